From an optimization exercise on the open Yosys and OpenROAD flow, aimed at small area; shortcuts taken in it are not production practice. The RTL was checked by simulation tests, not by an equivalence proof against the original design. Order is by start time. A run may have started before the one above it ended, and the first run may already hold edits. The series may have gaps, and a smaller design here may also do less where the tests do not look. The clock cells of runs 8 to 13 come from the design's own scripts or RTL, not from TritonCTS. No driver is modelled on the clock port, so clock power and skew are understated where the tree is cut down; a real chip needs a root buffer or a tree.

File: flow/run.sh
#!/bin/bash
# synth_recipe.tcl (not shown) runs the flow's synth.tcl, then flattens the netlist and writes it again
# the make line also repeats each setting of config.mk as NAME=value (left out here)
make -C /OpenROAD-flow-scripts/flow DESIGN_CONFIG=/design/flow/config.mk WORK_HOME=/design/flow/orfs CLKGATE_MAP_FILE= SYNTH_SCRIPT=/design/flow/synth_recipe.tcl finish
File: flow/config.mk
export PLATFORM = sky130hd
export DESIGN_NAME = system
export DESIGN_NICKNAME = system
export VERILOG_FILES = /design/flow/design.v
export SDC_FILE = /design/flow/constraint.sdc
export NUM_CORES = 4
export LEC_CHECK = 0
export CAP_MARGIN = 20
export CORE_MARGIN = 2
export CORE_UTILIZATION = 40
export SLEW_MARGIN = 20
File: flow/constraint.sdc
create_clock -name core_clock -period 12.0 [get_ports {CLOCK_50}]
set_input_delay 2.4000 -clock core_clock [delete_from_list [all_inputs] [get_ports {CLOCK_50}]]
set_output_delay 2.4000 -clock core_clock [all_outputs]
set_load 0.01 [all_outputs]
File: flow/design.v
module Debouncer
#(
	parameter WIDTH = 19
)
(
	input wire iClock,
	input wire iReset_n,
	input wire iBouncy,
	output reg oPulse,
	output reg oState
);
reg [1:0] FF;
always @(posedge iClock)
	if (!iReset_n)
		FF <= 2'b0;
	else
		FF <= { FF[0], iBouncy };
reg [WIDTH-1:0] Counter;
wire [WIDTH-1:0] NextCounter;
wire CarryOut;
assign { CarryOut, NextCounter } = Counter + 1'b1;
always @(posedge iClock)
	if (!iReset_n)
		Counter <= {WIDTH{1'b0}};
	else if (^FF)
		Counter <= {WIDTH{1'b0}};
	else if (!CarryOut)
		Counter <= NextCounter;
reg State;
always @(posedge iClock)
	if (!iReset_n)
		State <= 1'b0;
	else if (CarryOut)
		State <= FF[1];
assign oState = State;
assign oPulse = State != FF[1] && CarryOut && !State;
endmodule
module controller #(
	parameter SCAN = 1000000,
	parameter DEB_WIDTH = 19
) (
	input   		clk,
	input   		reset_n,
	output [3:0] rowN,
	input 	  [3:0] columnN,
	output reg [3:0] key,
	output ready
	);
	reg [3:0] row;
	wire [3:0] column;
	assign rowN=~row;
	assign column=~columnN;
	wire [3:0] cold;
	wire [7:0] value;
	integer counter;
		assign value={row,cold};
	always @(posedge clk)
		if (!reset_n)
		begin
			counter<=0;
			row<=4'b0001;
		end
		else if (counter>=SCAN && ~ready)
		begin	
			counter<=0;
			if(row==4'b1000)
				row<=4'b0001;
			else
				row<=row<<1;
		end
		else
			counter<=counter+1;
	assign ready = (value[3:0]==4'b0000 ? 1'b0 : 1'b1);
	always @(posedge clk)
		if (!reset_n)
			key<=4'b0000;
		else
			case (value)
				8'b00010001: key<=4'b0001;
				8'b00010010: key<=4'b0010;
				8'b00010100: key<=4'b0011;		
				8'b00011000: key<=4'b1010;
				8'b00100001: key<=4'b0100;
				8'b00100010: key<=4'b0101;
				8'b00100100: key<=4'b0110;		
				8'b00101000: key<=4'b1011;
				8'b01000001: key<=4'b0111;
				8'b01000010: key<=4'b1000;
				8'b01000100: key<=4'b1001;		
				8'b01001000: key<=4'b1100;
				8'b10000001: key<=4'b1111;
				8'b10000010: key<=4'b0000;
				8'b10000100: key<=4'b1110;		
				8'b10001000: key<=4'b1101;
				default: key<=key;
			endcase
Debouncer #(.WIDTH(DEB_WIDTH)) d0 (.iClock(clk),.iReset_n(reset_n),.iBouncy(column[0]), .oPulse(), .oState(cold[0]));
Debouncer #(.WIDTH(DEB_WIDTH)) d1 (.iClock(clk),.iReset_n(reset_n),.iBouncy(column[1]), .oPulse(), .oState(cold[1]));
Debouncer #(.WIDTH(DEB_WIDTH)) d2 (.iClock(clk),.iReset_n(reset_n),.iBouncy(column[2]), .oPulse(), .oState(cold[2]));
Debouncer #(.WIDTH(DEB_WIDTH)) d3 (.iClock(clk),.iReset_n(reset_n),.iBouncy(column[3]), .oPulse(), .oState(cold[3]));
endmodule
module state(
	input logic clk,
	input logic [1:0] state,
	input logic [3:0] value,
	output logic passThrough,
	output logic [1:0] selector
	);
always @(posedge clk)
	casex({state,value})
		6'b 000xxx: {passThrough,selector} <= 3'b 100;
		6'b 00100x: {passThrough,selector} <= 3'b 100;
		6'b 001010: {passThrough,selector} <= 3'b 101;
		6'b 001011: {passThrough,selector} <= 3'b 101;
		6'b 001100: {passThrough,selector} <= 3'b 101;
		6'b 001101: {passThrough,selector} <= 3'b 000;
		6'b 001110: {passThrough,selector} <= 3'b 000;
		6'b 001111: {passThrough,selector} <= 3'b 100;
		6'b 010xxx: {passThrough,selector} <= 3'b 110;
		6'b 01100x: {passThrough,selector} <= 3'b 110;
		6'b 011010: {passThrough,selector} <= 3'b 101;
		6'b 011011: {passThrough,selector} <= 3'b 101;
		6'b 011100: {passThrough,selector} <= 3'b 101;
		6'b 011101: {passThrough,selector} <= 3'b 001;
		6'b 011110: {passThrough,selector} <= 3'b 001;
		6'b 011111: {passThrough,selector} <= 3'b 100;
		6'b 100xxx: {passThrough,selector} <= 3'b 110;
		6'b 10100x: {passThrough,selector} <= 3'b 110;
		6'b 101010: {passThrough,selector} <= 3'b 010;
		6'b 101011: {passThrough,selector} <= 3'b 010;
		6'b 101100: {passThrough,selector} <= 3'b 010;
		6'b 101101: {passThrough,selector} <= 3'b 011;
		6'b 101110: {passThrough,selector} <= 3'b 010;
		6'b 101111: {passThrough,selector} <= 3'b 100;
		6'b 110xxx: {passThrough,selector} <= 3'b 100;
		6'b 1110xx: {passThrough,selector} <= 3'b 100;
		6'b 11110x: {passThrough,selector} <= 3'b 011;
		6'b 111110: {passThrough,selector} <= 3'b 011;
		6'b 111111: {passThrough,selector} <= 3'b 100;
	endcase
endmodule
module filter(
	input logic clk,
	input logic reset,
	input logic released,
	input logic passThrough,
	input logic [1:0] selector,
	input logic [3:0] key,
	output logic [5:0] filtered
	);
logic released_q;
always_ff @(posedge clk)
	released_q <= released;
always_ff @(posedge clk)
	if (!reset)
		filtered <= 6'b 001111;
	else if (released & ~released_q & (passThrough | (selector == 2'b 11 && key == 4'b 1101)))
		filtered <= {selector,key};
endmodule
module memory(
    input logic clk,
    input logic enable,
    input logic reset,
    input logic [1:0] address,
    input logic [3:0] write,
    output logic [2:0][3:0] read
    );
always_ff @(posedge clk)
    if(!reset)
        read <= '1;
    else if(read[2] != 4'b 1111 & address == 2'b 00)
        read <= '1;
    else if (address != 2'b 11 && enable)
        read[address] <= write;
endmodule
module binToBCDConverter(
    input [7:0] bin,
    output reg [7:0] bcd
    );
reg [3:0] i;
always @(bin)
    begin
        bcd = 0;
        for (i = 0; i < 8; i = i+1)
            begin
                 bcd = {bcd[6:0],bin[7-i]};
                 if(i < 7 && bcd[3:0] > 4) 
                      bcd[3:0] = bcd[3:0] + 3;
                 if(i < 7 && bcd[7:4] > 4)
                      bcd[7:4] = bcd[7:4] + 3;
            end
        if (bcd[7:4] == 0)
            bcd = {4'b 1111,bcd[3:0]};
    end
endmodule
module operator(
    input logic enable,
    input logic [3:0] val0,
    input logic [3:0] operation,
    input logic [3:0] val1,
    output logic negative,
    output logic [7:0] result
    );
logic [7:0] toConvert;
wire [7:0] converted;
always_comb
    begin
        toConvert = 8'b 0;
        result = 8'b 11111111;
        negative = 1;
        if (enable)
            begin
                if (operation == 4'b 1010)
                    begin
                        toConvert = val0 * val1;
                        result = converted;
                        negative = 1;
                    end
                else if (operation == 4'b 1011)
                    begin
                        toConvert = val0 - val1;
                        if (toConvert[7])
                            begin
                                toConvert = ~({val0 - val1} - 1);  
                                result = {4'b 1111, converted[3:0]};
                                negative = 0;
                            end
                        else
                            begin
                                result = converted;
                                negative = 1;
                            end                    
                    end
                else
                    begin
                        toConvert = val0 + val1;
                        result = converted;
                    end
            end
    end
binToBCDConverter converter (.bin(toConvert),.bcd(converted));
endmodule
module calcDecoder7 (in, out);
    input [3:0] in;
    output reg[6:0] out;
    always_comb
        case (in)
            4'b0000 : out = ~7'b0111111;
            4'b0001 : out = ~7'b0000110;
            4'b0010 : out = ~7'b1011011;
            4'b0011 : out = ~7'b1001111;
            4'b0100 : out = ~7'b1100110;
            4'b0101 : out = ~7'b1101101;
            4'b0110 : out = ~7'b1111101;
            4'b0111 : out = ~7'b0000111;
            4'b1000 : out = ~7'b1111111;
            4'b1001 : out = ~7'b1101111;
            4'b1010 : out = ~7'b1110110;
            4'b1011 : out = ~7'b1000000;
            4'b1100 : out = ~7'b1110111;
            4'b1101 : out = ~7'b0000000;
            4'b1110 : out = ~7'b0000000;
            4'b1111 : out = ~7'b0000000;
            default : out = ~7'b0000000;
        endcase
endmodule
module lights(
    input logic [2:0][3:0] values,
    output logic [7:0] LEDR,
    output logic [1:0] LEDG
    );
always_comb
    begin
        if (&values[1])
            LEDG = 0;
        else
            LEDG = {~&values[1][3:2],~&values[1][1:0]};
        if (~&values[0] && &values[1])
            LEDR = {values[0],4'b 0000};
        else if (&values[0] && ~&values[2])
            LEDR = {4'b 0000,values[0]};
        else if (~&values[0] && ~&values[2])
            LEDR = {values[0],values[2]};
        else
            LEDR = 8'b 00000000;
    end
endmodule
module alu(
	input logic	clk,
	input logic	reset,
	input logic released,
	input logic	[3:0] key,
	output logic [6:0] HEX0,
	output logic [6:0] HEX1,
	output logic [6:0] HEX2,
	output logic [6:0] HEX4,
	output logic [6:0] HEX5,
	output logic [6:0] HEX6,
	output logic [7:0] LEDG,
	output logic [7:0] LEDR
	);
wire negative;
wire passThrough;
wire [1:0] selector;
wire [5:0] filtered;
wire [2:0][3:0] values;
wire [7:0] result;
assign LEDG[6:2] = 5'b 00000;
assign LEDG[7] = released & (~|filtered[5:4] | &filtered[5:4]);
state	s0(
	.clk(clk),
	.state(filtered[5:4]),
	.value(key),
	.selector(selector),
	.passThrough(passThrough)
	);
filter f0(
	.clk(clk),
	.reset(reset),
	.released(released),
	.passThrough(passThrough),
	.selector(selector),
	.key(key),
	.filtered(filtered)
	);
memory m0(
	.clk(clk),
	.enable(passThrough),
	.reset(reset),
	.address(filtered[5:4]),
	.write(filtered[3:0]),
	.read(values)
	);
operator	op0(
	.enable(&filtered[5:4]),
	.val0(values[0]),
	.val1(values[2]),
	.operation(values[1]),
	.result(result),
	.negative(negative)
	);
calcDecoder7 cd0(
	.in(result[3:0]),
	.out(HEX0)
	);
calcDecoder7 cd1(
	.in(result[7:4]),
	.out(HEX1)
	);
calcDecoder7 cd2(
	.in({1'b 1,negative,2'b 11}),
	.out(HEX2)
	);
calcDecoder7 cd3(
	.in(values[2]),
	.out(HEX4)
	);
calcDecoder7 cd4(
	.in(values[1]),
	.out(HEX5)
	);
calcDecoder7 cd5(
	.in(values[0]),
	.out(HEX6)
	);
lights L0(
	.values(values),
	.LEDR(LEDR),
	.LEDG(LEDG[1:0])
	);
endmodule
module system(
	input logic CLOCK_50,
	input logic RESET_N,
	input logic KEY0,
	input logic [3:0] COLUMN_N,
	output logic [3:0] ROW_N,
	output logic [7:0] LEDG,
	output logic [7:0] LEDR,
	output logic [6:0] HEX0,
	output logic [6:0] HEX1,
	output logic [6:0] HEX2,
	output logic [6:0] HEX4,
	output logic [6:0] HEX5,
	output logic [6:0] HEX6
	);
wire ready;
wire [3:0] key;
controller #(
	.SCAN(300),
	.DEB_WIDTH(7)
	) c0 (
	.clk(CLOCK_50),
	.reset_n(RESET_N),
	.rowN(ROW_N),
	.columnN(COLUMN_N),
	.key(key),
	.ready(ready)
	);
alu a0(
	.clk(CLOCK_50),
	.reset(RESET_N & (~&key | ~KEY0)),
	.released(~ready),
	.key(key),
	.HEX0(HEX0),
	.HEX1(HEX1),
	.HEX2(HEX2),
	.HEX4(HEX4),
	.HEX5(HEX5),
	.HEX6(HEX6),
	.LEDR(LEDR),
	.LEDG(LEDG)
	);
endmodule
==> flow_summary.html, run 1 <==
<table>
<tr><th>Metric</th><th>Value</th></tr>
<tr><th colspan="2">Detailed routing</th></tr>
<tr><td>Residual DRC</td><td>0</td></tr>
<tr><td>Detailed router's first-iteration violation count</td><td>~380</td></tr>
<tr><td>Total via count in the routed design</td><td>just under 8,000</td></tr>
<tr><td>First-pass DRT Iterations</td><td>5</td></tr>
<tr><td>Routed WL</td><td>20,700 um</td></tr>
<tr><td>Wire length per cell after detailed routing</td><td>between 10 and 15 um</td></tr>
<tr><td>DR vias/cell</td><td>about 5.4</td></tr>
<tr><td>Post-route antenna net violation count</td><td>0</td></tr>
<tr><th colspan="2">Yosys</th></tr>
<tr><td>Area of the mapped netlist</td><td>8740 um2</td></tr>
<tr><td>Number of synthesized flops with an enable pin</td><td>0</td></tr>
<tr><td>Synth cell count leaders</td><td>nand2_1, dfxtp_1, nor2_1, ha_1, inv_1</td></tr>
<tr><td>Post-synthesis cell type with the largest combined area</td><td>dfxtp_1</td></tr>
<tr><td>Most used standard cell by instance count after synthesis</td><td>nand2_1</td></tr>
<tr><td>Mapped Avg Cell Area</td><td>7.92 um2</td></tr>
<tr><td>Synth Instances</td><td>1,103</td></tr>
<tr><td>Most used DFF post-synth</td><td>dfxtp_1</td></tr>
<tr><td>Area share of the largest cell type after synthesis</td><td>0.282</td></tr>
<tr><td>Synthesis-stage register bit count</td><td>about 120</td></tr>
<tr><td>Synth area leaders</td><td>dfxtp_1, ha_1, nand2_1</td></tr>
<tr><td>Unique masters post-synth</td><td>about 90</td></tr>
<tr><td>Proportion of synthesized flip-flops having asynchronous set or reset</td><td>0</td></tr>
<tr><td>Syn. warnings</td><td>11</td></tr>
<tr><td>Sequential share of the synthesized area</td><td>0.282</td></tr>
<tr><th colspan="2">Timing</th></tr>
<tr><td>Worst-Margin Slew</td><td>a little over 1 ns</td></tr>
<tr><td>Max Transition Viols Final</td><td>0</td></tr>
<tr><td>Maximum achievable frequency</td><td>approximately 86 MHz</td></tr>
<tr><td>Ratio of final minimum period to clock period</td><td>0.967</td></tr>
<tr><td>Post-route minimum period</td><td>~12 ns</td></tr>
<tr><td>Worst setup skew after layout</td><td>0.00729 ns</td></tr>
<tr><td>Final Setup Violations</td><td>0</td></tr>
<tr><td>Number of hold violations in the final report</td><td>0</td></tr>
<tr><td>Worst setup margin</td><td>0.399 ns</td></tr>
<tr><td>Worst slew margin relative to its limit</td><td>0.326</td></tr>
<tr><th colspan="2">Global route</th></tr>
<tr><td>Number of antenna violations at the first check in global routing</td><td>0</td></tr>
<tr><td>Congestion Overflow GR</td><td>0</td></tr>
<tr><td>Layer with the highest usage</td><td>met2</td></tr>
<tr><td>Vias in the first global route</td><td>slightly above 7,000</td></tr>
<tr><td>Wire length of the first global-routing pass</td><td>roughly 34,000 um</td></tr>
<tr><td>Met1 usage in global routing</td><td>0.237</td></tr>
<tr><td>Overall track demand over capacity in global routing</td><td>0.181</td></tr>
<tr><td>Met3 global-route usage</td><td>0.0335</td></tr>
<tr><td>Met2 Resource Use GR</td><td>0.298</td></tr>
<tr><td>Largest net degree at the start of global routing</td><td>33</td></tr>
<tr><th colspan="2">Placed design</th></tr>
<tr><td>Port bufs</td><td>57</td></tr>
<tr><td>Area of placed instances</td><td>about 9600 um2</td></tr>
<tr><td>Placement Setup Slack</td><td>-0.0127 ns</td></tr>
<tr><td>Final HPWL from detailed placement</td><td>between 15,000 and 20,000 um</td></tr>
<tr><td>Routability congestion estimate</td><td>0.845</td></tr>
<tr><th colspan="2">Worst setup path</th></tr>
<tr><td>Highest fanout seen on the critical path</td><td>5</td></tr>
<tr><td>CP Data Arrival Time</td><td>just over 9 ns</td></tr>
<tr><td>Most Frequent Cell on Critical Path</td><td>inv_1</td></tr>
<tr><td>Depth of the worst register-to-register path</td><td>11</td></tr>
<tr><td>Slowest cell on crit path</td><td>or4b_4</td></tr>
<tr><td>Crit path from</td><td>a0.m0.read[0]</td></tr>
<tr><td>Type of element capturing the critical path</td><td>primary output</td></tr>
<tr><td>Delay of the slowest cell on the worst path</td><td>about 0.54 ns</td></tr>
<tr><td>Critical R2R Launch</td><td>a0.f0.filtered[4]</td></tr>
<tr><td>Endpoint of the worst-slack reg-to-reg timing path</td><td>HEX5[1]</td></tr>
<tr><td>Critical setup path kind</td><td>reg2out</td></tr>
<tr><td>CP Capture Point</td><td>HEX1[6]</td></tr>
<tr><td>Critical Path RT</td><td>9.60 ns</td></tr>
<tr><td>FF-to-FF setup slack</td><td>just under 9 ns</td></tr>
<tr><td>Type of origin of the critical path</td><td>flop</td></tr>
<tr><th colspan="2">Run</th></tr>
<tr><td>Max-cap check violation count</td><td>0</td></tr>
<tr><th colspan="2">Clock tree</th></tr>
<tr><td>CTS tree</td><td>yes</td></tr>
<tr><td>Clock insertion delay at the later pin of the skew report</td><td>around 0.42 ns</td></tr>
<tr><td>CTS H-tree lvls</td><td>4</td></tr>
<tr><td>Number of clock buffers inserted by TritonCTS</td><td>17</td></tr>
<tr><td>Buffer type at the clock tree root</td><td>clkbuf_16</td></tr>
<tr><td>Sink Count</td><td>123</td></tr>
<tr><td>Clock Tree Buf Depth</td><td>2</td></tr>
<tr><td>Clock slew seen by the registers of the worst setup and hold paths</td><td>roughly 0.060 ns</td></tr>
<tr><th colspan="2">Cells and area</th></tr>
<tr><td>Final net count</td><td>about 1,300</td></tr>
<tr><td>Number of filler instances in the final layout</td><td>2,133</td></tr>
<tr><td>Final non-filler cell area</td><td>10,300 um2</td></tr>
<tr><td>Antenna diodes</td><td>0</td></tr>
<tr><td>Share of final-layout standard cells stronger than drive strength 1</td><td>0.106</td></tr>
<tr><td>Area delta synth-&gt;final</td><td>18.1%</td></tr>
<tr><th colspan="2">Floorplan</th></tr>
<tr><td>Std-Cell Rows</td><td>54</td></tr>
<tr><td>Initial Utilization</td><td>0.404</td></tr>
<tr><td>Chip Height</td><td>152 um</td></tr>
<tr><td>Die area</td><td>23,000 um2</td></tr>
<tr><td>Area of the core</td><td>around 22,000 um2</td></tr>
<tr><td>Chip width</td><td>152 um</td></tr>
<tr><td>I/O Pins</td><td>roughly 70</td></tr>
<tr><th colspan="2">Min path</th></tr>
<tr><td>HP Class</td><td>reg2reg</td></tr>
<tr><td>Worst hold path cell count</td><td>1</td></tr>
<tr><th colspan="2">Status</th></tr>
<tr><td>Result of the run</td><td>no timing/DRC/antenna violations</td></tr>
</table>
-- state kept, by name, summed over array words and instances, names as in the netlist, 4 cells and up --
name            flops
c0.d3.Counter       7
c0.row              4
c0.d2.Counter       7
a0.m0.read         12
c0.key              4
c0.d0.Counter       7
c0.counter         32
HEX4                7
HEX5                7
c0.d1.Counter       7
HEX6                7
a0.f0.filtered      6
-- cell families (layout without fill, tap and decap cells) --
| kind of cell | Yosys count | count (layout) | share of synthesized area |
|---|---|---|---|
| other | 2 | 11 | 0.000860 |
| multiplexers | 27 | 27 | 0.0321 |
| XOR/XNOR | 56 | 56 | 0.0570 |
| AO/OA/AOI/OAI | 258 | 258 | 0.209 |
| adder cells (fa/ha/maj) | 73 | 73 | 0.110 |
| buffers and inverters | 115 | 188 | 0.0586 |
| AND/OR/NAND/NOR | 449 | 449 | 0.251 |
| flip-flops | 123 | 123 | 0.282 |
-- layer usage --
metal / vias up / part of all wire
met2: 135 / 0.47
li1: 4053 / -
met4: 0 / 0.015
met5: - / 0
met1: 3696 / 0.47
met3: 25 / 0.041
-- layout by cell type (no fill, tap or decap), types with 11 or more instances in the layout --
cell type / instances
nand2_1: 129
dfxtp_1: 122
nor2_1: 105
a21oi_1: 65
inv_1: 64
ha_1: 63
clkdlybuf4s50_1: 47
o21ai_0: 44
nand3_1: 41
nor3_1: 32
buf_4: 32
xor2_1: 31
xnor2_1: 24
and2_1: 24
mux2i_1: 21
and3_1: 21
nor2b_1: 18
clkbuf_16: 17
nand4_1: 15
or3_1: 11
a31oi_1: 11
conb_1: 11
-- layout make-up --
type	instances	area (um2)	share of cell area
multi-input cells	874	5910	0.572
flip-flops and latches	123	2470	0.239
repair buffers	89	800	0.0775
clock buffers	20	457	0.0443
well taps	280	350	0.0340
inverters	67	251	0.0244
clock inverters	12	87.6	0.00849
-- worst max-delay path: cells and delay by family, from the launching register on --
kind | cells | cell delay [ns]
multiplexers | 1 | 0.16
XOR/XNOR | 1 | 0.18
AO/OA/AOI/OAI | 10 | 1.73
AND/OR/NAND/NOR | 16 | 2.54
adder cells (fa/ha/maj) | 9 | 2.77
flip-flops | 1 | 0.36
buffers and inverters | 9 | 1.02
-- how the worst min path moves through the flow --
stage	startpoint	endpoint	slack (ns)
after CTS	c0.d1.Counter[0]	c0.d1.Counter[0]	0.46
after floorplan	c0.d1.Counter[0]	c0.d1.Counter[0]	0.43
after detailed placement	c0.d3.Counter[0]	c0.d3.Counter[0]	0.45
after global placement	c0.d2.Counter[0]	c0.d2.Counter[0]	0.45
after global routing	c0.d3.Counter[0]	c0.d3.Counter[0]	0.48
final	c0.d1.Counter[0]	c0.d1.Counter[0]	0.46
-- repair_timing --
item                       4_1_cts  5_1_grt
hold buffers                     0        0
pin swaps                        3        9
gates cloned                     0        0
resized for setup               17       30
setup endpoints to repair       10       14
hold endpoints to repair         0        0
buffers inserted                 4        6
-- through the flow --
step,hold slack (ns),setup TNS [ns],std cells,utilization
floorplan,0.430,0,1112,-
global placement,0.448,0,1423,0.444
detailed placement,0.450,-0.0127,1423,0.444
CTS,0.463,0,1459,0.473
global route,0.478,-0.400,1465,0.477
finish,0.459,0,1465,0.477
Power of run 1 is not shown: the default activity estimate is doubtful for this run.
==> inputs of run 2 (changes only) <==
==> flow/design.v (replaced) <==
module Debouncer (
	input  wire iClock,
	input  wire iReset_n,
	input  wire iBouncy,
	output wire oState
);
reg [1:0] FF;
reg [6:0] Counter;
reg State;
wire low_ones = &Counter[5:0];
wire CarryOut = Counter[6] & low_ones;
wire fb = ~(Counter[6] ^ Counter[5]) | low_ones;
always @(posedge iClock) begin
	if (!iReset_n)
		FF <= 2'b00;
	else
		FF <= {FF[0], iBouncy};
	if (!iReset_n || (FF[1] ^ FF[0]))
		Counter <= 7'b1111110;
	else
		Counter <= {Counter[5:0], fb};
	if (!iReset_n)
		State <= 1'b0;
	else if (CarryOut)
		State <= FF[1];
end
assign oState = State;
endmodule
module controller (
	input        clk,
	input        reset_n,
	output [3:0] rowN,
	input  [3:0] columnN,
	output reg [3:0] key,
	output       ready
);
reg  [1:0] row;
reg  [8:0] counter;
wire [3:0] cold;
wire low_ones = &counter[7:0];
wire term = counter[8] & low_ones;
wire fb = ~(counter[8] ^ counter[4]) | low_ones;
assign ready = |cold;
assign rowN[0] = ~(row == 2'd0);
assign rowN[1] = ~(row == 2'd1);
assign rowN[2] = ~(row == 2'd2);
assign rowN[3] = ~(row == 2'd3);
always @(posedge clk)
	if (!reset_n) begin
		counter <= 9'b101111100;
		row <= 2'd0;
	end else if (term && !ready) begin
		counter <= 9'b101111100;
		row <= row + 2'd1;
	end else
		counter <= {counter[7:0], fb};
wire single = (cold == 4'b0001) | (cold == 4'b0010) | (cold == 4'b0100) | (cold == 4'b1000);
wire [1:0] col = {cold[2] | cold[3], cold[1] | cold[3]};
reg  [3:0] code;
always @* begin
	case ({row, col})
		4'b00_00: code = 4'h1;
		4'b00_01: code = 4'h2;
		4'b00_10: code = 4'h3;
		4'b00_11: code = 4'hA;
		4'b01_00: code = 4'h4;
		4'b01_01: code = 4'h5;
		4'b01_10: code = 4'h6;
		4'b01_11: code = 4'hB;
		4'b10_00: code = 4'h7;
		4'b10_01: code = 4'h8;
		4'b10_10: code = 4'h9;
		4'b10_11: code = 4'hC;
		4'b11_00: code = 4'hF;
		4'b11_01: code = 4'h0;
		4'b11_10: code = 4'hE;
		default:  code = 4'hD;
	endcase
end
always @(posedge clk)
	if (!reset_n)
		key <= 4'b0000;
	else if (single)
		key <= code;
Debouncer d0 (.iClock(clk), .iReset_n(reset_n), .iBouncy(~columnN[0]), .oState(cold[0]));
Debouncer d1 (.iClock(clk), .iReset_n(reset_n), .iBouncy(~columnN[1]), .oState(cold[1]));
Debouncer d2 (.iClock(clk), .iReset_n(reset_n), .iBouncy(~columnN[2]), .oState(cold[2]));
Debouncer d3 (.iClock(clk), .iReset_n(reset_n), .iBouncy(~columnN[3]), .oState(cold[3]));
endmodule
module state(
	input logic clk,
	input logic [1:0] state,
	input logic [3:0] value,
	output logic passThrough,
	output logic [1:0] selector
	);
always @(posedge clk)
	casex({state,value})
		6'b 000xxx: {passThrough,selector} <= 3'b 100;
		6'b 00100x: {passThrough,selector} <= 3'b 100;
		6'b 001010: {passThrough,selector} <= 3'b 101;
		6'b 001011: {passThrough,selector} <= 3'b 101;
		6'b 001100: {passThrough,selector} <= 3'b 101;
		6'b 001101: {passThrough,selector} <= 3'b 000;
		6'b 001110: {passThrough,selector} <= 3'b 000;
		6'b 001111: {passThrough,selector} <= 3'b 100;
		6'b 010xxx: {passThrough,selector} <= 3'b 110;
		6'b 01100x: {passThrough,selector} <= 3'b 110;
		6'b 011010: {passThrough,selector} <= 3'b 101;
		6'b 011011: {passThrough,selector} <= 3'b 101;
		6'b 011100: {passThrough,selector} <= 3'b 101;
		6'b 011101: {passThrough,selector} <= 3'b 001;
		6'b 011110: {passThrough,selector} <= 3'b 001;
		6'b 011111: {passThrough,selector} <= 3'b 100;
		6'b 100xxx: {passThrough,selector} <= 3'b 110;
		6'b 10100x: {passThrough,selector} <= 3'b 110;
		6'b 101010: {passThrough,selector} <= 3'b 010;
		6'b 101011: {passThrough,selector} <= 3'b 010;
		6'b 101100: {passThrough,selector} <= 3'b 010;
		6'b 101101: {passThrough,selector} <= 3'b 011;
		6'b 101110: {passThrough,selector} <= 3'b 010;
		6'b 101111: {passThrough,selector} <= 3'b 100;
		6'b 110xxx: {passThrough,selector} <= 3'b 100;
		6'b 1110xx: {passThrough,selector} <= 3'b 100;
		6'b 11110x: {passThrough,selector} <= 3'b 011;
		6'b 111110: {passThrough,selector} <= 3'b 011;
		6'b 111111: {passThrough,selector} <= 3'b 100;
	endcase
endmodule
module filter(
	input logic clk,
	input logic reset,
	input logic released,
	input logic passThrough,
	input logic [1:0] selector,
	input logic [3:0] key,
	output logic [5:0] filtered
	);
logic released_q;
always_ff @(posedge clk)
	released_q <= released;
always_ff @(posedge clk)
	if (!reset)
		filtered <= 6'b 001111;
	else if (released & ~released_q & (passThrough | (selector == 2'b 11 && key == 4'b 1101)))
		filtered <= {selector,key};
endmodule
module memory(
    input logic clk,
    input logic enable,
    input logic reset,
    input logic [1:0] address,
    input logic [3:0] write,
    output logic [2:0][3:0] read
    );
always_ff @(posedge clk)
    if(!reset)
        read <= '1;
    else if(read[2] != 4'b 1111 & address == 2'b 00)
        read <= '1;
    else if (address != 2'b 11 && enable)
        read[address] <= write;
endmodule
module operator (
    input  logic       enable,
    input  logic [3:0] val0,
    input  logic [3:0] operation,
    input  logic [3:0] val1,
    output logic       negative,
    output logic [6:0] hex0,
    output logic [6:0] hex1
    );
wire en = enable;
wire [3:0] a = val0, b = val1, op = operation;
wire [6:0] h0, h1;
wire neg;
wire mul = op == 4'hA;
wire sub = op == 4'hB;
wire [7:0] p = a * b;
wire [4:0] s = a + b;
wire lt = a < b;
wire [3:0] d = lt ? b - a : a - b;
wire [7:0] V = mul ? p : sub ? {4'b0, d} : {3'b0, s};
reg [7:0] bcd;
integer i;
always @* begin
  bcd = 0;
  for (i = 0; i < 8; i = i + 1) begin
    bcd = {bcd[6:0], V[7-i]};
    if (i < 7 && bcd[3:0] > 4) bcd[3:0] = bcd[3:0] + 3;
    if (i < 7 && bcd[7:4] > 4) bcd[7:4] = bcd[7:4] + 3;
  end
end
wire hib = ~en | (bcd[7:4] == 0) | (sub & lt);
function [6:0] seg(input [3:0] x);
  case (x)
    4'd0: seg = 7'b1000000; 4'd1: seg = 7'b1111001; 4'd2: seg = 7'b0100100; 4'd3: seg = 7'b0110000;
    4'd4: seg = 7'b0011001; 4'd5: seg = 7'b0010010; 4'd6: seg = 7'b0000010; 4'd7: seg = 7'b1111000;
    4'd8: seg = 7'b0000000; 4'd9: seg = 7'b0010000; default: seg = 7'bxxxxxxx;
  endcase
endfunction
assign h0 = en ? seg(bcd[3:0]) : 7'h7f;
assign h1 = hib ? 7'h7f : seg(bcd[7:4]);
assign neg = ~(en & sub & lt);
assign hex0 = h0;
assign hex1 = h1;
assign negative = neg;
endmodule
module calcDecoder7 (in, out);
    input [3:0] in;
    output [6:0] out;
    wire [15:0] m = 16'b1 << in;
    assign out[0] = ~(m[0] | m[2] | m[3] | m[5] | m[6] | m[7] | m[8] | m[9] | m[12]);
    assign out[1] = ~(m[0] | m[1] | m[2] | m[3] | m[4] | m[7] | m[8] | m[9] | m[10] | m[12]);
    assign out[2] = ~(m[0] | m[1] | m[3] | m[4] | m[5] | m[6] | m[7] | m[8] | m[9] | m[10] | m[12]);
    assign out[3] = ~(m[0] | m[2] | m[3] | m[5] | m[6] | m[8] | m[9]);
    assign out[4] = ~(m[0] | m[2] | m[6] | m[8] | m[10] | m[12]);
    assign out[5] = ~(m[0] | m[4] | m[5] | m[6] | m[8] | m[9] | m[10] | m[12]);
    assign out[6] = ~(m[2] | m[3] | m[4] | m[5] | m[6] | m[8] | m[9] | m[10] | m[11] | m[12]);
endmodule
module lights(
    input logic [2:0][3:0] values,
    output logic [7:0] LEDR,
    output logic [1:0] LEDG
    );
always_comb
    begin
        if (&values[1])
            LEDG = 0;
        else
            LEDG = {~&values[1][3:2],~&values[1][1:0]};
        if (~&values[0] && &values[1])
            LEDR = {values[0],4'b 0000};
        else if (&values[0] && ~&values[2])
            LEDR = {4'b 0000,values[0]};
        else if (~&values[0] && ~&values[2])
            LEDR = {values[0],values[2]};
        else
            LEDR = 8'b 00000000;
    end
endmodule
module alu(
	input logic	clk,
	input logic	reset,
	input logic released,
	input logic	[3:0] key,
	output logic [6:0] HEX0,
	output logic [6:0] HEX1,
	output logic [6:0] HEX2,
	output logic [6:0] HEX4,
	output logic [6:0] HEX5,
	output logic [6:0] HEX6,
	output logic [7:0] LEDG,
	output logic [7:0] LEDR
	);
wire negative;
wire passThrough;
wire [1:0] selector;
wire [5:0] filtered;
wire [2:0][3:0] values;
assign LEDG[6:2] = 5'b 00000;
assign LEDG[7] = released & ~(filtered[5] ^ filtered[4]);
state	s0(
	.clk(clk),
	.state(filtered[5:4]),
	.value(key),
	.selector(selector),
	.passThrough(passThrough)
	);
filter f0(
	.clk(clk),
	.reset(reset),
	.released(released),
	.passThrough(passThrough),
	.selector(selector),
	.key(key),
	.filtered(filtered)
	);
memory m0(
	.clk(clk),
	.enable(passThrough),
	.reset(reset),
	.address(filtered[5:4]),
	.write(filtered[3:0]),
	.read(values)
	);
operator	op0(
	.enable(&filtered[5:4]),
	.val0(values[0]),
	.val1(values[2]),
	.operation(values[1]),
	.hex0(HEX0),
	.hex1(HEX1),
	.negative(negative)
	);
assign HEX2 = {negative, 6'b111111};
calcDecoder7 cd3(
	.in(values[2]),
	.out(HEX4)
	);
calcDecoder7 cd4(
	.in(values[1]),
	.out(HEX5)
	);
calcDecoder7 cd5(
	.in(values[0]),
	.out(HEX6)
	);
lights L0(
	.values(values),
	.LEDR(LEDR),
	.LEDG(LEDG[1:0])
	);
endmodule
module system(
	input logic CLOCK_50,
	input logic RESET_N,
	input logic KEY0,
	input logic [3:0] COLUMN_N,
	output logic [3:0] ROW_N,
	output logic [7:0] LEDG,
	output logic [7:0] LEDR,
	output logic [6:0] HEX0,
	output logic [6:0] HEX1,
	output logic [6:0] HEX2,
	output logic [6:0] HEX4,
	output logic [6:0] HEX5,
	output logic [6:0] HEX6
	);
wire ready;
wire [3:0] key;
controller c0 (
	.clk(CLOCK_50),
	.reset_n(RESET_N),
	.rowN(ROW_N),
	.columnN(COLUMN_N),
	.key(key),
	.ready(ready)
	);
alu a0(
	.clk(CLOCK_50),
	.reset(RESET_N & (~&key | ~KEY0)),
	.released(~ready),
	.key(key),
	.HEX0(HEX0),
	.HEX1(HEX1),
	.HEX2(HEX2),
	.HEX4(HEX4),
	.HEX5(HEX5),
	.HEX6(HEX6),
	.LEDR(LEDR),
	.LEDG(LEDG)
	);
endmodule
==> flow_summary.html, run 2 <==
<table>
<tr><th>Metric</th><th>Value</th></tr>
<tr><th colspan="2">Status</th></tr>
<tr><td>Result of the run</td><td>no timing/DRC/antenna violations</td></tr>
<tr><th colspan="2">Clock tree</th></tr>
<tr><td>CTS H-tree lvls</td><td>3</td></tr>
<tr><td>Clock insertion delay at the later pin of the skew report</td><td>between 0.3 and 0.4 ns</td></tr>
<tr><td>Clock slew seen by the registers of the worst setup and hold paths</td><td>roughly 0.050 ns</td></tr>
<tr><td>Post-cts gate resize count</td><td>0</td></tr>
<tr><td>Number of clock buffers inserted by TritonCTS</td><td>9</td></tr>
<tr><td>Sink Count</td><td>77</td></tr>
<tr><td>Count of hold-fix buffers inserted at cts</td><td>0</td></tr>
<tr><td>CTS tree</td><td>yes</td></tr>
<tr><td>Setup bufs post-CTS</td><td>0</td></tr>
<tr><td>Clock Tree Buf Depth</td><td>2</td></tr>
<tr><td>Buffer type at the clock tree root</td><td>clkbuf_16</td></tr>
<tr><th colspan="2">Yosys</th></tr>
<tr><td>Synth cell count leaders</td><td>dfxtp_1, nand2_1, ha_1, nor2_1, inv_1</td></tr>
<tr><td>Syn. warnings</td><td>7</td></tr>
<tr><td>Unique masters post-synth</td><td>81</td></tr>
<tr><td>Number of synthesized flops with an enable pin</td><td>0</td></tr>
<tr><td>Sequential share of the synthesized area</td><td>0.262</td></tr>
<tr><td>Proportion of synthesized flip-flops having asynchronous set or reset</td><td>0</td></tr>
<tr><td>Most used standard cell by instance count after synthesis</td><td>dfxtp_1</td></tr>
<tr><td>Synthesis-stage register bit count</td><td>77</td></tr>
<tr><td>Mapped Avg Cell Area</td><td>approximately 8.2 um2</td></tr>
<tr><td>Synth Instances</td><td>722</td></tr>
<tr><td>Area share of the largest cell type after synthesis</td><td>0.262</td></tr>
<tr><td>Area of the mapped netlist</td><td>5890 um2</td></tr>
<tr><td>Post-synthesis cell type with the largest combined area</td><td>dfxtp_1</td></tr>
<tr><td>Synth area leaders</td><td>dfxtp_1, ha_1, nand2_1</td></tr>
<tr><td>Most used DFF post-synth</td><td>dfxtp_1</td></tr>
<tr><th colspan="2">Cells and area</th></tr>
<tr><td>Reg with most FFs</td><td>a0.m0.read</td></tr>
<tr><td>Share of final-layout standard cells stronger than drive strength 1</td><td>0.0974</td></tr>
<tr><td>Number of filler instances in the final layout</td><td>1,372</td></tr>
<tr><td>Final net count</td><td>~800</td></tr>
<tr><td>Largest registers</td><td>a0.m0.read (12), c0.counter (9)</td></tr>
<tr><td>Most used cells in the layout excluding fill and tap cells</td><td>dfxtp_1, nand2_1, clkdlybuf4s50_1</td></tr>
<tr><td>Commonest non-fill, non-tap cell in the layout</td><td>dfxtp_1</td></tr>
<tr><td>Antenna diodes</td><td>0</td></tr>
<tr><td>Area delta synth-&gt;final</td><td>16.0%</td></tr>
<tr><td>Number of flip-flops in the largest register</td><td>12</td></tr>
<tr><th colspan="2">Timing</th></tr>
<tr><td>Number of hold violations in the final report</td><td>0</td></tr>
<tr><td>Ratio of final minimum period to clock period</td><td>0.922</td></tr>
<tr><td>Maximum achievable frequency</td><td>between 90 and 100 MHz</td></tr>
<tr><td>Setup_tns</td><td>0 ns</td></tr>
<tr><td>Worst-Margin Slew</td><td>0.740 ns</td></tr>
<tr><td>Final Setup Violations</td><td>0</td></tr>
<tr><td>RSZ-0062 raised after global routing</td><td>false</td></tr>
<tr><td>Max Transition Viols Final</td><td>0</td></tr>
<tr><td>Worst slew margin relative to its limit</td><td>0.502</td></tr>
<tr><td>Post-route minimum period</td><td>11.07 ns</td></tr>
<tr><td>Worst setup skew after layout</td><td>0.00443 ns</td></tr>
<tr><th colspan="2">Detailed routing</th></tr>
<tr><td>Total via count in the routed design</td><td>between 4,000 and 5,000</td></tr>
<tr><td>Wire length per cell after detailed routing</td><td>between 10 and 15 um</td></tr>
<tr><td>Post-route antenna net violation count</td><td>0</td></tr>
<tr><td>Detailed router's first-iteration violation count</td><td>approximately 260</td></tr>
<tr><td>Routed WL</td><td>between 10,000 and 15,000 um</td></tr>
<tr><td>Residual DRC</td><td>0</td></tr>
<tr><td>DR vias/cell</td><td>approximately 5.3</td></tr>
<tr><td>First-pass DRT Iterations</td><td>4</td></tr>
<tr><th colspan="2">Worst setup path</th></tr>
<tr><td>Type of origin of the critical path</td><td>flop</td></tr>
<tr><td>Most Frequent Cell on Critical Path</td><td>inv_1</td></tr>
<tr><td>Highest fanout seen on the critical path</td><td>17</td></tr>
<tr><td>Number of buffers and inverters on the critical path</td><td>10</td></tr>
<tr><td>Type of element capturing the critical path</td><td>primary output</td></tr>
<tr><td>Critical setup path kind</td><td>reg2out</td></tr>
<tr><td>Slowest cell on crit path</td><td>dfxtp_1</td></tr>
<tr><td>Delay of the slowest cell on the worst path</td><td>approximately 0.75 ns</td></tr>
<tr><td>CP Data Arrival Time</td><td>between 8 and 9 ns</td></tr>
<tr><td>Critical Path RT</td><td>9.60 ns</td></tr>
<tr><td>Largest delay share family, worst path</td><td>adder cells</td></tr>
<tr><th colspan="2">Global route</th></tr>
<tr><td>Congestion Overflow GR</td><td>0</td></tr>
<tr><td>Largest net degree at the start of global routing</td><td>26</td></tr>
<tr><td>Vias in the first global route</td><td>4,939</td></tr>
<tr><td>Overall track demand over capacity in global routing</td><td>0.173</td></tr>
<tr><td>Wire length of the first global-routing pass</td><td>about 23,000 um</td></tr>
<tr><td>Number of antenna violations at the first check in global routing</td><td>0</td></tr>
<tr><th colspan="2">Floorplan</th></tr>
<tr><td>I/O Pins</td><td>between 60 and 70</td></tr>
<tr><td>Chip width</td><td>about 130 um</td></tr>
<tr><td>Area of the core</td><td>14,500 um2</td></tr>
<tr><td>Initial Utilization</td><td>0.407</td></tr>
<tr><td>Std-Cell Rows</td><td>44</td></tr>
<tr><td>Die area</td><td>~16,000 um2</td></tr>
<tr><td>Chip Height</td><td>between 100 and 150 um</td></tr>
<tr><th colspan="2">Placed design</th></tr>
<tr><td>Final HPWL from detailed placement</td><td>10,200 um</td></tr>
<tr><td>Port bufs</td><td>between 50 and 60</td></tr>
<tr><td>Routability congestion estimate</td><td>slightly below 0.9</td></tr>
<tr><th colspan="2">Run</th></tr>
<tr><td>Max-cap check violation count</td><td>0</td></tr>
<tr><th colspan="2">Min path</th></tr>
<tr><td>HP Class</td><td>reg2reg</td></tr>
</table>
## run 2: final cells by class
cell class	instances	area, um2	share of cell area
Clock buffer	11	243	0.0356
Timing Repair Buffer	57	571	0.0836
Multi-Input combinational cell	562	3990	0.584
Inverter	49	184	0.0269
Sequential cell	77	1540	0.226
Clock inverter	4	72.6	0.0106
Tap cell	184	230	0.0337
## run 2: final timing paths
check,from,endpoint,slack (ns),cells after the start
min,c0.counter[0],c0.counter[1],0.43,2
min reg2reg,c0.counter[0],c0.counter[1],0.43,2
max,a0.m0.read[1],HEX0[5],0.93,36
max reg2reg,a0.f0.filtered[4],a0.m0.read[4],9.83,5
## run 2: kinds of logic after synthesis
kind of cell | Yosys count | synth area share
AND/OR/NAND/NOR | 259 | 0.232
XOR/XNOR | 28 | 0.0416
adder cells (fa/ha/maj) | 63 | 0.141
flip-flops | 77 | 0.262
AO/OA/AOI/OAI | 175 | 0.207
multiplexers | 26 | 0.0474
other | 2 | 0.00128
buffers and inverters | 92 | 0.0669
## run 2: metrics by stage
step	cell area, um2	instances	hold slack, ns	util	setup WS (ns)
after floorplan	5920	731	0.408	-	2.33
after global placement	6510	929	0.415	0.450	1.63
after detailed placement	6510	929	0.418	0.450	1.35
after CTS	6830	944	0.427	0.472	0.951
after global routing	6830	944	0.444	0.472	0.177
final	6830	944	0.428	0.472	0.934
## run 2: per-layer routing
layer	share of wire	vias up	GRT usage
met4	0.015	0	0.0542
met1	0.46	2325	0.216
met3	0.034	17	0.0312
met5	0	-	0
li1	-	2572	-
met2	0.50	79	0.301
## run 2: tightest hold or removal path, stage by stage, from the launching register on
cell	delay [ns]
dfxtp_1	0.31
inv_1	0.05
nor2_1	0.03
Power of run 2 is not shown: the default activity estimate is doubtful for this run.
==> inputs of run 3 (changes only) <==
--- a/flow/config.mk
+++ b/flow/config.mk
@@ -7,2 +7,3 @@
 export LEC_CHECK = 0
+export ABC_AREA = 1
 export CAP_MARGIN = 20
==> flow_summary.html, run 3 <==
<table>
<tr><th>Metric</th><th>Value</th></tr>
<tr><th colspan="2">Yosys</th></tr>
<tr><td>Synthesis-stage register bit count</td><td>between 70 and 80</td></tr>
<tr><td>Most used standard cell by instance count after synthesis</td><td>nand2_1</td></tr>
<tr><td>Simple-gate area share of the yosys netlist</td><td>0.370</td></tr>
<tr><td>Synth area leaders</td><td>dfxtp_1, nand2_1, ha_1</td></tr>
<tr><td>Mapped Avg Cell Area</td><td>between 6 and 7 um2</td></tr>
<tr><td>Largest family of logic cells by synthesized area</td><td>simple AND/OR/NAND/NOR gates</td></tr>
<tr><td>Syn. warnings</td><td>7</td></tr>
<tr><td>Synth Instances</td><td>about 870</td></tr>
<tr><td>Number of synthesized flops with an enable pin</td><td>0</td></tr>
<tr><td>Synth cell count leaders</td><td>nand2_1, inv_1, nor2_1, dfxtp_1, nand3_1</td></tr>
<tr><td>Proportion of synthesized flip-flops having asynchronous set or reset</td><td>0</td></tr>
<tr><td>Unique masters post-synth</td><td>47</td></tr>
<tr><td>Area share of the largest cell type after synthesis</td><td>0.261</td></tr>
<tr><td>Post-synthesis cell type with the largest combined area</td><td>dfxtp_1</td></tr>
<tr><td>Area of the mapped netlist</td><td>a little under 6000 um2</td></tr>
<tr><td>Compound-gate portion of the synthesized area</td><td>0.104</td></tr>
<tr><td>Sequential share of the synthesized area</td><td>0.261</td></tr>
<tr><td>Share of the synthesized netlist area taken by xor and xnor gates</td><td>0.0134</td></tr>
<tr><td>Mux cell area share after synthesis</td><td>0</td></tr>
<tr><td>Synth Area in Adders</td><td>0.134</td></tr>
<tr><td>Most used DFF post-synth</td><td>dfxtp_1</td></tr>
<tr><th colspan="2">Worst setup path</th></tr>
<tr><td>Critical R2R Launch</td><td>c0.d3.State</td></tr>
<tr><td>Highest fanout seen on the critical path</td><td>15</td></tr>
<tr><td>Largest delay share family, worst path</td><td>adder cells</td></tr>
<tr><td>Endpoint of the worst-slack reg-to-reg timing path</td><td>a0.f0.filtered[5]</td></tr>
<tr><td>Instance count on the critical path</td><td>43</td></tr>
<tr><td>CP Capture Point</td><td>HEX0[0]</td></tr>
<tr><td>Number of buffers and inverters on the critical path</td><td>10</td></tr>
<tr><td>Delay of the slowest cell on the worst path</td><td>around 0.68 ns</td></tr>
<tr><td>FF-to-FF setup slack</td><td>just under 10 ns</td></tr>
<tr><td>Slowest cell on crit path</td><td>dfxtp_1</td></tr>
<tr><td>CP Data Arrival Time</td><td>7.52 ns</td></tr>
<tr><td>Type of element capturing the critical path</td><td>primary output</td></tr>
<tr><td>Critical setup path kind</td><td>reg2out</td></tr>
<tr><td>Critical Path RT</td><td>about 9.6 ns</td></tr>
<tr><td>Crit path from</td><td>a0.m0.read[1]</td></tr>
<tr><td>Type of origin of the critical path</td><td>flop</td></tr>
<tr><td>Most Frequent Cell on Critical Path</td><td>nand2_1</td></tr>
<tr><td>Depth of the worst register-to-register path</td><td>8</td></tr>
<tr><th colspan="2">Clock tree</th></tr>
<tr><td>Buffer type at the clock tree root</td><td>clkbuf_16</td></tr>
<tr><td>CTS H-tree lvls</td><td>3</td></tr>
<tr><td>Clock insertion delay at the later pin of the skew report</td><td>0.34 ns</td></tr>
<tr><td>Number of clock buffers inserted by TritonCTS</td><td>9</td></tr>
<tr><td>Clock slew seen by the registers of the worst setup and hold paths</td><td>~0.06 ns</td></tr>
<tr><td>Post-cts gate resize count</td><td>0</td></tr>
<tr><td>CTS tree</td><td>yes</td></tr>
<tr><td>Setup bufs post-CTS</td><td>0</td></tr>
<tr><td>Count of hold-fix buffers inserted at cts</td><td>0</td></tr>
<tr><td>Sink Count</td><td>77</td></tr>
<tr><td>Clock Tree Buf Depth</td><td>2</td></tr>
<tr><th colspan="2">Timing</th></tr>
<tr><td>Hold_ws</td><td>between 0.4 and 0.5 ns</td></tr>
<tr><td>Ratio of final minimum period to clock period</td><td>0.826</td></tr>
<tr><td>Worst slew margin relative to its limit</td><td>0.411</td></tr>
<tr><td>Worst setup skew after layout</td><td>slightly below 0.007 ns</td></tr>
<tr><td>Maximum achievable frequency</td><td>101 MHz</td></tr>
<tr><td>Number of hold violations in the final report</td><td>0</td></tr>
<tr><td>Post-route minimum period</td><td>approximately 10 ns</td></tr>
<tr><td>Setup_tns</td><td>0 ns</td></tr>
<tr><td>Max Transition Viols Final</td><td>0</td></tr>
<tr><td>Worst setup margin</td><td>roughly 2.1 ns</td></tr>
<tr><td>Worst-Margin Slew</td><td>0.861 ns</td></tr>
<tr><td>Final Setup Violations</td><td>0</td></tr>
<tr><td>RSZ-0062 raised after global routing</td><td>false</td></tr>
<tr><th colspan="2">Cells and area</th></tr>
<tr><td>Share of final-layout standard cells stronger than drive strength 1</td><td>0.117</td></tr>
<tr><td>Commonest non-fill, non-tap cell in the layout</td><td>nand2_1</td></tr>
<tr><td>Largest registers</td><td>a0.m0.read (12), c0.counter (9)</td></tr>
<tr><td>Area of the multi-input gates</td><td>roughly 3700 um2</td></tr>
<tr><td>Final net count</td><td>around 990</td></tr>
<tr><td>Number of filler instances in the final layout</td><td>1,500</td></tr>
<tr><td>Area of all sequential standard cells</td><td>between 1500 and 2000 um2</td></tr>
<tr><td>Reg with most FFs</td><td>a0.m0.read</td></tr>
<tr><td>Most used cells in the layout excluding fill and tap cells</td><td>nand2_1, inv_1, nor2_1</td></tr>
<tr><td>Area delta synth-&gt;final</td><td>16.7%</td></tr>
<tr><td>Antenna diodes</td><td>0</td></tr>
<tr><td>Number of flip-flops in the largest register</td><td>12</td></tr>
<tr><th colspan="2">Detailed routing</th></tr>
<tr><td>Routed WL</td><td>12,800 um</td></tr>
<tr><td>First-pass DRT Iterations</td><td>4</td></tr>
<tr><td>DR vias/cell</td><td>4.81</td></tr>
<tr><td>Detailed router's first-iteration violation count</td><td>between 300 and 400</td></tr>
<tr><td>Total via count in the routed design</td><td>between 5,000 and 6,000</td></tr>
<tr><td>Post-route antenna net violation count</td><td>0</td></tr>
<tr><td>Wire length per cell after detailed routing</td><td>between 10 and 15 um</td></tr>
<tr><td>Residual DRC</td><td>0</td></tr>
<tr><th colspan="2">Floorplan</th></tr>
<tr><td>Initial Utilization</td><td>0.407</td></tr>
<tr><td>I/O Pins</td><td>~70</td></tr>
<tr><td>Area of the core</td><td>between 10,000 and 15,000 um2</td></tr>
<tr><td>Die area</td><td>around 16,000 um2</td></tr>
<tr><td>Chip Height</td><td>around 130 um</td></tr>
<tr><td>Std-Cell Rows</td><td>44</td></tr>
<tr><td>Chip width</td><td>approximately 130 um</td></tr>
<tr><th colspan="2">Placed design</th></tr>
<tr><td>Port bufs</td><td>57</td></tr>
<tr><td>Final HPWL from detailed placement</td><td>a little over 10,000 um</td></tr>
<tr><td>Placement Setup Slack</td><td>approximately 2.4 ns</td></tr>
<tr><td>Routability congestion estimate</td><td>0.853</td></tr>
<tr><th colspan="2">Global route</th></tr>
<tr><td>Congestion Overflow GR</td><td>0</td></tr>
<tr><td>Largest net degree at the start of global routing</td><td>18</td></tr>
<tr><td>Wire length of the first global-routing pass</td><td>between 20,000 and 25,000 um</td></tr>
<tr><td>Vias in the first global route</td><td>~4,800</td></tr>
<tr><td>Number of antenna violations at the first check in global routing</td><td>0</td></tr>
<tr><td>Overall track demand over capacity in global routing</td><td>0.164</td></tr>
<tr><th colspan="2">Status</th></tr>
<tr><td>Result of the run</td><td>no timing/DRC/antenna violations</td></tr>
<tr><th colspan="2">Min path</th></tr>
<tr><td>HP Class</td><td>reg2reg</td></tr>
<tr><th colspan="2">Run</th></tr>
<tr><td>Max-cap check violation count</td><td>0</td></tr>
</table>
## run 3: cell count changes after synthesis, moves of 13 or more
cell	before	now
a21oi_1	41	26
clkbuf_1	28	11
inv_1	46	132
mux2i_1	22	0
nand2_1	62	189
nand2_2	1	22
nand3_1	21	56
nand3_2	0	14
nor2_1	48	93
nor2b_1	18	0
xnor2_1	18	5
## run 3: worst min-delay path by stage
| stage | from | end | slack [ns] | cells after the start |
|---|---|---|---|---|
| finish | c0.counter[0] | c0.counter[1] | 0.43 | 2 |
| global route | c0.counter[7] | c0.counter[8] | 0.45 | 2 |
| CTS | c0.counter[0] | c0.counter[1] | 0.43 | 2 |
| detailed placement | c0.counter[7] | c0.counter[8] | 0.42 | 2 |
| global placement | c0.counter[7] | c0.counter[8] | 0.41 | 2 |
| floorplan | c0.counter[7] | c0.counter[8] | 0.40 | 2 |
## run 3: layout make-up
class	instances	share of cell area
inverters	145	0.0800
flip-flops and latches	77	0.224
well taps	184	0.0335
multi-input cells	636	0.539
clock inverters	7	0.00818
clock buffers	9	0.0327
repair buffers	57	0.0829
## run 3: worst min-delay path, cell delays in order (launching register included)
cell	delay, ns
dfxtp_1	0.31
inv_1	0.05
nor2_1	0.03
## run 3: per-layer routing
metal | routed length, um | global-route usage | vias to the layer above | share of wire
li1 | - | - | 2888 | -
met1 | 6310 | 0.223 | 2383 | 0.49
met2 | 5890 | 0.271 | 77 | 0.46
met3 | 419 | 0.0257 | 12 | 0.033
met4 | 170 | 0.0464 | 0 | 0.013
met5 | 0 | 0 | - | 0
## run 3: cells by family after synthesis
group	after synthesis
and+or+nand+nor	456
xor gates and xnor gates	9
AOI/OAI and AO/OA	101
adders and majority gates	59
DFF	77
other	2
buffers and inverters	168
## run 3: through the flow
step,util,area (um2),std cells
after CTS,0.475,6880,1115
final,0.475,6880,1115
after global routing,0.475,6880,1115
after floorplan,-,5930,881
after detailed placement,0.456,6600,1099
after global placement,0.456,6600,1099
Power of run 3 is not shown: the default activity estimate is doubtful for this run.
==> inputs of run 4 (changes only) <==
==> flow/flow/run.sh (new file) <==
#!/bin/bash
# Standard ORFS layout; only the synthesis mapping differs (see my_synth.tcl).
set -euo pipefail
HERE=$(pwd)
export FLOW_FLOW_ABC_SCRIPT=$HERE/flow/area.abc
bash standard.sh SYNTH_SCRIPT=$HERE/flow/my_synth.tcl finish > flow_make.log 2>&1
==> flow/flow/area.abc (new file) <==
strash
balance; rewrite; refactor; balance; rewrite; rewrite -z; balance; refactor -z; rewrite -z; balance
balance -l; resub -K 6 -l; rewrite -l; resub -K 6 -N 2 -l; refactor -l; resub -K 8 -l; balance -l; resub -K 8 -N 2 -l; rewrite -l; resub -K 10 -l; rewrite -z -l; resub -K 10 -N 2 -l; balance -l; resub -K 12 -l; refactor -z -l; resub -K 12 -N 2 -l; rewrite -z -l; balance -l
dch -f
amap
topo
stime -c
==> flow/flow/my_synth.tcl (new file) <==
# The standard flow's synthesis (synth_recipe.tcl), with two changes to the mapping only:
# no full/half-adder extraction, and an area-oriented ABC script.
# Registers are inferred and mapped exactly as in the standard synthesis.
proc synth {args} { yosys synth -nofsm -noshare {*}$args }
proc extract_fa {args} { puts "extract_fa skipped" }
proc abc {args} {
  set i [lsearch -exact $args -script]
  if { $i >= 0 } { lset args [expr { $i + 1 }] $::env(FLOW_FLOW_ABC_SCRIPT) }
  yosys abc {*}$args
}
source $::env(SCRIPTS_DIR)/synth.tcl
# left out here: clear keep_hierarchy, flatten, clean up, hide names made inside functions, write 1_2_yosys.v
==> flow/standard.sh (new file) <==
#!/bin/bash
# synth_recipe.tcl (not shown) runs the flow's synth.tcl, then flattens the netlist and writes it again
# the make line also repeats each setting of config.mk as NAME=value (left out here)
make -C /OpenROAD-flow-scripts/flow DESIGN_CONFIG=/design/flow/config.mk WORK_HOME=/design/flow/orfs CLKGATE_MAP_FILE= SYNTH_SCRIPT=/design/flow/synth_recipe.tcl "${@:-finish}"
--- a/flow/config.mk
+++ b/flow/config.mk
@@ -7,3 +7,2 @@
 export LEC_CHECK = 0
-export ABC_AREA = 1
 export CAP_MARGIN = 20
removed: flow/run.sh
==> flow_summary.html, run 4 <==
<table>
<tr><th>Metric</th><th>Value</th></tr>
<tr><th colspan="2">Placed design</th></tr>
<tr><td>Area of placed instances</td><td>4840 um2</td></tr>
<tr><td>Port bufs</td><td>57</td></tr>
<tr><td>Placed Cells incl. Taps</td><td>789</td></tr>
<tr><td>Routability congestion estimate</td><td>between 0.9 and 1</td></tr>
<tr><td>Final HPWL from detailed placement</td><td>approximately 7800 um</td></tr>
<tr><th colspan="2">Worst setup path</th></tr>
<tr><td>Critical Path RT</td><td>9.60 ns</td></tr>
<tr><td>Critical setup path kind</td><td>reg2out</td></tr>
<tr><td>Type of origin of the critical path</td><td>flop</td></tr>
<tr><td>Slowest cell on crit path</td><td>clkdlybuf4s50_1</td></tr>
<tr><td>Number of buffers and inverters on the critical path</td><td>6</td></tr>
<tr><td>Delay of the slowest cell on the worst path</td><td>about 0.53 ns</td></tr>
<tr><td>Highest fanout seen on the critical path</td><td>11</td></tr>
<tr><td>Type of element capturing the critical path</td><td>primary output</td></tr>
<tr><td>Largest delay share family, worst path</td><td>simple AND/OR/NAND/NOR gates</td></tr>
<tr><td>CP Data Arrival Time</td><td>a little over 8 ns</td></tr>
<tr><td>Most Frequent Cell on Critical Path</td><td>nor2_1</td></tr>
<tr><th colspan="2">Detailed routing</th></tr>
<tr><td>Routed WL</td><td>approximately 10,000 um</td></tr>
<tr><td>Detailed router's first-iteration violation count</td><td>around 240</td></tr>
<tr><td>Residual DRC</td><td>0</td></tr>
<tr><td>Wire length per cell after detailed routing</td><td>12.6 um</td></tr>
<tr><td>Post-route antenna net violation count</td><td>0</td></tr>
<tr><td>DR vias/cell</td><td>5.16</td></tr>
<tr><td>Total via count in the routed design</td><td>~4,200</td></tr>
<tr><td>First-pass DRT Iterations</td><td>4</td></tr>
<tr><th colspan="2">Clock tree</th></tr>
<tr><td>Clock Tree Buf Depth</td><td>2</td></tr>
<tr><td>Count of hold-fix buffers inserted at cts</td><td>0</td></tr>
<tr><td>Sink Count</td><td>77</td></tr>
<tr><td>CTS tree</td><td>yes</td></tr>
<tr><td>CTS H-tree lvls</td><td>3</td></tr>
<tr><td>Number of clock buffers inserted by TritonCTS</td><td>9</td></tr>
<tr><td>Clock insertion delay at the later pin of the skew report</td><td>about 0.36 ns</td></tr>
<tr><td>Setup bufs post-CTS</td><td>0</td></tr>
<tr><td>Clock slew seen by the registers of the worst setup and hold paths</td><td>roughly 0.090 ns</td></tr>
<tr><td>Post-cts gate resize count</td><td>0</td></tr>
<tr><td>Buffer type at the clock tree root</td><td>clkbuf_8</td></tr>
<tr><th colspan="2">Floorplan</th></tr>
<tr><td>Initial Utilization</td><td>0.408</td></tr>
<tr><td>Chip width</td><td>~110 um</td></tr>
<tr><td>Die area</td><td>11,200 um2</td></tr>
<tr><td>Chip Height</td><td>~110 um</td></tr>
<tr><td>Std-Cell Rows</td><td>37</td></tr>
<tr><td>Area of the core</td><td>about 10,000 um2</td></tr>
<tr><td>I/O Pins</td><td>69</td></tr>
<tr><th colspan="2">Yosys</th></tr>
<tr><td>Syn. warnings</td><td>7</td></tr>
<tr><td>Sequential share of the synthesized area</td><td>0.371</td></tr>
<tr><td>Area share of the largest cell type after synthesis</td><td>0.371</td></tr>
<tr><td>Unique masters post-synth</td><td>34</td></tr>
<tr><td>Most used standard cell by instance count after synthesis</td><td>nor2_1</td></tr>
<tr><td>Synth cell count leaders</td><td>nor2_1, dfxtp_1, clkinv_1, nand2_1, o21ai_0</td></tr>
<tr><td>Most used DFF post-synth</td><td>dfxtp_1</td></tr>
<tr><td>Number of synthesized flops with an enable pin</td><td>0</td></tr>
<tr><td>Synth area leaders</td><td>dfxtp_1, nor2_1, clkinv_1</td></tr>
<tr><td>Synthesis-stage register bit count</td><td>77</td></tr>
<tr><td>Synth Instances</td><td>approximately 600</td></tr>
<tr><td>Post-synthesis cell type with the largest combined area</td><td>dfxtp_1</td></tr>
<tr><td>Proportion of synthesized flip-flops having asynchronous set or reset</td><td>0</td></tr>
<tr><td>Area of the mapped netlist</td><td>a little over 4000 um2</td></tr>
<tr><td>Mapped Avg Cell Area</td><td>between 6 and 7 um2</td></tr>
<tr><th colspan="2">Timing</th></tr>
<tr><td>Number of hold violations in the final report</td><td>0</td></tr>
<tr><td>Hold_ws</td><td>0.423 ns</td></tr>
<tr><td>Worst-Margin Slew</td><td>roughly 0.74 ns</td></tr>
<tr><td>Ratio of final minimum period to clock period</td><td>0.874</td></tr>
<tr><td>Final Setup Violations</td><td>0</td></tr>
<tr><td>Max Transition Viols Final</td><td>0</td></tr>
<tr><td>Maximum achievable frequency</td><td>approximately 95 MHz</td></tr>
<tr><td>Post-route minimum period</td><td>approximately 10 ns</td></tr>
<tr><td>Worst setup skew after layout</td><td>around 0.016 ns</td></tr>
<tr><td>Worst slew margin relative to its limit</td><td>0.504</td></tr>
<tr><td>RSZ-0062 raised after global routing</td><td>false</td></tr>
<tr><td>Setup_tns</td><td>0 ns</td></tr>
<tr><th colspan="2">Run</th></tr>
<tr><td>Max-cap check violation count</td><td>0</td></tr>
<tr><th colspan="2">Global route</th></tr>
<tr><td>Overall track demand over capacity in global routing</td><td>0.186</td></tr>
<tr><td>Vias in the first global route</td><td>~3,700</td></tr>
<tr><td>Number of antenna violations at the first check in global routing</td><td>0</td></tr>
<tr><td>Wire length of the first global-routing pass</td><td>roughly 17,000 um</td></tr>
<tr><td>Congestion Overflow GR</td><td>0</td></tr>
<tr><td>Largest net degree at the start of global routing</td><td>23</td></tr>
<tr><th colspan="2">Cells and area</th></tr>
<tr><td>Final non-filler cell area</td><td>a little over 5000 um2</td></tr>
<tr><td>Antenna diodes</td><td>0</td></tr>
<tr><td>Number of flip-flops in the largest register</td><td>12</td></tr>
<tr><td>Final net count</td><td>671</td></tr>
<tr><td>Area delta synth-&gt;final</td><td>21.7%</td></tr>
<tr><td>Final cell count without fillers</td><td>between 800 and 900</td></tr>
<tr><td>Most used cells in the layout excluding fill and tap cells</td><td>nor2_1, dfxtp_1, clkinv_1</td></tr>
<tr><td>Reg with most FFs</td><td>a0.m0.read</td></tr>
<tr><td>Commonest non-fill, non-tap cell in the layout</td><td>nor2_1</td></tr>
<tr><td>Share of final-layout standard cells stronger than drive strength 1</td><td>0.0239</td></tr>
<tr><td>Largest registers</td><td>a0.m0.read (12), c0.counter (9)</td></tr>
<tr><th colspan="2">Status</th></tr>
<tr><td>Result of the run</td><td>no timing/DRC/antenna violations</td></tr>
<tr><th colspan="2">Min path</th></tr>
<tr><td>HP Class</td><td>reg2reg</td></tr>
</table>
[run 4: cell types whose count changed in the layout (fill, tap and decap cells not counted), sizes merged, moves of 8 or more]
cell    previous run  this run
or3                0        11
o21a               1        16
inv              145         3
clkinv             4        75
nor3              14        29
ha                52         0
o221ai             2        16
nor2              97       139
o22ai              2        10
nand2            219        51
nand4             15         6
nand3             71         7
[run 4: worst register-to-register path: cells and delay by family, from the launching register on]
kind,cells,cell delay [ns]
flip-flops,1,0.52
AO/OA/AOI/OAI,2,0.62
AND/OR/NAND/NOR,2,0.62
buffers and inverters,2,0.61
[run 4: layer usage]
metal	global-route usage	up-vias	part of all wire	wire (um)
met2	0.303	127	0.44	4430
li1	-	2188	-	-
met4	0.0498	0	0.014	141
met5	0	-	0	0
met3	0.0276	15	0.056	562
met1	0.257	1822	0.49	4990
[run 4: layout make-up]
class | instances | area [um2]
fillers | 1013 | 5130
clock buffers | 9 | 124
multi-input cells | 446 | 2280
well taps | 136 | 170
inverters | 73 | 274
repair buffers | 57 | 571
clock inverters | 7 | 91.3
flip-flops and latches | 77 | 1540
[run 4: path summary, 6_finish.rpt]
kind	slack (ns)	from	endpoint	cells after the start
worst max register to register	9.49	a0.m0.read[10]	a0.m0.read[6]	6
worst min register to register	0.42	c0.d2.FF[0]	c0.d2.FF[1]	2
worst min-delay path	0.42	c0.d2.FF[0]	c0.d2.FF[1]	2
worst max-delay path	1.52	a0.m0.read[10]	HEX0[0]	44
[run 4: metrics by stage]
step                      setup WS [ns]   util
after floorplan                    3.37      -
after global placement             2.22  0.475
after detailed placement           2.04  0.475
after CTS                          1.60  0.496
after global routing              0.312  0.496
final                              1.52  0.496
[run 4: kinds of logic after synthesis]
family / after synthesis / synth area share
other: 2 / 0.00181
buffers and inverters: 85 / 0.0877
and+or+nand+nor: 282 / 0.300
DFF: 77 / 0.371
AOI/OAI and AO/OA: 153 / 0.239
Power of run 4 is not shown: the default activity estimate is doubtful for this run.
==> inputs of run 5 (changes only) <==
==> flow/flow/run.sh (replaced) <==
#!/bin/bash
# Standard ORFS layout with: area-oriented synthesis mapping (my_synth.tcl),
# small port buffers, and a clock tree without dummy loads.
set -euo pipefail
HERE=$(pwd)
export FLOW_FLOW_ABC_SCRIPT=$HERE/flow/area.abc
bash standard.sh \
  SYNTH_SCRIPT=$HERE/flow/my_synth.tcl \
  "BUFFER_PORTS_ARGS=-buffer_cell sky130_fd_sc_hd__buf_1" \
  "CTS_ARGS=-sink_clustering_enable -repair_clock_nets -dont_use_dummy_load -buf_list {sky130_fd_sc_hd__clkbuf_2 sky130_fd_sc_hd__clkbuf_4 sky130_fd_sc_hd__clkbuf_8}" \
  finish > flow_make.log 2>&1
==> flow_summary.html, run 5 <==
<table>
<tr><th>Metric</th><th>Value</th></tr>
<tr><th colspan="2">Status</th></tr>
<tr><td>Result of the run</td><td>no timing/DRC/antenna violations</td></tr>
<tr><th colspan="2">Floorplan</th></tr>
<tr><td>Chip width</td><td>about 110 um</td></tr>
<tr><td>Std-Cell Rows</td><td>37</td></tr>
<tr><td>I/O Pins</td><td>69</td></tr>
<tr><td>Die area</td><td>11,200 um2</td></tr>
<tr><td>Chip Height</td><td>between 100 and 150 um</td></tr>
<tr><td>Initial Utilization</td><td>0.408</td></tr>
<tr><td>Area of the core</td><td>around 10,000 um2</td></tr>
<tr><th colspan="2">Placed design</th></tr>
<tr><td>Routability congestion estimate</td><td>around 0.92</td></tr>
<tr><td>Final HPWL from detailed placement</td><td>about 7700 um</td></tr>
<tr><td>Port bufs</td><td>57</td></tr>
<tr><td>Placed Cells incl. Taps</td><td>~790</td></tr>
<tr><th colspan="2">Global route</th></tr>
<tr><td>Congestion Overflow GR</td><td>0</td></tr>
<tr><td>Overall track demand over capacity in global routing</td><td>0.190</td></tr>
<tr><td>Vias in the first global route</td><td>roughly 3,900</td></tr>
<tr><td>Largest net degree at the start of global routing</td><td>23</td></tr>
<tr><td>Wire length of the first global-routing pass</td><td>about 18,000 um</td></tr>
<tr><td>Number of antenna violations at the first check in global routing</td><td>0</td></tr>
<tr><th colspan="2">Yosys</th></tr>
<tr><td>Most used standard cell by instance count after synthesis</td><td>nor2_1</td></tr>
<tr><td>Proportion of synthesized flip-flops having asynchronous set or reset</td><td>0</td></tr>
<tr><td>Simple-gate area share of the yosys netlist</td><td>0.300</td></tr>
<tr><td>Area of the mapped netlist</td><td>4150 um2</td></tr>
<tr><td>Unique masters post-synth</td><td>34</td></tr>
<tr><td>Number of synthesized flops with an enable pin</td><td>0</td></tr>
<tr><td>Synth area leaders</td><td>dfxtp_1, nor2_1, clkinv_1</td></tr>
<tr><td>Mux cell area share after synthesis</td><td>0</td></tr>
<tr><td>Post-synthesis cell type with the largest combined area</td><td>dfxtp_1</td></tr>
<tr><td>Mapped Avg Cell Area</td><td>6.93 um2</td></tr>
<tr><td>Most used DFF post-synth</td><td>dfxtp_1</td></tr>
<tr><td>Largest family of logic cells by synthesized area</td><td>simple AND/OR/NAND/NOR gates</td></tr>
<tr><td>Sequential share of the synthesized area</td><td>0.371</td></tr>
<tr><td>Synth Area in Adders</td><td>0</td></tr>
<tr><td>Synth cell count leaders</td><td>nor2_1, dfxtp_1, clkinv_1, nand2_1, o21ai_0</td></tr>
<tr><td>Share of the synthesized netlist area taken by xor and xnor gates</td><td>0</td></tr>
<tr><td>Syn. warnings</td><td>7</td></tr>
<tr><td>Synthesis-stage register bit count</td><td>slightly below 80</td></tr>
<tr><td>Synth Instances</td><td>599</td></tr>
<tr><td>Area share of the largest cell type after synthesis</td><td>0.371</td></tr>
<tr><td>Compound-gate portion of the synthesized area</td><td>0.239</td></tr>
<tr><th colspan="2">Clock tree</th></tr>
<tr><td>Sink Count</td><td>between 70 and 80</td></tr>
<tr><td>CTS tree</td><td>yes</td></tr>
<tr><td>Count of hold-fix buffers inserted at cts</td><td>0</td></tr>
<tr><td>Post-cts gate resize count</td><td>0</td></tr>
<tr><td>Clock Tree Buf Depth</td><td>2</td></tr>
<tr><td>Clock insertion delay at the later pin of the skew report</td><td>approximately 0.35 ns</td></tr>
<tr><td>CTS H-tree lvls</td><td>3</td></tr>
<tr><td>Setup bufs post-CTS</td><td>0</td></tr>
<tr><td>Clock slew seen by the registers of the worst setup and hold paths</td><td>0.08 ns</td></tr>
<tr><td>Buffer type at the clock tree root</td><td>clkbuf_8</td></tr>
<tr><td>Number of clock buffers inserted by TritonCTS</td><td>9</td></tr>
<tr><th colspan="2">Detailed routing</th></tr>
<tr><td>Detailed router's first-iteration violation count</td><td>around 220</td></tr>
<tr><td>Routed WL</td><td>about 9900 um</td></tr>
<tr><td>Residual DRC</td><td>0</td></tr>
<tr><td>First-pass DRT Iterations</td><td>5</td></tr>
<tr><td>Wire length per cell after detailed routing</td><td>about 12 um</td></tr>
<tr><td>DR vias/cell</td><td>between 5 and 6</td></tr>
<tr><td>Post-route antenna net violation count</td><td>0</td></tr>
<tr><td>Total via count in the routed design</td><td>about 4,100</td></tr>
<tr><th colspan="2">Timing</th></tr>
<tr><td>Post-route minimum period</td><td>slightly above 10 ns</td></tr>
<tr><td>Number of hold violations in the final report</td><td>0</td></tr>
<tr><td>Setup_tns</td><td>0 ns</td></tr>
<tr><td>Ratio of final minimum period to clock period</td><td>0.843</td></tr>
<tr><td>Maximum achievable frequency</td><td>between 90 and 100 MHz</td></tr>
<tr><td>Worst setup skew after layout</td><td>0.0247 ns</td></tr>
<tr><td>Max Transition Viols Final</td><td>0</td></tr>
<tr><td>Final Setup Violations</td><td>0</td></tr>
<tr><td>RSZ-0062 raised after global routing</td><td>false</td></tr>
<tr><td>Worst-Margin Slew</td><td>~0.73 ns</td></tr>
<tr><td>Worst slew margin relative to its limit</td><td>0.507</td></tr>
<tr><th colspan="2">Cells and area</th></tr>
<tr><td>Most used cells in the layout excluding fill and tap cells</td><td>nor2_1, dfxtp_1, clkinv_1</td></tr>
<tr><td>Area delta synth-&gt;final</td><td>10.9%</td></tr>
<tr><td>Area of the multi-input gates</td><td>between 2000 and 2500 um2</td></tr>
<tr><td>Share of final-layout standard cells stronger than drive strength 1</td><td>0.0136</td></tr>
<tr><td>Number of filler instances in the final layout</td><td>about 1,100</td></tr>
<tr><td>Final net count</td><td>~670</td></tr>
<tr><td>Antenna diodes</td><td>0</td></tr>
<tr><td>Commonest non-fill, non-tap cell in the layout</td><td>nor2_1</td></tr>
<tr><td>Finished Core Util</td><td>0.452</td></tr>
<tr><td>Final cell count without fillers</td><td>roughly 800</td></tr>
<tr><td>Area of all sequential standard cells</td><td>between 1500 and 2000 um2</td></tr>
<tr><td>Reg with most FFs</td><td>a0.m0.read</td></tr>
<tr><td>Largest registers</td><td>a0.m0.read (12), c0.counter (9)</td></tr>
<tr><td>Number of flip-flops in the largest register</td><td>12</td></tr>
<tr><th colspan="2">Run</th></tr>
<tr><td>Max-cap check violation count</td><td>0</td></tr>
<tr><th colspan="2">Worst setup path</th></tr>
<tr><td>Type of element capturing the critical path</td><td>primary output</td></tr>
<tr><td>Critical setup path kind</td><td>reg2out</td></tr>
<tr><td>Slowest cell on crit path</td><td>dfxtp_1</td></tr>
<tr><td>CP Data Arrival Time</td><td>roughly 7.7 ns</td></tr>
<tr><td>Highest fanout seen on the critical path</td><td>11</td></tr>
<tr><td>Type of origin of the critical path</td><td>flop</td></tr>
<tr><td>Critical Path RT</td><td>9.60 ns</td></tr>
<tr><td>Most Frequent Cell on Critical Path</td><td>nor2_1</td></tr>
<tr><td>Delay of the slowest cell on the worst path</td><td>just over 0.5 ns</td></tr>
<tr><th colspan="2">Min path</th></tr>
<tr><td>HP Class</td><td>reg2reg</td></tr>
</table>
-- run 5: cell types whose count changed in the layout (fill, tap and decap cells not counted), sizes merged --
| cell | previous run | this run |
|---|---|---|
| clkdlybuf4s50 | 57 | 0 |
| clkinvlp | 1 | 0 |
| inv | 3 | 0 |
| buf | 0 | 57 |
| clkinv | 75 | 73 |
| bufinv | 1 | 0 |
-- run 5: worst max-delay path: cells and delay by family (launching register included) --
kind	cells	cell delay, ns
buf+inv	6	1.03
compound gates	15	2.57
flops	1	0.51
simple gates	23	3.25
-- run 5: stage by stage --
stage / hold slack (ns) / cell area, um2 / setup slack (ns)
3_3_place_gp: 0.419 / 4480 / 2.69
2_1_floorplan: 0.408 / 4190 / 3.37
5_1_grt: 0.453 / 4610 / 0.470
3_5_place_dp: 0.419 / 4480 / 2.36
4_1_cts: 0.418 / 4610 / 1.93
6_report: 0.415 / 4610 / 1.88
-- run 5: path summary, 6_finish.rpt --
| kind | from | endpoint | slack [ns] | cells past startpoint |
|---|---|---|---|---|
| worst max-delay path | a0.m0.read[10] | HEX0[0] | 1.88 | 44 |
| worst min-delay path | c0.d2.FF[0] | c0.d2.FF[1] | 0.42 | 2 |
| worst max register to register | a0.m0.read[10] | a0.m0.read[4] | 9.47 | 6 |
| worst min register to register | c0.d2.FF[0] | c0.d2.FF[1] | 0.42 | 2 |
-- run 5: logic make-up after synthesis --
| logic type | after synthesis |
|---|---|
| AND/OR/NAND/NOR | 282 |
| AO/OA/AOI/OAI | 153 |
| buffers and inverters | 85 |
| flip-flops | 77 |
| other | 2 |
-- run 5: area by class of cell --
class	instances	area share
flip-flops and latches	77	0.335
clock buffers	9	0.0269
multi-input cells	446	0.496
inverters	73	0.0595
well taps	136	0.0369
repair buffers	57	0.0465
-- run 5: layer usage --
layer / vias up / routed length [um] / share of wire / global-route usage
met1: 1778 / 4950 / 0.50 / 0.264
met3: 16 / 486 / 0.049 / 0.0349
met4: 0 / 144 / 0.014 / 0.0545
met5: - / 0 / 0 / 0
li1: 2168 / - / - / -
met2: 100 / 4360 / 0.44 / 0.300
Power of run 5 is not shown: the default activity estimate is doubtful for this run.
==> inputs of run 6 (changes only) <==
--- a/flow/design.v
+++ b/flow/design.v
@@ -6,17 +6,22 @@
 );
-reg [1:0] FF;
+reg FF0, FF1n;
 reg [6:0] Counter;
 reg State;
-wire low_ones = &Counter[5:0];
-wire CarryOut = Counter[6] & low_ones;
-wire fb = ~(Counter[6] ^ Counter[5]) | low_ones;
+wire FF1 = ~FF1n;
+wire [6:0] s = Counter ^ 7'b0101010;
+wire low_ones = &s[5:0];
+wire CarryOut = s[6] & low_ones;
+wire fb = ~(s[6] ^ s[5]) | low_ones;
 always @(posedge iClock) begin
-	if (!iReset_n)
-		FF <= 2'b00;
-	else
-		FF <= {FF[0], iBouncy};
-	if (!iReset_n || (FF[1] ^ FF[0]))
-		Counter <= 7'b1111110;
+	if (!iReset_n) begin
+		FF0 <= 1'b0;
+		FF1n <= 1'b1;
+	end else begin
+		FF0 <= iBouncy;
+		FF1n <= ~FF0;
+	end
+	if (!iReset_n || (FF1 ^ FF0))
+		Counter <= 7'b1010100;
 	else
-		Counter <= {Counter[5:0], fb};
+		Counter <= {~Counter[5:0], fb};
 	if (!iReset_n)
@@ -24,3 +29,3 @@
 	else if (CarryOut)
-		State <= FF[1];
+		State <= FF1;
 end
@@ -39,5 +44,6 @@
 wire [3:0] cold;
-wire low_ones = &counter[7:0];
-wire term = counter[8] & low_ones;
-wire fb = ~(counter[8] ^ counter[4]) | low_ones;
+wire [8:0] cs = counter ^ 9'b010101010;
+wire low_ones = &cs[7:0];
+wire term = cs[8] & low_ones;
+wire fb = ~(cs[8] ^ cs[4]) | low_ones;
 assign ready = |cold;
@@ -49,9 +55,9 @@
 	if (!reset_n) begin
-		counter <= 9'b101111100;
+		counter <= 9'b111010110;
 		row <= 2'd0;
 	end else if (term && !ready) begin
-		counter <= 9'b101111100;
+		counter <= 9'b111010110;
 		row <= row + 2'd1;
 	end else
-		counter <= {counter[7:0], fb};
+		counter <= {~counter[7:0], fb};
 wire single = (cold == 4'b0001) | (cold == 4'b0010) | (cold == 4'b0100) | (cold == 4'b1000);
@@ -174,11 +180,18 @@
 wire [3:0] a = val0, b = val1, op = operation;
-wire [6:0] h0, h1;
-wire neg;
 wire mul = op == 4'hA;
 wire sub = op == 4'hB;
+function [6:0] seg(input [3:0] x);
+  case (x)
+    4'd0: seg = 7'b1000000; 4'd1: seg = 7'b1111001; 4'd2: seg = 7'b0100100; 4'd3: seg = 7'b0110000;
+    4'd4: seg = 7'b0011001; 4'd5: seg = 7'b0010010; 4'd6: seg = 7'b0000010; 4'd7: seg = 7'b1111000;
+    4'd8: seg = 7'b0000000; 4'd9: seg = 7'b0010000; default: seg = 7'b1111111;
+  endcase
+endfunction
+wire [3:0] bx = sub ? ~b : b;
+wire [4:0] t = a + bx + sub;       
+wire lt = sub & ~t[4];
+wire [3:0] dn = ~t[3:0] + 4'd1;    
+wire [4:0] as = lt ? {1'b0, dn} : sub ? {1'b0, t[3:0]} : t;
 wire [7:0] p = a * b;
-wire [4:0] s = a + b;
-wire lt = a < b;
-wire [3:0] d = lt ? b - a : a - b;
-wire [7:0] V = mul ? p : sub ? {4'b0, d} : {3'b0, s};
+wire [7:0] V = mul ? p : {3'b0, as};
 reg [7:0] bcd;
@@ -193,16 +206,6 @@
 end
-wire hib = ~en | (bcd[7:4] == 0) | (sub & lt);
-function [6:0] seg(input [3:0] x);
-  case (x)
-    4'd0: seg = 7'b1000000; 4'd1: seg = 7'b1111001; 4'd2: seg = 7'b0100100; 4'd3: seg = 7'b0110000;
-    4'd4: seg = 7'b0011001; 4'd5: seg = 7'b0010010; 4'd6: seg = 7'b0000010; 4'd7: seg = 7'b1111000;
-    4'd8: seg = 7'b0000000; 4'd9: seg = 7'b0010000; default: seg = 7'bxxxxxxx;
-  endcase
-endfunction
-assign h0 = en ? seg(bcd[3:0]) : 7'h7f;
-assign h1 = hib ? 7'h7f : seg(bcd[7:4]);
-assign neg = ~(en & sub & lt);
-assign hex0 = h0;
-assign hex1 = h1;
-assign negative = neg;
+wire hib = ~en | (bcd[7:4] == 0) | lt;
+assign hex0 = en ? seg(bcd[3:0]) : 7'h7f;
+assign hex1 = hib ? 7'h7f : seg(bcd[7:4]);
+assign negative = ~(en & lt);
 endmodule
==> flow_summary.html, run 6 <==
<table>
<tr><th>Metric</th><th>Value</th></tr>
<tr><th colspan="2">Clock tree</th></tr>
<tr><td>Clock Tree Buf Depth</td><td>2</td></tr>
<tr><td>CTS tree</td><td>yes</td></tr>
<tr><td>Clock insertion delay at the later pin of the skew report</td><td>approximately 0.35 ns</td></tr>
<tr><td>Post-cts gate resize count</td><td>0</td></tr>
<tr><td>CTS H-tree lvls</td><td>3</td></tr>
<tr><td>Sink Count</td><td>77</td></tr>
<tr><td>Buffer type at the clock tree root</td><td>clkbuf_8</td></tr>
<tr><td>Setup bufs post-CTS</td><td>0</td></tr>
<tr><td>Number of clock buffers inserted by TritonCTS</td><td>9</td></tr>
<tr><td>Clock slew seen by the registers of the worst setup and hold paths</td><td>about 0.080 ns</td></tr>
<tr><td>Count of hold-fix buffers inserted at cts</td><td>0</td></tr>
<tr><th colspan="2">Detailed routing</th></tr>
<tr><td>First-pass DRT Iterations</td><td>4</td></tr>
<tr><td>Total via count in the routed design</td><td>4,092</td></tr>
<tr><td>Post-route antenna net violation count</td><td>0</td></tr>
<tr><td>Detailed router's first-iteration violation count</td><td>180</td></tr>
<tr><td>DR vias/cell</td><td>5.29</td></tr>
<tr><td>Routed WL</td><td>9660 um</td></tr>
<tr><td>Residual DRC</td><td>0</td></tr>
<tr><td>Wire length per cell after detailed routing</td><td>approximately 13 um</td></tr>
<tr><th colspan="2">Yosys</th></tr>
<tr><td>Area of the mapped netlist</td><td>between 4000 and 5000 um2</td></tr>
<tr><td>Most used DFF post-synth</td><td>dfxtp_1</td></tr>
<tr><td>Mapped Avg Cell Area</td><td>7.03 um2</td></tr>
<tr><td>Synth cell count leaders</td><td>nor2_1, dfxtp_1, clkinv_1, nand2_1, o21ai_0</td></tr>
<tr><td>Sequential share of the synthesized area</td><td>0.380</td></tr>
<tr><td>Synth Instances</td><td>around 580</td></tr>
<tr><td>Proportion of synthesized flip-flops having asynchronous set or reset</td><td>0</td></tr>
<tr><td>Area share of the largest cell type after synthesis</td><td>0.380</td></tr>
<tr><td>Synth area leaders</td><td>dfxtp_1, nor2_1, clkinv_1</td></tr>
<tr><td>Post-synthesis cell type with the largest combined area</td><td>dfxtp_1</td></tr>
<tr><td>Syn. warnings</td><td>7</td></tr>
<tr><td>Unique masters post-synth</td><td>38</td></tr>
<tr><td>Most used standard cell by instance count after synthesis</td><td>nor2_1</td></tr>
<tr><td>Synthesis-stage register bit count</td><td>77</td></tr>
<tr><td>Number of synthesized flops with an enable pin</td><td>0</td></tr>
<tr><th colspan="2">Cells and area</th></tr>
<tr><td>Area delta synth-&gt;final</td><td>11.0%</td></tr>
<tr><td>Area of the multi-input gates</td><td>about 2200 um2</td></tr>
<tr><td>Final net count</td><td>about 650</td></tr>
<tr><td>Most used cells in the layout excluding fill and tap cells</td><td>nor2_1, dfxtp_1, clkinv_1</td></tr>
<tr><td>Finished Core Util</td><td>0.458</td></tr>
<tr><td>Number of filler instances in the final layout</td><td>approximately 1,100</td></tr>
<tr><td>Number of flip-flops in the largest register</td><td>12</td></tr>
<tr><td>Antenna diodes</td><td>0</td></tr>
<tr><td>Final cell count without fillers</td><td>approximately 770</td></tr>
<tr><td>Commonest non-fill, non-tap cell in the layout</td><td>nor2_1</td></tr>
<tr><td>Largest registers</td><td>a0.m0.read (12), c0.counter (9)</td></tr>
<tr><td>Reg with most FFs</td><td>a0.m0.read</td></tr>
<tr><td>Share of final-layout standard cells stronger than drive strength 1</td><td>0.0141</td></tr>
<tr><td>Area of all sequential standard cells</td><td>1540 um2</td></tr>
<tr><th colspan="2">Global route</th></tr>
<tr><td>Congestion Overflow GR</td><td>0</td></tr>
<tr><td>Largest net degree at the start of global routing</td><td>15</td></tr>
<tr><td>Wire length of the first global-routing pass</td><td>approximately 16,000 um</td></tr>
<tr><td>Vias in the first global route</td><td>3,597</td></tr>
<tr><td>Number of antenna violations at the first check in global routing</td><td>0</td></tr>
<tr><td>Overall track demand over capacity in global routing</td><td>0.178</td></tr>
<tr><th colspan="2">Placed design</th></tr>
<tr><td>Placed Cells incl. Taps</td><td>between 700 and 800</td></tr>
<tr><td>Final HPWL from detailed placement</td><td>7470 um</td></tr>
<tr><td>Port bufs</td><td>57</td></tr>
<tr><td>Routability congestion estimate</td><td>0.904</td></tr>
<tr><th colspan="2">Worst setup path</th></tr>
<tr><td>Critical Path RT</td><td>around 9.6 ns</td></tr>
<tr><td>Highest fanout seen on the critical path</td><td>6</td></tr>
<tr><td>Most Frequent Cell on Critical Path</td><td>nor2_1</td></tr>
<tr><td>Type of element capturing the critical path</td><td>primary output</td></tr>
<tr><td>Slowest cell on crit path</td><td>nor3_1</td></tr>
<tr><td>Critical setup path kind</td><td>reg2out</td></tr>
<tr><td>Delay of the slowest cell on the worst path</td><td>0.37 ns</td></tr>
<tr><td>Type of origin of the critical path</td><td>flop</td></tr>
<tr><td>CP Data Arrival Time</td><td>around 8 ns</td></tr>
<tr><th colspan="2">Floorplan</th></tr>
<tr><td>Std-Cell Rows</td><td>36</td></tr>
<tr><td>I/O Pins</td><td>69</td></tr>
<tr><td>Area of the core</td><td>9820 um2</td></tr>
<tr><td>Die area</td><td>about 11,000 um2</td></tr>
<tr><td>Initial Utilization</td><td>0.413</td></tr>
<tr><td>Chip Height</td><td>about 100 um</td></tr>
<tr><td>Chip width</td><td>about 100 um</td></tr>
<tr><th colspan="2">Timing</th></tr>
<tr><td>Worst setup skew after layout</td><td>around 0.022 ns</td></tr>
<tr><td>Number of hold violations in the final report</td><td>0</td></tr>
<tr><td>RSZ-0062 raised after global routing</td><td>false</td></tr>
<tr><td>Worst-Margin Slew</td><td>between 0.7 and 0.8 ns</td></tr>
<tr><td>Setup_tns</td><td>0 ns</td></tr>
<tr><td>Worst slew margin relative to its limit</td><td>0.479</td></tr>
<tr><td>Max Transition Viols Final</td><td>0</td></tr>
<tr><td>Final Setup Violations</td><td>0</td></tr>
<tr><td>Maximum achievable frequency</td><td>96.0 MHz</td></tr>
<tr><td>Post-route minimum period</td><td>~10 ns</td></tr>
<tr><td>Ratio of final minimum period to clock period</td><td>0.868</td></tr>
<tr><th colspan="2">Min path</th></tr>
<tr><td>HP Class</td><td>reg2reg</td></tr>
<tr><th colspan="2">Status</th></tr>
<tr><td>Result of the run</td><td>no timing/DRC/antenna violations</td></tr>
<tr><th colspan="2">Run</th></tr>
<tr><td>Max-cap check violation count</td><td>0</td></tr>
</table>
run 6: changes by cell type after synthesis, moves of 6 or more:
cell and change:
nand2_1 +16, nor3_1 -8, or2_0 -18, or3_1 -7, o21ai_0 +9, o21a_1 -6, a21oi_1 -8, nor2_1 -7
run 6: cell families (layout without fill, tap and decap cells):
logic type	after synthesis	count (layout)	synth area share
compound gates	163	163	0.264
xor+xnor	4	4	0.00864
buf+inv	81	135	0.0861
flops	77	77	0.380
other cells	2	11	0.00185
simple gates	250	250	0.259
run 6: critical path: cells and delay by family (launching register included):
kind            cells  cell delay, ns
simple gates       22            3.96
buf+inv             6            1.09
flops               1            0.36
compound gates     12            2.25
run 6: final cells by class:
| type | count | area share |
|---|---|---|
| clock buffer | 9 | 0.0275 |
| multi-input combinational | 428 | 0.488 |
| timing repair buffer | 57 | 0.0475 |
| tap | 133 | 0.0370 |
| sequential | 77 | 0.342 |
| inverter | 69 | 0.0575 |
run 6: through the flow:
stage / setup WS (ns) / cell area, um2 / hold WS [ns]
finish: 1.58 / 4500 / 0.374
floorplan: 2.93 / 4090 / 0.352
global placement: 2.26 / 4380 / 0.359
CTS: 1.62 / 4500 / 0.378
detailed placement: 2.04 / 4380 / 0.364
global route: 0.544 / 4500 / 0.391
run 6: metal layers:
layer | up-vias | GRT usage | share of wire
li1 | 2129 | - | -
met1 | 1810 | 0.240 | 0.48
met2 | 137 | 0.282 | 0.44
met3 | 16 | 0.0368 | 0.064
met4 | 0 | 0.0667 | 0.018
met5 | - | 0 | 0
run 6: path summary, 6_finish.rpt:
| kind | cells after the start | slack (ns) | endpoint | start |
|---|---|---|---|---|
| min | 1 | 0.37 | c0.d1.Counter[4] | c0.d1.Counter[3] |
| min reg2reg | 1 | 0.37 | c0.d1.Counter[4] | c0.d1.Counter[3] |
| max | 40 | 1.58 | HEX0[0] | a0.m0.read[7] |
| max reg2reg | 8 | 9.58 | a0.f0.filtered[5] | c0.key[3] |
Power of run 6 is not shown: the default activity estimate is doubtful for this run.
==> inputs of run 7 (changes only) <==
==> flow/flow/area.abc (replaced) <==
strash
 balance
 rewrite
 refactor
 balance
 rewrite
 rewrite -z
 balance
 refactor -z
 rewrite -z
 balance
 balance -l
 resub -K 6 -l
 rewrite -l
 resub -K 6 -N 2 -l
 refactor -l
 resub -K 8 -l
 balance -l
 resub -K 8 -N 2 -l
 rewrite -l
 resub -K 10 -l
 rewrite -z -l
 resub -K 10 -N 2 -l
 balance -l
 resub -K 12 -l
 refactor -z -l
 resub -K 12 -N 2 -l
 rewrite -z -l
 balance -l
 &get -n
 &deepsyn -T 30
 &put
 dch -f
 amap
 topo
 stime -c
==> flow_summary.html, run 7 <==
<table>
<tr><th>Metric</th><th>Value</th></tr>
<tr><th colspan="2">Timing</th></tr>
<tr><td>Ratio of final minimum period to clock period</td><td>0.894</td></tr>
<tr><td>Maximum achievable frequency</td><td>~93 MHz</td></tr>
<tr><td>Max Transition Viols Final</td><td>0</td></tr>
<tr><td>Setup_tns</td><td>0 ns</td></tr>
<tr><td>Worst slew margin relative to its limit</td><td>0.515</td></tr>
<tr><td>RSZ-0062 raised after global routing</td><td>false</td></tr>
<tr><td>Worst-Margin Slew</td><td>around 0.72 ns</td></tr>
<tr><td>Post-route minimum period</td><td>between 10 and 15 ns</td></tr>
<tr><td>Number of hold violations in the final report</td><td>0</td></tr>
<tr><td>Final Setup Violations</td><td>0</td></tr>
<tr><td>Worst setup skew after layout</td><td>0.0252 ns</td></tr>
<tr><th colspan="2">Yosys</th></tr>
<tr><td>Synthesis-stage register bit count</td><td>77</td></tr>
<tr><td>Synth Instances</td><td>543</td></tr>
<tr><td>Area of the mapped netlist</td><td>around 3900 um2</td></tr>
<tr><td>Mapped Avg Cell Area</td><td>between 7 and 8 um2</td></tr>
<tr><td>Area share of the largest cell type after synthesis</td><td>0.396</td></tr>
<tr><td>Most used DFF post-synth</td><td>dfxtp_1</td></tr>
<tr><td>Syn. warnings</td><td>7</td></tr>
<tr><td>Synth area leaders</td><td>dfxtp_1, nor2_1, nand2_1</td></tr>
<tr><td>Number of synthesized flops with an enable pin</td><td>0</td></tr>
<tr><td>Unique masters post-synth</td><td>40</td></tr>
<tr><td>Most used standard cell by instance count after synthesis</td><td>nor2_1</td></tr>
<tr><td>Sequential share of the synthesized area</td><td>0.396</td></tr>
<tr><td>Proportion of synthesized flip-flops having asynchronous set or reset</td><td>0</td></tr>
<tr><td>Post-synthesis cell type with the largest combined area</td><td>dfxtp_1</td></tr>
<tr><td>Synth cell count leaders</td><td>nor2_1, dfxtp_1, nand2_1, clkinv_1, o21ai_0</td></tr>
<tr><th colspan="2">Detailed routing</th></tr>
<tr><td>First-pass DRT Iterations</td><td>5</td></tr>
<tr><td>Routed WL</td><td>between 8000 and 9000 um</td></tr>
<tr><td>Detailed router's first-iteration violation count</td><td>approximately 180</td></tr>
<tr><td>Post-route antenna net violation count</td><td>0</td></tr>
<tr><td>Wire length per cell after detailed routing</td><td>roughly 12 um</td></tr>
<tr><td>Total via count in the routed design</td><td>around 3,800</td></tr>
<tr><td>Residual DRC</td><td>0</td></tr>
<tr><td>DR vias/cell</td><td>5.18</td></tr>
<tr><th colspan="2">Cells and area</th></tr>
<tr><td>Commonest non-fill, non-tap cell in the layout</td><td>nor2_1</td></tr>
<tr><td>Number of flip-flops in the largest register</td><td>12</td></tr>
<tr><td>Largest registers</td><td>a0.m0.read (12), c0.counter (9)</td></tr>
<tr><td>Area delta synth-&gt;final</td><td>11.4%</td></tr>
<tr><td>Share of final-layout standard cells stronger than drive strength 1</td><td>0.0149</td></tr>
<tr><td>Antenna diodes</td><td>0</td></tr>
<tr><td>Reg with most FFs</td><td>a0.m0.read</td></tr>
<tr><td>Most used cells in the layout excluding fill and tap cells</td><td>nor2_1, dfxtp_1, nand2_1</td></tr>
<tr><td>Final net count</td><td>between 600 and 700</td></tr>
<tr><th colspan="2">Status</th></tr>
<tr><td>Result of the run</td><td>no timing/DRC/antenna violations</td></tr>
<tr><th colspan="2">Placed design</th></tr>
<tr><td>Port bufs</td><td>between 50 and 60</td></tr>
<tr><td>Routability congestion estimate</td><td>approximately 0.86</td></tr>
<tr><td>Final HPWL from detailed placement</td><td>approximately 6900 um</td></tr>
<tr><th colspan="2">Worst setup path</th></tr>
<tr><td>Type of origin of the critical path</td><td>flop</td></tr>
<tr><td>CP Data Arrival Time</td><td>roughly 8.3 ns</td></tr>
<tr><td>Critical Path RT</td><td>between 9 and 10 ns</td></tr>
<tr><td>Type of element capturing the critical path</td><td>primary output</td></tr>
<tr><td>Delay of the slowest cell on the worst path</td><td>~0.49 ns</td></tr>
<tr><td>Critical setup path kind</td><td>reg2out</td></tr>
<tr><td>Most Frequent Cell on Critical Path</td><td>nor2_1</td></tr>
<tr><td>Highest fanout seen on the critical path</td><td>10</td></tr>
<tr><td>Slowest cell on crit path</td><td>dfxtp_1</td></tr>
<tr><th colspan="2">Min path</th></tr>
<tr><td>HP Class</td><td>reg2reg</td></tr>
<tr><th colspan="2">Floorplan</th></tr>
<tr><td>Chip Height</td><td>between 100 and 150 um</td></tr>
<tr><td>Area of the core</td><td>slightly above 9000 um2</td></tr>
<tr><td>Die area</td><td>10,500 um2</td></tr>
<tr><td>I/O Pins</td><td>between 60 and 70</td></tr>
<tr><td>Initial Utilization</td><td>0.417</td></tr>
<tr><td>Chip width</td><td>~100 um</td></tr>
<tr><td>Std-Cell Rows</td><td>35</td></tr>
<tr><th colspan="2">Global route</th></tr>
<tr><td>Largest net degree at the start of global routing</td><td>20</td></tr>
<tr><td>Vias in the first global route</td><td>around 3,500</td></tr>
<tr><td>Congestion Overflow GR</td><td>0</td></tr>
<tr><td>Wire length of the first global-routing pass</td><td>approximately 15,000 um</td></tr>
<tr><td>Overall track demand over capacity in global routing</td><td>0.180</td></tr>
<tr><td>Number of antenna violations at the first check in global routing</td><td>0</td></tr>
<tr><th colspan="2">Clock tree</th></tr>
<tr><td>Clock Tree Buf Depth</td><td>2</td></tr>
<tr><td>Number of clock buffers inserted by TritonCTS</td><td>9</td></tr>
<tr><td>Count of hold-fix buffers inserted at cts</td><td>0</td></tr>
<tr><td>Setup bufs post-CTS</td><td>0</td></tr>
<tr><td>Buffer type at the clock tree root</td><td>clkbuf_8</td></tr>
<tr><td>Sink Count</td><td>77</td></tr>
<tr><td>Clock insertion delay at the later pin of the skew report</td><td>between 0.3 and 0.4 ns</td></tr>
<tr><td>CTS H-tree lvls</td><td>3</td></tr>
<tr><td>CTS tree</td><td>yes</td></tr>
<tr><td>Clock slew seen by the registers of the worst setup and hold paths</td><td>roughly 0.080 ns</td></tr>
<tr><td>Post-cts gate resize count</td><td>0</td></tr>
<tr><th colspan="2">Run</th></tr>
<tr><td>Max-cap check violation count</td><td>0</td></tr>
</table>
## run 7: cell types whose count changed after synthesis, sizes merged, moves of 3 or more
cell	delta
nor2	-25
a21oi	+9
o22ai	+7
a211oi	-6
a31oi	-6
a221oi	+3
nor3	-3
o21ai	-3
## run 7: cell type report
class / count / area (um2)
sequential: 77 / 1540
inverter: 67 / 251
fill: 967 / 4990
timing repair buffer: 57 / 214
tap: 129 / 161
clock buffer: 9 / 124
multi-input combinational: 396 / 2040
## run 7: critical path, delay by kind of cell (launching register included)
| kind | cells | cell delay (ns) |
|---|---|---|
| buffers and inverters | 7 | 1.24 |
| DFF | 1 | 0.49 |
| AOI/OAI and AO/OA | 14 | 2.83 |
| and+or+nand+nor | 23 | 3.44 |
## run 7: routing by layer
layer / routed length [um] / GRT usage / up-vias
met2: 3860 / 0.291 / 107
met1: 4360 / 0.235 / 1676
met4: 174 / 0.0667 / 0
met3: 470 / 0.0434 / 14
met5: 0 / 0 / -
li1: - / - / 2010
## run 7: kinds of logic after synthesis
logic type | count (synthesis) | share of synthesized area
buf+inv | 79 | 0.0878
other cells | 2 | 0.00193
xor+xnor | 4 | 0.00900
flops | 77 | 0.396
simple gates | 218 | 0.234
compound gates | 163 | 0.271
## run 7: stage by stage
| step | util | cells | hold slack (ns) | area, um2 | setup WS, ns |
|---|---|---|---|---|---|
| 4_1_cts | 0.465 | 735 | 0.356 | 4330 | 1.37 |
| 3_3_place_gp | 0.451 | 726 | 0.359 | 4210 | 2.12 |
| 6_report | 0.465 | 735 | 0.356 | 4330 | 1.27 |
| 3_5_place_dp | 0.451 | 726 | 0.363 | 4210 | 1.80 |
| 5_1_grt | 0.465 | 735 | 0.365 | 4330 | 0.0761 |
| 2_1_floorplan | - | 552 | 0.352 | 3930 | 2.87 |
## run 7: final timing paths
kind	startpoint	endpoint	slack, ns	cells after the start
setup reg to reg	c0.d1.State	a0.f0.filtered[4]	9.28	7
hold / removal	c0.counter[5]	c0.counter[6]	0.36	1
hold reg to reg	c0.counter[5]	c0.counter[6]	0.36	1
setup / recovery	a0.m0.read[10]	HEX0[3]	1.27	44
Power of run 7 is not shown: the default activity estimate is doubtful for this run.
==> inputs of run 8 (changes only) <==
==> flow/flow/run.sh (replaced) <==
#!/bin/bash
# Standard ORFS layout with: area-oriented synthesis mapping (my_synth.tcl),
# small port buffers, and a one-level clock tree (cts_pre.tcl).
set -euo pipefail
HERE=$(pwd)
export FLOW_FLOW_ABC_SCRIPT=$HERE/flow/area.abc
bash standard.sh \
  SYNTH_SCRIPT=$HERE/flow/my_synth.tcl \
  "BUFFER_PORTS_ARGS=-buffer_cell sky130_fd_sc_hd__buf_1" \
  PRE_CTS_TCL=$HERE/flow/cts_pre.tcl \
  finish > flow_make.log 2>&1
==> flow/flow/cts_pre.tcl (new file) <==
# Sourced by ORFS's cts.tcl just before clock tree synthesis (PRE_CTS_TCL).
# Replaces TritonCTS with a one-level tree: the clock port drives three
# clkbuf_16 buffers, each driving one placement cluster of flip-flops.
source [file join [file dirname [info script]] my_cts.tcl]
proc clock_tree_synthesis { args } {
  my_clock_tree 3 sky130_fd_sc_hd__clkbuf_16
  set_propagated_clock [all_clocks]
}
==> flow/flow/my_cts.tcl (new file) <==
# Clock tree: the clock port drives a few clock buffers directly, each
# buffer drives one cluster of flip-flops (k-means on their placement).
# Every flip-flop sits behind exactly one buffer of the same type.
proc my_clock_tree { nclusters bufcell } {
  set block [ord::get_db_block]
  set db [ord::get_db]
  set clknet [$block findNet CLOCK_50]
  set sinks {}
  foreach it [$clknet getITerms] {
    if { [$it isInputSignal] } { lappend sinks $it }
  }
  set n [llength $sinks]
  set xs {}; set ys {}
  foreach it $sinks {
    set inst [$it getInst]
    set bb [$inst getBBox]
    lappend xs [expr { ([$bb xMin] + [$bb xMax]) / 2.0 }]
    lappend ys [expr { ([$bb yMin] + [$bb yMax]) / 2.0 }]
  }
  # k-means, deterministic start: sinks sorted by angle around the centroid
  set cx 0.0; set cy 0.0
  for {set i 0} {$i < $n} {incr i} { set cx [expr {$cx + [lindex $xs $i]}]; set cy [expr {$cy + [lindex $ys $i]}] }
  set cx [expr {$cx / $n}]; set cy [expr {$cy / $n}]
  set order {}
  for {set i 0} {$i < $n} {incr i} {
    lappend order [list $i [expr {atan2([lindex $ys $i] - $cy, [lindex $xs $i] - $cx)}]]
  }
  set order [lsort -real -index 1 $order]
  set assign [lrepeat $n 0]
  for {set k 0} {$k < $n} {incr k} {
    lset assign [lindex $order $k 0] [expr {$k * $nclusters / $n}]
  }
  for {set iter 0} {$iter < 50} {incr iter} {
    set mx [lrepeat $nclusters 0.0]; set my [lrepeat $nclusters 0.0]; set mc [lrepeat $nclusters 0]
    for {set i 0} {$i < $n} {incr i} {
      set c [lindex $assign $i]
      lset mx $c [expr {[lindex $mx $c] + [lindex $xs $i]}]
      lset my $c [expr {[lindex $my $c] + [lindex $ys $i]}]
      lset mc $c [expr {[lindex $mc $c] + 1}]
    }
    for {set c 0} {$c < $nclusters} {incr c} {
      if {[lindex $mc $c] > 0} {
        lset mx $c [expr {[lindex $mx $c] / [lindex $mc $c]}]
        lset my $c [expr {[lindex $my $c] / [lindex $mc $c]}]
      }
    }
    # balanced assignment: each cluster takes at most ceil(n/k) sinks, greedy by distance
    set cap [expr {($n + $nclusters - 1) / $nclusters}]
    set pairs {}
    for {set i 0} {$i < $n} {incr i} {
      for {set c 0} {$c < $nclusters} {incr c} {
        set d [expr {abs([lindex $xs $i] - [lindex $mx $c]) + abs([lindex $ys $i] - [lindex $my $c])}]
        lappend pairs [list $d $i $c]
      }
    }
    set pairs [lsort -real -index 0 $pairs]
    set newassign [lrepeat $n -1]
    set cnt [lrepeat $nclusters 0]
    foreach p $pairs {
      lassign $p d i c
      if {[lindex $newassign $i] >= 0} continue
      if {[lindex $cnt $c] >= $cap} continue
      lset newassign $i $c
      lset cnt $c [expr {[lindex $cnt $c] + 1}]
    }
    if {$newassign == $assign} break
    set assign $newassign
  }
  set master [$db findMaster $bufcell]
  for {set c 0} {$c < $nclusters} {incr c} {
    set inst [odb::dbInst_create $block $master "clkbuf_leaf_$c"]
    set net [odb::dbNet_create $block "clknet_leaf_$c"]
    $net setSigType CLOCK
    [$inst findITerm A] connect $clknet
    [$inst findITerm X] connect $net
    $inst setLocation [expr {int([lindex $mx $c])}] [expr {int([lindex $my $c])}]
    $inst setPlacementStatus PLACED
  }
  for {set i 0} {$i < $n} {incr i} {
    set it [lindex $sinks $i]
    set net [$block findNet "clknet_leaf_[lindex $assign $i]"]
    $it disconnect
    $it connect $net
  }
  puts "my_clock_tree: $n sinks in $nclusters clusters of $bufcell"
}
==> flow_summary.html, run 8 <==
<table>
<tr><th>Metric</th><th>Value</th></tr>
<tr><th colspan="2">Status</th></tr>
<tr><td>Result of the run</td><td>no timing/DRC/antenna violations</td></tr>
<tr><th colspan="2">Yosys</th></tr>
<tr><td>Area share of the largest cell type after synthesis</td><td>0.396</td></tr>
<tr><td>Sequential share of the synthesized area</td><td>0.396</td></tr>
<tr><td>Number of synthesized flops with an enable pin</td><td>0</td></tr>
<tr><td>Unique masters post-synth</td><td>40</td></tr>
<tr><td>Mapped Avg Cell Area</td><td>approximately 7 um2</td></tr>
<tr><td>Synth Instances</td><td>about 540</td></tr>
<tr><td>Most used standard cell by instance count after synthesis</td><td>nor2_1</td></tr>
<tr><td>Most used DFF post-synth</td><td>dfxtp_1</td></tr>
<tr><td>Synth cell count leaders</td><td>nor2_1, dfxtp_1, nand2_1, clkinv_1, o21ai_0</td></tr>
<tr><td>Syn. warnings</td><td>7</td></tr>
<tr><td>Area of the mapped netlist</td><td>a little under 4000 um2</td></tr>
<tr><td>Proportion of synthesized flip-flops having asynchronous set or reset</td><td>0</td></tr>
<tr><td>Post-synthesis cell type with the largest combined area</td><td>dfxtp_1</td></tr>
<tr><td>Synthesis-stage register bit count</td><td>77</td></tr>
<tr><td>Synth area leaders</td><td>dfxtp_1, nor2_1, nand2_1</td></tr>
<tr><th colspan="2">Global route</th></tr>
<tr><td>Overall track demand over capacity in global routing</td><td>0.167</td></tr>
<tr><td>Largest net degree at the start of global routing</td><td>27</td></tr>
<tr><td>Wire length of the first global-routing pass</td><td>around 15,000 um</td></tr>
<tr><td>Vias in the first global route</td><td>about 3,500</td></tr>
<tr><td>Number of antenna violations at the first check in global routing</td><td>0</td></tr>
<tr><td>Congestion Overflow GR</td><td>0</td></tr>
<tr><th colspan="2">Clock tree</th></tr>
<tr><td>Clock slew seen by the registers of the worst setup and hold paths</td><td>roughly 0.09 ns</td></tr>
<tr><td>Post-cts gate resize count</td><td>0</td></tr>
<tr><td>Count of hold-fix buffers inserted at cts</td><td>0</td></tr>
<tr><td>Setup bufs post-CTS</td><td>0</td></tr>
<tr><td>Clock insertion delay at the later pin of the skew report</td><td>around 0.16 ns</td></tr>
<tr><th colspan="2">Floorplan</th></tr>
<tr><td>Chip Height</td><td>103 um</td></tr>
<tr><td>Chip width</td><td>around 100 um</td></tr>
<tr><td>Initial Utilization</td><td>0.417</td></tr>
<tr><td>Die area</td><td>~11,000 um2</td></tr>
<tr><td>Std-Cell Rows</td><td>35</td></tr>
<tr><td>Area of the core</td><td>9330 um2</td></tr>
<tr><td>I/O Pins</td><td>69</td></tr>
<tr><th colspan="2">Cells and area</th></tr>
<tr><td>Area of all sequential standard cells</td><td>1540 um2</td></tr>
<tr><td>Largest registers</td><td>a0.m0.read (12), c0.counter (9)</td></tr>
<tr><td>Final net count</td><td>609</td></tr>
<tr><td>Final cell count without fillers</td><td>between 700 and 800</td></tr>
<tr><td>Area of the multi-input gates</td><td>between 2000 and 2500 um2</td></tr>
<tr><td>Number of flip-flops in the largest register</td><td>12</td></tr>
<tr><td>Area delta synth-&gt;final</td><td>10.1%</td></tr>
<tr><td>Share of final-layout standard cells stronger than drive strength 1</td><td>0.00500</td></tr>
<tr><td>Number of filler instances in the final layout</td><td>about 970</td></tr>
<tr><td>Most used cells in the layout excluding fill and tap cells</td><td>nor2_1, dfxtp_1, nand2_1</td></tr>
<tr><td>Reg with most FFs</td><td>a0.m0.read</td></tr>
<tr><td>Antenna diodes</td><td>0</td></tr>
<tr><td>Commonest non-fill, non-tap cell in the layout</td><td>nor2_1</td></tr>
<tr><th colspan="2">Worst setup path</th></tr>
<tr><td>FF-to-FF setup slack</td><td>between 9 and 10 ns</td></tr>
<tr><td>Delay of the slowest cell on the worst path</td><td>around 0.5 ns</td></tr>
<tr><td>Slowest cell on crit path</td><td>dfxtp_1</td></tr>
<tr><td>Critical R2R Launch</td><td>c0.d3.State</td></tr>
<tr><td>Highest fanout seen on the critical path</td><td>10</td></tr>
<tr><td>Most Frequent Cell on Critical Path</td><td>nor2_1</td></tr>
<tr><td>CP Data Arrival Time</td><td>8.14 ns</td></tr>
<tr><td>Depth of the worst register-to-register path</td><td>7</td></tr>
<tr><td>Endpoint of the worst-slack reg-to-reg timing path</td><td>a0.f0.filtered[4]</td></tr>
<tr><td>Type of origin of the critical path</td><td>flop</td></tr>
<tr><td>Critical setup path kind</td><td>reg2out</td></tr>
<tr><td>Critical Path RT</td><td>9.60 ns</td></tr>
<tr><td>Type of element capturing the critical path</td><td>primary output</td></tr>
<tr><th colspan="2">Min path</th></tr>
<tr><td>Worst hold path cell count</td><td>1</td></tr>
<tr><td>Startpoint of the tightest hold check path</td><td>c0.d0.Counter[3]</td></tr>
<tr><td>Endpoint of the worst hold-timing path</td><td>c0.d0.Counter[4]</td></tr>
<tr><td>HP Class</td><td>reg2reg</td></tr>
<tr><th colspan="2">Timing</th></tr>
<tr><td>Setup_tns</td><td>0 ns</td></tr>
<tr><td>Post-route minimum period</td><td>~11 ns</td></tr>
<tr><td>Worst slew margin relative to its limit</td><td>0.516</td></tr>
<tr><td>Worst setup skew after layout</td><td>a little over 0.009 ns</td></tr>
<tr><td>RSZ-0062 raised after global routing</td><td>false</td></tr>
<tr><td>Maximum achievable frequency</td><td>~95 MHz</td></tr>
<tr><td>Number of hold violations in the final report</td><td>0</td></tr>
<tr><td>Worst setup margin</td><td>1.46 ns</td></tr>
<tr><td>Ratio of final minimum period to clock period</td><td>0.879</td></tr>
<tr><td>Final Setup Violations</td><td>0</td></tr>
<tr><td>Max Transition Viols Final</td><td>0</td></tr>
<tr><td>Worst-Margin Slew</td><td>a little over 0.7 ns</td></tr>
<tr><th colspan="2">Placed design</th></tr>
<tr><td>Port bufs</td><td>between 50 and 60</td></tr>
<tr><td>Placed Cells incl. Taps</td><td>around 730</td></tr>
<tr><td>Final HPWL from detailed placement</td><td>just under 7000 um</td></tr>
<tr><td>Placement Setup Slack</td><td>around 1.8 ns</td></tr>
<tr><td>Routability congestion estimate</td><td>0.859</td></tr>
<tr><th colspan="2">Run</th></tr>
<tr><td>Max-cap check violation count</td><td>0</td></tr>
<tr><th colspan="2">Detailed routing</th></tr>
<tr><td>Residual DRC</td><td>0</td></tr>
<tr><td>Detailed router's first-iteration violation count</td><td>roughly 140</td></tr>
<tr><td>First-pass DRT Iterations</td><td>5</td></tr>
<tr><td>DR vias/cell</td><td>around 5.2</td></tr>
<tr><td>Total via count in the routed design</td><td>about 3,800</td></tr>
<tr><td>Routed WL</td><td>a little under 9000 um</td></tr>
<tr><td>Wire length per cell after detailed routing</td><td>around 12 um</td></tr>
<tr><td>Post-route antenna net violation count</td><td>0</td></tr>
</table>
-- run 8: cell counts after synthesis --
No cell type changed its count.
-- run 8: through the flow --
stage                      util  cell area (um2)  hold WS, ns
after floorplan               -             3930        0.352
after global placement    0.451             4210        0.359
after detailed placement  0.451             4210        0.363
after CTS                 0.459             4290        0.384
after global routing      0.459             4290        0.397
final                     0.459             4290        0.386
-- run 8: kinds of logic (layout without fill, tap and decap cells) --
group,Yosys count,after routing,synth area share
AND/OR/NAND/NOR,218,218,0.234
AO/OA/AOI/OAI,163,163,0.271
buffers and inverters,79,127,0.0878
flip-flops,77,77,0.396
XOR/XNOR,4,4,0.00900
other,2,11,0.00193
-- run 8: layer usage --
| metal | up-vias | wire, um | global-route usage |
|---|---|---|---|
| met3 | 11 | 412 | 0.00814 |
| met5 | - | 0 | 0 |
| li1 | 1994 | - | - |
| met2 | 110 | 3880 | 0.294 |
| met1 | 1665 | 4240 | 0.231 |
| met4 | 0 | 138 | 0.0256 |
-- run 8: worst max-delay path by stage --
stage          slack (ns)  depth (start not counted)  endpoint      startpoint
2_1_floorplan        2.87                         43   HEX0[3]  a0.m0.read[10]
5_1_grt              0.27                         46   HEX0[3]  a0.m0.read[10]
6_report             1.46                         44   HEX0[3]  a0.m0.read[10]
3_5_place_dp         1.80                         44   HEX0[3]  a0.m0.read[10]
3_3_place_gp         2.12                         44   HEX0[3]  a0.m0.read[10]
4_1_cts              1.57                         44   HEX0[3]  a0.m0.read[10]
-- run 8: layout make-up --
class,instances,share of cell area
Buffer,3,0.0175
Sequential cell,77,0.360
Tap cell,129,0.0377
Multi-Input combinational cell,396,0.476
Inverter,67,0.0587
Timing Repair Buffer,57,0.0499
-- run 8: worst max-delay path, delay by kind of cell (launching register included) --
kind | cells | cell delay, ns
buffers and inverters | 7 | 1.22
AO/OA/AOI/OAI | 14 | 2.83
flip-flops | 1 | 0.49
AND/OR/NAND/NOR | 23 | 3.44
Power of run 8 is not shown: the default activity estimate is doubtful for this run.
==> inputs of run 9 (changes only) <==
--- a/flow/design.v
+++ b/flow/design.v
@@ -145,2 +145,4 @@
 logic released_q;
+logic [1:0] state_q;
+logic [3:0] key_n;	 
 always_ff @(posedge clk)
@@ -148,6 +150,11 @@
 always_ff @(posedge clk)
-	if (!reset)
-		filtered <= 6'b 001111;
-	else if (released & ~released_q & (passThrough | (selector == 2'b 11 && key == 4'b 1101)))
-		filtered <= {selector,key};
+	if (!reset) begin
+		state_q <= 2'b 00;
+		key_n <= 4'b 0000;
+	end
+	else if (released & ~released_q & (passThrough | (selector == 2'b 11 && key == 4'b 1101))) begin
+		state_q <= selector;
+		key_n <= ~key;
+	end
+assign filtered = {state_q, ~key_n};
 endmodule
@@ -194,3 +201,17 @@
 wire [4:0] as = lt ? {1'b0, dn} : sub ? {1'b0, t[3:0]} : t;
-wire [7:0] p = a * b;
+function [1:0] fa(input x, y, z); fa = {(x & y) | (x & z) | (y & z), x ^ y ^ z}; endfunction
+wire [3:0] pp0 = a & {4{b[0]}}, pp1 = a & {4{b[1]}}, pp2 = a & {4{b[2]}}, pp3 = a & {4{b[3]}};
+wire [1:0] s10 = fa(pp0[1], pp1[0], 1'b0);
+wire [1:0] s11 = fa(pp0[2], pp1[1], s10[1]);
+wire [1:0] s12 = fa(pp0[3], pp1[2], s11[1]);
+wire [1:0] s13 = fa(1'b0, pp1[3], s12[1]);
+wire [1:0] s20 = fa(s11[0], pp2[0], 1'b0);
+wire [1:0] s21 = fa(s12[0], pp2[1], s20[1]);
+wire [1:0] s22 = fa(s13[0], pp2[2], s21[1]);
+wire [1:0] s23 = fa(s13[1], pp2[3], s22[1]);
+wire [1:0] s30 = fa(s21[0], pp3[0], 1'b0);
+wire [1:0] s31 = fa(s22[0], pp3[1], s30[1]);
+wire [1:0] s32 = fa(s23[0], pp3[2], s31[1]);
+wire [1:0] s33 = fa(s23[1], pp3[3], s32[1]);
+wire [7:0] p = {s33[1], s33[0], s32[0], s31[0], s30[0], s20[0], s10[0], pp0[0]};
 wire [7:0] V = mul ? p : {3'b0, as};
--- a/flow/flow/run.sh
+++ b/flow/flow/run.sh
@@ -5,3 +5,3 @@
 HERE=$(pwd)
-export FLOW_FLOW_ABC_SCRIPT=$HERE/flow/area.abc
+export FLOW_FLOW_DIR=$HERE/flow
 bash standard.sh \
==> flow/flow/abc_a.script (new file) <==
strash
balance
rewrite
refactor
balance
rewrite
rewrite -z
balance
refactor -z
rewrite -z
balance
balance -l
resub -K 6 -l
rewrite -l
resub -K 6 -N 2 -l
refactor -l
resub -K 8 -l
balance -l
resub -K 8 -N 2 -l
rewrite -l
resub -K 10 -l
rewrite -z -l
resub -K 10 -N 2 -l
balance -l
resub -K 12 -l
refactor -z -l
resub -K 12 -N 2 -l
rewrite -z -l
balance -l
dch -f
amap
topo
stime -c
==> flow/flow/abc_d1.script (new file) <==
strash
balance
rewrite
refactor
balance
rewrite
rewrite -z
balance
refactor -z
rewrite -z
balance
balance -l
resub -K 6 -l
rewrite -l
resub -K 6 -N 2 -l
refactor -l
resub -K 8 -l
balance -l
resub -K 8 -N 2 -l
rewrite -l
resub -K 10 -l
rewrite -z -l
resub -K 10 -N 2 -l
balance -l
resub -K 12 -l
refactor -z -l
resub -K 12 -N 2 -l
rewrite -z -l
balance -l
&get -n
&deepsyn -T 30 -S 1
&put
dch -f
amap
topo
stime -c
==> flow/flow/abc_d2.script (new file) <==
strash
balance
rewrite
refactor
balance
rewrite
rewrite -z
balance
refactor -z
rewrite -z
balance
balance -l
resub -K 6 -l
rewrite -l
resub -K 6 -N 2 -l
refactor -l
resub -K 8 -l
balance -l
resub -K 8 -N 2 -l
rewrite -l
resub -K 10 -l
rewrite -z -l
resub -K 10 -N 2 -l
balance -l
resub -K 12 -l
refactor -z -l
resub -K 12 -N 2 -l
rewrite -z -l
balance -l
&get -n
&deepsyn -T 30 -S 2
&put
dch -f
amap
topo
stime -c
==> flow/flow/abc_d3.script (new file) <==
strash
balance
rewrite
refactor
balance
rewrite
rewrite -z
balance
refactor -z
rewrite -z
balance
balance -l
resub -K 6 -l
rewrite -l
resub -K 6 -N 2 -l
refactor -l
resub -K 8 -l
balance -l
resub -K 8 -N 2 -l
rewrite -l
resub -K 10 -l
rewrite -z -l
resub -K 10 -N 2 -l
balance -l
resub -K 12 -l
refactor -z -l
resub -K 12 -N 2 -l
rewrite -z -l
balance -l
&get -n
&deepsyn -T 30 -S 3
&put
dch -f
amap
topo
stime -c
==> flow/flow/my_synth.tcl (replaced) <==
# The standard flow's synthesis (synth_recipe.tcl), with changes to the combinational
# mapping only: no full/half-adder extraction, and area-oriented ABC
# scripts, of which the one giving the smallest area is kept.
# Registers are inferred and mapped exactly as in the standard synthesis.
proc synth {args} { yosys synth -nofsm -noshare {*}$args }
proc extract_fa {args} { puts "extract_fa skipped" }
proc abc {args} {
  set i [lsearch -exact $args -script]
  set dir $::env(FLOW_FLOW_DIR)
  set libs {}
  foreach lib $::env(LIB_FILES) { lappend libs -liberty $lib }
  yosys design -save pre_abc
  set best_area 1e30
  set best ""
  foreach s {abc_a abc_d1 abc_d2 abc_d3} {
    yosys design -load pre_abc
    lset args [expr { $i + 1 }] [file join $dir $s.script]
    yosys abc {*}$args
    set rpt [file join $::env(OBJECTS_DIR) abc_try_$s.txt]
    yosys tee -q -o $rpt stat {*}$libs
    set fh [open $rpt r]
    set txt [read $fh]
    close $fh
    if { [regexp {Chip area for module '[^']*': ([0-9.]+)} $txt -> area] } {
      puts "abc script $s: area $area"
      if { $area < $best_area } {
        set best_area $area
        set best $s
        yosys design -save best_abc
      }
    }
  }
  puts "abc script kept: $best (area $best_area)"
  yosys design -load best_abc
}
source $::env(SCRIPTS_DIR)/synth.tcl
# left out here: clear keep_hierarchy, flatten, clean up, hide names made inside functions, write 1_2_yosys.v
removed: flow/flow/area.abc
==> flow_summary.html, run 9 <==
<table>
<tr><th>Metric</th><th>Value</th></tr>
<tr><th colspan="2">Detailed routing</th></tr>
<tr><td>DR vias/cell</td><td>roughly 5.3</td></tr>
<tr><td>Post-route antenna net violation count</td><td>0</td></tr>
<tr><td>Detailed router's first-iteration violation count</td><td>145</td></tr>
<tr><td>First-pass DRT Iterations</td><td>4</td></tr>
<tr><td>Total via count in the routed design</td><td>roughly 3,900</td></tr>
<tr><td>Wire length per cell after detailed routing</td><td>about 12 um</td></tr>
<tr><td>Routed WL</td><td>9280 um</td></tr>
<tr><td>Residual DRC</td><td>0</td></tr>
<tr><th colspan="2">Status</th></tr>
<tr><td>Result of the run</td><td>no timing/DRC/antenna violations</td></tr>
<tr><th colspan="2">Yosys</th></tr>
<tr><td>Synthesis-stage register bit count</td><td>77</td></tr>
<tr><td>Most used standard cell by instance count after synthesis</td><td>nor2_1</td></tr>
<tr><td>Most used DFF post-synth</td><td>dfxtp_1</td></tr>
<tr><td>Synth area leaders</td><td>dfxtp_1, nor2_1, nand2_1</td></tr>
<tr><td>Synth Instances</td><td>555</td></tr>
<tr><td>Synth cell count leaders</td><td>nor2_1, dfxtp_1, nand2_1, clkinv_1, o21ai_0</td></tr>
<tr><td>Mapped Avg Cell Area</td><td>7.10 um2</td></tr>
<tr><td>Number of synthesized flops with an enable pin</td><td>0</td></tr>
<tr><td>Syn. warnings</td><td>7</td></tr>
<tr><td>Post-synthesis cell type with the largest combined area</td><td>dfxtp_1</td></tr>
<tr><td>Area of the mapped netlist</td><td>a little under 4000 um2</td></tr>
<tr><td>Sequential share of the synthesized area</td><td>0.391</td></tr>
<tr><td>Proportion of synthesized flip-flops having asynchronous set or reset</td><td>0</td></tr>
<tr><td>Area share of the largest cell type after synthesis</td><td>0.391</td></tr>
<tr><td>Unique masters post-synth</td><td>37</td></tr>
<tr><th colspan="2">Worst setup path</th></tr>
<tr><td>FF-to-FF setup slack</td><td>9.67 ns</td></tr>
<tr><td>Critical Path RT</td><td>around 9.6 ns</td></tr>
<tr><td>Delay of the slowest cell on the worst path</td><td>between 0.5 and 0.6 ns</td></tr>
<tr><td>Critical setup path kind</td><td>reg2out</td></tr>
<tr><td>Highest fanout seen on the critical path</td><td>11</td></tr>
<tr><td>CP Data Arrival Time</td><td>~8.3 ns</td></tr>
<tr><td>Type of element capturing the critical path</td><td>primary output</td></tr>
<tr><td>Slowest cell on crit path</td><td>dfxtp_1</td></tr>
<tr><td>Type of origin of the critical path</td><td>flop</td></tr>
<tr><td>Most Frequent Cell on Critical Path</td><td>nor2_1</td></tr>
<tr><th colspan="2">Global route</th></tr>
<tr><td>Congestion Overflow GR</td><td>0</td></tr>
<tr><td>Largest net degree at the start of global routing</td><td>27</td></tr>
<tr><td>Vias in the first global route</td><td>between 3,000 and 4,000</td></tr>
<tr><td>Number of antenna violations at the first check in global routing</td><td>0</td></tr>
<tr><td>Overall track demand over capacity in global routing</td><td>0.168</td></tr>
<tr><td>Wire length of the first global-routing pass</td><td>~15,000 um</td></tr>
<tr><th colspan="2">Clock tree</th></tr>
<tr><td>Count of hold-fix buffers inserted at cts</td><td>0</td></tr>
<tr><td>Post-cts gate resize count</td><td>0</td></tr>
<tr><td>Setup bufs post-CTS</td><td>0</td></tr>
<tr><td>Clock insertion delay at the later pin of the skew report</td><td>around 0.16 ns</td></tr>
<tr><td>Clock slew seen by the registers of the worst setup and hold paths</td><td>~0.09 ns</td></tr>
<tr><th colspan="2">Placed design</th></tr>
<tr><td>Area of placed instances</td><td>4260 um2</td></tr>
<tr><td>Routability congestion estimate</td><td>0.940</td></tr>
<tr><td>Port bufs</td><td>57</td></tr>
<tr><td>Final HPWL from detailed placement</td><td>between 7000 and 8000 um</td></tr>
<tr><th colspan="2">Cells and area</th></tr>
<tr><td>Final net count</td><td>between 600 and 700</td></tr>
<tr><td>Share of final-layout standard cells stronger than drive strength 1</td><td>0.00653</td></tr>
<tr><td>Commonest non-fill, non-tap cell in the layout</td><td>nor2_1</td></tr>
<tr><td>Number of flip-flops in the largest register</td><td>12</td></tr>
<tr><td>Area of the multi-input gates</td><td>roughly 2100 um2</td></tr>
<tr><td>Antenna diodes</td><td>0</td></tr>
<tr><td>Largest registers</td><td>a0.m0.read (12), c0.counter (9)</td></tr>
<tr><td>Number of filler instances in the final layout</td><td>approximately 1,000</td></tr>
<tr><td>Final non-filler cell area</td><td>around 4300 um2</td></tr>
<tr><td>Area delta synth-&gt;final</td><td>10.3%</td></tr>
<tr><td>Area of all sequential standard cells</td><td>roughly 1500 um2</td></tr>
<tr><td>Reg with most FFs</td><td>a0.m0.read</td></tr>
<tr><td>Most used cells in the layout excluding fill and tap cells</td><td>nor2_1, dfxtp_1, nand2_1</td></tr>
<tr><th colspan="2">Timing</th></tr>
<tr><td>Number of hold violations in the final report</td><td>0</td></tr>
<tr><td>Worst-Margin Slew</td><td>around 0.70 ns</td></tr>
<tr><td>Worst setup skew after layout</td><td>around 0.0075 ns</td></tr>
<tr><td>RSZ-0062 raised after global routing</td><td>false</td></tr>
<tr><td>Ratio of final minimum period to clock period</td><td>0.894</td></tr>
<tr><td>Worst slew margin relative to its limit</td><td>0.530</td></tr>
<tr><td>Post-route minimum period</td><td>roughly 11 ns</td></tr>
<tr><td>Hold_ws</td><td>between 0.3 and 0.4 ns</td></tr>
<tr><td>Setup_tns</td><td>0 ns</td></tr>
<tr><td>Final Setup Violations</td><td>0</td></tr>
<tr><td>Max Transition Viols Final</td><td>0</td></tr>
<tr><td>Maximum achievable frequency</td><td>around 93 MHz</td></tr>
<tr><th colspan="2">Floorplan</th></tr>
<tr><td>Chip Height</td><td>103 um</td></tr>
<tr><td>I/O Pins</td><td>between 60 and 70</td></tr>
<tr><td>Chip width</td><td>103 um</td></tr>
<tr><td>Die area</td><td>roughly 11,000 um2</td></tr>
<tr><td>Area of the core</td><td>9680 um2</td></tr>
<tr><td>Initial Utilization</td><td>0.407</td></tr>
<tr><td>Std-Cell Rows</td><td>36</td></tr>
<tr><th colspan="2">Run</th></tr>
<tr><td>Max-cap check violation count</td><td>0</td></tr>
<tr><th colspan="2">Min path</th></tr>
<tr><td>HP Class</td><td>reg2reg</td></tr>
</table>
## run 9: worst paths after layout
kind	startpoint	end	cells past startpoint
worst max-delay path	a0.m0.read[2]	HEX1[3]	49
worst min-delay path	c0.d3.Counter[3]	c0.d3.Counter[4]	1
worst max register to register	a0.m0.read[9]	a0.m0.read[10]	6
worst min register to register	c0.d3.Counter[3]	c0.d3.Counter[4]	1
## run 9: area by class of cell
type	count	area share
Multi-Input combinational cell	419	0.491
Sequential cell	77	0.355
Timing Repair Buffer	58	0.0504
Inverter	56	0.0484
Tap cell	133	0.0383
Buffer	3	0.0173
## run 9: logic make-up after synthesis
| kind of cell | count (synthesis) | synth area share |
|---|---|---|
| other | 2 | 0.00191 |
| buffers and inverters | 68 | 0.0762 |
| XOR/XNOR | 4 | 0.00889 |
| AO/OA/AOI/OAI | 157 | 0.255 |
| flip-flops | 77 | 0.391 |
| AND/OR/NAND/NOR | 247 | 0.267 |
## run 9: layer usage
layer,vias up,wire length [um],global-route usage
met5,-,0,0
met4,0,119,0.0213
met3,10,319,0.00672
met2,75,4630,0.327
met1,1783,4210,0.210
li1,2050,-,-
## run 9: critical path: cells and delay by family (launching register included)
kind	cells	cell delay [ns]
AO/OA/AOI/OAI	19	3.29
buffers and inverters	5	0.91
flip-flops	1	0.51
AND/OR/NAND/NOR	25	3.49
## run 9: through the flow
| stage | setup WS, ns | instances | utilization |
|---|---|---|---|
| 5_1_grt | 0.0552 | 746 | 0.448 |
| 2_1_floorplan | 2.66 | 564 | - |
| 6_report | 1.27 | 746 | 0.448 |
| 3_5_place_dp | 1.59 | 742 | 0.440 |
| 4_1_cts | 1.37 | 745 | 0.448 |
| 3_3_place_gp | 1.91 | 742 | 0.440 |
Power of run 9 is not shown: the default activity estimate is doubtful for this run.
==> inputs of run 10 (changes only) <==
--- a/flow/flow/run.sh
+++ b/flow/flow/run.sh
@@ -9,2 +9,3 @@
   "BUFFER_PORTS_ARGS=-buffer_cell sky130_fd_sc_hd__buf_1" \
+  SKIP_REPAIR_TIE_FANOUT=1 \
   PRE_CTS_TCL=$HERE/flow/cts_pre.tcl \
==> flow_summary.html, run 10 <==
<table>
<tr><th>Metric</th><th>Value</th></tr>
<tr><th colspan="2">Status</th></tr>
<tr><td>Result of the run</td><td>no timing/DRC/antenna violations</td></tr>
<tr><th colspan="2">Worst setup path</th></tr>
<tr><td>Most Frequent Cell on Critical Path</td><td>nor2_1</td></tr>
<tr><td>Critical setup path kind</td><td>reg2out</td></tr>
<tr><td>Critical Path RT</td><td>9.60 ns</td></tr>
<tr><td>Type of element capturing the critical path</td><td>primary output</td></tr>
<tr><td>Highest fanout seen on the critical path</td><td>11</td></tr>
<tr><td>Delay of the slowest cell on the worst path</td><td>slightly below 0.5 ns</td></tr>
<tr><td>Number of buffers and inverters on the critical path</td><td>4</td></tr>
<tr><td>Largest delay share family, worst path</td><td>simple AND/OR/NAND/NOR gates</td></tr>
<tr><td>Slowest cell on crit path</td><td>dfxtp_1</td></tr>
<tr><td>Type of origin of the critical path</td><td>flop</td></tr>
<tr><td>CP Data Arrival Time</td><td>8.31 ns</td></tr>
<tr><th colspan="2">Timing</th></tr>
<tr><td>Hold_ws</td><td>0.378 ns</td></tr>
<tr><td>Setup_tns</td><td>0 ns</td></tr>
<tr><td>Max Transition Viols Final</td><td>0</td></tr>
<tr><td>Worst slew margin relative to its limit</td><td>0.354</td></tr>
<tr><td>Maximum achievable frequency</td><td>between 90 and 100 MHz</td></tr>
<tr><td>Post-route minimum period</td><td>between 10 and 15 ns</td></tr>
<tr><td>Worst-Margin Slew</td><td>between 0.9 and 1 ns</td></tr>
<tr><td>Worst setup skew after layout</td><td>just under 0.01 ns</td></tr>
<tr><td>Ratio of final minimum period to clock period</td><td>0.893</td></tr>
<tr><td>Final Setup Violations</td><td>0</td></tr>
<tr><td>RSZ-0062 raised after global routing</td><td>false</td></tr>
<tr><td>Number of hold violations in the final report</td><td>0</td></tr>
<tr><th colspan="2">Cells and area</th></tr>
<tr><td>Area of the multi-input gates</td><td>between 2000 and 2500 um2</td></tr>
<tr><td>Number of flip-flops in the largest register</td><td>12</td></tr>
<tr><td>Most used cells in the layout excluding fill and tap cells</td><td>nor2_1, dfxtp_1, nand2_1</td></tr>
<tr><td>Antenna diodes</td><td>0</td></tr>
<tr><td>Largest registers</td><td>a0.m0.read (12), c0.counter (9)</td></tr>
<tr><td>Commonest non-fill, non-tap cell in the layout</td><td>nor2_1</td></tr>
<tr><td>Reg with most FFs</td><td>a0.m0.read</td></tr>
<tr><td>Final net count</td><td>approximately 600</td></tr>
<tr><td>Area of all sequential standard cells</td><td>around 1500 um2</td></tr>
<tr><td>Area delta synth-&gt;final</td><td>9.28%</td></tr>
<tr><td>Number of filler instances in the final layout</td><td>1,010</td></tr>
<tr><td>Share of final-layout standard cells stronger than drive strength 1</td><td>0.00498</td></tr>
<tr><th colspan="2">Floorplan</th></tr>
<tr><td>Chip width</td><td>slightly above 100 um</td></tr>
<tr><td>Die area</td><td>between 10,000 and 15,000 um2</td></tr>
<tr><td>Std-Cell Rows</td><td>36</td></tr>
<tr><td>Area of the core</td><td>approximately 9700 um2</td></tr>
<tr><td>Initial Utilization</td><td>0.407</td></tr>
<tr><td>Chip Height</td><td>a little over 100 um</td></tr>
<tr><td>I/O Pins</td><td>a little under 70</td></tr>
<tr><th colspan="2">Yosys</th></tr>
<tr><td>Syn. warnings</td><td>7</td></tr>
<tr><td>Mapped Avg Cell Area</td><td>roughly 7.1 um2</td></tr>
<tr><td>Sequential share of the synthesized area</td><td>0.391</td></tr>
<tr><td>Proportion of synthesized flip-flops having asynchronous set or reset</td><td>0</td></tr>
<tr><td>Most used standard cell by instance count after synthesis</td><td>nor2_1</td></tr>
<tr><td>Unique masters post-synth</td><td>37</td></tr>
<tr><td>Synth area leaders</td><td>dfxtp_1, nor2_1, nand2_1</td></tr>
<tr><td>Synth Instances</td><td>555</td></tr>
<tr><td>Area share of the largest cell type after synthesis</td><td>0.391</td></tr>
<tr><td>Number of synthesized flops with an enable pin</td><td>0</td></tr>
<tr><td>Synthesis-stage register bit count</td><td>slightly below 80</td></tr>
<tr><td>Synth cell count leaders</td><td>nor2_1, dfxtp_1, nand2_1, clkinv_1, o21ai_0</td></tr>
<tr><td>Most used DFF post-synth</td><td>dfxtp_1</td></tr>
<tr><td>Area of the mapped netlist</td><td>about 3900 um2</td></tr>
<tr><td>Post-synthesis cell type with the largest combined area</td><td>dfxtp_1</td></tr>
<tr><th colspan="2">Min path</th></tr>
<tr><td>HP Class</td><td>reg2reg</td></tr>
<tr><th colspan="2">Placed design</th></tr>
<tr><td>Port bufs</td><td>57</td></tr>
<tr><td>Final HPWL from detailed placement</td><td>between 7000 and 8000 um</td></tr>
<tr><td>Routability congestion estimate</td><td>slightly above 0.9</td></tr>
<tr><th colspan="2">Global route</th></tr>
<tr><td>Wire length of the first global-routing pass</td><td>about 15,000 um</td></tr>
<tr><td>Largest net degree at the start of global routing</td><td>27</td></tr>
<tr><td>Overall track demand over capacity in global routing</td><td>0.171</td></tr>
<tr><td>Number of antenna violations at the first check in global routing</td><td>0</td></tr>
<tr><td>Congestion Overflow GR</td><td>0</td></tr>
<tr><td>Vias in the first global route</td><td>around 3,600</td></tr>
<tr><th colspan="2">Detailed routing</th></tr>
<tr><td>Residual DRC</td><td>0</td></tr>
<tr><td>Detailed router's first-iteration violation count</td><td>approximately 120</td></tr>
<tr><td>Routed WL</td><td>between 9000 and 10,000 um</td></tr>
<tr><td>Wire length per cell after detailed routing</td><td>12.6 um</td></tr>
<tr><td>First-pass DRT Iterations</td><td>4</td></tr>
<tr><td>DR vias/cell</td><td>5.30</td></tr>
<tr><td>Total via count in the routed design</td><td>about 3,900</td></tr>
<tr><td>Post-route antenna net violation count</td><td>0</td></tr>
<tr><th colspan="2">Run</th></tr>
<tr><td>Max-cap check violation count</td><td>0</td></tr>
<tr><th colspan="2">Clock tree</th></tr>
<tr><td>Clock insertion delay at the later pin of the skew report</td><td>0.16 ns</td></tr>
<tr><td>Setup bufs post-CTS</td><td>0</td></tr>
<tr><td>Clock slew seen by the registers of the worst setup and hold paths</td><td>0.10 ns</td></tr>
<tr><td>Count of hold-fix buffers inserted at cts</td><td>0</td></tr>
<tr><td>Post-cts gate resize count</td><td>0</td></tr>
</table>
==> run 10: layout make-up <==
class	count	area share
multi-input combinational	410	0.487
sequential	77	0.358
timing repair buffer	57	0.0497
inverter	56	0.0488
tap	133	0.0387
buffer	3	0.0174
==> run 10: path summary, 6_finish.rpt <==
check | from | to | slack [ns] | cells past startpoint
worst min register to register | c0.d0.Counter[3] | c0.d0.Counter[4] | 0.38 | 1
worst min-delay path | c0.d0.Counter[3] | c0.d0.Counter[4] | 0.38 | 1
worst max register to register | c0.key[1] | a0.f0.state_q[1] | 9.41 | 6
worst max-delay path | a0.m0.read[2] | HEX0[3] | 1.29 | 50
==> run 10: worst register-to-register path: cells and delay by family, from the launching register on <==
kind                   cells  cell delay [ns]
DFF                        1             0.41
AOI/OAI and AO/OA          3             0.63
and+or+nand+nor            2             1.22
buffers and inverters      1             0.22
==> run 10: metal layers <==
metal,vias up,global-route usage,part of all wire
li1,2042,-,-
met1,1794,0.205,0.45
met2,50,0.334,0.50
met3,18,0.00941,0.021
met4,0,0.0385,0.021
met5,-,0,0
==> run 10: through the flow <==
stage	setup WS, ns	area [um2]	std cells	utilization
global route	0.0771	4300	736	0.444
detailed placement	1.59	4230	733	0.437
finish	1.29	4300	736	0.444
floorplan	2.66	3940	555	-
global placement	1.93	4230	733	0.437
CTS	1.36	4300	736	0.444
==> run 10: cells by family after synthesis <==
kind of cell    synth area share
simple gates               0.267
compound gates             0.255
flops                      0.391
buf+inv                   0.0762
xor+xnor                 0.00889
other cells              0.00191
Power of run 10 is not shown: the default activity estimate is doubtful for this run.
==> inputs of run 11 (changes only) <==
==> flow/flow/my_synth.tcl (replaced) <==
# The standard flow's synthesis (synth_recipe.tcl), with changes to the combinational
# mapping only: no full/half-adder extraction, and an area-oriented ABC
# script (AIG rewriting, &deepsyn, area mapping) run with several random
# seeds, of which the one giving the smallest cell area is kept.
# Registers are inferred and mapped exactly as in the standard synthesis.
proc synth {args} { yosys synth -nofsm -noshare {*}$args }
proc extract_fa {args} { puts "extract_fa skipped" }

set ::abc_pre "strash
balance; rewrite; refactor; balance; rewrite; rewrite -z; balance; refactor -z; rewrite -z; balance
balance -l; resub -K 6 -l; rewrite -l; resub -K 6 -N 2 -l; refactor -l; resub -K 8 -l; balance -l; resub -K 8 -N 2 -l; rewrite -l; resub -K 10 -l; rewrite -z -l; resub -K 10 -N 2 -l; balance -l; resub -K 12 -l; refactor -z -l; resub -K 12 -N 2 -l; rewrite -z -l; balance -l"
set ::abc_post "dch -f
amap
topo
stime -c"

proc abc_script { name body } {
  set f [file join $::env(OBJECTS_DIR) $name.script]
  set fh [open $f w]
  puts $fh $body
  close $fh
  return $f
}

proc abc {args} {
  set i [lsearch -exact $args -script]
  set libs {}
  foreach lib $::env(LIB_FILES) { lappend libs -liberty $lib }
  set scripts [list [abc_script abc_plain "$::abc_pre\n$::abc_post"]]
  for {set s 0} {$s < 16} {incr s} {
    lappend scripts [abc_script abc_seed$s "$::abc_pre\n&get -n\n&deepsyn -J 20 -T 60 -S $s\n&put\n$::abc_post"]
  }
  yosys design -save pre_abc
  set best_area 1e30
  set best ""
  foreach script $scripts {
    yosys design -load pre_abc
    lset args [expr { $i + 1 }] $script
    yosys abc {*}$args
    set rpt [file join $::env(OBJECTS_DIR) abc_area.txt]
    yosys tee -q -o $rpt stat {*}$libs
    set fh [open $rpt r]
    set txt [read $fh]
    close $fh
    if { [regexp {Chip area for module '[^']*': ([0-9.]+)} $txt -> area] } {
      puts "abc [file tail $script]: area $area"
      if { $area < $best_area } {
        set best_area $area
        set best $script
        yosys design -save best_abc
      }
    }
  }
  puts "abc kept: [file tail $best] (area $best_area)"
  yosys design -load best_abc
}

source $::env(SCRIPTS_DIR)/synth.tcl
# left out here: clear keep_hierarchy, flatten, clean up, hide names made inside functions, write 1_2_yosys.v
removed: flow/flow/abc_a.script
removed: flow/flow/abc_d1.script
removed: flow/flow/abc_d2.script
removed: flow/flow/abc_d3.script
==> flow_summary.html, run 11 <==
<table>
<tr><th>Metric</th><th>Value</th></tr>
<tr><th colspan="2">Worst setup path</th></tr>
<tr><td>Type of element capturing the critical path</td><td>primary output</td></tr>
<tr><td>Critical Path RT</td><td>~9.6 ns</td></tr>
<tr><td>FF-to-FF setup slack</td><td>roughly 9.5 ns</td></tr>
<tr><td>Endpoint of the worst-slack reg-to-reg timing path</td><td>a0.f0.state_q[1]</td></tr>
<tr><td>Most Frequent Cell on Critical Path</td><td>nor2_1</td></tr>
<tr><td>Slowest cell on crit path</td><td>dfxtp_1</td></tr>
<tr><td>Highest fanout seen on the critical path</td><td>10</td></tr>
<tr><td>Depth of the worst register-to-register path</td><td>8</td></tr>
<tr><td>Critical R2R Launch</td><td>c0.key[0]</td></tr>
<tr><td>Type of origin of the critical path</td><td>flop</td></tr>
<tr><td>Delay of the slowest cell on the worst path</td><td>0.42 ns</td></tr>
<tr><td>CP Data Arrival Time</td><td>8.14 ns</td></tr>
<tr><td>Critical setup path kind</td><td>reg2out</td></tr>
<tr><th colspan="2">Global route</th></tr>
<tr><td>Vias in the first global route</td><td>between 3,000 and 4,000</td></tr>
<tr><td>Congestion Overflow GR</td><td>0</td></tr>
<tr><td>Overall track demand over capacity in global routing</td><td>0.166</td></tr>
<tr><td>Wire length of the first global-routing pass</td><td>14,700 um</td></tr>
<tr><td>Largest net degree at the start of global routing</td><td>27</td></tr>
<tr><td>Number of antenna violations at the first check in global routing</td><td>0</td></tr>
<tr><th colspan="2">Floorplan</th></tr>
<tr><td>Die area</td><td>~10,000 um2</td></tr>
<tr><td>Initial Utilization</td><td>0.415</td></tr>
<tr><td>Std-Cell Rows</td><td>35</td></tr>
<tr><td>I/O Pins</td><td>slightly below 70</td></tr>
<tr><td>Chip Height</td><td>just over 100 um</td></tr>
<tr><td>Area of the core</td><td>between 9000 and 10,000 um2</td></tr>
<tr><td>Chip width</td><td>slightly above 100 um</td></tr>
<tr><th colspan="2">Clock tree</th></tr>
<tr><td>Count of hold-fix buffers inserted at cts</td><td>0</td></tr>
<tr><td>Setup bufs post-CTS</td><td>0</td></tr>
<tr><td>Clock insertion delay at the later pin of the skew report</td><td>roughly 0.16 ns</td></tr>
<tr><td>Clock slew seen by the registers of the worst setup and hold paths</td><td>~0.1 ns</td></tr>
<tr><td>Post-cts gate resize count</td><td>0</td></tr>
<tr><th colspan="2">Yosys</th></tr>
<tr><td>Unique masters post-synth</td><td>34</td></tr>
<tr><td>Synthesis-stage register bit count</td><td>77</td></tr>
<tr><td>Simple-gate area share of the yosys netlist</td><td>0.248</td></tr>
<tr><td>Sequential share of the synthesized area</td><td>0.398</td></tr>
<tr><td>Share of the synthesized netlist area taken by xor and xnor gates</td><td>0.00905</td></tr>
<tr><td>Synth cell count leaders</td><td>nor2_1, dfxtp_1, nand2_1, clkinv_1, o21ai_0</td></tr>
<tr><td>Mapped Avg Cell Area</td><td>7.11 um2</td></tr>
<tr><td>Largest family of logic cells by synthesized area</td><td>compound AO/OA/AOI/OAI gates</td></tr>
<tr><td>Area share of the largest cell type after synthesis</td><td>0.398</td></tr>
<tr><td>Area of the mapped netlist</td><td>around 3900 um2</td></tr>
<tr><td>Post-synthesis cell type with the largest combined area</td><td>dfxtp_1</td></tr>
<tr><td>Synth Area in Adders</td><td>0</td></tr>
<tr><td>Synth area leaders</td><td>dfxtp_1, nor2_1, o21ai_0</td></tr>
<tr><td>Compound-gate portion of the synthesized area</td><td>0.267</td></tr>
<tr><td>Most used standard cell by instance count after synthesis</td><td>nor2_1</td></tr>
<tr><td>Synth Instances</td><td>around 550</td></tr>
<tr><td>Most used DFF post-synth</td><td>dfxtp_1</td></tr>
<tr><td>Syn. warnings</td><td>7</td></tr>
<tr><td>Proportion of synthesized flip-flops having asynchronous set or reset</td><td>0</td></tr>
<tr><td>Number of synthesized flops with an enable pin</td><td>0</td></tr>
<tr><td>Mux cell area share after synthesis</td><td>0</td></tr>
<tr><th colspan="2">Detailed routing</th></tr>
<tr><td>Detailed router's first-iteration violation count</td><td>roughly 130</td></tr>
<tr><td>Post-route antenna net violation count</td><td>0</td></tr>
<tr><td>First-pass DRT Iterations</td><td>5</td></tr>
<tr><td>Routed WL</td><td>slightly below 9000 um</td></tr>
<tr><td>Residual DRC</td><td>0</td></tr>
<tr><td>Total via count in the routed design</td><td>around 3,800</td></tr>
<tr><td>Wire length per cell after detailed routing</td><td>~12 um</td></tr>
<tr><td>DR vias/cell</td><td>5.21</td></tr>
<tr><th colspan="2">Timing</th></tr>
<tr><td>RSZ-0062 raised after global routing</td><td>false</td></tr>
<tr><td>Worst setup skew after layout</td><td>about 0.0083 ns</td></tr>
<tr><td>Max Transition Viols Final</td><td>0</td></tr>
<tr><td>Number of hold violations in the final report</td><td>0</td></tr>
<tr><td>Worst slew margin relative to its limit</td><td>0.545</td></tr>
<tr><td>Worst-Margin Slew</td><td>between 0.6 and 0.7 ns</td></tr>
<tr><td>Post-route minimum period</td><td>around 11 ns</td></tr>
<tr><td>Final Setup Violations</td><td>0</td></tr>
<tr><td>Setup_tns</td><td>0 ns</td></tr>
<tr><td>Ratio of final minimum period to clock period</td><td>0.878</td></tr>
<tr><td>Maximum achievable frequency</td><td>between 90 and 100 MHz</td></tr>
<tr><th colspan="2">Cells and area</th></tr>
<tr><td>Number of flip-flops in the largest register</td><td>12</td></tr>
<tr><td>Reg with most FFs</td><td>a0.m0.read</td></tr>
<tr><td>Final net count</td><td>roughly 600</td></tr>
<tr><td>Area delta synth-&gt;final</td><td>9.43%</td></tr>
<tr><td>Final cell count without fillers</td><td>around 720</td></tr>
<tr><td>Antenna diodes</td><td>0</td></tr>
<tr><td>Share of final-layout standard cells stronger than drive strength 1</td><td>0.00675</td></tr>
<tr><td>Largest registers</td><td>a0.m0.read (12), c0.counter (9)</td></tr>
<tr><td>Number of filler instances in the final layout</td><td>~960</td></tr>
<tr><td>Most used cells in the layout excluding fill and tap cells</td><td>nor2_1, dfxtp_1, nand2_1</td></tr>
<tr><td>Commonest non-fill, non-tap cell in the layout</td><td>nor2_1</td></tr>
<tr><td>Final non-filler cell area</td><td>4240 um2</td></tr>
<tr><th colspan="2">Placed design</th></tr>
<tr><td>Placed Cells incl. Taps</td><td>719</td></tr>
<tr><td>Port bufs</td><td>57</td></tr>
<tr><td>Area of placed instances</td><td>4160 um2</td></tr>
<tr><td>Final HPWL from detailed placement</td><td>~6900 um</td></tr>
<tr><td>Routability congestion estimate</td><td>about 0.84</td></tr>
<tr><th colspan="2">Min path</th></tr>
<tr><td>Startpoint of the tightest hold check path</td><td>c0.counter[7]</td></tr>
<tr><td>Worst hold path cell count</td><td>1</td></tr>
<tr><td>Endpoint of the worst hold-timing path</td><td>c0.counter[8]</td></tr>
<tr><td>HP Class</td><td>reg2reg</td></tr>
<tr><th colspan="2">Status</th></tr>
<tr><td>Result of the run</td><td>no timing/DRC/antenna violations</td></tr>
<tr><th colspan="2">Run</th></tr>
<tr><td>Max-cap check violation count</td><td>0</td></tr>
</table>
[run 11: cell count changes after synthesis, sizes merged, moves of 3 or more]
cell,delta
or3,+5
nor2,-11
o32ai,-4
nand2,+7
a21oi,+4
o21ai,+7
nand3,+3
o22ai,+3
nor3,-10
a31oi,-4
[run 11: layout make-up]
cell class	instances	area (um2)	share of cell area
Timing Repair Buffer	57	214	0.0505
Tap cell	129	161	0.0381
Inverter	54	203	0.0478
Multi-Input combinational cell	402	2040	0.482
Buffer	3	75.1	0.0177
Sequential cell	77	1540	0.364
[run 11: cell families (layout without fill, tap and decap cells)]
kind of cell,count (synthesis),in the layout
simple gates,231,231
other cells,2,2
flops,77,77
buf+inv,66,114
xor+xnor,4,4
compound gates,165,165
[run 11: metrics by stage]
stage	worst slack [ns]	utilization	hold slack (ns)
finish	1.46	0.454	0.388
CTS	1.53	0.454	0.391
global placement	2.23	0.446	0.362
floorplan	2.78	-	0.352
global route	0.365	0.454	0.404
detailed placement	1.77	0.446	0.368
[run 11: layer usage]
| metal | vias up | global-route usage | routed length, um |
|---|---|---|---|
| li1 | 1994 | - | - |
| met1 | 1690 | 0.234 | 4340 |
| met2 | 71 | 0.294 | 4040 |
| met3 | 7 | 0.00958 | 351 |
| met4 | 0 | 0.0123 | 68 |
| met5 | - | 0 | 0 |
[run 11: worst max path at each step]
stage | start | endpoint | slack [ns] | depth (start not counted)
2_1_floorplan | a0.m0.read[1] | HEX0[4] | 2.78 | 49
3_3_place_gp | a0.m0.read[1] | HEX0[3] | 2.23 | 50
3_5_place_dp | a0.m0.read[1] | HEX0[3] | 1.77 | 50
4_1_cts | a0.m0.read[1] | HEX0[3] | 1.53 | 50
5_1_grt | a0.m0.read[1] | HEX0[4] | 0.36 | 50
6_report | a0.m0.read[1] | HEX0[3] | 1.46 | 50
[run 11: critical path, delay by kind of cell, from the launching register on]
| kind | cells | cell delay, ns |
|---|---|---|
| flip-flops | 1 | 0.42 |
| AND/OR/NAND/NOR | 25 | 3.21 |
| AO/OA/AOI/OAI | 19 | 3.43 |
| buffers and inverters | 6 | 0.93 |
Power of run 11 is not shown: the default activity estimate is doubtful for this run.
==> inputs of run 12 (changes only) <==
==> flow/flow/cts_pre.tcl (replaced) <==
source [file join [file dirname [info script]] my_cts.tcl]
proc clock_tree_synthesis { args } {
  my_clock_tree_auto 0.115
}
--- a/flow/flow/my_cts.tcl
+++ b/flow/flow/my_cts.tcl
@@ -86 +86,51 @@
 }
+
+# Undo my_clock_tree: reconnect every sink to the clock port net and remove
+# the leaf buffers and their nets.
+proc my_clock_tree_undo { nclusters } {
+  set block [ord::get_db_block]
+  set clknet [$block findNet CLOCK_50]
+  for {set c 0} {$c < $nclusters} {incr c} {
+    set inst [$block findInst "clkbuf_leaf_$c"]
+    set net [$block findNet "clknet_leaf_$c"]
+    foreach it [$net getITerms] {
+      if { [$it getInst] != $inst } {
+        $it disconnect
+        $it connect $clknet
+      }
+    }
+    odb::dbInst_destroy $inst
+    odb::dbNet_destroy $net
+  }
+}
+
+proc my_worst_clock_slew { } {
+  estimate_parasitics -placement
+  set worst 0
+  foreach pin [get_pins -hierarchical */CLK] {
+    set s [get_property $pin slew_max]
+    if { $s > $worst } { set worst $s }
+  }
+  return $worst
+}
+
+proc my_clock_tree_auto { limit } {
+  set configs {
+    {3 sky130_fd_sc_hd__clkbuf_8}
+    {2 sky130_fd_sc_hd__clkbuf_16}
+    {4 sky130_fd_sc_hd__clkbuf_8}
+    {3 sky130_fd_sc_hd__clkbuf_16}
+  }
+  foreach cfg $configs {
+    lassign $cfg n cell
+    my_clock_tree $n $cell
+    set_propagated_clock [all_clocks]
+    set slew [my_worst_clock_slew]
+    puts "my_clock_tree_auto: $n x $cell, estimated worst clock slew $slew"
+    if { $slew <= $limit } { return }
+    my_clock_tree_undo $n
+  }
+  my_clock_tree 4 sky130_fd_sc_hd__clkbuf_16
+  set_propagated_clock [all_clocks]
+  puts "my_clock_tree_auto: fell back to 4 x clkbuf_16"
+}
--- a/flow/config.mk
+++ b/flow/config.mk
@@ -9,3 +9,3 @@
 export CORE_MARGIN = 2
-export CORE_UTILIZATION = 40
+export CORE_UTILIZATION = 78
 export SLEW_MARGIN = 20
==> flow_summary.html, run 12 <==
<table>
<tr><th>Metric</th><th>Value</th></tr>
<tr><th colspan="2">Worst setup path</th></tr>
<tr><td>Depth of the worst register-to-register path</td><td>8</td></tr>
<tr><td>Delay of the slowest cell on the worst path</td><td>between 0.4 and 0.5 ns</td></tr>
<tr><td>Critical Path RT</td><td>about 9.6 ns</td></tr>
<tr><td>FF-to-FF setup slack</td><td>9.11 ns</td></tr>
<tr><td>Slowest cell on crit path</td><td>dfxtp_1</td></tr>
<tr><td>Type of origin of the critical path</td><td>flop</td></tr>
<tr><td>Critical setup path kind</td><td>reg2out</td></tr>
<tr><td>Highest fanout seen on the critical path</td><td>10</td></tr>
<tr><td>Most Frequent Cell on Critical Path</td><td>nor2_1</td></tr>
<tr><td>Type of element capturing the critical path</td><td>primary output</td></tr>
<tr><td>Endpoint of the worst-slack reg-to-reg timing path</td><td>a0.f0.state_q[1]</td></tr>
<tr><td>Critical R2R Launch</td><td>c0.key[0]</td></tr>
<tr><td>CP Data Arrival Time</td><td>roughly 8.5 ns</td></tr>
<tr><th colspan="2">Clock tree</th></tr>
<tr><td>Setup bufs post-CTS</td><td>0</td></tr>
<tr><td>Clock slew seen by the registers of the worst setup and hold paths</td><td>0.12 ns</td></tr>
<tr><td>Count of hold-fix buffers inserted at cts</td><td>0</td></tr>
<tr><td>Post-cts gate resize count</td><td>0</td></tr>
<tr><td>Clock insertion delay at the later pin of the skew report</td><td>~0.17 ns</td></tr>
<tr><th colspan="2">Yosys</th></tr>
<tr><td>Proportion of synthesized flip-flops having asynchronous set or reset</td><td>0</td></tr>
<tr><td>Synth cell count leaders</td><td>nor2_1, dfxtp_1, nand2_1, clkinv_1, o21ai_0</td></tr>
<tr><td>Mapped Avg Cell Area</td><td>approximately 7.1 um2</td></tr>
<tr><td>Synthesis-stage register bit count</td><td>77</td></tr>
<tr><td>Area share of the largest cell type after synthesis</td><td>0.398</td></tr>
<tr><td>Area of the mapped netlist</td><td>3870 um2</td></tr>
<tr><td>Syn. warnings</td><td>7</td></tr>
<tr><td>Number of synthesized flops with an enable pin</td><td>0</td></tr>
<tr><td>Most used standard cell by instance count after synthesis</td><td>nor2_1</td></tr>
<tr><td>Synth area leaders</td><td>dfxtp_1, nor2_1, o21ai_0</td></tr>
<tr><td>Unique masters post-synth</td><td>34</td></tr>
<tr><td>Synth Instances</td><td>~550</td></tr>
<tr><td>Most used DFF post-synth</td><td>dfxtp_1</td></tr>
<tr><td>Post-synthesis cell type with the largest combined area</td><td>dfxtp_1</td></tr>
<tr><td>Sequential share of the synthesized area</td><td>0.398</td></tr>
<tr><th colspan="2">Placed design</th></tr>
<tr><td>Port bufs</td><td>between 50 and 60</td></tr>
<tr><td>Final HPWL from detailed placement</td><td>7510 um</td></tr>
<tr><td>Placed Cells incl. Taps</td><td>between 600 and 700</td></tr>
<tr><td>Area of placed instances</td><td>between 4000 and 5000 um2</td></tr>
<tr><td>Routability congestion estimate</td><td>between 1 and 1.5</td></tr>
<tr><th colspan="2">Timing</th></tr>
<tr><td>Post-route minimum period</td><td>around 11 ns</td></tr>
<tr><td>Maximum achievable frequency</td><td>92.1 MHz</td></tr>
<tr><td>Final Setup Violations</td><td>0</td></tr>
<tr><td>Hold_ws</td><td>0.385 ns</td></tr>
<tr><td>Number of hold violations in the final report</td><td>0</td></tr>
<tr><td>Max Transition Viols Final</td><td>0</td></tr>
<tr><td>Worst setup skew after layout</td><td>approximately 0.01 ns</td></tr>
<tr><td>RSZ-0062 raised after global routing</td><td>false</td></tr>
<tr><td>Worst slew margin relative to its limit</td><td>0.343</td></tr>
<tr><td>Worst-Margin Slew</td><td>0.978 ns</td></tr>
<tr><td>Ratio of final minimum period to clock period</td><td>0.904</td></tr>
<tr><td>Setup_tns</td><td>0 ns</td></tr>
<tr><th colspan="2">Cells and area</th></tr>
<tr><td>Number of filler instances in the final layout</td><td>265</td></tr>
<tr><td>Area delta synth-&gt;final</td><td>6.79%</td></tr>
<tr><td>Final non-filler cell area</td><td>4140 um2</td></tr>
<tr><td>Most used cells in the layout excluding fill and tap cells</td><td>nor2_1, dfxtp_1, nand2_1</td></tr>
<tr><td>Largest registers</td><td>a0.m0.read (12), c0.counter (9)</td></tr>
<tr><td>Reg with most FFs</td><td>a0.m0.read</td></tr>
<tr><td>Share of final-layout standard cells stronger than drive strength 1</td><td>0.00673</td></tr>
<tr><td>Final cell count without fillers</td><td>661</td></tr>
<tr><td>Commonest non-fill, non-tap cell in the layout</td><td>nor2_1</td></tr>
<tr><td>Antenna diodes</td><td>0</td></tr>
<tr><td>Final net count</td><td>between 600 and 700</td></tr>
<tr><td>Number of flip-flops in the largest register</td><td>12</td></tr>
<tr><th colspan="2">Global route</th></tr>
<tr><td>Largest net degree at the start of global routing</td><td>21</td></tr>
<tr><td>Number of antenna violations at the first check in global routing</td><td>0</td></tr>
<tr><td>Vias in the first global route</td><td>3,747</td></tr>
<tr><td>Overall track demand over capacity in global routing</td><td>0.384</td></tr>
<tr><td>Wire length of the first global-routing pass</td><td>16,900 um</td></tr>
<tr><td>Congestion Overflow GR</td><td>0</td></tr>
<tr><th colspan="2">Min path</th></tr>
<tr><td>HP Class</td><td>reg2reg</td></tr>
<tr><td>Endpoint of the worst hold-timing path</td><td>c0.d1.Counter[4]</td></tr>
<tr><td>Worst hold path cell count</td><td>1</td></tr>
<tr><td>Startpoint of the tightest hold check path</td><td>c0.d1.Counter[3]</td></tr>
<tr><th colspan="2">Detailed routing</th></tr>
<tr><td>Routed WL</td><td>about 11,000 um</td></tr>
<tr><td>Residual DRC</td><td>0</td></tr>
<tr><td>Detailed router's first-iteration violation count</td><td>488</td></tr>
<tr><td>Wire length per cell after detailed routing</td><td>about 16 um</td></tr>
<tr><td>Post-route antenna net violation count</td><td>0</td></tr>
<tr><td>DR vias/cell</td><td>about 6.5</td></tr>
<tr><td>First-pass DRT Iterations</td><td>5</td></tr>
<tr><td>Total via count in the routed design</td><td>around 4,300</td></tr>
<tr><th colspan="2">Status</th></tr>
<tr><td>Result of the run</td><td>no timing/DRC/antenna violations</td></tr>
<tr><th colspan="2">Floorplan</th></tr>
<tr><td>Initial Utilization</td><td>0.814</td></tr>
<tr><td>Std-Cell Rows</td><td>25</td></tr>
<tr><td>I/O Pins</td><td>a little under 70</td></tr>
<tr><td>Chip Height</td><td>between 70 and 80 um</td></tr>
<tr><td>Die area</td><td>~5500 um2</td></tr>
<tr><td>Area of the core</td><td>between 4000 and 5000 um2</td></tr>
<tr><td>Chip width</td><td>between 70 and 80 um</td></tr>
<tr><th colspan="2">Run</th></tr>
<tr><td>Max-cap check violation count</td><td>0</td></tr>
</table>
-- run 12: final cells by class --
cell class | count | area (um2) | share of cell area
plain buffers | 4 | 55.1 | 0.0133
inverters | 54 | 203 | 0.0490
multi-input cells | 402 | 2040 | 0.493
flip-flops and latches | 77 | 1540 | 0.373
well taps | 67 | 83.8 | 0.0203
repair buffers | 57 | 214 | 0.0517
-- run 12: worst max-delay path by stage --
stage | slack (ns) | endpoint | start
4_1_cts | 1.40 | HEX0[3] | a0.m0.read[1]
3_3_place_gp | 2.34 | HEX0[3] | a0.m0.read[1]
6_report | 1.15 | HEX0[3] | a0.m0.read[1]
2_1_floorplan | 2.78 | HEX0[4] | a0.m0.read[1]
3_5_place_dp | 1.69 | HEX0[3] | a0.m0.read[1]
5_1_grt | 0.08 | HEX0[4] | a0.m0.read[1]
-- run 12: stage by stage --
step / worst slack (ns) / utilization
2_1_floorplan: 2.78 / -
3_3_place_gp: 2.34 / 0.858
3_5_place_dp: 1.69 / 0.858
4_1_cts: 1.40 / 0.870
5_1_grt: 0.0813 / 0.870
6_report: 1.15 / 0.870
-- run 12: cells by family after synthesis --
logic type / share of synthesized area
AO/OA/AOI/OAI: 0.267
XOR/XNOR: 0.00905
buffers and inverters: 0.0756
flip-flops: 0.398
other: 0.00194
AND/OR/NAND/NOR: 0.248
-- run 12: routing by layer --
layer,global-route usage,vias to the layer above,routed length (um)
li1,-,1998,-
met1,0.431,1919,3820
met2,0.721,290,5380
met3,0.0379,73,758
met4,0.183,0,620
met5,0,-,0
-- run 12: worst max-delay path: cells and delay by family, from the launching register on --
| family | cells | cell delay (ns) |
|---|---|---|
| AO/OA/AOI/OAI | 19 | 3.54 |
| AND/OR/NAND/NOR | 25 | 3.36 |
| buffers and inverters | 6 | 0.93 |
| flip-flops | 1 | 0.43 |
Power of run 12 is not shown: the default activity estimate is doubtful for this run.
==> inputs of run 13 (changes only) <==
--- a/flow/config.mk
+++ b/flow/config.mk
@@ -9,3 +9,3 @@
 export CORE_MARGIN = 2
-export CORE_UTILIZATION = 78
+export CORE_UTILIZATION = 65
 export SLEW_MARGIN = 20
==> flow_summary.html, run 13 <==
<table>
<tr><th>Metric</th><th>Value</th></tr>
<tr><th colspan="2">Cells and area</th></tr>
<tr><td>Largest registers</td><td>a0.m0.read (12), c0.counter (9)</td></tr>
<tr><td>Antenna diodes</td><td>0</td></tr>
<tr><td>Reg with most FFs</td><td>a0.m0.read</td></tr>
<tr><td>Number of flip-flops in the largest register</td><td>12</td></tr>
<tr><td>Share of final-layout standard cells stronger than drive strength 1</td><td>0.00673</td></tr>
<tr><td>Area delta synth-&gt;final</td><td>7.04%</td></tr>
<tr><td>Area of all sequential standard cells</td><td>1540 um2</td></tr>
<tr><td>Final net count</td><td>~600</td></tr>
<tr><td>Most used cells in the layout excluding fill and tap cells</td><td>nor2_1, dfxtp_1, nand2_1</td></tr>
<tr><td>Number of filler instances in the final layout</td><td>500</td></tr>
<tr><td>Commonest non-fill, non-tap cell in the layout</td><td>nor2_1</td></tr>
<tr><td>Area of the multi-input gates</td><td>approximately 2000 um2</td></tr>
<tr><th colspan="2">Yosys</th></tr>
<tr><td>Unique masters post-synth</td><td>34</td></tr>
<tr><td>Syn. warnings</td><td>7</td></tr>
<tr><td>Area of the mapped netlist</td><td>roughly 3900 um2</td></tr>
<tr><td>Area share of the largest cell type after synthesis</td><td>0.398</td></tr>
<tr><td>Most used DFF post-synth</td><td>dfxtp_1</td></tr>
<tr><td>Number of synthesized flops with an enable pin</td><td>0</td></tr>
<tr><td>Sequential share of the synthesized area</td><td>0.398</td></tr>
<tr><td>Synth cell count leaders</td><td>nor2_1, dfxtp_1, nand2_1, clkinv_1, o21ai_0</td></tr>
<tr><td>Synth area leaders</td><td>dfxtp_1, nor2_1, o21ai_0</td></tr>
<tr><td>Mapped Avg Cell Area</td><td>about 7 um2</td></tr>
<tr><td>Synth Instances</td><td>between 500 and 600</td></tr>
<tr><td>Most used standard cell by instance count after synthesis</td><td>nor2_1</td></tr>
<tr><td>Proportion of synthesized flip-flops having asynchronous set or reset</td><td>0</td></tr>
<tr><td>Post-synthesis cell type with the largest combined area</td><td>dfxtp_1</td></tr>
<tr><td>Synthesis-stage register bit count</td><td>slightly below 80</td></tr>
<tr><th colspan="2">Detailed routing</th></tr>
<tr><td>Total via count in the routed design</td><td>between 3,000 and 4,000</td></tr>
<tr><td>Wire length per cell after detailed routing</td><td>12.6 um</td></tr>
<tr><td>Detailed router's first-iteration violation count</td><td>205</td></tr>
<tr><td>Residual DRC</td><td>0</td></tr>
<tr><td>First-pass DRT Iterations</td><td>5</td></tr>
<tr><td>DR vias/cell</td><td>around 5.8</td></tr>
<tr><td>Routed WL</td><td>8450 um</td></tr>
<tr><td>Post-route antenna net violation count</td><td>0</td></tr>
<tr><th colspan="2">Clock tree</th></tr>
<tr><td>Setup bufs post-CTS</td><td>0</td></tr>
<tr><td>Clock insertion delay at the later pin of the skew report</td><td>~0.17 ns</td></tr>
<tr><td>Clock slew seen by the registers of the worst setup and hold paths</td><td>0.11 ns</td></tr>
<tr><td>Count of hold-fix buffers inserted at cts</td><td>0</td></tr>
<tr><td>Post-cts gate resize count</td><td>0</td></tr>
<tr><th colspan="2">Floorplan</th></tr>
<tr><td>Std-Cell Rows</td><td>28</td></tr>
<tr><td>Die area</td><td>6590 um2</td></tr>
<tr><td>Chip width</td><td>81.2 um</td></tr>
<tr><td>Area of the core</td><td>between 5000 and 6000 um2</td></tr>
<tr><td>I/O Pins</td><td>69</td></tr>
<tr><td>Chip Height</td><td>slightly above 80 um</td></tr>
<tr><td>Initial Utilization</td><td>0.662</td></tr>
<tr><th colspan="2">Placed design</th></tr>
<tr><td>Final HPWL from detailed placement</td><td>between 6000 and 7000 um</td></tr>
<tr><td>Routability congestion estimate</td><td>approximately 0.90</td></tr>
<tr><td>Port bufs</td><td>57</td></tr>
<tr><td>Placement Setup Slack</td><td>between 1.5 and 2 ns</td></tr>
<tr><th colspan="2">Worst setup path</th></tr>
<tr><td>Type of element capturing the critical path</td><td>primary output</td></tr>
<tr><td>Delay of the slowest cell on the worst path</td><td>around 0.44 ns</td></tr>
<tr><td>Highest fanout seen on the critical path</td><td>10</td></tr>
<tr><td>Most Frequent Cell on Critical Path</td><td>nor2_1</td></tr>
<tr><td>Critical setup path kind</td><td>reg2out</td></tr>
<tr><td>CP Data Arrival Time</td><td>about 8 ns</td></tr>
<tr><td>Type of origin of the critical path</td><td>flop</td></tr>
<tr><td>Slowest cell on crit path</td><td>dfxtp_1</td></tr>
<tr><td>Critical Path RT</td><td>around 9.6 ns</td></tr>
<tr><th colspan="2">Min path</th></tr>
<tr><td>HP Class</td><td>reg2reg</td></tr>
<tr><th colspan="2">Timing</th></tr>
<tr><td>RSZ-0062 raised after global routing</td><td>false</td></tr>
<tr><td>Number of hold violations in the final report</td><td>0</td></tr>
<tr><td>Maximum achievable frequency</td><td>94.8 MHz</td></tr>
<tr><td>Final Setup Violations</td><td>0</td></tr>
<tr><td>Post-route minimum period</td><td>roughly 11 ns</td></tr>
<tr><td>Max Transition Viols Final</td><td>0</td></tr>
<tr><td>Worst setup skew after layout</td><td>about 0.0069 ns</td></tr>
<tr><td>Ratio of final minimum period to clock period</td><td>0.879</td></tr>
<tr><td>Worst setup margin</td><td>1.45 ns</td></tr>
<tr><td>Worst-Margin Slew</td><td>just under 1 ns</td></tr>
<tr><td>Setup_tns</td><td>0 ns</td></tr>
<tr><td>Worst slew margin relative to its limit</td><td>0.335</td></tr>
<tr><th colspan="2">Global route</th></tr>
<tr><td>Wire length of the first global-routing pass</td><td>between 10,000 and 15,000 um</td></tr>
<tr><td>Congestion Overflow GR</td><td>0</td></tr>
<tr><td>Largest net degree at the start of global routing</td><td>21</td></tr>
<tr><td>Vias in the first global route</td><td>around 3,300</td></tr>
<tr><td>Overall track demand over capacity in global routing</td><td>0.248</td></tr>
<tr><td>Number of antenna violations at the first check in global routing</td><td>0</td></tr>
<tr><th colspan="2">Status</th></tr>
<tr><td>Result of the run</td><td>no timing/DRC/antenna violations</td></tr>
<tr><th colspan="2">Run</th></tr>
<tr><td>Max-cap check violation count</td><td>0</td></tr>
</table>
==> run 13: cell families (layout without fill, tap and decap cells) <==
| logic type | after synthesis | after routing | share of synthesized area |
|---|---|---|---|
| simple gates | 231 | 231 | 0.248 |
| buf+inv | 66 | 115 | 0.0756 |
| flops | 77 | 77 | 0.398 |
| xor+xnor | 4 | 4 | 0.00905 |
| compound gates | 165 | 165 | 0.267 |
| other cells | 2 | 2 | 0.00194 |
==> run 13: cell type report <==
class                      count  share of cell area
inverter                      54              0.0489
tap                           75              0.0226
multi-input combinational    402               0.492
buffer                         4              0.0133
timing repair buffer          57              0.0516
sequential                    77               0.372
==> run 13: critical path: cells and delay by family, from the launching register on <==
family / cells / cell delay (ns)
buffers and inverters: 6 / 0.95
and+or+nand+nor: 26 / 3.33
DFF: 1 / 0.44
AOI/OAI and AO/OA: 18 / 3.25
==> run 13: worst paths after layout <==
path / end / cells past startpoint / slack, ns / startpoint
worst max-delay path: HEX0[4] / 50 / 1.45 / a0.m0.read[1]
worst max register to register: a0.f0.state_q[1] / 8 / 9.20 / c0.key[0]
worst min register to register: c0.d0.Counter[4] / 1 / 0.38 / c0.d0.Counter[3]
worst min-delay path: c0.d0.Counter[4] / 1 / 0.38 / c0.d0.Counter[3]
==> run 13: metal layers <==
layer | part of all wire | vias up | global-route usage
li1 | - | 2004 | -
met1 | 0.45 | 1762 | 0.302
met2 | 0.50 | 94 | 0.483
met3 | 0.047 | 9 | 0.0211
met4 | 0.010 | 0 | 0.0356
met5 | 0 | - | 0
==> run 13: per-stage QoR <==
step | util | cells | cell area (um2) | hold slack [ns]
2_1_floorplan | - | 545 | 3870 | 0.352
3_3_place_gp | 0.699 | 665 | 4090 | 0.356
3_5_place_dp | 0.699 | 665 | 4090 | 0.361
4_1_cts | 0.709 | 669 | 4150 | 0.388
5_1_grt | 0.709 | 669 | 4150 | 0.398
6_report | 0.709 | 669 | 4150 | 0.383
Power of run 13 is not shown: the default activity estimate is doubtful for this run.

## afterwards: timing with drivers on the ports
In the flow no input, the clock included, has a driving cell. The finished layouts below were timed again as built, in two steps. Step 1 sets driving cells, clkbuf_16 on the clock port and buf_2 on the other inputs (assumed; they add their load-dependent delay and slew). Step 2, shift: input delay + t, output delay - t, t = (earliest + latest rising clock arrival at the registers) / 2. This alone moves slack from input paths to output paths. Slacks: ideal ports / drivers / drivers and shift; pairs: ideal ports / drivers.
run | t, ns | slack for setup (ns) | worst setup path after step 2 | clock arrival spread, ns
run 1 | 0.462 | 0.399 / 0.356 / 0.818 | register to output | 0.008 / 0.008
run 2 | 0.361 | 0.934 / 0.900 / 1.261 | register to output | 0.006 / 0.006
run 3 | 0.372 | 2.083 / 2.050 / 2.422 | register to output | 0.009 / 0.008
run 4 | 0.376 | 1.516 / 1.490 / 1.866 | register to output | 0.017 / 0.016
run 5 | 0.361 | 1.882 / 1.854 / 2.215 | register to output | 0.031 / 0.032
run 6 | 0.365 | 1.584 / 1.555 / 1.920 | register to output | 0.022 / 0.022
run 7 | 0.365 | 1.269 / 1.239 / 1.604 | register to output | 0.026 / 0.026
run 8 | 0.209 | 1.458 / 1.402 / 1.611 | register to output | 0.011 / 0.011
run 9 | 0.214 | 1.272 / 1.214 / 1.428 | register to output | 0.008 / 0.008
run 10 | 0.213 | 1.285 / 1.228 / 1.441 | register to output | 0.010 / 0.010
run 11 | 0.217 | 1.462 / 1.401 / 1.619 | register to output | 0.009 / 0.009
run 12 | 0.222 | 1.147 / 1.092 / 1.313 | register to output | 0.011 / 0.011
run 13 | 0.216 | 1.447 / 1.392 / 1.608 | register to output | 0.008 / 0.008
After both steps every run listed still meets setup and hold.
